Context: an optimization exercise on an open-source flow, tuned for small area. The choices shown serve that exercise and are no tape-out recipe.
RTL that was checked went through simulation tests only; none was proved equivalent to the original.
The runs stand in the order in which they began. Some may have run side by side, so a run need not build on the results above it, and the first need not be the original design.
Some runs may be left out. An edit can pass the tests and still lose a function that they never use.
Function not checked in runs 3, 18 to 20, 27 and 28: the RTL went through the layout flow alone.
The clock port is modelled as an ideal driver; clocking choices that lean on that would not hold on a real chip.

**flow/run.sh**
```bash
#!/bin/bash
# synth_recipe.tcl (not shown) runs the flow's synth.tcl, then flattens the netlist and writes it again
# the make line also repeats each setting of config.mk as NAME=value (left out here)
make -C /OpenROAD-flow-scripts/flow DESIGN_CONFIG=/design/flow/config.mk WORK_HOME=/design/flow/orfs CLKGATE_MAP_FILE= SYNTH_SCRIPT=/design/flow/synth_recipe.tcl finish
```
**flow/config.mk**
```make
export PLATFORM = sky130hd
export DESIGN_NAME = SDRAM_arbit
export DESIGN_NICKNAME = SDRAM_arbit
export VERILOG_FILES = /design/flow/design.v
export SDC_FILE = /design/flow/constraint.sdc
export NUM_CORES = 4
export LEC_CHECK = 0
export CAP_MARGIN = 20
export CORE_MARGIN = 2
export CORE_UTILIZATION = 40
export SLEW_MARGIN = 20
```
**flow/constraint.sdc**
```tcl
create_clock -name core_clock -period 10.0 [get_ports {sysclk_100M}]
set_input_delay 2.0000 -clock core_clock [delete_from_list [all_inputs] [get_ports {sysclk_100M}]]
set_output_delay 2.0000 -clock core_clock [all_outputs]
set_load 0.01 [all_outputs]
```
**flow/design.v**
```verilog
module SDRAM_init(
    input                   sysclk_100M     ,        
    input                   rst_n           ,
    output  reg     [ 3:0]  cmd_reg         ,
    output          [1:0]   sdram_ba        ,
    output  reg     [12:0]  sdram_addr      ,
    output                  init_end_flag
);
localparam              POWERUP_200us    =   20000  ;
localparam              CMD_CNT          =   11     ;
localparam              NOP         =   4'b0111 ;
localparam              PRECHARGE   =   4'b0010 ;
localparam              REFRESH     =   4'b0001 ;
localparam              MODEREG_SET =   4'b0000 ;
reg     [14:0]      powerup_cnt     ;
reg     [ 3:0]       cmd_cnt         ;
wire                powerup_done    ;
always @(posedge sysclk_100M or negedge rst_n) begin
    if (rst_n == 1'b0)
        powerup_cnt     <=  11'd0   ;
    else if (powerup_cnt == POWERUP_200us)
        powerup_cnt     <=  POWERUP_200us   ;
    else
        powerup_cnt     <= powerup_cnt + 15'd1;
end
assign  powerup_done = (powerup_cnt == POWERUP_200us) ? 1'b1 : 1'b0;
always @(posedge sysclk_100M or negedge rst_n) begin
    if (rst_n == 1'b0)
        cmd_cnt     <= 4'd0     ;
    else if (cmd_cnt == CMD_CNT)
        cmd_cnt     <= CMD_CNT  ;
    else if (powerup_done == 1'b1)
        cmd_cnt     <=  cmd_cnt + 4'd1;
    else
        cmd_cnt     <=  4'd0    ;
end
always @(posedge sysclk_100M or negedge rst_n) begin
    if (rst_n == 1'b0)
        cmd_reg    <=   NOP ;
    else
        case (cmd_cnt)
            0:  begin
                cmd_reg     <=  NOP                     ;
                sdram_addr  <=  13'b0_0100_0000_0000    ;
                end
            1:  begin
                cmd_reg     <=  PRECHARGE               ;
                sdram_addr  <=  13'b0_0100_0000_0000    ;
                end
            3:  begin
                cmd_reg     <=  REFRESH                 ;
                sdram_addr  <=  13'b0_0100_0000_0000    ;
                end
           10:  begin
                cmd_reg     <=  MODEREG_SET             ;
                sdram_addr  <=  13'b0_0000_0011_0010    ;
                end
            default:    begin
                        cmd_reg     <=  NOP                     ;
                        sdram_addr  <=  13'b0_0100_0000_0000    ;
                        end
        endcase
end
assign sdram_ba = 2'b00;
assign init_end_flag = (cmd_cnt == CMD_CNT) ? 1'b1 : 1'b0;
endmodule
module SDRAM_refresh (
    input                       sysclk_100M         ,         
    input                       rst_n               ,
    output          [ 3:0]      cmd_reg             ,
    input                       arbit_refresh_ack   ,
    output                      arbit_refresh_req   ,
    output                      refresh_end      
);
localparam          CNT_7800ns  =   780         ;
localparam          CNT_70ns    =   7           ;
localparam              NOP         =   4'b0111 ;
localparam              REFRESH     =   4'b0001 ;
reg     [12:0]      cnt_refresh                 ;
reg     [ 3:0]      cnt_cmd                     ;
wire                time2refresh                ;
always @(posedge sysclk_100M or negedge rst_n) begin
    if (rst_n == 1'b0)
        cnt_refresh <= 13'd0;
    else if (arbit_refresh_ack == 1'b1)
        cnt_refresh <= 13'd0;
    else if (cnt_refresh == CNT_7800ns)
        cnt_refresh <= cnt_refresh;
    else
        cnt_refresh <= cnt_refresh + 13'd1;
end
assign time2refresh         = (cnt_refresh == CNT_7800ns) ? 1'b1 : 1'b0;
assign arbit_refresh_req    = time2refresh & (~arbit_refresh_ack);
always @(posedge sysclk_100M or negedge rst_n) begin
    if (rst_n == 1'b0)
        cnt_cmd <= 4'd0;
    else if (arbit_refresh_req == 1'b1)
        cnt_cmd <= 4'd0;
    else if (cnt_cmd == CNT_70ns)
        cnt_cmd <= cnt_cmd;
    else
        cnt_cmd <= cnt_cmd + 4'd1;
end
assign cmd_reg = (cnt_cmd == 4'd1) ? REFRESH : NOP;
assign refresh_end = (cnt_cmd == 4'd7) ? 1'b1 : 1'b0;
endmodule
module SDRAM_write(
    input                       sysclk_100M     ,
    input                       rst_n           ,
    output  reg                 arbit_write_req ,
    input                       arbit_write_ack ,
    output  reg                 arbit_prech_end ,
    output  reg                 write_end       ,
    input                       refresh_req     ,
    output  reg     [ 3:0]      cmd_reg         ,
    output  reg     [12:0]      sdram_addr      ,
    output  reg     [ 1:0]      sdram_bank_addr ,
    input                       write_trig      ,
    output  reg                 data_vld        
);
localparam          S_IDLE      =   5'b0_0001   ;
localparam          S_REQ       =   5'b0_0010   ;
localparam          S_ACT       =   5'b0_0100   ;
localparam          S_WRITE     =   5'b0_1000   ;
localparam          S_PRECHG    =   5'b1_0000   ;
localparam          ACTIVE_CMD  =   4'b0011     ;
localparam          WRITE_CMD   =   4'b0100     ;
localparam          NOP         =   4'b0111     ;
localparam          PRECHARGE   =   4'b0010     ;
localparam          ACT_END     =   1           ;
localparam          BURST_END   =   3           ;
localparam          PRECH_END   =   1           ;
localparam          WRITE_TIMEs =   64          ;
reg     [ 4:0]      state       ;
reg                 act_cnt     ;
reg     [ 1:0]      burst_cnt   ;
reg     [19:0]      write_cnt   ;
reg                 prech_cnt   ;
wire                row_end     ;
reg     [12:0]      row_addr    ;
reg     [ 6:0]      col_addr_p  ;
always @(posedge sysclk_100M or negedge rst_n) begin
    if (rst_n == 1'b0)
        state   <=  S_IDLE  ;
    else case (state)
        S_IDLE:
                if (write_trig == 1'b1)
                    state   <=  S_REQ   ;
                else
                    state   <=  S_IDLE  ;
        S_REQ:
                if (arbit_write_ack == 1'b1)
                    state   <=  S_ACT   ;
                else
                    state   <=  S_REQ   ;
        S_ACT:
                if (act_cnt == ACT_END)
                    state   <=  S_WRITE ;
                else
                    state   <=  S_ACT   ;
        S_WRITE:
                if (burst_cnt == 2'd3 && (refresh_req == 1'b1 || write_end == 1'b1 || row_end == 1'b1)     )
                    state   <=  S_PRECHG;
                else
                    state   <=  S_WRITE ;
        S_PRECHG:
                if (prech_cnt == PRECH_END && write_end == 1'b1)
                    state   <=  S_IDLE  ;
                else if (prech_cnt == PRECH_END && refresh_req == 1'b1)
                    state   <=  S_REQ   ;
                else if (prech_cnt == PRECH_END)
                    state   <=  S_ACT   ;
        default:    state   <=  S_IDLE  ;
    endcase
end
assign row_end = ({col_addr_p, burst_cnt} == 9'b1_1111_1111) ? 1'b1 : 1'b0;
always @(posedge sysclk_100M or negedge rst_n) begin
    if (rst_n == 1'b0)
        arbit_write_req <= 1'b0 ;
    else if (state == S_REQ)
        arbit_write_req <= 1'b1 ;
    else
        arbit_write_req <= 1'b0 ;
end
always @(posedge sysclk_100M or negedge rst_n) begin
    if (rst_n == 1'b0)
        write_cnt   <=  8'd0    ;
    else if (burst_cnt == 2'd3 && write_cnt == WRITE_TIMEs-1)
        write_cnt   <=  8'd0    ;
    else if (burst_cnt == 2'd3)
        write_cnt   <= write_cnt + 8'd1 ;
end
always @(posedge sysclk_100M or negedge rst_n) begin
    if (rst_n == 1'b0)
        write_end   <=  1'b0    ;
    else if (burst_cnt == 2'd2 && write_cnt == WRITE_TIMEs-1)
        write_end   <=  1'b1    ;
    else if (state == S_ACT)
        write_end   <=  1'b0    ;
end
always @(posedge sysclk_100M or negedge rst_n) begin
    if (rst_n == 1'b0)
        act_cnt <=  1'd0;
    else if (state == S_ACT)
        act_cnt <=  1'b1;
    else
        act_cnt <=  1'b0;
end
always @(posedge sysclk_100M or negedge rst_n) begin
    if (rst_n == 1'b0)
        prech_cnt <=    1'b0;
    else if (state == S_PRECHG)
        prech_cnt <=    1'b1;
    else
        prech_cnt <=    1'b0;
end
always @(posedge sysclk_100M or negedge rst_n) begin
    if (rst_n == 1'b0)
        arbit_prech_end <=  1'b0 ;
    else if (prech_cnt == PRECH_END)
        arbit_prech_end <=  1'b1 ;
    else
        arbit_prech_end <=  1'b0 ;
end
always @(posedge sysclk_100M or negedge rst_n) begin
    if (rst_n == 1'b0)
        data_vld    <=  1'b0    ;
    else if (state == S_WRITE)
        data_vld    <=  1'b1    ;
    else
        data_vld    <=  1'b0    ;
end
always @(posedge sysclk_100M or negedge rst_n) begin
    if (rst_n == 1'b0)
        burst_cnt   <=  2'd0    ;
    else if (state == S_WRITE && burst_cnt == BURST_END)
        burst_cnt   <=  2'd0    ;
    else if (state == S_WRITE)
        burst_cnt   <=  burst_cnt + 2'd1    ;
    else
        burst_cnt   <=  2'd0    ;
end
always @(posedge sysclk_100M) begin
    case (state)
        S_ACT: 
                if (act_cnt == 1'd0) begin
                    cmd_reg         <=      ACTIVE_CMD        ;
                    sdram_addr      <=      row_addr          ;
                    end
                else begin
                    cmd_reg         <=      NOP               ;
                    sdram_addr      <=      row_addr          ;
                    end
        S_WRITE:
                if (burst_cnt == 2'd0) begin
                    cmd_reg         <=      WRITE_CMD         ;
                    sdram_addr      <=      {4'b0000,col_addr_p, burst_cnt}    ;
                    end
                else begin
                    cmd_reg         <=      NOP               ;
                    sdram_addr      <=      {4'b0000,col_addr_p, burst_cnt}    ;
                    end
        S_PRECHG:
                if (prech_cnt == 1'd0) begin
                    cmd_reg         <=      PRECHARGE         ;
                    sdram_addr      <=      {4'b0000,col_addr_p, burst_cnt}    ;
                    end
                else begin
                    cmd_reg         <=      NOP               ;
                    sdram_addr      <=      {4'b0000,col_addr_p, burst_cnt}    ;
                    end
        default: 
                    begin
                    cmd_reg         <=      NOP               ;
                    sdram_addr      <=      {4'b0000,col_addr_p, burst_cnt}    ;
                    end
    endcase
end
always @(posedge sysclk_100M or negedge rst_n) begin
    if (rst_n == 1'b0)
        col_addr_p <= 7'd0;
    else if (row_addr == (938-1) && col_addr_p == ((256>>2)-1) && burst_cnt == BURST_END)
        col_addr_p <= 7'd0;
    else if (state == S_WRITE && burst_cnt == BURST_END) 
        col_addr_p <= col_addr_p + 7'd1;
    else
        col_addr_p  <=  col_addr_p  ;
end
always @(posedge sysclk_100M or negedge rst_n) begin
    if (rst_n == 1'b0)
        row_addr    <=  13'd0;
    else if (row_addr == (938-1) && col_addr_p == ((256>>2)-1) && burst_cnt == BURST_END)
        row_addr    <=  13'd0   ;
    else if (state == S_WRITE && {col_addr_p, burst_cnt} == 9'b1_1111_1111)
        row_addr    <=  row_addr + 13'd1;
    else
        row_addr    <=  row_addr    ;
end
always @(posedge sysclk_100M or negedge rst_n) begin
    if (rst_n == 1'b0)
        sdram_bank_addr   <=  2'd0    ;
    else if (row_addr == (938-1) && col_addr_p == ((256>>2)-1) && burst_cnt == BURST_END)
            sdram_bank_addr   <=  sdram_bank_addr + 2'b10   ;
    else
        sdram_bank_addr   <=  sdram_bank_addr   ;
end
endmodule
module SDRAM_read(
    input                       sysclk_100M     ,
    input                       rst_n           ,
    output  reg     [ 3:0]      cmd_reg         ,
    output  reg     [12:0]      sdram_addr      ,
    output  reg     [ 1:0]      sdram_bank_addr ,
    input                       refresh_req     ,
    output  reg                 arbit_read_req  ,
    input                       arbit_read_ack  ,
    output  reg                 arbit_read_end  ,
    output  reg                 arbit_prech_end ,
        input       [ 1:0]      write_bank_addr ,
    input                       read_trig       ,
    output  reg                 data_vld        
);
localparam                      BURST_TIMES =   64  ;   
localparam                      ACT_END     =   1   ;
localparam                      READ_END    =   7   ;
localparam                      PRECH_END   =   1   ;
localparam                      READ_CMD    =   4'b0101 ;
localparam                      ACTIVE_CMD  =   4'b0011     ;
localparam                      NOP         =   4'b0111     ;
localparam                      PRECH_CMD   =   4'b0010     ;
localparam                      S_IDLE      =   5'b0_0001   ;
localparam                      S_REQ       =   5'b0_0010   ;
localparam                      S_ACT       =   5'b0_0100   ;
localparam                      S_READ      =   5'b0_1000   ;
localparam                      S_PRECH     =   5'b1_0000   ;
reg                             act_cnt     ;
reg                             prech_cnt   ;
reg                 [ 2:0]      read_cnt    ;
reg                 [19:0]      burst_cnt   ;
reg                 [ 4:0]      state       ;
reg                             row_end     ;
reg                 [12:0]      row_addr    ;
reg                 [ 8:0]      col_addr    ;
always @(posedge sysclk_100M or negedge rst_n) begin
    if (rst_n == 1'b0)
        state   <= S_IDLE   ;
    else 
    case (state)
        S_IDLE: begin
                if (read_trig == 1'b1)
                    state   <=  S_REQ   ;
                else 
                    state   <=  S_IDLE  ;
                end
        S_REQ:  begin
                if (arbit_read_ack == 1'b1)
                    state   <=  S_ACT   ;
                else
                    state   <=  S_REQ   ;
                end
        S_ACT:  begin
                if (act_cnt == ACT_END)
                    state   <=  S_READ  ;
                else 
                    state   <=  S_ACT   ;
                end
        S_READ: begin
                if (read_cnt == READ_END && (arbit_read_end == 1'b1 || refresh_req == 1'b1 || row_end == 1'b1) )
                    state   <=  S_PRECH ;
                else
                    state   <=  S_READ  ;
                end
        S_PRECH:begin
                if (prech_cnt == PRECH_END && arbit_read_end == 1'b1)
                    state   <=  S_IDLE  ;
                else if (prech_cnt == PRECH_END && refresh_req == 1'b1)
                    state   <=  S_REQ   ;
                else if (prech_cnt == PRECH_END)
                    state   <=  S_ACT   ;
                else 
                    state   <=  S_PRECH ;
                end
        default:    state   <=  S_IDLE  ;
    endcase
end
always @(posedge sysclk_100M) begin
    case (state)
        S_ACT:  begin
                if (act_cnt == 1'b0)
                    cmd_reg <=  ACTIVE_CMD  ;
                else
                    cmd_reg <=  NOP         ;
                end
        S_READ: begin
                if (read_cnt == 3'd0)
                    cmd_reg <=  READ_CMD    ;
                else
                    cmd_reg <=  NOP         ;
                end
        S_PRECH:begin
                if (prech_cnt == 1'b0)
                    cmd_reg <=  PRECH_CMD   ;
                else
                    cmd_reg <=  NOP         ;
                end
        default: cmd_reg    <=  NOP         ;
    endcase
end
always @(posedge sysclk_100M) begin
    case (state)
        S_REQ:      arbit_read_req  <=  1'b1    ;
        default:    arbit_read_req  <=  1'b0    ;
    endcase
end
always @(posedge sysclk_100M) begin
    case (state)
        S_ACT:      sdram_addr   <=  row_addr   ;
        S_READ:     sdram_addr   <=  {4'b0000, col_addr}    ;
        default:    sdram_addr   <=  13'b0_0100_0000_0000   ;
    endcase
end
always @(posedge sysclk_100M or negedge rst_n) begin
    if (rst_n == 1'b0)
        col_addr    <=  9'd0    ;
    else if (row_addr == (938-1) && col_addr == (256-1-2'b11) && read_cnt == READ_END)
        col_addr    <=  9'd0    ;
    else if (read_cnt == 3'd7)
        col_addr    <=  col_addr + 9'd4 ;
end
always @(posedge sysclk_100M or negedge rst_n) begin
    if (rst_n == 1'b0)
        sdram_bank_addr <=  2'd0    ;
    else if (row_addr == (938-1) && col_addr == (256-1-2'b11) && read_cnt == READ_END) begin
            sdram_bank_addr <=  write_bank_addr + 2'b10     ;
    end
end
always @(posedge sysclk_100M or negedge rst_n) begin
    if (rst_n == 1'b0)
        row_addr <=  13'd0   ;
    else if (row_addr == (938-1) && col_addr == (256-1-2'b11) && read_cnt == READ_END)
        row_addr <=  13'd0   ;
    else if (state == S_READ && col_addr == 9'b1_1111_1100 && read_cnt == READ_END)
        row_addr <= row_addr + 13'd1;
end
always @(posedge sysclk_100M or negedge rst_n) begin
    if (rst_n == 1'b0)
        row_end     <=  1'b0   ;
    else if (col_addr == 9'b1_1111_1100)
        row_end     <=  1'b1   ;
    else if (state == S_ACT)
        row_end     <=  1'b0   ;
end
always @(posedge sysclk_100M or negedge rst_n) begin
    if (rst_n == 1'b0)
        act_cnt     <=  1'b0;
    else if (state == S_ACT && act_cnt == ACT_END)
        act_cnt     <=  act_cnt ;
    else if (state == S_ACT)
        act_cnt     <=  act_cnt + 1'b1;
    else
        act_cnt     <=  1'b0;
end
always @(posedge sysclk_100M or negedge rst_n) begin
    if (rst_n == 1'b0)
        read_cnt    <=  3'd0    ;
    else if (state == S_READ && read_cnt == READ_END)
        read_cnt    <=  3'd0;
    else if (state == S_READ)
        read_cnt    <=  read_cnt + 3'd1 ;
    else
        read_cnt    <=  3'd0    ;
end
always @(posedge sysclk_100M or negedge rst_n) begin
    if (rst_n == 1'b0)
        prech_cnt     <=  1'b0;
    else if (state == S_PRECH && prech_cnt == PRECH_END)
        prech_cnt     <=  prech_cnt ;
    else if (state == S_PRECH)
        prech_cnt     <=  prech_cnt + 1'b1;
    else
        prech_cnt     <=  1'b0;
end
always @(posedge sysclk_100M or negedge rst_n) begin
    if (rst_n == 1'b0)
        arbit_prech_end <=  1'b0 ;
    else if (prech_cnt == PRECH_END)
        arbit_prech_end <=  1'b1 ;
    else
        arbit_prech_end <=  1'b0 ;
end
always @(posedge sysclk_100M) begin
    if (read_cnt >= 3'd4 && read_cnt <= 3'd7)
        data_vld    <=  1'b1    ;
    else
        data_vld    <=  1'b0    ;
end
always @(posedge sysclk_100M or negedge rst_n) begin
    if (rst_n == 1'b0)
        burst_cnt   <=  4'd0    ;
    else if (burst_cnt == BURST_TIMES)
        burst_cnt   <=  4'd0    ;
    else if (state == S_READ && read_cnt == 3'd5)
        burst_cnt   <=  burst_cnt + 4'd1    ;
end
always @(posedge sysclk_100M or negedge rst_n) begin
    if (rst_n == 1'b0)
        arbit_read_end    <=  1'b1    ;
    else if (read_cnt == 3'd6 && burst_cnt == BURST_TIMES)
        arbit_read_end    <=  1'b1    ;
    else if (state == S_ACT)
        arbit_read_end    <=  1'b0    ;
end
endmodule
module SDRAM_arbit(
    input                   sysclk_100M         ,
    input                   rst_n               ,
    output                  CKE                 ,
    output  reg             cs_n                ,
    output  reg             ras_n               ,
    output  reg             cas_n               ,
    output  reg             we_n                ,
    output  reg     [12:0]  addr                ,
    output  reg     [ 1:0]  ba                  ,
    output          [ 1:0]  dqm                 ,
    output                  dq_oe               ,   
    input                   write_trig          ,   
    output                  write_data_vld      ,   
    input                   read_trig           ,
    output                  read_data_vld       ,   
    output                  write_end           
);
localparam              NOP     =   4'b0111     ;
localparam              S_INIT  =   5'b0_0001   ;
localparam              S_ARBIT =   5'b0_0010   ;
localparam              S_REF   =   5'b0_0100   ;
localparam              S_WRITE =   5'b0_1000   ;
localparam              S_READ  =   5'b1_0000   ;
reg         [ 4:0]      state                   ;
wire                    init_end_flag           ;
wire        [ 3:0]      cmd_init                ;
wire        [12:0]      sdram_addr_init         ;
wire        [ 1:0]      bank_addr_init          ;
wire                    arbit_refresh_req       ;
wire                    arbit_refresh_end       ;
reg                     arbit_refresh_ack       ;
wire        [ 3:0]      cmd_refresh             ;
wire        [12:0]      sdram_addr_refresh      ;
wire        [ 1:0]      bank_addr_refresh       ;
wire                    arbit_write_req         ;
wire                    write_prech_end         ;
reg                     arbit_write_ack         ;
wire        [ 3:0]      cmd_write               ;
wire        [12:0]      sdram_addr_write        ;
wire        [ 1:0]      bank_addr_write         ;
wire                    arbit_read_req          ;
wire                    read_prech_end          ;
reg                     arbit_read_ack          ;
wire                    read_end                ;
wire        [ 3:0]      cmd_read                ;
wire        [12:0]      sdram_addr_read         ;
wire        [ 1:0]      bank_addr_read          ;
reg                     write_read_flag         ;
assign dqm  = 2'b00         ;
assign CKE  = 1'b1          ;
assign dq_oe = (state == S_WRITE) ? 1'b1 : 1'b0   ;
always @(posedge sysclk_100M or negedge rst_n) begin
    if (rst_n == 1'b0)
        state <=    S_INIT  ;
    else
    case (state)
        S_INIT: 
                begin
                    if (init_end_flag == 1'b1)
                        state   <=  S_ARBIT ;
                    else
                        state   <=  S_INIT  ;
                end
        S_ARBIT:
                begin
                    if (arbit_refresh_req == 1'b1)
                        state   <=  S_REF    ;
                    else if (arbit_write_req == 1'b1 && arbit_read_req == 1'b1 && 
                            write_end == 1'b1 && read_end == 1'b1 && write_read_flag == 1'b0)
                        state   <=  S_WRITE ;
                    else if (arbit_write_req == 1'b1 && arbit_read_req == 1'b1 && 
                            write_end == 1'b1 && read_end == 1'b1 && write_read_flag == 1'b1)
                        state   <=  S_READ  ;
                    else if (arbit_write_req == 1'b1 && read_end == 1'b1)
                        state   <= S_WRITE  ;
                    else if (arbit_read_req == 1'b1 && write_end == 1'b1)
                        state   <=  S_READ  ;
                    else 
                        state   <=  S_ARBIT  ;
                end
        S_REF:
                begin
                    if (arbit_refresh_end == 1'b1)
                        state   <=  S_ARBIT ;
                    else
                        state   <=  S_REF   ;
                end
        S_WRITE:
                begin
                    if (write_prech_end == 1'b1 && (arbit_refresh_req == 1'b1 || write_end == 1'b1)) 
                        state   <=  S_ARBIT ;
                    else
                        state   <=  S_WRITE ;
                end
        S_READ:
                begin
                    if (read_prech_end == 1'b1 && (arbit_refresh_req == 1'b1 || read_end == 1'b1))
                        state   <=  S_ARBIT ;
                    else
                        state   <=  S_READ  ;
                end
        default:        state   <=  S_INIT  ;
    endcase
end
always @(posedge sysclk_100M) begin
    case (state)
        S_INIT: 
                begin
                    {cs_n, ras_n, cas_n, we_n}  <=  cmd_init            ;
                    addr                        <=  sdram_addr_init     ;
                    ba                          <=  bank_addr_init      ;
                    write_read_flag             <=  1'b0                ;
                    arbit_refresh_ack           <=  1'b0                ;
                    arbit_write_ack             <=  1'b0                ;
                    arbit_read_ack              <=  1'b0                ;
                end
        S_ARBIT: 
                begin
                    {cs_n, ras_n, cas_n, we_n}  <=  NOP                 ;
                    addr                        <=  addr                ;
                    ba                          <=  ba                  ;
                    write_read_flag             <=  write_read_flag     ;
                    if (arbit_refresh_req == 1'b1) begin
                        arbit_refresh_ack           <=  1'b1                ;
                        arbit_write_ack             <=  1'b0                ;
                        arbit_read_ack              <=  1'b0                ;
                    end
                    else if (arbit_write_req == 1'b1 && arbit_read_req == 1'b1 && 
                            write_end == 1'b1 && read_end == 1'b1 && write_read_flag == 1'b0) begin 
                        arbit_refresh_ack           <=  1'b0                ;
                        arbit_write_ack             <=  1'b1                ;
                        arbit_read_ack              <=  1'b0                ;
                    end
                    else if (arbit_write_req == 1'b1 && arbit_read_req == 1'b1 && 
                            write_end == 1'b1 && read_end == 1'b1 && write_read_flag == 1'b1) begin 
                        arbit_refresh_ack           <=  1'b0                ;
                        arbit_write_ack             <=  1'b0                ;
                        arbit_read_ack              <=  1'b1                ;
                    end
                    else if (arbit_write_req == 1'b1 && read_end == 1'b1) begin 
                        arbit_refresh_ack           <=  1'b0                ;
                        arbit_write_ack             <=  1'b1                ;
                        arbit_read_ack              <=  1'b0                ;
                    end
                    else if (arbit_read_req == 1'b1 && write_end == 1'b1) begin 
                        arbit_refresh_ack           <=  1'b0                ;
                        arbit_write_ack             <=  1'b0                ;
                        arbit_read_ack              <=  1'b1                ;
                    end
                    else begin
                        arbit_refresh_ack           <=  1'b0                ;
                        arbit_write_ack             <=  1'b0                ;
                        arbit_read_ack              <=  1'b0                ;
                    end
                end
        S_REF: 
                begin
                    {cs_n, ras_n, cas_n, we_n}  <=  cmd_refresh         ;
                    addr                        <=  sdram_addr_refresh  ;
                    ba                          <=  bank_addr_refresh   ;
                    write_read_flag             <=  write_read_flag     ;
                    arbit_refresh_ack           <=  1'b0                ;
                    arbit_write_ack             <=  1'b0                ;
                    arbit_read_ack              <=  1'b0                ;
                end
        S_WRITE: 
                begin
                    {cs_n, ras_n, cas_n, we_n}  <=  cmd_write           ;
                    addr                        <=  sdram_addr_write    ;
                    ba                          <=  bank_addr_write     ;
                    write_read_flag             <=  1'b1                ;
                    arbit_refresh_ack           <=  1'b0                ;
                    arbit_write_ack             <=  1'b0                ;
                    arbit_read_ack              <=  1'b0                ;
                end
        S_READ: 
                begin
                    {cs_n, ras_n, cas_n, we_n}  <=  cmd_read            ;
                    addr                        <=  sdram_addr_read     ;
                    ba                          <=  bank_addr_read      ;
                    write_read_flag             <=  1'b0                ;
                    arbit_refresh_ack           <=  1'b0                ;
                    arbit_write_ack             <=  1'b0                ;
                    arbit_read_ack              <=  1'b0                ;
                end
        default: 
                begin
                    {cs_n, ras_n, cas_n, we_n}  <=  NOP                 ;
                    addr                        <=  addr                ;
                    ba                          <=  ba                  ;
                    write_read_flag             <=  write_read_flag     ;
                    arbit_refresh_ack           <=  1'b0                ;
                    arbit_write_ack             <=  1'b0                ;
                    arbit_read_ack              <=  1'b0                ;
                end
    endcase
end
SDRAM_init SDRAM_init_inst(
    .sysclk_100M                (   sysclk_100M                 )   ,        
    .rst_n                      (   rst_n                       )   ,
    .cmd_reg                    (   cmd_init                    )   ,
    .sdram_ba                   (   bank_addr_init              )   ,
    .sdram_addr                 (   sdram_addr_init             )   ,
    .init_end_flag              (   init_end_flag               )
);
SDRAM_refresh SDRAM_refresh_inst(
    .sysclk_100M                (   sysclk_100M                 )   ,         
    .rst_n                      (   rst_n                       )   ,
    .cmd_reg                    (   cmd_refresh                 )   ,
    .arbit_refresh_ack          (   arbit_refresh_ack           )   ,
    .arbit_refresh_req          (   arbit_refresh_req           )   ,
    .refresh_end                (   arbit_refresh_end           )
);
assign  sdram_addr_refresh = 13'd0  ;
assign  bank_addr_refresh  = 2'd0   ;
SDRAM_write SDRAM_write_inst(
    .sysclk_100M                (   sysclk_100M                 )   ,
    .rst_n                      (   rst_n                       )   ,
    .arbit_write_req            (   arbit_write_req             )   ,
    .arbit_write_ack            (   arbit_write_ack             )   ,
    .arbit_prech_end            (   write_prech_end             )   ,
    .write_end                  (   write_end                   )   ,
    .refresh_req                (   arbit_refresh_req           )   ,
    .cmd_reg                    (   cmd_write                   )   ,
    .sdram_addr                 (   sdram_addr_write            )   ,
    .sdram_bank_addr            (   bank_addr_write             )   ,
    .write_trig                 (   write_trig                  )   ,
    .data_vld                   (   write_data_vld              )   
);
SDRAM_read SDRAM_read_inst(
    .sysclk_100M                (   sysclk_100M                 )   ,
    .rst_n                      (   rst_n                       )   ,
    .cmd_reg                    (   cmd_read                    )   ,
    .sdram_addr                 (   sdram_addr_read             )   ,
    .sdram_bank_addr            (   bank_addr_read              )   ,
    .refresh_req                (   arbit_refresh_req           )   ,
    .arbit_read_req             (   arbit_read_req              )   ,
    .arbit_read_ack             (   arbit_read_ack              )   ,
    .arbit_read_end             (   read_end                    )   ,
    .arbit_prech_end            (   read_prech_end              )   ,
        .write_bank_addr        (   bank_addr_write             )   ,
    .read_trig                  (   read_trig                   )   ,
    .data_vld                   (   read_data_vld               )   
);
endmodule
```
==> flow_metrics.env, run 1 <==
export IMPL_status="complete, no violations"
export IMPL_io_buffers=24
export IMPL_path_clk_slew_ns=0.06
export IMPL_met3_usage=0.0260
export IMPL_fillerInstances=2122
export IMPL_cts_tree="done"
export IMPL_routed_wl_mm=18.3
export IMPL_synth_area_top_cells="dfrtp_1, dfxtp_1, edfxtp_1"
export IMPL_startpoint="state[4]"
export IMPL_grt_pass1_wl_mm=31.8
export IMPL_max_freq_mhz=235
export IMPL_synth_top_flop_cell="dfrtp_1"
export IMPL_avgSynthCellArea_um2=10.5
export IMPL_via_per_inst=5.14
export IMPL_vias=6299
export IMPL_syn_to_final_growth_pct=14.4
export IMPL_yosys_area_top_type_share=0.390
export IMPL_syn_inst=888
export IMPL_grt_usage=0.158
export IMPL_gp_congestion=0.782
export IMPL_grt_most_used_layer="met1"
export IMPL_fin_crit_ns=4.25
export IMPL_antenna_left=0
export IMPL_die_area_um2=24500
export IMPL_drt_iter0_drc=375
export IMPL_worst_slew_pin_slew_ns=0.875
export IMPL_layout_commonest_cell="dfrtp_1"
export IMPL_tns_ns=0
export IMPL_cts_root_buf="clkbuf_16"
export IMPL_setup_viol=0
export IMPL_multi_input_area_um2=3990
export IMPL_min_path_type="register to register"
export IMPL_antenna_found_initial=0
export IMPL_grt_max_degree=111
export IMPL_ys_seq_area_frac=0.551
export IMPL_cts_made_buffers=23
export IMPL_r2r_setup_slack_ns=7.30
export IMPL_met2_usage=0.237
export IMPL_rsz0062_at_grt="no"
export IMPL_post_cts_resize_count=0
export IMPL_pre_cts_ws_ns=6.09
export IMPL_num_io_pins=30
export IMPL_post_cts_buffers=0
export IMPL_hold_violations=0
export IMPL_ys_warn_count=5
export IMPL_die_width_um=156
export IMPL_nNetsFinal=957
export IMPL_synth_top_area_cell="dfrtp_1"
export IMPL_ys_ff_latch=209
export IMPL_clock_latency_ns=0.51
export IMPL_core_um2=22700
export IMPL_synth_edf_count=17
export IMPL_crit_path_max_fanout=22
export IMPL_grt_pass1_vias=6195
export IMPL_num_rows=55
export IMPL_die_h_um=156
export IMPL_grtUsageMet1=0.241
export IMPL_yosysUniqueCellTypes=63
export IMPL_cp_start_kind="register"
export IMPL_cp_end_kind="output port"
export IMPL_holdWs_ns=0.396
export IMPL_wl_per_cell_um=14.9
export IMPL_hold_depth=0
export IMPL_async_flop_share=0.727
export IMPL_grt_overflow_total=0
export IMPL_final_seq_area_um2=5120
export IMPL_slew_violations=0
export IMPL_dpl_hpwl_mm=12.3
export IMPL_syn_area_um2=9300
export IMPL_finalCritPeriodShare=0.425
export IMPL_maxSlewHeadroom=0.417
export IMPL_first_pass_iters=5
export IMPL_ctsHoldBuffers=0
export IMPL_htree_levels=1
export IMPL_skew_ns=0.0150
export IMPL_maxCapViolCount=0
export IMPL_clock_sinks=209
export IMPL_drc=0
export IMPL_start_util=0.409
export IMPL_reg2reg_from="SDRAM_write_inst.burst_cnt[0]"
export IMPL_setup_ws_ns=5.75
export IMPL_top_regs="SDRAM_read_inst.burst_cnt (20), SDRAM_write_inst.write_cnt (20), SDRAM_init_inst.powerup_cnt (15)"
export IMPL_min_from="SDRAM_read_inst.prech_cnt"
export IMPL_required_ns=8.00
export IMPL_drive_above_1_share=0.0776
export IMPL_clockBufferDepth=3
export IMPL_arrival_ns=2.25
export IMPL_reg2regPathDepth=6
export IMPL_final_cell_mix="dfrtp_1, nand2_1, nor2_1"
export IMPL_diodes=0
export IMPL_critPathKind="register to output port"
final timing paths:
| path | end |
|---|---|
| worst max-delay path | dq_oe |
| worst min-delay path | SDRAM_read_inst.arbit_prech_end |
| worst max register to register | SDRAM_write_inst.row_addr[6] |
| worst min register to register | SDRAM_read_inst.arbit_prech_end |
| max in group asynchronous | state[3] |
| min in group asynchronous | SDRAM_write_inst.write_cnt[19] |
worst max-delay path, stage by stage (launching register included):
cell             delay [ns]
dfrtp_1                0.41
nor2_1                 0.20
nand3b_1               0.17
nor2_1                 0.12
buf_4                  0.26
clkdlybuf4s50_1        0.59
area by class of cell:
type,count,area share
sequential,209,0.482
clock buffer,33,0.0643
tap,285,0.0335
inverter,31,0.0109
multi-input combinational,629,0.375
timing repair buffer,30,0.0275
clock inverter,9,0.00706
per-stage QoR:
| stage | instances | instance area (µm²) | utilization |
|---|---|---|---|
| finish | 1226 | 10600 | 0.468 |
| global route | 1226 | 10600 | 0.468 |
| CTS | 1226 | 10600 | 0.468 |
| detailed placement | 1184 | 9870 | 0.435 |
| global placement | 1183 | 9860 | 0.434 |
| floorplan | 891 | 9310 | - |
metal layers:
layer | part of all wire | wire length [µm]
met5 | 0 | 0
met4 | 0.017 | 310
met1 | 0.51 | 9280
met3 | 0.037 | 679
met2 | 0.44 | 8050
cells by family (layout without fill, tap and decap cells):
kind of cell / count (synthesis) / after routing / share of synthesized area
simple gates: 394 / 394 / 0.219
flops: 209 / 209 / 0.551
compound gates: 108 / 108 / 0.0772
xor+xnor: 83 / 83 / 0.0782
buf+inv: 53 / 103 / 0.0234
fa+ha+maj: 29 / 29 / 0.0390
mux: 10 / 10 / 0.0114
other cells: 2 / 5 / 0.000808
synth_stat cells, types with 14 or more instances:
master    instances
a21oi_1          23
o21ai_0          28
dfxtp_1          40
nand4_1          33
nand2_1         100
a22o_1           17
xor2_1           34
xnor2_1          49
and2_1           14
inv_1            30
nor3_1           22
edfxtp_1         17
clkbuf_1         16
ha_1             29
dfrtp_1         145
nor2_1           85
nand3_1          43
Power of run 1 is not shown: the default activity estimate is doubtful for this run.
==> run 2, diff against run 1 <==
==> flow/design.v (replaced) <==
module SDRAM_arbit(
    input                   sysclk_100M         ,
    input                   rst_n               ,
    output                  CKE                 ,
    output                  cs_n                ,
    output  reg             ras_n               ,
    output  reg             cas_n               ,
    output  reg             we_n                ,
    output          [12:0]  addr                ,
    output          [ 1:0]  ba                  ,
    output          [ 1:0]  dqm                 ,
    output                  dq_oe               ,   
    input                   write_trig          ,   
    output  reg             write_data_vld      ,   
    input                   read_trig           ,
    output  reg             read_data_vld       ,   
    output  reg             write_end
);
localparam  RW      = 10                        ;    
localparam  [RW-1:0] ROW_LAST = 938 - 1;    
localparam  [6:0]    COL_LAST = (256 >> 2) - 1;  
localparam  [2:0]   A_INIT  = 3'b000 ,
                    A_ARB   = 3'b001 ,
                    A_REF   = 3'b010 ,
                    A_W0    = 3'b100 ,    
                    A_W1    = 3'b101 ,
                    A_R0    = 3'b110 ,    
                    A_R1    = 3'b111 ;
reg     [ 2:0]  ast         ;
reg             wr_flag     ;    
wire    a_init  = (ast == A_INIT)               ;
wire    a_arb   = (ast == A_ARB)                ;
wire    a_ref   = (ast == A_REF)                ;
wire    a_wr    = ast[2] & ~ast[1]              ;
wire    a_rd    = ast[2] &  ast[1]              ;
wire    ack_w   = (ast == A_W0)                 ;
wire    ack_r   = (ast == A_R0)                 ;
reg     [14:0]  cnt         ;
wire    c_hi        = cnt[14] & cnt[11] & cnt[10] & cnt[9] & cnt[5];     
wire    init_last   = c_hi & cnt[3] & cnt[1] & cnt[0];                   
wire    ref_req     = cnt[14] | (cnt[9] & cnt[8] & cnt[3] & cnt[2] & cnt[0]);  
always @(posedge sysclk_100M or negedge rst_n) begin
    if (rst_n == 1'b0)
        cnt <= 15'd0;
    else if (a_arb & ref_req)
        cnt <= 15'd0;
    else if (a_init | ~ref_req)
        cnt <= cnt + 15'd1;
end
localparam  [2:0]   W_IDLE  = 3'd0 ,
                    W_REQ0  = 3'd1 ,
                    W_REQ1  = 3'd2 ,
                    W_ACT0  = 3'd3 ,
                    W_ACT1  = 3'd4 ,
                    W_WR    = 3'd5 ,
                    W_PRE   = 3'd6 ;
reg     [ 2:0]  wst         ;
reg             w_pc        ;    
reg             w_pe        ;    
reg     [ 8:0]  w_al        ;    
reg             w_wrap      ;    
reg     [RW-1:0] w_row      ;
reg             w_bank      ;    
wire    w_row_last = &(w_row | ~ROW_LAST);
wire    w_req   = (wst == W_REQ1) | ((wst == W_ACT0) & ~w_pc);
wire    w_b3    = write_data_vld & (w_al[1:0] == 2'd2);      
wire    w_rowend = w_b3 & (w_al[8:2] == 7'h7f);
wire    w_wrapc = w_b3 & (w_al[8:2] == COL_LAST) & w_row_last;
always @(posedge sysclk_100M or negedge rst_n) begin
    if (rst_n == 1'b0)
        wst <= W_IDLE;
    else case (wst)
        W_IDLE: if (write_trig) wst <= W_REQ0;
        W_REQ0: wst <= W_REQ1;
        W_REQ1: if (ack_w) wst <= W_ACT0;
        W_ACT0: wst <= W_ACT1;
        W_ACT1: wst <= W_WR;
        W_WR:   if (w_b3 & (ref_req | write_end | w_rowend)) wst <= W_PRE;
        W_PRE:  if (w_pc) begin
                    if (write_end)      wst <= W_IDLE;
                    else if (ref_req)   wst <= W_REQ0;
                    else                wst <= W_ACT0;
                end
        default: wst <= W_IDLE;
    endcase
end
always @(posedge sysclk_100M or negedge rst_n) begin
    if (rst_n == 1'b0) begin
        w_pc            <= 1'b0;
        w_pe            <= 1'b0;
        write_data_vld  <= 1'b0;
        write_end       <= 1'b0;
        w_al            <= 9'd0;
        w_wrap          <= 1'b0;
        w_row           <= {RW{1'b0}};
        w_bank          <= 1'b0;
    end else begin
        w_pc            <= (wst == W_PRE);
        w_pe            <= w_pc;
        write_data_vld  <= (wst == W_WR);
        if (write_data_vld & (w_al[1:0] == 2'd1) & (w_al[7:2] == 6'h3f))
            write_end   <= 1'b1;
        else if (wst == W_ACT0 || wst == W_ACT1)
            write_end   <= 1'b0;
        w_wrap          <= w_wrapc;
        if (w_wrap)
            w_al        <= 9'd0;
        else
            w_al        <= w_al + {8'd0, write_data_vld};
        if (w_wrapc) begin
            w_row       <= {RW{1'b0}};
            w_bank      <= ~w_bank;
        end else if (w_rowend)
            w_row       <= w_row + 1'b1;
    end
end
localparam  [3:0]   R_IDLE  = 4'd0 ,
                    R_REQ0  = 4'd1 ,
                    R_REQ1  = 4'd2 ,
                    R_ACT0  = 4'd3 ,
                    R_ACT1  = 4'd4 ,
                    R_PRE   = 4'd5 ;
reg     [ 3:0]  rst         ;
reg             r_pc        ;
reg             r_pe        ;
reg             read_end    ;
reg     [ 6:0]  r_col       ;    
reg             r_wrap      ;    
reg     [RW-1:0] r_row      ;
reg             r_bank      ;
wire    r_rd    = rst[3];
wire    r_row_last = &(r_row | ~ROW_LAST);
wire    r_req   = (rst == R_REQ1) | ((rst == R_ACT0) & ~r_pc);
wire    r_c7    = (rst == 4'b1111);
wire    r_rowend = (r_col == 7'h7f);
wire    r_wrapc = r_c7 & (r_col == COL_LAST) & r_row_last;
always @(posedge sysclk_100M or negedge rst_n) begin
    if (rst_n == 1'b0)
        rst <= R_IDLE;
    else if (r_rd) begin
        if (rst[2:0] != 3'd7 || !(read_end | ref_req | r_rowend))
            rst <= {1'b1, rst[2:0] + 3'd1};
        else
            rst <= R_PRE;
    end else case (rst)
        R_IDLE: if (read_trig) rst <= R_REQ0;
        R_REQ0: rst <= R_REQ1;
        R_REQ1: if (ack_r) rst <= R_ACT0;
        R_ACT0: rst <= R_ACT1;
        R_ACT1: rst <= 4'b1000;
        R_PRE:  if (r_pc) begin
                    if (read_end)       rst <= R_IDLE;
                    else if (ref_req)   rst <= R_REQ0;
                    else                rst <= R_ACT0;
                end
        default: rst <= R_IDLE;
    endcase
end
always @(posedge sysclk_100M or negedge rst_n) begin
    if (rst_n == 1'b0) begin
        r_pc            <= 1'b0;
        r_pe            <= 1'b0;
        read_end        <= 1'b1;
        r_col           <= 7'h7f;
        r_wrap          <= 1'b0;
        r_row           <= {RW{1'b0}};
        r_bank          <= 1'b0;
    end else begin
        r_pc            <= (rst == R_PRE);
        r_pe            <= r_pc;
        if (rst == 4'b1110 && r_col[5:0] == 6'h3f)
            read_end    <= 1'b1;
        else if (rst == R_ACT0 || rst == R_ACT1)
            read_end    <= 1'b0;
        if (rst == 4'b1000) begin
            r_col       <= r_wrap ? 7'd0 : r_col + 7'd1;
            r_wrap      <= 1'b0;
        end else if (r_wrapc)
            r_wrap      <= 1'b1;
        if (r_wrapc) begin
            r_row       <= {RW{1'b0}};
            r_bank      <= ~w_bank;
        end else if (r_c7 & r_rowend)
            r_row       <= r_row + 1'b1;
    end
end
always @(posedge sysclk_100M)
    read_data_vld <= r_rd & rst[2];
wire    both    = w_req & r_req & write_end & read_end;
wire    go_w    = both ? ~wr_flag : (w_req & read_end);
wire    go_r    = both ?  wr_flag : (r_req & write_end);
always @(posedge sysclk_100M or negedge rst_n) begin
    if (rst_n == 1'b0)
        ast <= A_INIT;
    else case (ast)
        A_INIT: if (init_last) ast <= A_ARB;
        A_ARB:  if (ref_req)    ast <= A_REF;
                else if (go_w)  ast <= A_W0;
                else if (go_r)  ast <= A_R0;
        A_REF:  if (cnt[2:0] == 3'd7) ast <= A_ARB;
        A_W0:   ast <= A_W1;
        A_W1:   if (w_pe & (ref_req | write_end)) ast <= A_ARB;
        A_R0:   ast <= A_R1;
        A_R1:   if (r_pe & (ref_req | read_end)) ast <= A_ARB;
        default: ast <= A_INIT;
    endcase
end
always @(posedge sysclk_100M) begin
    if (a_init | a_rd)
        wr_flag <= 1'b0;
    else if (a_wr)
        wr_flag <= 1'b1;
end
wire        w_is_row = (wst == W_ACT1) | ((wst == W_WR) & ~write_data_vld);
wire        r_is_row = (rst == R_ACT1) | ((rst == 4'b1000) & ~read_data_vld);
wire        r_is_col = (r_rd & (rst[2:0] != 3'd0)) | ((rst == 4'b1000) & read_data_vld) |
                       ((rst == R_PRE) & ~r_pc);
reg     [ 2:0]  nx_cmd  ;
reg     [10:0]  nx_addr ;
reg             nx_ba   ;
reg     [10:0]  addr_q  ;
reg             ba_q    ;
always @(*) begin
    nx_cmd  = 3'b111;
    nx_addr = addr_q;
    nx_ba   = ba_q;
    if (a_init) begin
        if (c_hi && cnt[3:0] == 4'd2)   nx_cmd = 3'b010;     
        if (c_hi && cnt[3:0] == 4'd4)   nx_cmd = 3'b001;     
        if (init_last)                  nx_cmd = 3'b000;     
        nx_addr = init_last ? 11'h032 : 11'h400;
        nx_ba   = 1'b0;
    end else if (a_ref) begin
        if (cnt[2:0] == 3'd1)           nx_cmd = 3'b001;
        nx_addr = 11'h000;
        nx_ba   = 1'b0;
    end else if (a_wr) begin
        if (wst == W_ACT1)                                      nx_cmd = 3'b011;
        if (write_data_vld && w_al[1:0] == 2'd0)                nx_cmd = 3'b100;
        if (wst == W_PRE && w_pc)                               nx_cmd = 3'b010;
        nx_addr = w_is_row ? {{(11-RW){1'b0}}, w_row} : {2'b00, w_al};
        nx_ba   = w_bank;
    end else if (a_rd) begin
        if (rst == R_ACT1)                                      nx_cmd = 3'b011;
        if (rst == 4'b1001)                                     nx_cmd = 3'b101;
        if (rst == R_PRE && r_pc)                               nx_cmd = 3'b010;
        nx_addr = r_is_row ? {{(11-RW){1'b0}}, r_row} :
                  r_is_col ? {2'b00, r_col, 2'b00} : 11'h400;
        nx_ba   = r_bank;
    end
end
always @(posedge sysclk_100M) begin
    {ras_n, cas_n, we_n}    <= nx_cmd;
    addr_q                  <= nx_addr;
    ba_q                    <= nx_ba;
end
assign  addr    = {2'b00, addr_q};
assign  ba      = {ba_q, 1'b0};
assign  cs_n    = 1'b0;
assign  CKE     = 1'b1;
assign  dqm     = 2'b00;
assign  dq_oe   = a_wr;
endmodule
==> run 2 against run 1 <==
  * Sequential share of layout area decreased by 7.4 points
  * Global-route usage rose by 2.5 points
  * Fmax shrank 1.5%
  * Synthesized cell count down 42%
  * Critical endpoint unchanged
  * Area after synthesis shrank 47%
  * Die area fell by 46%
  * Critical path type unchanged
  * Cell count down 45%
  * Critical path depth down 2
  * Hold slack improved by 0.037 ns
  * Highest routed layer unchanged
  * Still clean
  * Count of clock-buffer cells in the layout shrank 22
  * First-iteration DRC count decreased by 44%
  * Clock skew decreased by 0.0082 ns
==> flow_metrics.env, run 2 <==
export IMPL_grt_max_degree=73
export IMPL_skew_ns=0.00671
export IMPL_synth_top_family_by_area="simple AND/OR/NAND/NOR gates"
export IMPL_min_from="w_pc"
export IMPL_required_ns=8.00
export IMPL_fillerInstances=1122
export IMPL_cp_start_kind="register"
export IMPL_rsz0062_at_grt="no"
export IMPL_reg2reg_from="r_col[0]"
export IMPL_largest_reg_flops=15
export IMPL_htree_levels=3
export IMPL_ys_ff_latch=89
export IMPL_fin_crit_ns=4.32
export IMPL_ctsHoldBuffers=0
export IMPL_arrival_ns=2.32
export IMPL_first_pass_iters=4
export IMPL_crit_buf_inv=2
export IMPL_clock_sinks=89
export IMPL_post_cts_buffers=0
export IMPL_wl_per_cell_um=16.5
export IMPL_placed_cells=663
export IMPL_final_cell_mix="dfrtp_1, nor2_1, nand2_1"
export IMPL_tns_ns=0
export IMPL_grt_pass1_wl_mm=19.0
export IMPL_maxSlewHeadroom=0.305
export IMPL_via_per_inst=5.63
export IMPL_maxCapViolCount=0
export IMPL_synth_simple_area_share=0.223
export IMPL_slew_violations=0
export IMPL_drc=0
export IMPL_pre_cts_ws_ns=6.05
export IMPL_die_width_um=115
export IMPL_diodes=0
export IMPL_top_register="cnt"
export IMPL_cts_root_buf="clkbuf_16"
export IMPL_top_regs="cnt (15), addr_q (11)"
export IMPL_cts_made_buffers=9
export IMPL_slowest_delay_ns=0.64
export IMPL_grt_usage=0.183
export IMPL_clock_latency_ns=0.35
export IMPL_critPathSlowestCell="dfrtp_1"
export IMPL_io_buffers=22
export IMPL_antenna_found_initial=0
export IMPL_dpl_hpwl_mm=7.85
export IMPL_finalCritPeriodShare=0.432
export IMPL_die_h_um=115
export IMPL_synth_compound_area_frac=0.141
export IMPL_max_freq_mhz=232
export IMPL_synth_common_cells="dfrtp_1, nor2_1, nand2_1"
export IMPL_multi_input_area_um2=2450
export IMPL_nNetsFinal=548
export IMPL_crit_chain="nand2b_1, clkinv_1, clkdlybuf4s50_1"
export IMPL_cts_tree="done"
export IMPL_syn_to_final_growth_pct=12.6
export IMPL_core_um2=12000
export IMPL_synth_area_top_cells="dfrtp_1, edfxtp_1, ha_1"
export IMPL_synth_most_common_cell="dfrtp_1"
export IMPL_post_cts_resize_count=0
export IMPL_worst_slew_pin_slew_ns=1.03
export IMPL_num_io_pins=30
export IMPL_synth_xor_xnor_area_share=0.0534
export IMPL_startpoint="ast[1]"
export IMPL_clockBufferDepth=2
export IMPL_crit_path_max_fanout=19
export IMPL_synth_mux_area_frac=0.0323
export IMPL_ys_warn_count=1
export IMPL_path_clk_slew_ns=0.06
export IMPL_setup_viol=0
export IMPL_yosys_area_top_type_share=0.325
export IMPL_critPathKind="register to output port"
export IMPL_async_flop_share=0.809
export IMPL_layout_commonest_cell="dfrtp_1"
export IMPL_gp_congestion=0.832
export IMPL_vias=3823
export IMPL_min_path_type="register to register"
export IMPL_drt_iter0_drc=211
export IMPL_crit_family="buffers and inverters"
export IMPL_start_util=0.410
export IMPL_syn_area_um2=4920
export IMPL_setup_ws_ns=5.68
export IMPL_antenna_left=0
export IMPL_grt_pass1_vias=3771
export IMPL_drive_above_1_share=0.0714
export IMPL_final_seq_area_um2=2260
export IMPL_hold_violations=0
export IMPL_synth_top_area_cell="dfrtp_1"
export IMPL_ys_seq_area_frac=0.460
export IMPL_avgSynthCellArea_um2=9.50
export IMPL_grt_overflow_total=0
export IMPL_cp_end_kind="output port"
export IMPL_die_area_um2=13200
export IMPL_synth_top_flop_cell="dfrtp_1"
export IMPL_num_rows=40
export IMPL_yosysUniqueCellTypes=63
export IMPL_synth_edf_count=11
export IMPL_finalNonFillerCells=679
export IMPL_status="complete, no violations"
export IMPL_routed_wl_mm=11.2
export IMPL_syn_inst=518
export IMPL_synth_fa_ha_area_frac=0.0432
run 2: cell count changes after synthesis, moves of 9 or more:
cell,delta
dfrtp_1,-81
nand2_1,-64
xnor2_1,-37
nor2_1,-36
dfxtp_1,-34
nand4_1,-18
xor2_1,-16
nand3_1,-13
a22o_1,-12
ha_1,-12
inv_1,-12
nor2b_1,+12
and2_1,-9
run 2: through the flow:
step                      instance area (µm²)  hold slack, ns  utilization
final                                    5540           0.433        0.461
after global routing                     5540           0.450        0.461
after CTS                                5540           0.443        0.461
after detailed placement                 5190           0.427        0.433
after global placement                   5190           0.418        0.433
after floorplan                          4940           0.390            -
run 2: area by class of cell:
type                    instances  area share
multi-input cells             385       0.443
repair buffers                 23      0.0402
flip-flops and latches         89       0.408
clock inverters                 5      0.0185
well taps                     147      0.0332
inverters                      19      0.0129
clock buffers                  11      0.0438
run 2: worst paths after layout:
check / slack, ns / depth (start not counted) / to
worst max-delay path: 5.68 / 3 / dq_oe
worst min-delay path: 0.43 / 0 / w_pe
worst max register to register: 7.14 / 6 / r_row[0]
worst min register to register: 0.43 / 0 / w_pe
max in group asynchronous: 7.51 / 2 / rst[1]
min in group asynchronous: 1.87 / 2 / w_row[4]
run 2: routing by layer:
| metal | track usage | share of wire | vias up |
|---|---|---|---|
| met5 | 0 | 0 | - |
| met4 | 0.0578 | 0.018 | 0 |
| met2 | 0.291 | 0.47 | 98 |
| met3 | 0.0411 | 0.047 | 15 |
| li1 | - | - | 1868 |
| met1 | 0.250 | 0.47 | 1842 |
run 2: kinds of logic after synthesis:
| group | count (synthesis) |
|---|---|
| flops | 89 |
| simple gates | 211 |
| compound gates | 105 |
| xor+xnor | 30 |
| mux | 15 |
| fa+ha+maj | 17 |
| other cells | 2 |
| buf+inv | 49 |
Power of run 2 is not shown: the default activity estimate is doubtful for this run.
==> run 3, diff against run 2 <==
--- a/flow/design.v
+++ b/flow/design.v
@@ -36,15 +36,15 @@
 wire    ack_w   = (ast == A_W0)                 ;
 wire    ack_r   = (ast == A_R0)                 ;
-reg     [14:0]  cnt         ;
-wire    c_hi        = cnt[14] & cnt[11] & cnt[10] & cnt[9] & cnt[5];     
-wire    init_last   = c_hi & cnt[3] & cnt[1] & cnt[0];                   
-wire    ref_req     = cnt[14] | (cnt[9] & cnt[8] & cnt[3] & cnt[2] & cnt[0]);  
-always @(posedge sysclk_100M or negedge rst_n) begin
-    if (rst_n == 1'b0)
-        cnt <= 15'd0;
+localparam  [14:0]  PWR_END = 15'd20000 ;    
+localparam  [ 9:0]  REF_SAT = 10'd781   ;    
+reg     [ 9:0]  cnt         ;
+wire    ref_req     = &(cnt | ~REF_SAT);
+always @(posedge sysclk_100M) begin
+    if (rst_n == 1'b0)
+        cnt <= 10'd0;
     else if (a_arb & ref_req)
-        cnt <= 15'd0;
-    else if (a_init | ~ref_req)
-        cnt <= cnt + 15'd1;
+        cnt <= 10'd0;
+    else if (~ref_req)
+        cnt <= cnt + 10'd1;
 end
 localparam  [2:0]   W_IDLE  = 3'd0 ,
@@ -59,13 +59,17 @@
 reg             w_pe        ;    
 reg     [ 8:0]  w_al        ;    
-reg             w_wrap      ;    
-reg     [RW-1:0] w_row      ;
+reg     [RW-1:0] w_rowl     ;    
 reg             w_bank      ;    
-wire    w_row_last = &(w_row | ~ROW_LAST);
+wire    w_row_last = &(w_rowl | ~ROW_LAST);
+wire    w_col_last = (w_al[8:2] == COL_LAST);
 wire    w_req   = (wst == W_REQ1) | ((wst == W_ACT0) & ~w_pc);
 wire    w_b3    = write_data_vld & (w_al[1:0] == 2'd2);      
 wire    w_rowend = w_b3 & (w_al[8:2] == 7'h7f);
-wire    w_wrapc = w_b3 & (w_al[8:2] == COL_LAST) & w_row_last;
-always @(posedge sysclk_100M or negedge rst_n) begin
+wire    w_wrapc = w_b3 & w_col_last & w_row_last;            
+wire    w_wrapd = (w_al[1:0] == 2'd3) & w_col_last & w_row_last;    
+wire    [14:0]  icnt    = {w_rowl[5:0], w_al};
+wire    c_hi        = &(icnt | ~PWR_END);                        
+wire    init_last   = a_init & c_hi & w_al[3] & w_al[1] & w_al[0];  
+always @(posedge sysclk_100M) begin
     if (rst_n == 1'b0)
         wst <= W_IDLE;
@@ -85,5 +89,5 @@
     endcase
 end
-always @(posedge sysclk_100M or negedge rst_n) begin
+always @(posedge sysclk_100M) begin
     if (rst_n == 1'b0) begin
         w_pc            <= 1'b0;
@@ -92,6 +96,5 @@
         write_end       <= 1'b0;
         w_al            <= 9'd0;
-        w_wrap          <= 1'b0;
-        w_row           <= {RW{1'b0}};
+        w_rowl          <= {RW{1'b0}};
         w_bank          <= 1'b0;
     end else begin
@@ -103,14 +106,10 @@
         else if (wst == W_ACT0 || wst == W_ACT1)
             write_end   <= 1'b0;
-        w_wrap          <= w_wrapc;
-        if (w_wrap)
-            w_al        <= 9'd0;
+        if (w_wrapd | init_last)
+            {w_rowl, w_al}  <= {(RW+9){1'b0}};
         else
-            w_al        <= w_al + {8'd0, write_data_vld};
-        if (w_wrapc) begin
-            w_row       <= {RW{1'b0}};
+            {w_rowl, w_al}  <= {w_rowl, w_al} + {{(RW+8){1'b0}}, write_data_vld | a_init};
+        if (w_wrapc)
             w_bank      <= ~w_bank;
-        end else if (w_rowend)
-            w_row       <= w_row + 1'b1;
     end
 end
@@ -125,15 +124,15 @@
 reg             r_pe        ;
 reg             read_end    ;
-reg     [ 6:0]  r_col       ;    
-reg             r_wrap      ;    
+reg             r_p7        ;    
+reg     [ 6:0]  r_col       ;
 reg     [RW-1:0] r_row      ;
-reg             r_bank      ;
+reg             r_bank      ;    
 wire    r_rd    = rst[3];
 wire    r_row_last = &(r_row | ~ROW_LAST);
+wire    r_col_last = (r_col == COL_LAST);
 wire    r_req   = (rst == R_REQ1) | ((rst == R_ACT0) & ~r_pc);
 wire    r_c7    = (rst == 4'b1111);
 wire    r_rowend = (r_col == 7'h7f);
-wire    r_wrapc = r_c7 & (r_col == COL_LAST) & r_row_last;
-always @(posedge sysclk_100M or negedge rst_n) begin
+always @(posedge sysclk_100M) begin
     if (rst_n == 1'b0)
         rst <= R_IDLE;
@@ -157,11 +156,11 @@
     endcase
 end
-always @(posedge sysclk_100M or negedge rst_n) begin
+always @(posedge sysclk_100M) begin
     if (rst_n == 1'b0) begin
         r_pc            <= 1'b0;
         r_pe            <= 1'b0;
         read_end        <= 1'b1;
-        r_col           <= 7'h7f;
-        r_wrap          <= 1'b0;
+        r_p7            <= 1'b0;
+        r_col           <= 7'd0;
         r_row           <= {RW{1'b0}};
         r_bank          <= 1'b0;
@@ -169,18 +168,17 @@
         r_pc            <= (rst == R_PRE);
         r_pe            <= r_pc;
+        r_p7            <= r_c7;
         if (rst == 4'b1110 && r_col[5:0] == 6'h3f)
             read_end    <= 1'b1;
         else if (rst == R_ACT0 || rst == R_ACT1)
             read_end    <= 1'b0;
-        if (rst == 4'b1000) begin
-            r_col       <= r_wrap ? 7'd0 : r_col + 7'd1;
-            r_wrap      <= 1'b0;
-        end else if (r_wrapc)
-            r_wrap      <= 1'b1;
-        if (r_wrapc) begin
-            r_row       <= {RW{1'b0}};
+        if (r_p7) begin
+            if (r_col_last & r_row_last)
+                {r_row, r_col}  <= {(RW+7){1'b0}};
+            else
+                {r_row, r_col}  <= {r_row, r_col} + 1'b1;
+        end
+        if (r_c7 & r_col_last & r_row_last)
             r_bank      <= ~w_bank;
-        end else if (r_c7 & r_rowend)
-            r_row       <= r_row + 1'b1;
     end
 end
@@ -190,5 +188,5 @@
 wire    go_w    = both ? ~wr_flag : (w_req & read_end);
 wire    go_r    = both ?  wr_flag : (r_req & write_end);
-always @(posedge sysclk_100M or negedge rst_n) begin
+always @(posedge sysclk_100M) begin
     if (rst_n == 1'b0)
         ast <= A_INIT;
@@ -213,7 +211,6 @@
 end
 wire        w_is_row = (wst == W_ACT1) | ((wst == W_WR) & ~write_data_vld);
-wire        r_is_row = (rst == R_ACT1) | ((rst == 4'b1000) & ~read_data_vld);
-wire        r_is_col = (r_rd & (rst[2:0] != 3'd0)) | ((rst == 4'b1000) & read_data_vld) |
-                       ((rst == R_PRE) & ~r_pc);
+wire        r_is_row = (rst == R_ACT1) | ((rst == 4'b1000) & ~r_p7);
+wire        r_is_col = (r_rd & (rst[2:0] != 3'd0)) | r_p7;
 reg     [ 2:0]  nx_cmd  ;
 reg     [10:0]  nx_addr ;
@@ -226,6 +223,6 @@
     nx_ba   = ba_q;
     if (a_init) begin
-        if (c_hi && cnt[3:0] == 4'd2)   nx_cmd = 3'b010;     
-        if (c_hi && cnt[3:0] == 4'd4)   nx_cmd = 3'b001;     
+        if (c_hi && w_al[3:0] == 4'd2)  nx_cmd = 3'b010;     
+        if (c_hi && w_al[3:0] == 4'd4)  nx_cmd = 3'b001;     
         if (init_last)                  nx_cmd = 3'b000;     
         nx_addr = init_last ? 11'h032 : 11'h400;
@@ -239,5 +236,5 @@
         if (write_data_vld && w_al[1:0] == 2'd0)                nx_cmd = 3'b100;
         if (wst == W_PRE && w_pc)                               nx_cmd = 3'b010;
-        nx_addr = w_is_row ? {{(11-RW){1'b0}}, w_row} : {2'b00, w_al};
+        nx_addr = w_is_row ? {{(11-RW){1'b0}}, w_rowl} : {2'b00, w_al};
         nx_ba   = w_bank;
     end else if (a_rd) begin
==> run 3 against run 2 <==
  * Worst setup slack better by 0.18 ns
  * Hold slack better by 0.043 ns
  * Global-route usage down 0.57 points
  * Sequential share of layout area down 4.3 points
  * Via count down 6.8%
  * Count of clock-buffer cells in the layout unchanged
  * Critical path depth up 1
  * Cell count down 3.1%
  * Critical endpoint unchanged
  * Clock skew up 0.0044 ns
  * Non-clock buffer count unchanged
  * Area after synthesis down 8.9%
  * First-iteration DRC count down 21%
==> flow_metrics.env, run 3 <==
export IMPL_synth_edf_count=11
export IMPL_status="complete, no violations"
export IMPL_synth_top_flop_cell="dfxtp_1"
export IMPL_hold_violations=0
export IMPL_critPathKind="register to output port"
export IMPL_clock_sinks=83
export IMPL_io_buffers=22
export IMPL_min_from="r_bank"
export IMPL_num_rows=38
export IMPL_path_clk_slew_ns=0.08
export IMPL_yosysUniqueCellTypes=71
export IMPL_syn_to_final_growth_pct=8.24
export IMPL_final_cell_mix="dfxtp_1, nor2_1, nand2_1"
export IMPL_synth_most_common_cell="dfxtp_1"
export IMPL_gp_congestion=0.873
export IMPL_finalNonFillerCells=658
export IMPL_htree_levels=3
export IMPL_async_flop_share=0
export IMPL_synth_area_top_cells="dfxtp_1, edfxtp_1, nor2_1"
export IMPL_ys_seq_area_frac=0.395
export IMPL_dpl_hpwl_mm=7.33
export IMPL_grt_pass1_vias=3313
export IMPL_grt_pass1_wl_mm=16.6
export IMPL_setup_viol=0
export IMPL_nNetsFinal=530
export IMPL_largest_reg_flops=11
export IMPL_r2r_end="w_rowl[5]"
export IMPL_cts_root_buf="clkbuf_8"
export IMPL_worst_slew_pin_slew_ns=0.876
export IMPL_drt_iter0_drc=167
export IMPL_slew_violations=0
export IMPL_synth_top_area_cell="dfxtp_1"
export IMPL_maxCapViolCount=0
export IMPL_grt_max_degree=27
export IMPL_antenna_left=0
export IMPL_diodes=0
export IMPL_drc=0
export IMPL_syn_area_um2=4480
export IMPL_die_width_um=110
export IMPL_clock_latency_ns=0.37
export IMPL_crit_chain="inv_2, nand2_1, inv_1, clkdlybuf4s50_1"
export IMPL_max_freq_mhz=242
export IMPL_num_io_pins=30
export IMPL_finalCritPeriodShare=0.413
export IMPL_cp_start_kind="register"
export IMPL_syn_inst=506
export IMPL_grt_overflow_total=0
export IMPL_min_path_type="register to register"
export IMPL_layout_commonest_cell="dfxtp_1"
export IMPL_reg2reg_from="ast[2]"
export IMPL_clockBufferDepth=2
export IMPL_crit_buf_inv=3
export IMPL_yosys_area_top_type_share=0.322
export IMPL_ys_ff_latch=83
export IMPL_core_um2=10900
export IMPL_r2r_setup_slack_ns=7.42
export IMPL_arrival_ns=2.13
export IMPL_placed_cells=642
export IMPL_via_per_inst=5.41
export IMPL_drive_above_1_share=0.0849
export IMPL_tns_ns=0
export IMPL_rsz0062_at_grt="no"
export IMPL_top_register="addr_q"
export IMPL_cts_tree="done"
export IMPL_ys_warn_count=1
export IMPL_skew_ns=0.0111
export IMPL_ctsHoldBuffers=0
export IMPL_vias=3563
export IMPL_post_cts_buffers=0
export IMPL_fin_crit_ns=4.13
export IMPL_start_util=0.412
export IMPL_hold_depth=2
export IMPL_grt_usage=0.177
export IMPL_die_area_um2=12100
export IMPL_crit_path_max_fanout=15
export IMPL_routed_wl_mm=10.0
export IMPL_required_ns=8.00
export IMPL_min_to="r_bank"
export IMPL_maxSlewHeadroom=0.414
export IMPL_antenna_found_initial=0
export IMPL_slowest_delay_ns=0.64
export IMPL_first_pass_iters=4
export IMPL_reg2regPathDepth=10
export IMPL_crit_family="buffers and inverters"
export IMPL_wl_per_cell_um=15.2
export IMPL_fillerInstances=1082
export IMPL_avgSynthCellArea_um2=8.86
export IMPL_die_h_um=110
export IMPL_synth_common_cells="dfxtp_1, nor2_1, nand2_1"
export IMPL_cp_end_kind="output port"
export IMPL_critPathSlowestCell="clkdlybuf4s50_1"
export IMPL_post_cts_resize_count=0
export IMPL_cts_made_buffers=9
run 3: cell count changes after synthesis, moves of 6 or more:
cell	change
nor2b_1	-9
nand3_1	-10
o21ai_0	-15
clkbuf_1	-8
xnor2_1	+7
a221oi_1	-7
dfxtp_1	+66
o31ai_1	-6
dfrtp_1	-64
nor2_1	+19
dfstp_2	-8
run 3: worst max-delay path by stage:
stage               startpoint     to  slack, ns  cells after the start
finish                  ast[1]  dq_oe       5.87                      4
global route            ast[1]  dq_oe       5.74                      4
CTS                     ast[1]  dq_oe       5.86                      4
detailed placement      ast[1]  dq_oe       6.26                      4
global placement        ast[1]  dq_oe       6.33                      4
floorplan               ast[1]  dq_oe       7.03                      5
run 3: kinds of logic after synthesis:
| group | after synthesis | synth area share |
|---|---|---|
| other cells | 2 | 0.00168 |
| compound gates | 80 | 0.128 |
| buf+inv | 54 | 0.0662 |
| mux | 15 | 0.0357 |
| flops | 83 | 0.395 |
| xor+xnor | 41 | 0.0801 |
| fa+ha+maj | 13 | 0.0363 |
| simple gates | 218 | 0.256 |
run 3: worst reg2reg max path: cells and delay by family (launching register included):
kind          cells  cell delay, ns
xor+xnor          1            0.11
fa+ha+maj         2            0.49
flops             1            0.40
buf+inv           2            0.30
simple gates      5            1.17
run 3: layout make-up:
type                       count  area (µm²)  area share
clock buffer                  11         131      0.0271
tap                          140         175      0.0361
sequential                    83        1770       0.365
inverter                      22        82.6      0.0170
multi-input combinational    374        2430       0.501
clock inverter                 5        30.0     0.00619
timing repair buffer          23         228      0.0469
run 3: routing by layer:
layer	wire, µm	GRT usage	part of all wire
met1	4710	0.233	0.47
met2	4770	0.284	0.48
met3	401	0.0409	0.040
met4	148	0.0651	0.015
met5	0	0	0
run 3: per-stage QoR:
| stage | instance area [µm²] | utilization | hold WS [ns] | setup WS [ns] |
|---|---|---|---|---|
| after floorplan | 4500 | - | 0.432 | 7.03 |
| after global placement | 4690 | 0.431 | 0.448 | 6.33 |
| after detailed placement | 4690 | 0.431 | 0.467 | 6.26 |
| after CTS | 4850 | 0.446 | 0.478 | 5.86 |
| after global routing | 4850 | 0.446 | 0.498 | 5.74 |
| final | 4850 | 0.446 | 0.477 | 5.87 |
Power of run 3 is not shown: the default activity estimate is doubtful for this run.
==> run 4, diff against run 3 <==
--- a/flow/design.v
+++ b/flow/design.v
@@ -40,4 +40,5 @@
 reg     [ 9:0]  cnt         ;
 wire    ref_req     = &(cnt | ~REF_SAT);
+wire    [ 9:0]  c_cy        = {c_cy[8:0] & cnt[8:0], ~ref_req};    
 always @(posedge sysclk_100M) begin
     if (rst_n == 1'b0)
@@ -45,6 +46,6 @@
     else if (a_arb & ref_req)
         cnt <= 10'd0;
-    else if (~ref_req)
-        cnt <= cnt + 10'd1;
+    else
+        cnt <= cnt ^ c_cy;
 end
 localparam  [2:0]   W_IDLE  = 3'd0 ,
@@ -68,4 +69,6 @@
 wire    w_wrapc = w_b3 & w_col_last & w_row_last;            
 wire    w_wrapd = (w_al[1:0] == 2'd3) & w_col_last & w_row_last;    
+wire    [RW+8:0]    w_cnt   = {w_rowl, w_al};
+wire    [RW+8:0]    w_cy    = {w_cy[RW+7:0] & w_cnt[RW+7:0], write_data_vld | a_init};
 wire    [14:0]  icnt    = {w_rowl[5:0], w_al};
 wire    c_hi        = &(icnt | ~PWR_END);                        
@@ -109,5 +112,5 @@
             {w_rowl, w_al}  <= {(RW+9){1'b0}};
         else
-            {w_rowl, w_al}  <= {w_rowl, w_al} + {{(RW+8){1'b0}}, write_data_vld | a_init};
+            {w_rowl, w_al}  <= {w_rowl, w_al} ^ w_cy;
         if (w_wrapc)
             w_bank      <= ~w_bank;
@@ -134,4 +137,6 @@
 wire    r_c7    = (rst == 4'b1111);
 wire    r_rowend = (r_col == 7'h7f);
+wire    [RW+6:0]    r_cnt   = {r_row, r_col};
+wire    [RW+6:0]    r_cy    = {r_cy[RW+5:0] & r_cnt[RW+5:0], r_p7};      
 always @(posedge sysclk_100M) begin
     if (rst_n == 1'b0)
@@ -173,10 +178,8 @@
         else if (rst == R_ACT0 || rst == R_ACT1)
             read_end    <= 1'b0;
-        if (r_p7) begin
-            if (r_col_last & r_row_last)
-                {r_row, r_col}  <= {(RW+7){1'b0}};
-            else
-                {r_row, r_col}  <= {r_row, r_col} + 1'b1;
-        end
+        if (r_p7 & r_col_last & r_row_last)
+            {r_row, r_col}  <= {(RW+7){1'b0}};
+        else
+            {r_row, r_col}  <= {r_row, r_col} ^ r_cy;
         if (r_c7 & r_col_last & r_row_last)
             r_bank      <= ~w_bank;
@@ -213,42 +216,32 @@
 wire        r_is_row = (rst == R_ACT1) | ((rst == 4'b1000) & ~r_p7);
 wire        r_is_col = (r_rd & (rst[2:0] != 3'd0)) | r_p7;
-reg     [ 2:0]  nx_cmd  ;
-reg     [10:0]  nx_addr ;
-reg             nx_ba   ;
+wire    i_pre   = a_init & c_hi & (w_al[3:0] == 4'd2);     
+wire    i_ref   = a_init & c_hi & (w_al[3:0] == 4'd4);     
+wire    i_mrs   = init_last;                                
+wire    f_ref   = a_ref & (cnt[2:0] == 3'd1);
+wire    c_act   = (a_wr & (wst == W_ACT1)) | (a_rd & (rst == R_ACT1));
+wire    c_pre   = (a_wr & (wst == W_PRE) & w_pc) | (a_rd & (rst == R_PRE) & r_pc) | i_pre;
+wire    c_wr    = a_wr & write_data_vld & (w_al[1:0] == 2'd0);
+wire    c_rd    = a_rd & (rst == 4'b1001);
+wire    c_ref   = i_ref | f_ref;
+wire    s_wrow  = a_wr & w_is_row;
+wire    s_wcol  = a_wr & ~w_is_row;
+wire    s_rrow  = a_rd & r_is_row;
+wire    s_rcol  = a_rd & ~r_is_row & r_is_col;
+wire    s_a10   = (a_rd & ~r_is_row & ~r_is_col) | (a_init & ~init_last);
 reg     [10:0]  addr_q  ;
 reg             ba_q    ;
-always @(*) begin
-    nx_cmd  = 3'b111;
-    nx_addr = addr_q;
-    nx_ba   = ba_q;
-    if (a_init) begin
-        if (c_hi && w_al[3:0] == 4'd2)  nx_cmd = 3'b010;     
-        if (c_hi && w_al[3:0] == 4'd4)  nx_cmd = 3'b001;     
-        if (init_last)                  nx_cmd = 3'b000;     
-        nx_addr = init_last ? 11'h032 : 11'h400;
-        nx_ba   = 1'b0;
-    end else if (a_ref) begin
-        if (cnt[2:0] == 3'd1)           nx_cmd = 3'b001;
-        nx_addr = 11'h000;
-        nx_ba   = 1'b0;
-    end else if (a_wr) begin
-        if (wst == W_ACT1)                                      nx_cmd = 3'b011;
-        if (write_data_vld && w_al[1:0] == 2'd0)                nx_cmd = 3'b100;
-        if (wst == W_PRE && w_pc)                               nx_cmd = 3'b010;
-        nx_addr = w_is_row ? {{(11-RW){1'b0}}, w_rowl} : {2'b00, w_al};
-        nx_ba   = w_bank;
-    end else if (a_rd) begin
-        if (rst == R_ACT1)                                      nx_cmd = 3'b011;
-        if (rst == 4'b1001)                                     nx_cmd = 3'b101;
-        if (rst == R_PRE && r_pc)                               nx_cmd = 3'b010;
-        nx_addr = r_is_row ? {{(11-RW){1'b0}}, r_row} :
-                  r_is_col ? {2'b00, r_col, 2'b00} : 11'h400;
-        nx_ba   = r_bank;
+always @(posedge sysclk_100M) begin
+    ras_n   <= ~(c_act | c_pre | c_ref | i_mrs);
+    cas_n   <= ~(c_wr | c_rd | c_ref | i_mrs);
+    we_n    <= ~(c_wr | c_pre | i_mrs);
+    if (~a_arb) begin
+        addr_q  <= ({11{s_wrow}} & {{(11-RW){1'b0}}, w_rowl}) |
+                   ({11{s_wcol}} & {2'b00, w_al}) |
+                   ({11{s_rrow}} & {{(11-RW){1'b0}}, r_row}) |
+                   ({11{s_rcol}} & {2'b00, r_col, 2'b00}) |
+                   {s_a10, 4'b0000, i_mrs, i_mrs, 2'b00, i_mrs, 1'b0};
+        ba_q    <= (a_wr & w_bank) | (a_rd & r_bank);
     end
-end
-always @(posedge sysclk_100M) begin
-    {ras_n, cas_n, we_n}    <= nx_cmd;
-    addr_q                  <= nx_addr;
-    ba_q                    <= nx_ba;
 end
 assign  addr    = {2'b00, addr_q};
==> run 4 against run 3 <==
  * Die area fell by 5.9%
  * Critical path depth rose by 18
  * Synthesized cell count fell by 18%
  * Wire length fell by 16%
  * Still clean
  * First-iteration DRC count fell by 24%
  * Flip-flop and latch count did not move
  * Count of clock-buffer cells in the layout fell by 1
  * Hold slack improved by 0.026 ns
  * Sequential share of layout area rose by 2.0 points
  * Critical path type is now register to register
==> flow_metrics.env, run 4 <==
export IMPL_status="complete, no violations"
export IMPL_path_clk_slew_ns=0.09
export IMPL_ctsHoldBuffers=0
export IMPL_grt_usage=0.157
export IMPL_slew_violations=0
export IMPL_max_freq_mhz=207
export IMPL_cp_end_kind="register"
export IMPL_setup_ws_ns=5.17
export IMPL_yosysUniqueCellTypes=68
export IMPL_tns_ns=0
export IMPL_synth_edf_count=12
export IMPL_htree_levels=3
export IMPL_grt_overflow_total=0
export IMPL_cts_made_buffers=9
export IMPL_setup_viol=0
export IMPL_vias=2964
export IMPL_gp_congestion=0.863
export IMPL_clock_sinks=83
export IMPL_die_h_um=107
export IMPL_die_width_um=107
export IMPL_drive_above_1_share=0.0862
export IMPL_yosys_area_top_type_share=0.338
export IMPL_antenna_left=0
export IMPL_syn_to_final_growth_pct=9.93
export IMPL_io_buffers=22
export IMPL_final_cell_mix="dfxtp_1, ha_1, and2_1"
export IMPL_top_register="addr_q"
export IMPL_clockBufferDepth=2
export IMPL_drt_iter0_drc=127
export IMPL_num_io_pins=30
export IMPL_ys_seq_area_frac=0.424
export IMPL_grt_pass1_vias=2774
export IMPL_wl_per_cell_um=14.9
export IMPL_diodes=0
export IMPL_maxCapViolCount=0
export IMPL_grt_max_degree=22
export IMPL_reg2reg_from="ast[1]"
export IMPL_nNetsFinal=477
export IMPL_synth_top_flop_cell="dfxtp_1"
export IMPL_min_path_type="register to register"
export IMPL_rsz0062_at_grt="no"
export IMPL_post_cts_buffers=0
export IMPL_via_per_inst=5.25
export IMPL_ys_warn_count=1
export IMPL_startpoint="ast[1]"
export IMPL_dpl_hpwl_mm=6.06
export IMPL_finalCritPeriodShare=0.483
export IMPL_synth_common_cells="dfxtp_1, ha_1, and2_1"
export IMPL_synth_most_common_cell="dfxtp_1"
export IMPL_arrival_ns=5.08
export IMPL_maxSlewHeadroom=0.357
export IMPL_placed_cells=549
export IMPL_critPathKind="register to register"
export IMPL_layout_commonest_cell="dfxtp_1"
export IMPL_syn_inst=413
export IMPL_min_from="wr_flag"
export IMPL_synth_top_area_cell="dfxtp_1"
export IMPL_final_core_util=0.450
export IMPL_syn_area_um2=4210
export IMPL_cts_tree="done"
export IMPL_post_cts_resize_count=0
export IMPL_worst_slew_pin_slew_ns=0.965
export IMPL_fin_crit_ns=4.83
export IMPL_ys_ff_latch=83
export IMPL_pre_cts_ws_ns=5.17
export IMPL_clock_latency_ns=0.36
export IMPL_drc=0
export IMPL_core_um2=10300
export IMPL_skew_ns=0.0106
export IMPL_cp_start_kind="register"
export IMPL_crit_path_max_fanout=21
export IMPL_avgSynthCellArea_um2=10.2
export IMPL_die_area_um2=11400
export IMPL_cts_root_buf="clkbuf_8"
export IMPL_first_pass_iters=4
export IMPL_required_ns=10.26
export IMPL_start_util=0.409
export IMPL_finalNonFillerCells=565
export IMPL_num_rows=37
export IMPL_hold_violations=0
export IMPL_async_flop_share=0
export IMPL_largest_reg_flops=11
export IMPL_synth_area_top_cells="dfxtp_1, ha_1, edfxtp_1"
export IMPL_antenna_found_initial=0
export IMPL_routed_wl_mm=8.42
export IMPL_grt_pass1_wl_mm=13.7
-- run 4: worst max-delay path, cell delays in order (launching register included) --
cell and delay (ns):
dfxtp_1 0.79, nor3_2 0.13, or2_2 0.31, ha_1 0.18, ha_1 0.19, ha_1 0.18
ha_1 0.18, ha_1 0.18, ha_1 0.18, ha_1 0.18, ha_1 0.18, ha_1 0.18
ha_1 0.18, ha_1 0.17, ha_1 0.17, ha_1 0.18, ha_1 0.18, ha_1 0.18
ha_1 0.18, ha_1 0.18, ha_1 0.18, xor2_1 0.13, and2_1 0.15
-- run 4: cells by family after synthesis --
| group | Yosys count | synth area share |
|---|---|---|
| AOI/OAI and AO/OA | 65 | 0.118 |
| buffers and inverters | 40 | 0.0515 |
| and+or+nand+nor | 155 | 0.215 |
| muxes | 15 | 0.0360 |
| DFF | 83 | 0.424 |
| xor gates and xnor gates | 4 | 0.00833 |
| other | 2 | 0.00179 |
| adders and majority gates | 49 | 0.146 |
-- run 4: worst paths after layout --
check               to  slack, ns  depth (start not counted)
max          w_rowl[9]       5.17                         22
min            wr_flag       0.50                          2
max reg2reg  w_rowl[9]       5.17                         22
min reg2reg    wr_flag       0.50                          2
-- run 4: stage by stage --
step,cell area (µm²),hold WS [ns]
after global placement,4450,0.475
final,4620,0.503
after global routing,4620,0.537
after floorplan,4230,0.458
after CTS,4620,0.509
after detailed placement,4450,0.496
-- run 4: layout make-up --
| class | instances | area [µm²] |
|---|---|---|
| Clock buffer | 10 | 128 |
| Clock inverter | 6 | 48.8 |
| Fill cell | 1019 | 5650 |
| Inverter | 13 | 48.8 |
| Multi-Input combinational cell | 295 | 2230 |
| Sequential cell | 83 | 1780 |
| Tap cell | 136 | 170 |
| Timing Repair Buffer | 22 | 220 |
-- run 4: metal layers --
layer | GRT usage | up-vias | routed length (µm)
li1 | - | 1488 | -
met1 | 0.211 | 1408 | 4080
met2 | 0.242 | 54 | 3940
met3 | 0.0288 | 14 | 252
met4 | 0.0742 | 0 | 144
met5 | 0 | - | 0
Power of run 4 is not shown: the default activity estimate is doubtful for this run.
==> run 5, diff against run 4 <==
--- a/flow/design.v
+++ b/flow/design.v
@@ -37,16 +37,23 @@
 wire    ack_r   = (ast == A_R0)                 ;
 localparam  [14:0]  PWR_END = 15'd20000 ;    
-localparam  [ 9:0]  REF_SAT = 10'd781   ;    
+localparam  [ 9:0]  S780    = 10'b0011010100;
+localparam  [ 9:0]  M780    = 10'b1101101110;
 reg     [ 9:0]  cnt         ;
-wire    ref_req     = &(cnt | ~REF_SAT);
-wire    [ 9:0]  c_cy        = {c_cy[8:0] & cnt[8:0], ~ref_req};    
-always @(posedge sysclk_100M) begin
-    if (rst_n == 1'b0)
-        cnt <= 10'd0;
-    else if (a_arb & ref_req)
-        cnt <= 10'd0;
-    else
-        cnt <= cnt ^ c_cy;
-end
+reg             ref_req     ;
+always @(posedge sysclk_100M) begin
+    if (rst_n == 1'b0) begin
+        cnt     <= 10'd0;
+        ref_req <= 1'b0;
+    end else if (a_arb & ref_req) begin
+        cnt     <= 10'd0;
+        ref_req <= 1'b0;
+    end else begin
+        cnt     <= {cnt[8:0], ~(cnt[9] ^ cnt[6])};
+        if ((cnt & M780) == (S780 & M780))
+            ref_req <= 1'b1;
+    end
+end
+wire    ref_cmd     = cnt[0] & ~cnt[1];      
+wire    ref_last    = cnt[6];                
 localparam  [2:0]   W_IDLE  = 3'd0 ,
                     W_REQ0  = 3'd1 ,
@@ -127,5 +134,4 @@
 reg             r_pe        ;
 reg             read_end    ;
-reg             r_p7        ;    
 reg     [ 6:0]  r_col       ;
 reg     [RW-1:0] r_row      ;
@@ -136,4 +142,5 @@
 wire    r_req   = (rst == R_REQ1) | ((rst == R_ACT0) & ~r_pc);
 wire    r_c7    = (rst == 4'b1111);
+wire    r_p7    = ((rst == 4'b1000) & read_data_vld) | ((rst == R_PRE) & ~r_pc);
 wire    r_rowend = (r_col == 7'h7f);
 wire    [RW+6:0]    r_cnt   = {r_row, r_col};
@@ -166,5 +173,4 @@
         r_pe            <= 1'b0;
         read_end        <= 1'b1;
-        r_p7            <= 1'b0;
         r_col           <= 7'd0;
         r_row           <= {RW{1'b0}};
@@ -173,5 +179,4 @@
         r_pc            <= (rst == R_PRE);
         r_pe            <= r_pc;
-        r_p7            <= r_c7;
         if (rst == 4'b1110 && r_col[5:0] == 6'h3f)
             read_end    <= 1'b1;
@@ -199,5 +204,5 @@
                 else if (go_w)  ast <= A_W0;
                 else if (go_r)  ast <= A_R0;
-        A_REF:  if (cnt[2:0] == 3'd7) ast <= A_ARB;
+        A_REF:  if (ref_last) ast <= A_ARB;
         A_W0:   ast <= A_W1;
         A_W1:   if (w_pe & (ref_req | write_end)) ast <= A_ARB;
@@ -219,5 +224,5 @@
 wire    i_ref   = a_init & c_hi & (w_al[3:0] == 4'd4);     
 wire    i_mrs   = init_last;                                
-wire    f_ref   = a_ref & (cnt[2:0] == 3'd1);
+wire    f_ref   = a_ref & ref_cmd;
 wire    c_act   = (a_wr & (wst == W_ACT1)) | (a_rd & (rst == R_ACT1));
 wire    c_pre   = (a_wr & (wst == W_PRE) & w_pc) | (a_rd & (rst == R_PRE) & r_pc) | i_pre;
==> run 5 against run 4 <==
  * Wire length fell by 2.1%
  * Sequential share of layout area rose by 1.4 points
  * Cell count fell by 3.2%
  * Global-route usage rose by 1.4 points
  * Die area fell by 6.0%
  * Clock skew barely moved
  * Largest cell class unchanged
==> flow_metrics.env, run 5 <==
export IMPL_tns_ns=0
export IMPL_io_buffers=22
export IMPL_nNetsFinal=453
export IMPL_largest_reg_flops=11
export IMPL_grt_pass1_wl_mm=13.9
export IMPL_wl_per_cell_um=15.1
export IMPL_yosys_area_top_type_share=0.361
export IMPL_avgSynthCellArea_um2=9.96
export IMPL_syn_inst=396
export IMPL_htree_levels=3
export IMPL_top_register="addr_q"
export IMPL_async_flop_share=0
export IMPL_clockBufferDepth=2
export IMPL_grt_pass1_vias=2819
export IMPL_drc=0
export IMPL_syn_area_um2=3940
export IMPL_num_io_pins=30
export IMPL_diodes=0
export IMPL_cts_root_buf="clkbuf_8"
export IMPL_start_util=0.407
export IMPL_rsz0062_at_grt="no"
export IMPL_maxSlewHeadroom=0.505
export IMPL_maxCapViolCount=0
export IMPL_hold_violations=0
export IMPL_cp_end_kind="register"
export IMPL_die_width_um=103
export IMPL_synth_most_common_cell="dfxtp_1"
export IMPL_synth_common_cells="dfxtp_1, and2_1, ha_1"
export IMPL_yosysUniqueCellTypes=57
export IMPL_min_path_type="register to register"
export IMPL_crit_path_max_fanout=13
export IMPL_num_rows=36
export IMPL_drt_iter0_drc=140
export IMPL_synth_top_area_cell="dfxtp_1"
export IMPL_path_clk_slew_ns=0.08
export IMPL_ctsHoldBuffers=0
export IMPL_hold_depth=1
export IMPL_syn_to_final_growth_pct=13.1
export IMPL_status="complete, no violations"
export IMPL_routed_wl_mm=8.24
export IMPL_worst_slew_pin_slew_ns=0.738
export IMPL_post_cts_buffers=0
export IMPL_synth_edf_count=12
export IMPL_slew_violations=0
export IMPL_critPathKind="register to register"
export IMPL_setup_viol=0
export IMPL_antenna_found_initial=0
export IMPL_via_per_inst=5.35
export IMPL_grt_most_used_layer="met2"
export IMPL_grtUsageMet1=0.225
export IMPL_die_h_um=103
export IMPL_grt_max_degree=20
export IMPL_drive_above_1_share=0.0628
export IMPL_reg2regPathDepth=22
export IMPL_finalCritPeriodShare=0.460
export IMPL_grt_usage=0.170
export IMPL_final_cell_mix="dfxtp_1, and2_1, ha_1"
export IMPL_met2_usage=0.261
export IMPL_fin_crit_ns=4.60
export IMPL_ys_warn_count=1
export IMPL_met3_usage=0.0491
export IMPL_crit_chain="nor3_2, or2_2, ha_1, ha_1, ha_1, ha_1, ha_1, ha_1, ha_1, ha_1, ha_1, ha_1, ha_1, ha_1, ha_1, ha_1, ha_1, ha_1, ha_1, ha_1, xor2_1, and2_1"
export IMPL_required_ns=10.26
export IMPL_synth_top_flop_cell="dfxtp_1"
export IMPL_synth_area_top_cells="dfxtp_1, ha_1, edfxtp_1"
export IMPL_arrival_ns=4.85
export IMPL_gp_congestion=0.860
export IMPL_ys_ff_latch=83
export IMPL_fillerInstances=922
export IMPL_cp_start_kind="register"
export IMPL_core_um2=9680
export IMPL_layout_commonest_cell="dfxtp_1"
export IMPL_first_pass_iters=4
export IMPL_skew_ns=0.0108
export IMPL_vias=2928
export IMPL_slowest_delay_ns=0.60
export IMPL_cts_made_buffers=9
export IMPL_critical_path_most_common_cell="ha_1"
export IMPL_clock_sinks=83
export IMPL_ys_seq_area_frac=0.452
export IMPL_grt_overflow_total=0
export IMPL_clock_latency_ns=0.36
export IMPL_post_cts_resize_count=0
export IMPL_die_area_um2=10700
export IMPL_cts_tree="done"
export IMPL_dpl_hpwl_mm=5.94
export IMPL_critPathSlowestCell="dfxtp_1"
export IMPL_antenna_left=0
export IMPL_max_freq_mhz=218
==> run 5: cell types whose count changed after synthesis, moves of 4 or more <==
cell / previous run / this run
ha_1: 49 / 40
and2_1: 41 / 49
clkbuf_1: 4 / 8
mux2i_1: 14 / 4
buf_2: 11 / 7
o21ai_0: 8 / 15
and2_4: 9 / 0
a22o_1: 2 / 6
==> run 5: through the flow <==
step | instances | utilization | hold WS, ns | worst slack [ns] | area, µm²
finish | 547 | 0.461 | 0.432 | 5.40 | 4460
global route | 547 | 0.461 | 0.445 | 5.12 | 4460
CTS | 547 | 0.461 | 0.437 | 5.38 | 4460
detailed placement | 531 | 0.435 | 0.416 | 5.40 | 4210
global placement | 531 | 0.435 | 0.410 | 5.48 | 4210
floorplan | 401 | - | 0.406 | 5.82 | 3960
==> run 5: final cells by class <==
class / count / area [µm²] / area share
inverters: 13 / 48.8 / 0.0109
flip-flops and latches: 83 / 1780 / 0.399
multi-input cells: 280 / 2000 / 0.447
repair buffers: 22 / 220 / 0.0494
clock buffers: 9 / 124 / 0.0278
well taps: 133 / 166 / 0.0373
clock inverters: 7 / 124 / 0.0278
==> run 5: metal layers <==
metal	wire length [µm]	up-vias
met5	0	-
met2	3670	75
li1	-	1435
met1	4010	1404
met3	402	14
met4	152	0
==> run 5: kinds of logic after synthesis <==
family                   after synthesis  share of synthesized area
AND/OR/NAND/NOR                      149                      0.213
flip-flops                            83                      0.452
AO/OA/AOI/OAI                         76                      0.141
adder cells (fa/ha/maj)               40                      0.127
buffers and inverters                 38                     0.0467
XOR/XNOR                               4                    0.00889
multiplexers                           4                     0.0102
other                                  2                    0.00190
==> run 5: path summary, 6_finish.rpt <==
kind | from | to | slack, ns
setup / recovery | ast[1] | w_rowl[9] | 5.40
hold / removal | cnt[4] | cnt[5] | 0.43
setup reg to reg | ast[1] | w_rowl[9] | 5.40
hold reg to reg | cnt[4] | cnt[5] | 0.43
==> run 5: worst max-delay path: cells and delay by family, from the launching register on <==
family,cells,cell delay (ns)
fa+ha+maj,18,3.17
flops,1,0.60
xor+xnor,1,0.14
simple gates,3,0.58
Power of run 5 is not shown: the default activity estimate is doubtful for this run.
==> run 6, diff against run 5 <==
==> flow/flow/run.sh (new file) <==
#!/bin/bash
cp standard.sh standard_sh_copy.log
export BUFFER_PORTS_ARGS="-buffer_cell sky130_fd_sc_hd__buf_1"
export CTS_ARGS="-sink_clustering_enable -repair_clock_nets -dont_use_dummy_load -buf_list sky130_fd_sc_hd__clkbuf_4 -root_buf sky130_fd_sc_hd__clkbuf_8 -sink_clustering_size 10"
bash standard.sh > standard.log 2>&1
==> flow/standard.sh (new file) <==
#!/bin/bash
# synth_recipe.tcl (not shown) runs the flow's synth.tcl, then flattens the netlist and writes it again
# the make line also repeats each setting of config.mk as NAME=value (left out here)
make -C /OpenROAD-flow-scripts/flow DESIGN_CONFIG=/design/flow/config.mk WORK_HOME=/design/flow/orfs CLKGATE_MAP_FILE= SYNTH_SCRIPT=/design/flow/synth_recipe.tcl "${@:-finish}"
removed: flow/run.sh
==> run 6 against run 5 <==
  * Worst setup slack got worse by 0.016 ns
  * Fmax decreased by 0.35%
  * Hold slack improved by 0.0024 ns
  * Global-route usage decreased by 0.61 points
  * Wire length decreased by 2.3%
  * Cell count decreased by 1.3%
  * Synthesized cell count unchanged
==> flow_metrics.env, run 6 <==
export IMPL_syn_area_um2=3940
export IMPL_wl_per_cell_um=14.9
export IMPL_num_io_pins=30
export IMPL_yosysUniqueCellTypes=57
export IMPL_post_cts_resize_count=0
export IMPL_nNetsFinal=453
export IMPL_syn_inst=396
export IMPL_finalNonFillerCells=540
export IMPL_skew_ns=0.0336
export IMPL_antenna_left=0
export IMPL_setup_viol=0
export IMPL_critPathKind="register to register"
export IMPL_first_pass_iters=5
export IMPL_post_cts_buffers=0
export IMPL_avgSynthCellArea_um2=9.96
export IMPL_startpoint="ast[0]"
export IMPL_crit_path_max_fanout=14
export IMPL_vias=2879
export IMPL_synth_xor_xnor_area_share=0.00889
export IMPL_maxSlewHeadroom=0.502
export IMPL_synth_area_top_cells="dfxtp_1, ha_1, edfxtp_1"
export IMPL_ys_ff_latch=83
export IMPL_tns_ns=0
export IMPL_slew_violations=0
export IMPL_drt_iter0_drc=197
export IMPL_gp_congestion=0.874
export IMPL_synth_compound_area_frac=0.141
export IMPL_via_per_inst=5.33
export IMPL_ys_warn_count=1
export IMPL_dpl_hpwl_mm=5.74
export IMPL_synth_mux_area_frac=0.0102
export IMPL_drive_above_1_share=0.0467
export IMPL_synth_most_common_cell="dfxtp_1"
export IMPL_clockBufferDepth=2
export IMPL_antenna_found_initial=0
export IMPL_synth_fa_ha_area_frac=0.127
export IMPL_arrival_ns=4.88
export IMPL_hold_violations=0
export IMPL_grt_usage=0.164
export IMPL_cts_made_buffers=9
export IMPL_synth_common_cells="dfxtp_1, and2_1, ha_1"
export IMPL_reg2reg_from="ast[0]"
export IMPL_finalCritPeriodShare=0.461
export IMPL_grt_pass1_vias=2699
export IMPL_yosys_area_top_type_share=0.361
export IMPL_cts_tree="done"
export IMPL_layout_commonest_cell="dfxtp_1"
export IMPL_fin_crit_ns=4.61
export IMPL_largest_reg_flops=11
export IMPL_clock_sinks=83
export IMPL_min_from="cnt[4]"
export IMPL_start_util=0.407
export IMPL_maxCapViolCount=0
export IMPL_die_width_um=103
export IMPL_synth_top_flop_cell="dfxtp_1"
export IMPL_async_flop_share=0
export IMPL_max_freq_mhz=217
export IMPL_synth_simple_area_share=0.213
export IMPL_cp_start_kind="register"
export IMPL_routed_wl_mm=8.05
export IMPL_io_buffers=22
export IMPL_ys_seq_area_frac=0.452
export IMPL_grt_pass1_wl_mm=13.5
export IMPL_die_h_um=103
export IMPL_cts_root_buf="clkbuf_8"
export IMPL_final_seq_area_um2=1780
export IMPL_worst_slew_pin_slew_ns=0.747
export IMPL_crit_chain="nor3_2, or2_2, ha_1, ha_1, ha_1, ha_1, ha_1, ha_1, ha_1, ha_1, ha_1, ha_1, ha_1, ha_1, ha_1, ha_1, ha_1, ha_1, ha_1, ha_1, xor2_1, and2_1"
export IMPL_min_path_type="register to register"
export IMPL_syn_to_final_growth_pct=6.51
export IMPL_final_cell_mix="dfxtp_1, and2_1, ha_1"
export IMPL_fillerInstances=961
export IMPL_rsz0062_at_grt="no"
export IMPL_top_register="addr_q"
export IMPL_diodes=0
export IMPL_multi_input_area_um2=2000
export IMPL_die_area_um2=10700
export IMPL_placed_cells=531
export IMPL_required_ns=10.26
export IMPL_clock_latency_ns=0.36
export IMPL_grt_overflow_total=0
export IMPL_drc=0
export IMPL_htree_levels=3
export IMPL_path_clk_slew_ns=0.10
export IMPL_cp_end_kind="register"
export IMPL_ctsHoldBuffers=0
export IMPL_status="complete, no violations"
export IMPL_core_um2=9680
export IMPL_slowest_delay_ns=0.59
export IMPL_synth_top_family_by_area="simple AND/OR/NAND/NOR gates"
export IMPL_critPathSlowestCell="dfxtp_1"
export IMPL_holdWs_ns=0.434
export IMPL_synth_edf_count=12
export IMPL_synth_top_area_cell="dfxtp_1"
export IMPL_grt_max_degree=20
export IMPL_critical_path_most_common_cell="ha_1"
export IMPL_num_rows=36
==> run 6: per-layer routing <==
layer	track usage	part of all wire	up-vias
li1	-	-	1422
met3	0.0437	0.030	16
met4	0.0547	0.020	0
met1	0.238	0.51	1371
met5	0	0	-
met2	0.237	0.44	70
==> run 6: cell families (layout without fill, tap and decap cells) <==
kind of cell             count (synthesis)  count (layout)
flip-flops                              83              83
XOR/XNOR                                 4               4
AO/OA/AOI/OAI                           76              76
multiplexers                             4               4
other                                    2               7
adder cells (fa/ha/maj)                 40              40
AND/OR/NAND/NOR                        149             149
buffers and inverters                   38              44
==> run 6: area by class of cell <==
cell class,instances,area share
Multi-Input combinational cell,280,0.475
Sequential cell,83,0.424
Tap cell,133,0.0396
Clock buffer,9,0.0295
Timing Repair Buffer,22,0.0197
Inverter,13,0.0116
==> run 6: worst paths after layout <==
kind / cells after the start / slack, ns / to
worst min-delay path: 1 / 0.43 / cnt[5]
worst max register to register: 22 / 5.39 / w_rowl[9]
worst max-delay path: 22 / 5.39 / w_rowl[9]
worst min register to register: 1 / 0.43 / cnt[5]
==> run 6: critical path, delay by kind of cell, from the launching register on <==
family / cells / cell delay (ns)
xor+xnor: 1 / 0.13
fa+ha+maj: 18 / 3.21
flops: 1 / 0.59
simple gates: 3 / 0.59
==> run 6: metrics by stage <==
step / setup WS (ns) / util / instance area, µm²
2_1_floorplan: 5.82 / - / 3960
3_3_place_gp: 5.48 / 0.421 / 4080
3_5_place_dp: 5.37 / 0.421 / 4080
4_1_cts: 5.38 / 0.434 / 4200
5_1_grt: 5.10 / 0.434 / 4200
6_report: 5.39 / 0.434 / 4200
Power of run 6 is not shown: the default activity estimate is doubtful for this run.
==> run 7, diff against run 6 <==
==> flow/flow/run.sh (replaced) <==
#!/bin/bash
cp standard.sh standard_sh_copy.log
export BUFFER_PORTS_ARGS="-buffer_cell sky130_fd_sc_hd__buf_1"
export CTS_ARGS="-sink_clustering_enable -repair_clock_nets -dont_use_dummy_load -buf_list sky130_fd_sc_hd__clkbuf_8 -root_buf sky130_fd_sc_hd__clkbuf_8"
bash standard.sh > standard.log 2>&1
==> run 7 against run 6 <==
  * Fmax unchanged
  * Register-to-register slack about the same
  * Largest cell class unchanged
  * First-iteration DRC count unchanged
  * Hold slack unchanged
  * Worst setup slack unchanged
  * Wire length unchanged
  * Die area unchanged
  * Synthesized cell count unchanged
  * Area after synthesis unchanged
==> flow_metrics.env, run 7 <==
export IMPL_required_ns=10.26
export IMPL_via_per_inst=5.33
export IMPL_gp_congestion=0.874
export IMPL_avgSynthCellArea_um2=9.96
export IMPL_ys_ff_latch=83
export IMPL_top_register="addr_q"
export IMPL_async_flop_share=0
export IMPL_placed_cells=531
export IMPL_yosysUniqueCellTypes=57
export IMPL_antenna_left=0
export IMPL_ctsHoldBuffers=0
export IMPL_core_um2=9680
export IMPL_routed_wl_mm=8.05
export IMPL_layout_commonest_cell="dfxtp_1"
export IMPL_syn_inst=396
export IMPL_diodes=0
export IMPL_worst_slew_pin_slew_ns=0.747
export IMPL_grt_max_degree=20
export IMPL_drc=0
export IMPL_drt_iter0_drc=197
export IMPL_htree_levels=3
export IMPL_largest_reg_flops=11
export IMPL_r2r_setup_slack_ns=5.39
export IMPL_min_to="cnt[5]"
export IMPL_crit_buf_inv=0
export IMPL_cp_start_kind="register"
export IMPL_min_path_type="register to register"
export IMPL_maxCapViolCount=0
export IMPL_nNetsFinal=453
export IMPL_slew_violations=0
export IMPL_maxSlewHeadroom=0.502
export IMPL_critical_path_most_common_cell="ha_1"
export IMPL_synth_area_top_cells="dfxtp_1, ha_1, edfxtp_1"
export IMPL_synth_top_area_cell="dfxtp_1"
export IMPL_synth_edf_count=12
export IMPL_die_area_um2=10700
export IMPL_post_cts_buffers=0
export IMPL_die_width_um=103
export IMPL_crit_chain="nor3_2, or2_2, ha_1, ha_1, ha_1, ha_1, ha_1, ha_1, ha_1, ha_1, ha_1, ha_1, ha_1, ha_1, ha_1, ha_1, ha_1, ha_1, ha_1, ha_1, xor2_1, and2_1"
export IMPL_skew_ns=0.0336
export IMPL_vias=2879
export IMPL_max_freq_mhz=217
export IMPL_crit_path_max_fanout=14
export IMPL_cts_made_buffers=9
export IMPL_arrival_ns=4.88
export IMPL_drive_above_1_share=0.0467
export IMPL_start_util=0.407
export IMPL_first_pass_iters=5
export IMPL_syn_area_um2=3940
export IMPL_status="complete, no violations"
export IMPL_crit_family="adder cells"
export IMPL_final_cell_mix="dfxtp_1, and2_1, ha_1"
export IMPL_finalNonFillerCells=540
export IMPL_wl_per_cell_um=14.9
export IMPL_tns_ns=0
export IMPL_critPathKind="register to register"
export IMPL_cp_end_kind="register"
export IMPL_die_h_um=103
export IMPL_hold_depth=1
export IMPL_critPathSlowestCell="dfxtp_1"
export IMPL_num_rows=36
export IMPL_grt_pass1_wl_mm=13.5
export IMPL_finalCritPeriodShare=0.461
export IMPL_num_io_pins=30
export IMPL_dpl_hpwl_mm=5.74
export IMPL_synth_common_cells="dfxtp_1, and2_1, ha_1"
export IMPL_clock_sinks=83
export IMPL_syn_to_final_growth_pct=6.51
export IMPL_synth_most_common_cell="dfxtp_1"
export IMPL_path_clk_slew_ns=0.10
export IMPL_clock_latency_ns=0.36
export IMPL_post_cts_resize_count=0
export IMPL_r2r_end="w_rowl[9]"
export IMPL_reg2regPathDepth=22
export IMPL_hold_violations=0
export IMPL_synth_top_flop_cell="dfxtp_1"
export IMPL_setup_viol=0
export IMPL_fillerInstances=961
export IMPL_rsz0062_at_grt="no"
export IMPL_clockBufferDepth=2
export IMPL_cts_root_buf="clkbuf_8"
export IMPL_slowest_delay_ns=0.59
export IMPL_grt_pass1_vias=2699
export IMPL_ys_warn_count=1
export IMPL_grt_usage=0.164
export IMPL_io_buffers=22
export IMPL_min_from="cnt[4]"
export IMPL_fin_crit_ns=4.61
export IMPL_cts_tree="done"
export IMPL_ys_seq_area_frac=0.452
export IMPL_yosys_area_top_type_share=0.361
export IMPL_reg2reg_from="ast[0]"
export IMPL_grt_overflow_total=0
export IMPL_antenna_found_initial=0
## run 7: cell counts after synthesis
Identical to the previous run, type by type.
## run 7: worst register-to-register path, delay by kind of cell, from the launching register on
kind | cells | cell delay, ns
adders and majority gates | 18 | 3.21
DFF | 1 | 0.59
and+or+nand+nor | 3 | 0.59
xor gates and xnor gates | 1 | 0.13
## run 7: kinds of logic (layout without fill, tap and decap cells)
group | Yosys count | in the layout | synth area share
other cells | 2 | 7 | 0.00190
xor+xnor | 4 | 4 | 0.00889
mux | 4 | 4 | 0.0102
compound gates | 76 | 76 | 0.141
buf+inv | 38 | 44 | 0.0467
fa+ha+maj | 40 | 40 | 0.127
flops | 83 | 83 | 0.452
simple gates | 149 | 149 | 0.213
## run 7: worst max-delay path by stage
stage | startpoint | endpoint | cells after the start
global route | ast[0] | w_rowl[9] | 22
CTS | ast[0] | w_rowl[9] | 22
floorplan | ast[0] | w_rowl[9] | 22
detailed placement | ast[0] | w_rowl[9] | 22
global placement | ast[0] | w_rowl[9] | 22
finish | ast[0] | w_rowl[9] | 22
## run 7: metrics by stage
step	area, µm²	utilization	hold slack, ns	setup slack (ns)
after global placement	4080	0.421	0.408	5.48
after detailed placement	4080	0.421	0.416	5.37
after CTS	4200	0.434	0.439	5.38
after floorplan	3960	-	0.406	5.82
after global routing	4200	0.434	0.454	5.10
final	4200	0.434	0.434	5.39
## run 7: area by class of cell
class | instances | area [µm²] | share of cell area
Clock buffer | 9 | 124 | 0.0295
Inverter | 13 | 48.8 | 0.0116
Timing Repair Buffer | 22 | 82.6 | 0.0197
Multi-Input combinational cell | 280 | 2000 | 0.475
Sequential cell | 83 | 1780 | 0.424
Tap cell | 133 | 166 | 0.0396
## run 7: per-layer routing
metal  wire length, µm  share of wire  GRT usage  up-vias
li1                  -              -          -     1422
met1              4110           0.51      0.238     1371
met2              3530           0.44      0.237       70
met3               243          0.030     0.0437       16
met4               161          0.020     0.0547        0
met5                 0              0          0        -
Power of run 7 is not shown: the default activity estimate is doubtful for this run.
==> run 8, diff against run 7 <==
==> flow/flow/run.sh (replaced) <==
#!/bin/bash
cp standard.sh standard_sh_copy.log
export BUFFER_PORTS_ARGS="-buffer_cell sky130_fd_sc_hd__buf_1"
export CTS_ARGS="-sink_clustering_enable -repair_clock_nets -dont_use_dummy_load -buf_list sky130_fd_sc_hd__clkbuf_4 -root_buf sky130_fd_sc_hd__clkbuf_8 -tree_buf sky130_fd_sc_hd__clkbuf_4 -sink_clustering_buffer sky130_fd_sc_hd__clkbuf_4 -sink_clustering_size 10"
bash standard.sh > standard.log 2>&1
==> run 8 against run 7 <==
  * Still clean
  * Flip-flop and latch count stayed put
  * First-iteration DRC count did not move
  * Cell area stayed put
  * Worst setup slack unchanged
  * Fmax did not move
  * Non-clock buffer count unchanged
  * Sequential share of layout area unchanged
  * Cell count unchanged
  * Area after synthesis did not move
  * Global-route usage stayed put
  * Clock skew unchanged
  * Critical endpoint unchanged
==> flow_metrics.env, run 8 <==
export IMPL_cp_end_kind="register"
export IMPL_crit_path_max_fanout=14
export IMPL_cp_start_kind="register"
export IMPL_cts_tree="done"
export IMPL_gp_congestion=0.874
export IMPL_crit_buf_inv=0
export IMPL_critical_path_most_common_cell="ha_1"
export IMPL_num_io_pins=30
export IMPL_ys_ff_latch=83
export IMPL_grt_max_degree=20
export IMPL_largest_reg_flops=11
export IMPL_clock_latency_ns=0.36
export IMPL_post_cts_resize_count=0
export IMPL_syn_area_um2=3940
export IMPL_antenna_found_initial=0
export IMPL_crit_family="adder cells"
export IMPL_final_cell_mix="dfxtp_1, and2_1, ha_1"
export IMPL_nNetsFinal=453
export IMPL_num_rows=36
export IMPL_cts_root_buf="clkbuf_8"
export IMPL_drt_iter0_drc=197
export IMPL_antenna_left=0
export IMPL_io_buffers=22
export IMPL_finalCritPeriodShare=0.461
export IMPL_arrival_ns=4.88
export IMPL_skew_ns=0.0336
export IMPL_clockBufferDepth=2
export IMPL_grt_overflow_total=0
export IMPL_cts_made_buffers=9
export IMPL_placed_cells=531
export IMPL_finalNonFillerCells=540
export IMPL_fin_crit_ns=4.61
export IMPL_syn_to_final_growth_pct=6.51
export IMPL_core_um2=9680
export IMPL_grt_pass1_vias=2699
export IMPL_crit_chain="nor3_2, or2_2, ha_1, ha_1, ha_1, ha_1, ha_1, ha_1, ha_1, ha_1, ha_1, ha_1, ha_1, ha_1, ha_1, ha_1, ha_1, ha_1, ha_1, ha_1, xor2_1, and2_1"
export IMPL_slowest_delay_ns=0.59
export IMPL_post_cts_buffers=0
export IMPL_critPathSlowestCell="dfxtp_1"
export IMPL_ys_seq_area_frac=0.452
export IMPL_layout_commonest_cell="dfxtp_1"
export IMPL_setup_viol=0
export IMPL_routed_wl_mm=8.05
export IMPL_hold_violations=0
export IMPL_synth_area_top_cells="dfxtp_1, ha_1, edfxtp_1"
export IMPL_via_per_inst=5.33
export IMPL_critPathKind="register to register"
export IMPL_min_path_type="register to register"
export IMPL_grt_usage=0.164
export IMPL_die_h_um=103
export IMPL_synth_common_cells="dfxtp_1, and2_1, ha_1"
export IMPL_synth_edf_count=12
export IMPL_rsz0062_at_grt="no"
export IMPL_slew_violations=0
export IMPL_maxSlewHeadroom=0.502
export IMPL_maxCapViolCount=0
export IMPL_yosys_area_top_type_share=0.361
export IMPL_htree_levels=3
export IMPL_async_flop_share=0
export IMPL_avgSynthCellArea_um2=9.96
export IMPL_die_width_um=103
export IMPL_max_freq_mhz=217
export IMPL_worst_slew_pin_slew_ns=0.747
export IMPL_synth_top_flop_cell="dfxtp_1"
export IMPL_required_ns=10.26
export IMPL_synth_top_area_cell="dfxtp_1"
export IMPL_die_area_um2=10700
export IMPL_drc=0
export IMPL_first_pass_iters=5
export IMPL_ctsHoldBuffers=0
export IMPL_synth_most_common_cell="dfxtp_1"
export IMPL_yosysUniqueCellTypes=57
export IMPL_clock_sinks=83
export IMPL_tns_ns=0
export IMPL_ys_warn_count=1
export IMPL_start_util=0.407
export IMPL_top_register="addr_q"
export IMPL_grt_pass1_wl_mm=13.5
export IMPL_drive_above_1_share=0.0467
export IMPL_dpl_hpwl_mm=5.74
export IMPL_diodes=0
export IMPL_vias=2879
export IMPL_path_clk_slew_ns=0.10
export IMPL_syn_inst=396
export IMPL_status="complete, no violations"
export IMPL_wl_per_cell_um=14.9
-- run 8: cell counts after synthesis --
Identical to the previous run, type by type.
-- run 8: layer usage --
| layer | vias to the layer above | GRT usage | wire length, µm | part of all wire |
|---|---|---|---|---|
| met5 | - | 0 | 0 | 0 |
| li1 | 1422 | - | - | - |
| met3 | 16 | 0.0437 | 243 | 0.030 |
| met2 | 70 | 0.237 | 3530 | 0.44 |
| met1 | 1371 | 0.238 | 4110 | 0.51 |
| met4 | 0 | 0.0547 | 161 | 0.020 |
-- run 8: per-stage QoR --
stage	utilization	worst slack (ns)	hold slack, ns	instance area (µm²)
6_report	0.434	5.39	0.434	4200
5_1_grt	0.434	5.10	0.454	4200
4_1_cts	0.434	5.38	0.439	4200
3_5_place_dp	0.421	5.37	0.416	4080
3_3_place_gp	0.421	5.48	0.408	4080
2_1_floorplan	-	5.82	0.406	3960
-- run 8: layout make-up --
type	count	area, µm²
Fill cell	961	5490
Clock buffer	9	124
Timing Repair Buffer	22	82.6
Multi-Input combinational cell	280	2000
Tap cell	133	166
Sequential cell	83	1780
Inverter	13	48.8
-- run 8: kinds of logic after synthesis --
kind of cell / after synthesis / share of synthesized area
adders and majority gates: 40 / 0.127
DFF: 83 / 0.452
other: 2 / 0.00190
buffers and inverters: 38 / 0.0467
and+or+nand+nor: 149 / 0.213
AOI/OAI and AO/OA: 76 / 0.141
muxes: 4 / 0.0102
xor gates and xnor gates: 4 / 0.00889
-- run 8: final timing paths --
kind          start   endpoint  slack, ns  depth (start not counted)
max          ast[0]  w_rowl[9]       5.39                         22
min          cnt[4]     cnt[5]       0.43                          1
max reg2reg  ast[0]  w_rowl[9]       5.39                         22
min reg2reg  cnt[4]     cnt[5]       0.43                          1
Power of run 8 is not shown: the default activity estimate is doubtful for this run.
==> run 9, diff against run 8 <==
==> flow/flow/run.sh (replaced) <==
#!/bin/bash
cp standard.sh standard_sh_copy.log
export BUFFER_PORTS_ARGS="-buffer_cell sky130_fd_sc_hd__buf_1"
export CTS_ARGS="-sink_clustering_enable -repair_clock_nets -dont_use_dummy_load -buf_list sky130_fd_sc_hd__clkbuf_4 -root_buf sky130_fd_sc_hd__clkbuf_8 -tree_buf sky130_fd_sc_hd__clkbuf_4 -sink_clustering_buffer sky130_fd_sc_hd__clkbuf_4 -sink_clustering_size 6"
bash standard.sh > standard.log 2>&1
==> run 9 against run 8 <==
  * Still clean on timing, DRC and antenna
  * Area after synthesis unchanged
  * Register-to-register slack about the same
  * First-iteration DRC count unchanged
  * Flip-flop and latch count unchanged
  * Worst setup slack unchanged
  * Synthesized cell count unchanged
  * Largest cell class unchanged
==> flow_metrics.env, run 9 <==
export IMPL_grt_usage=0.164
export IMPL_async_flop_share=0
export IMPL_clock_sinks=83
export IMPL_grt_overflow_total=0
export IMPL_htree_levels=3
export IMPL_status="complete, no violations"
export IMPL_cts_root_buf="clkbuf_8"
export IMPL_syn_inst=396
export IMPL_max_freq_mhz=217
export IMPL_routed_wl_mm=8.05
export IMPL_met2_usage=0.237
export IMPL_num_io_pins=30
export IMPL_nNetsFinal=453
export IMPL_crit_path_max_fanout=14
export IMPL_drc=0
export IMPL_required_ns=10.26
export IMPL_cp_start_kind="register"
export IMPL_final_cell_mix="dfxtp_1, and2_1, ha_1"
export IMPL_r2r_setup_slack_ns=5.39
export IMPL_min_path_type="register to register"
export IMPL_grtUsageMet1=0.238
export IMPL_antenna_left=0
export IMPL_antenna_found_initial=0
export IMPL_gp_congestion=0.874
export IMPL_yosys_area_top_type_share=0.361
export IMPL_syn_area_um2=3940
export IMPL_drive_above_1_share=0.0467
export IMPL_fin_crit_ns=4.61
export IMPL_die_h_um=103
export IMPL_path_clk_slew_ns=0.10
export IMPL_grt_pass1_vias=2699
export IMPL_fillerInstances=961
export IMPL_synth_top_area_cell="dfxtp_1"
export IMPL_clockBufferDepth=2
export IMPL_grt_pass1_wl_mm=13.5
export IMPL_diodes=0
export IMPL_multi_input_area_um2=2000
export IMPL_worst_slew_pin_slew_ns=0.747
export IMPL_synth_most_common_cell="dfxtp_1"
export IMPL_ctsHoldBuffers=0
export IMPL_num_rows=36
export IMPL_synth_common_cells="dfxtp_1, and2_1, ha_1"
export IMPL_cts_tree="done"
export IMPL_cts_made_buffers=9
export IMPL_core_um2=9680
export IMPL_hold_violations=0
export IMPL_synth_edf_count=12
export IMPL_maxSlewHeadroom=0.502
export IMPL_largest_reg_flops=11
export IMPL_ys_ff_latch=83
export IMPL_ys_seq_area_frac=0.452
export IMPL_first_pass_iters=5
export IMPL_rsz0062_at_grt="no"
export IMPL_avgSynthCellArea_um2=9.96
export IMPL_yosysUniqueCellTypes=57
export IMPL_io_buffers=22
export IMPL_vias=2879
export IMPL_arrival_ns=4.88
export IMPL_die_area_um2=10700
export IMPL_synth_area_top_cells="dfxtp_1, ha_1, edfxtp_1"
export IMPL_die_width_um=103
export IMPL_dpl_hpwl_mm=5.74
export IMPL_grt_max_degree=20
export IMPL_cp_end_kind="register"
export IMPL_top_register="addr_q"
export IMPL_via_per_inst=5.33
export IMPL_slew_violations=0
export IMPL_grt_most_used_layer="met1"
export IMPL_critPathKind="register to register"
export IMPL_tns_ns=0
export IMPL_finalCritPeriodShare=0.461
export IMPL_clock_latency_ns=0.36
export IMPL_drt_iter0_drc=197
export IMPL_met3_usage=0.0437
export IMPL_synth_top_flop_cell="dfxtp_1"
export IMPL_post_cts_buffers=0
export IMPL_final_seq_area_um2=1780
export IMPL_wl_per_cell_um=14.9
export IMPL_syn_to_final_growth_pct=6.51
export IMPL_layout_commonest_cell="dfxtp_1"
export IMPL_maxCapViolCount=0
export IMPL_start_util=0.407
export IMPL_post_cts_resize_count=0
export IMPL_ys_warn_count=1
export IMPL_skew_ns=0.0336
export IMPL_setup_viol=0
## run 9: cell counts in the layout (fill, tap and decap cells not counted)
No cell type changed its count.
## run 9: routing by layer
layer  wire [µm]  vias to the layer above  part of all wire
li1            -                     1422                 -
met4         161                        0             0.020
met3         243                       16             0.030
met2        3530                       70              0.44
met1        4110                     1371              0.51
met5           0                        -                 0
## run 9: path summary, 6_finish.rpt
path | from | cells after the start | endpoint
worst max-delay path | ast[0] | 22 | w_rowl[9]
worst min register to register | cnt[4] | 1 | cnt[5]
worst max register to register | ast[0] | 22 | w_rowl[9]
worst min-delay path | cnt[4] | 1 | cnt[5]
## run 9: metrics by stage
stage / area, µm² / setup WS (ns) / util / hold WS, ns / std cells
2_1_floorplan: 3960 / 5.82 / - / 0.406 / 401
3_3_place_gp: 4080 / 5.48 / 0.421 / 0.408 / 531
3_5_place_dp: 4080 / 5.37 / 0.421 / 0.416 / 531
4_1_cts: 4200 / 5.38 / 0.434 / 0.439 / 540
5_1_grt: 4200 / 5.10 / 0.434 / 0.454 / 540
6_report: 4200 / 5.39 / 0.434 / 0.434 / 540
## run 9: final cells by class
cell class              instances  share of cell area
repair buffers                 22              0.0197
multi-input cells             280               0.475
well taps                     133              0.0396
clock buffers                   9              0.0295
flip-flops and latches         83               0.424
inverters                      13              0.0116
## run 9: cell families after synthesis
family                   after synthesis  share of synthesized area
flip-flops                            83                      0.452
AND/OR/NAND/NOR                      149                      0.213
multiplexers                           4                     0.0102
adder cells (fa/ha/maj)               40                      0.127
AO/OA/AOI/OAI                         76                      0.141
buffers and inverters                 38                     0.0467
other                                  2                    0.00190
XOR/XNOR                               4                    0.00889
## run 9: critical path, stage by stage (launching register included)
cell and delay [ns]:
dfxtp_1 0.59, nor3_2 0.14, or2_2 0.30, ha_1 0.18, ha_1 0.18, ha_1 0.18
ha_1 0.18, ha_1 0.18, ha_1 0.18, ha_1 0.18, ha_1 0.18, ha_1 0.18
ha_1 0.18, ha_1 0.18, ha_1 0.17, ha_1 0.18, ha_1 0.18, ha_1 0.18
ha_1 0.17, ha_1 0.17, ha_1 0.18, xor2_1 0.13, and2_1 0.15
Power of run 9 is not shown: the default activity estimate is doubtful for this run.
==> run 10, diff against run 9 <==
==> flow/flow/run.sh (replaced) <==
#!/bin/bash
cp standard.sh standard_sh_copy.log
export BUFFER_PORTS_ARGS="-buffer_cell sky130_fd_sc_hd__buf_1"
export CTS_ARGS="-sink_clustering_enable -repair_clock_nets -dont_use_dummy_load -buf_list sky130_fd_sc_hd__clkbuf_8 -root_buf sky130_fd_sc_hd__clkbuf_8"
export SKIP_REPAIR_TIE_FANOUT=1
bash standard.sh > standard.log 2>&1
==> run 10 against run 9 <==
  * Still clean on timing, DRC and antenna
  * Critical path depth stayed put
  * First-iteration DRC count is 28% higher
  * Via count is 1.5% lower
  * Register-to-register slack worse by 0.03 ns
  * Flip-flop and latch count stayed put
  * Synthesized cell count stayed put
  * Clock skew is 0.0045 ns higher
==> flow_metrics.env, run 10 <==
export IMPL_status="complete, no violations"
export IMPL_yosys_area_top_type_share=0.361
export IMPL_cts_root_buf="clkbuf_8"
export IMPL_rsz0062_at_grt="no"
export IMPL_diodes=0
export IMPL_hold_depth=1
export IMPL_grt_pass1_vias=2663
export IMPL_ys_seq_area_frac=0.452
export IMPL_gp_congestion=0.897
export IMPL_final_cell_mix="dfxtp_1, and2_1, ha_1"
export IMPL_die_width_um=103
export IMPL_antenna_left=0
export IMPL_reg2regPathDepth=22
export IMPL_first_pass_iters=4
export IMPL_tns_ns=0
export IMPL_clock_latency_ns=0.37
export IMPL_post_cts_resize_count=0
export IMPL_crit_family="adder cells"
export IMPL_drt_iter0_drc=252
export IMPL_clock_sinks=83
export IMPL_dpl_hpwl_mm=5.79
export IMPL_yosysUniqueCellTypes=57
export IMPL_drive_above_1_share=0.0473
export IMPL_skew_ns=0.0382
export IMPL_cp_start_kind="register"
export IMPL_antenna_found_initial=0
export IMPL_min_path_type="register to register"
export IMPL_layout_commonest_cell="dfxtp_1"
export IMPL_grt_overflow_total=0
export IMPL_worst_slew_pin_slew_ns=0.726
export IMPL_finalCritPeriodShare=0.464
export IMPL_maxCapViolCount=0
export IMPL_critPathKind="register to register"
export IMPL_cts_tree="done"
export IMPL_num_io_pins=30
export IMPL_htree_levels=3
export IMPL_synth_common_cells="dfxtp_1, and2_1, ha_1"
export IMPL_ctsHoldBuffers=0
export IMPL_fin_crit_ns=4.64
export IMPL_setup_viol=0
export IMPL_crit_buf_inv=0
export IMPL_post_cts_buffers=0
export IMPL_die_h_um=103
export IMPL_start_util=0.407
export IMPL_synth_edf_count=12
export IMPL_path_clk_slew_ns=0.08
export IMPL_syn_to_final_growth_pct=6.03
export IMPL_io_buffers=22
export IMPL_async_flop_share=0
export IMPL_clockBufferDepth=2
export IMPL_maxSlewHeadroom=0.516
export IMPL_cts_made_buffers=9
export IMPL_via_per_inst=5.30
export IMPL_grt_usage=0.169
export IMPL_max_freq_mhz=215
export IMPL_r2r_setup_slack_ns=5.36
export IMPL_place_area_um2=4060
export IMPL_arrival_ns=4.90
export IMPL_top_register="addr_q"
export IMPL_nNetsFinal=448
export IMPL_ys_ff_latch=83
export IMPL_final_cell_area_um2=4180
export IMPL_crit_chain="nor3_2, or2_2, ha_1, ha_1, ha_1, ha_1, ha_1, ha_1, ha_1, ha_1, ha_1, ha_1, ha_1, ha_1, ha_1, ha_1, ha_1, ha_1, ha_1, ha_1, xor2_1, and2_1"
export IMPL_slowest_delay_ns=0.59
export IMPL_num_rows=36
export IMPL_grt_pass1_wl_mm=13.5
export IMPL_wl_per_cell_um=15.1
export IMPL_synth_most_common_cell="dfxtp_1"
export IMPL_synth_area_top_cells="dfxtp_1, ha_1, edfxtp_1"
export IMPL_hold_violations=0
export IMPL_critical_path_most_common_cell="ha_1"
export IMPL_required_ns=10.26
export IMPL_die_area_um2=10700
export IMPL_crit_cells=22
export IMPL_critPathSlowestCell="dfxtp_1"
export IMPL_grt_max_degree=20
export IMPL_vias=2835
export IMPL_fillerInstances=949
export IMPL_largest_reg_flops=11
export IMPL_core_um2=9680
export IMPL_synth_top_flop_cell="dfxtp_1"
export IMPL_slew_violations=0
export IMPL_syn_area_um2=3940
export IMPL_routed_wl_mm=8.05
export IMPL_synth_top_area_cell="dfxtp_1"
export IMPL_avgSynthCellArea_um2=9.96
export IMPL_cp_end_kind="register"
export IMPL_ys_warn_count=1
export IMPL_syn_inst=396
export IMPL_crit_path_max_fanout=13
export IMPL_drc=0
[run 10: cell counts after synthesis]
Identical to the previous run, type by type.
[run 10: cells by family (layout without fill, tap and decap cells)]
| kind of cell | after synthesis | after routing | share of synthesized area |
|---|---|---|---|
| fa+ha+maj | 40 | 40 | 0.127 |
| mux | 4 | 4 | 0.0102 |
| simple gates | 149 | 149 | 0.213 |
| xor+xnor | 4 | 4 | 0.00889 |
| compound gates | 76 | 76 | 0.141 |
| other cells | 2 | 2 | 0.00190 |
| buf+inv | 38 | 44 | 0.0467 |
| flops | 83 | 83 | 0.452 |
[run 10: final timing paths]
path	start	endpoint
worst max-delay path	ast[1]	w_rowl[9]
worst min-delay path	cnt[4]	cnt[5]
worst max register to register	ast[1]	w_rowl[9]
worst min register to register	cnt[4]	cnt[5]
[run 10: area by class of cell]
cell class | instances | area, µm² | share of cell area
clock buffers | 9 | 124 | 0.0296
multi-input cells | 275 | 1980 | 0.473
inverters | 13 | 48.8 | 0.0117
repair buffers | 22 | 82.6 | 0.0198
flip-flops and latches | 83 | 1780 | 0.426
well taps | 133 | 166 | 0.0398
[run 10: through the flow]
stage | setup WS (ns) | cells | util | hold WS [ns]
floorplan | 5.82 | 396 | - | 0.406
global placement | 5.47 | 526 | 0.419 | 0.410
detailed placement | 5.37 | 526 | 0.419 | 0.417
CTS | 5.35 | 535 | 0.432 | 0.439
global route | 5.08 | 535 | 0.432 | 0.466
finish | 5.36 | 535 | 0.432 | 0.433
[run 10: layer usage]
| metal | up-vias | wire [µm] | track usage |
|---|---|---|---|
| met5 | - | 0 | 0 |
| met4 | 0 | 199 | 0.0779 |
| met3 | 13 | 443 | 0.0343 |
| met2 | 73 | 3450 | 0.244 |
| met1 | 1318 | 3960 | 0.242 |
| li1 | 1431 | - | - |
Power of run 10 is not shown: the default activity estimate is doubtful for this run.
==> run 11, diff against run 10 <==
==> flow/flow/run.sh (replaced) <==
#!/bin/bash
cp standard.sh standard_sh_copy.log
export BUFFER_PORTS_ARGS="-buffer_cell sky130_fd_sc_hd__buf_1"
export CTS_ARGS="-sink_clustering_enable -repair_clock_nets -dont_use_dummy_load -buf_list sky130_fd_sc_hd__clkbuf_16 -root_buf sky130_fd_sc_hd__clkbuf_8"
export SKIP_REPAIR_TIE_FANOUT=1
bash standard.sh > standard.log 2>&1
==> run 11 against run 10 <==
  * Highest routed layer unchanged
  * Cell area is the same
  * Critical path type unchanged
  * Worst setup slack did not move
  * Still clean
  * Global-route usage stayed put
  * Sequential share of layout area is the same
  * Fmax unchanged
  * Flip-flop and latch count is the same
  * Die area unchanged
  * Largest cell class unchanged
  * Area after synthesis unchanged
  * Via count is the same
==> flow_metrics.env, run 11 <==
export IMPL_critPathSlowestCell="dfxtp_1"
export IMPL_largest_reg_flops=11
export IMPL_core_um2=9680
export IMPL_crit_chain="nor3_2, or2_2, ha_1, ha_1, ha_1, ha_1, ha_1, ha_1, ha_1, ha_1, ha_1, ha_1, ha_1, ha_1, ha_1, ha_1, ha_1, ha_1, ha_1, ha_1, xor2_1, and2_1"
export IMPL_dpl_hpwl_mm=5.79
export IMPL_synth_simple_area_share=0.213
export IMPL_final_cell_area_um2=4180
export IMPL_hold_depth=1
export IMPL_r2r_setup_slack_ns=5.36
export IMPL_async_flop_share=0
export IMPL_min_from="cnt[4]"
export IMPL_post_cts_resize_count=0
export IMPL_top_register="addr_q"
export IMPL_maxSlewHeadroom=0.516
export IMPL_drt_iter0_drc=252
export IMPL_crit_path_max_fanout=13
export IMPL_cts_tree="done"
export IMPL_synth_compound_area_frac=0.141
export IMPL_crit_buf_inv=0
export IMPL_num_rows=36
export IMPL_ys_seq_area_frac=0.452
export IMPL_synth_top_area_cell="dfxtp_1"
export IMPL_critical_path_most_common_cell="ha_1"
export IMPL_die_area_um2=10700
export IMPL_final_cell_mix="dfxtp_1, and2_1, ha_1"
export IMPL_htree_levels=3
export IMPL_clock_latency_ns=0.37
export IMPL_diodes=0
export IMPL_skew_ns=0.0382
export IMPL_slowest_delay_ns=0.59
export IMPL_cp_start_kind="register"
export IMPL_cts_root_buf="clkbuf_8"
export IMPL_min_to="cnt[5]"
export IMPL_maxCapViolCount=0
export IMPL_avgSynthCellArea_um2=9.96
export IMPL_r2r_end="w_rowl[9]"
export IMPL_min_path_type="register to register"
export IMPL_reg2reg_from="ast[1]"
export IMPL_die_h_um=103
export IMPL_rsz0062_at_grt="no"
export IMPL_synth_fa_ha_area_frac=0.127
export IMPL_die_width_um=103
export IMPL_io_buffers=22
export IMPL_synth_common_cells="dfxtp_1, and2_1, ha_1"
export IMPL_synth_top_family_by_area="simple AND/OR/NAND/NOR gates"
export IMPL_nNetsFinal=448
export IMPL_slew_violations=0
export IMPL_synth_xor_xnor_area_share=0.00889
export IMPL_yosysUniqueCellTypes=57
export IMPL_cts_made_buffers=9
export IMPL_finalCritPeriodShare=0.464
export IMPL_crit_family="adder cells"
export IMPL_antenna_left=0
export IMPL_synth_mux_area_frac=0.0102
export IMPL_setup_viol=0
export IMPL_fin_crit_ns=4.64
export IMPL_ys_warn_count=1
export IMPL_routed_wl_mm=8.05
export IMPL_synth_top_flop_cell="dfxtp_1"
export IMPL_worst_slew_pin_slew_ns=0.726
export IMPL_synth_edf_count=12
export IMPL_gp_congestion=0.897
export IMPL_drc=0
export IMPL_layout_commonest_cell="dfxtp_1"
export IMPL_synth_area_top_cells="dfxtp_1, ha_1, edfxtp_1"
export IMPL_hold_violations=0
export IMPL_start_util=0.407
export IMPL_drive_above_1_share=0.0473
export IMPL_max_freq_mhz=215
export IMPL_syn_to_final_growth_pct=6.03
export IMPL_syn_area_um2=3940
export IMPL_first_pass_iters=4
export IMPL_ctsHoldBuffers=0
export IMPL_grt_pass1_wl_mm=13.5
export IMPL_yosys_area_top_type_share=0.361
export IMPL_clock_sinks=83
export IMPL_clockBufferDepth=2
export IMPL_grt_max_degree=20
export IMPL_status="complete, no violations"
export IMPL_via_per_inst=5.30
export IMPL_ys_ff_latch=83
export IMPL_grt_pass1_vias=2663
export IMPL_reg2regPathDepth=22
export IMPL_grt_overflow_total=0
export IMPL_vias=2835
export IMPL_antenna_found_initial=0
export IMPL_synth_most_common_cell="dfxtp_1"
export IMPL_critPathKind="register to register"
export IMPL_required_ns=10.26
export IMPL_cp_end_kind="register"
export IMPL_place_area_um2=4060
export IMPL_post_cts_buffers=0
export IMPL_num_io_pins=30
export IMPL_arrival_ns=4.90
export IMPL_tns_ns=0
export IMPL_wl_per_cell_um=15.1
export IMPL_path_clk_slew_ns=0.08
export IMPL_grt_usage=0.169
export IMPL_syn_inst=396
run 11: cell counts after synthesis:
No cell type changed its count.
run 11: worst max-delay path by stage:
| stage | start | slack (ns) | to | cells after the start |
|---|---|---|---|---|
| floorplan | ast[0] | 5.82 | w_rowl[9] | 22 |
| CTS | ast[1] | 5.35 | w_rowl[9] | 22 |
| global route | ast[1] | 5.08 | w_rowl[9] | 22 |
| global placement | ast[0] | 5.47 | w_rowl[9] | 22 |
| finish | ast[1] | 5.36 | w_rowl[9] | 22 |
| detailed placement | ast[1] | 5.37 | w_rowl[9] | 22 |
run 11: final cells by class:
class	instances	area (µm²)
clock buffer	9	124
fill	949	5500
inverter	13	48.8
multi-input combinational	275	1980
sequential	83	1780
tap	133	166
timing repair buffer	22	82.6
run 11: logic make-up after synthesis:
family                   after synthesis
AO/OA/AOI/OAI                         76
XOR/XNOR                               4
adder cells (fa/ha/maj)               40
buffers and inverters                 38
flip-flops                            83
multiplexers                           4
other                                  2
AND/OR/NAND/NOR                      149
run 11: worst reg2reg max path: cells and delay by family, from the launching register on:
| kind | cells | cell delay, ns |
|---|---|---|
| xor gates and xnor gates | 1 | 0.13 |
| and+or+nand+nor | 3 | 0.58 |
| DFF | 1 | 0.59 |
| adders and majority gates | 18 | 3.28 |
run 11: stage by stage:
stage                     utilization  worst slack (ns)  std cells  hold WS (ns)
after global routing            0.432              5.08        535         0.466
after CTS                       0.432              5.35        535         0.439
final                           0.432              5.36        535         0.433
after global placement          0.419              5.47        526         0.410
after detailed placement        0.419              5.37        526         0.417
after floorplan                     -              5.82        396         0.406
run 11: metal layers:
metal  GRT usage  part of all wire  up-vias
li1            -                 -     1431
met1       0.242              0.49     1318
met2       0.244              0.43       73
met3      0.0343             0.055       13
met4      0.0779             0.025        0
met5           0                 0        -
Power of run 11 is not shown: the default activity estimate is doubtful for this run.
==> run 12, diff against run 11 <==
==> flow/flow/run.sh (replaced) <==
#!/bin/bash
cp standard.sh standard_sh_copy.log
export BUFFER_PORTS_ARGS="-buffer_cell sky130_fd_sc_hd__buf_1"
export CTS_ARGS="-sink_clustering_enable -repair_clock_nets -dont_use_dummy_load -buf_list sky130_fd_sc_hd__clkbuf_8 -root_buf sky130_fd_sc_hd__clkbuf_8"
export SKIP_REPAIR_TIE_FANOUT=1
# after clock tree synthesis, size cells down where timing allows
export POST_CTS_TCL="$(pwd)/flow/recover.tcl"
bash standard.sh > standard.log 2>&1
==> flow/flow/recover.tcl (new file) <==
# After clock tree synthesis: the design has several ns of setup slack, so
# size cells down where timing allows (power recovery), then re-legalize.
log_cmd estimate_parasitics -placement
log_cmd repair_timing -recover_power 100 -verbose
log_cmd detailed_placement
log_cmd check_placement -verbose
==> run 12 against run 11 <==
  * Still clean on timing, DRC and antenna
  * Die area stayed put
  * Hold slack better by 0.0046 ns
  * Cell count is 0.19% higher
  * Critical endpoint unchanged
  * Critical path type unchanged
  * Fmax is 0.67% lower
  * Count of clock-buffer cells in the layout stayed put
==> flow_metrics.env, run 12 <==
export IMPL_skew_ns=0.0359
export IMPL_start_util=0.407
export IMPL_syn_area_um2=3940
export IMPL_fin_crit_ns=4.67
export IMPL_layout_commonest_cell="dfxtp_1"
export IMPL_dpl_hpwl_mm=5.79
export IMPL_syn_inst=396
export IMPL_grt_pass1_vias=2662
export IMPL_synth_top_flop_cell="dfxtp_1"
export IMPL_async_flop_share=0
export IMPL_fillerInstances=953
export IMPL_synth_top_area_cell="dfxtp_1"
export IMPL_cts_tree="done"
export IMPL_slew_violations=0
export IMPL_routed_wl_mm=8.08
export IMPL_grt_max_degree=20
export IMPL_diodes=0
export IMPL_nNetsFinal=449
export IMPL_ys_ff_latch=83
export IMPL_die_h_um=103
export IMPL_tns_ns=0
export IMPL_drc=0
export IMPL_setup_viol=0
export IMPL_yosysUniqueCellTypes=57
export IMPL_largest_reg_flops=11
export IMPL_finalCritPeriodShare=0.467
export IMPL_synth_most_common_cell="dfxtp_1"
export IMPL_via_per_inst=5.29
export IMPL_num_rows=36
export IMPL_worst_slew_pin_slew_ns=0.741
export IMPL_arrival_ns=4.93
export IMPL_die_area_um2=10700
export IMPL_vias=2837
export IMPL_hold_violations=0
export IMPL_ys_seq_area_frac=0.452
export IMPL_cp_end_kind="register"
export IMPL_cp_start_kind="register"
export IMPL_grt_pass1_wl_mm=13.4
export IMPL_io_buffers=22
export IMPL_yosys_area_top_type_share=0.361
export IMPL_crit_path_max_fanout=13
export IMPL_synth_edf_count=12
export IMPL_maxSlewHeadroom=0.506
export IMPL_clock_latency_ns=0.37
export IMPL_grt_usage=0.168
export IMPL_synth_common_cells="dfxtp_1, and2_1, ha_1"
export IMPL_synth_area_top_cells="dfxtp_1, ha_1, edfxtp_1"
export IMPL_core_um2=9680
export IMPL_drt_iter0_drc=274
export IMPL_wl_per_cell_um=15.1
export IMPL_drive_above_1_share=0.0397
export IMPL_antenna_found_initial=0
export IMPL_max_freq_mhz=214
export IMPL_rsz0062_at_grt="no"
export IMPL_maxCapViolCount=0
export IMPL_path_clk_slew_ns=0.08
export IMPL_final_cell_mix="dfxtp_1, ha_1, and2_1"
export IMPL_gp_congestion=0.897
export IMPL_grt_overflow_total=0
export IMPL_antenna_left=0
export IMPL_critPathKind="register to register"
export IMPL_avgSynthCellArea_um2=9.96
export IMPL_ys_warn_count=1
export IMPL_status="complete, no violations"
export IMPL_clock_sinks=83
export IMPL_top_register="addr_q"
export IMPL_required_ns=10.26
export IMPL_first_pass_iters=4
export IMPL_die_width_um=103
export IMPL_num_io_pins=30
export IMPL_min_path_type="register to register"
export IMPL_syn_to_final_growth_pct=5.84
[run 12: worst max-delay path, cell delays in order, from the launching register on]
cell	delay (ns)
dfxtp_1	0.57
nor3_1	0.17
or2_2	0.31
ha_1	0.19
ha_1	0.19
ha_1	0.18
ha_1	0.18
ha_1	0.18
ha_1	0.18
ha_1	0.17
ha_1	0.18
ha_1	0.18
ha_1	0.18
ha_1	0.18
ha_1	0.18
ha_1	0.18
ha_1	0.19
ha_1	0.19
ha_1	0.19
ha_1	0.18
ha_1	0.18
xor2_1	0.13
and2_0	0.15
[run 12: per-layer routing]
layer | up-vias | global-route usage | wire length, µm
met2 | 84 | 0.245 | 3500
met3 | 12 | 0.0343 | 462
met5 | - | 0 | 0
met1 | 1312 | 0.240 | 3970
li1 | 1429 | - | -
met4 | 0 | 0.0739 | 136
[run 12: logic make-up (layout without fill, tap and decap cells)]
logic type,Yosys count,in the layout,share of synthesized area
buffers and inverters,38,45,0.0467
adder cells (fa/ha/maj),40,40,0.127
flip-flops,83,83,0.452
AND/OR/NAND/NOR,149,149,0.213
multiplexers,4,4,0.0102
AO/OA/AOI/OAI,76,76,0.141
XOR/XNOR,4,4,0.00889
other,2,2,0.00190
[run 12: worst paths after layout]
path / start / to / slack, ns / cells after the start
min reg2reg: cnt[4] / cnt[5] / 0.44 / 1
min: cnt[4] / cnt[5] / 0.44 / 1
max reg2reg: ast[1] / w_rowl[9] / 5.33 / 22
max: ast[1] / w_rowl[9] / 5.33 / 22
[run 12: area by class of cell]
type,instances,area (µm²),area share
clock buffer,9,124,0.0297
inverter,13,48.8,0.0117
multi-input combinational,275,1960,0.470
sequential,83,1780,0.427
tap,133,166,0.0399
timing repair buffer,23,90.1,0.0216
[run 12: through the flow]
| step | hold WS, ns | worst slack (ns) | cell area (µm²) | cells | utilization |
|---|---|---|---|---|---|
| after detailed placement | 0.417 | 5.37 | 4060 | 526 | 0.419 |
| after global placement | 0.410 | 5.47 | 4060 | 526 | 0.419 |
| after floorplan | 0.406 | 5.82 | 3940 | 396 | - |
| final | 0.438 | 5.33 | 4170 | 536 | 0.431 |
| after global routing | 0.473 | 5.04 | 4170 | 536 | 0.431 |
Power of run 12 is not shown: the default activity estimate is doubtful for this run.
==> run 13, diff against run 12 <==
==> flow/flow/run.sh (replaced) <==
#!/bin/bash
cp standard.sh standard_sh_copy.log
export BUFFER_PORTS_ARGS="-buffer_cell sky130_fd_sc_hd__buf_1"
export CTS_ARGS="-sink_clustering_enable -repair_clock_nets -dont_use_dummy_load -root_buf sky130_fd_sc_hd__clkbuf_16 -buf_list sky130_fd_sc_hd__clkbuf_4"
export SKIP_REPAIR_TIE_FANOUT=1
# after clock tree synthesis, size cells down where timing allows
export POST_CTS_TCL="$(pwd)/flow/recover.tcl"
bash standard.sh > standard.log 2>&1
==> run 13 against run 12 <==
  * Still clean on timing, DRC and antenna
  * Count of clock-buffer cells in the layout is the same
  * Area after synthesis is the same
  * Critical path type unchanged
  * Clock skew shrank 0.014 ns
  * Flip-flop and latch count is the same
  * Critical path depth is the same
  * Via count shrank 0.49%
  * Hold slack lost 0.0034 ns
  * Die area is the same
  * Global-route usage grew 0.16 points
  * Cell count is the same
  * Non-clock buffer count is the same
  * Cell area grew 2.4%
  * Critical endpoint unchanged
  * Largest cell class unchanged
==> flow_metrics.env, run 13 <==
export IMPL_route_met2_wl_mm=3.47
export IMPL_rsz0062_at_grt="no"
export IMPL_grt_overflow_total=0
export IMPL_largest_reg_flops=11
export IMPL_cp_end_kind="register"
export IMPL_top_layer_used="met4"
export IMPL_grt_max_degree=20
export IMPL_nNetsFinal=449
export IMPL_num_rows=36
export IMPL_antenna_found_initial=0
export IMPL_via_per_inst=5.27
export IMPL_diodes=0
export IMPL_gp_congestion=0.897
export IMPL_skew_ns=0.0220
export IMPL_start_util=0.407
export IMPL_grt_usage=0.169
export IMPL_syn_inst=396
export IMPL_wl_met3_um=336
export IMPL_synth_most_common_cell="dfxtp_1"
export IMPL_fin_crit_ns=4.68
export IMPL_hold_violations=0
export IMPL_grt_pass1_wl_mm=13.6
export IMPL_synth_edf_count=12
export IMPL_tns_ns=0
export IMPL_status="complete, no violations"
export IMPL_num_io_pins=30
export IMPL_die_width_um=103
export IMPL_synth_common_cells="dfxtp_1, and2_1, ha_1"
export IMPL_avgSynthCellArea_um2=9.96
export IMPL_dpl_hpwl_mm=5.79
export IMPL_met1_length_mm=4.10
export IMPL_clock_latency_ns=0.34
export IMPL_synth_area_top_cells="dfxtp_1, ha_1, edfxtp_1"
export IMPL_finalCritPeriodShare=0.468
export IMPL_die_h_um=103
export IMPL_cts_tree="done"
export IMPL_drt_iter0_drc=232
export IMPL_ys_ff_latch=83
export IMPL_antenna_left=0
export IMPL_path_clk_slew_ns=0.06
export IMPL_maxCapViolCount=0
export IMPL_required_ns=10.23
export IMPL_setup_viol=0
export IMPL_synth_top_flop_cell="dfxtp_1"
export IMPL_io_buffers=22
export IMPL_r2r_setup_slack_ns=5.32
export IMPL_grt_pass1_vias=2675
export IMPL_routed_wl_mm=8.11
export IMPL_die_area_um2=10700
export IMPL_wl_per_cell_um=15.1
export IMPL_max_freq_mhz=214
export IMPL_crit_path_max_fanout=13
export IMPL_clock_sinks=83
export IMPL_maxSlewHeadroom=0.519
export IMPL_core_um2=9680
export IMPL_async_flop_share=0
export IMPL_synth_top_area_cell="dfxtp_1"
export IMPL_syn_area_um2=3940
export IMPL_ys_warn_count=1
export IMPL_worst_slew_pin_slew_ns=0.721
export IMPL_arrival_ns=4.91
export IMPL_drive_above_1_share=0.0397
export IMPL_ys_seq_area_frac=0.452
export IMPL_syn_to_final_growth_pct=8.41
export IMPL_min_path_type="register to register"
export IMPL_vias=2823
export IMPL_yosysUniqueCellTypes=57
export IMPL_layout_commonest_cell="dfxtp_1"
export IMPL_top_register="addr_q"
export IMPL_drc=0
export IMPL_yosys_area_top_type_share=0.361
export IMPL_critPathKind="register to register"
export IMPL_final_cell_mix="dfxtp_1, ha_1, and2_1"
export IMPL_cp_start_kind="register"
export IMPL_first_pass_iters=4
export IMPL_slew_violations=0
## run 13: layout make-up
class	instances	area, µm²
tap	133	166
sequential	83	1780
timing repair buffer	23	90.1
multi-input combinational	275	1960
clock buffer	9	225
fill	944	5410
inverter	13	48.8
## run 13: critical path: stages (launching register included)
cell and delay, ns:
dfxtp_1 0.56, nor3_1 0.17, or2_2 0.31, ha_1 0.19
ha_1 0.18, ha_1 0.18, ha_1 0.18, ha_1 0.18
ha_1 0.18, ha_1 0.17, ha_1 0.18, ha_1 0.18
ha_1 0.18, ha_1 0.18, ha_1 0.18, ha_1 0.17
ha_1 0.18, ha_1 0.20, ha_1 0.19, ha_1 0.18
ha_1 0.18, xor2_1 0.13, and2_0 0.15
## run 13: worst paths after layout
path / from / to / depth (start not counted)
hold reg to reg: cnt[4] / cnt[5] / 1
setup reg to reg: ast[1] / w_rowl[9] / 22
hold / removal: cnt[4] / cnt[5] / 1
setup / recovery: ast[1] / w_rowl[9] / 22
## run 13: metal layers
metal	track usage	vias to the layer above
met5	0	-
met4	0.0830	0
met3	0.0262	14
met2	0.248	48
met1	0.243	1332
li1	-	1429
## run 13: cells by family after synthesis
kind of cell | count (synthesis) | share of synthesized area
adder cells (fa/ha/maj) | 40 | 0.127
flip-flops | 83 | 0.452
buffers and inverters | 38 | 0.0467
AO/OA/AOI/OAI | 76 | 0.141
multiplexers | 4 | 0.0102
AND/OR/NAND/NOR | 149 | 0.213
XOR/XNOR | 4 | 0.00889
other | 2 | 0.00190
## run 13: metrics by stage
stage / util / setup WS, ns / instances / hold slack, ns / area, µm²
after floorplan: - / 5.82 / 396 / 0.406 / 3940
after global placement: 0.419 / 5.47 / 526 / 0.410 / 4060
after detailed placement: 0.419 / 5.37 / 526 / 0.417 / 4060
after global routing: 0.441 / 5.00 / 536 / 0.469 / 4270
final: 0.441 / 5.32 / 536 / 0.435 / 4270
Power of run 13 is not shown: the default activity estimate is doubtful for this run.
==> run 14, diff against run 13 <==
==> flow/flow/run.sh (replaced) <==
#!/bin/bash
cp standard.sh standard_sh_copy.log
export BUFFER_PORTS_ARGS="-buffer_cell sky130_fd_sc_hd__buf_1"
export CTS_ARGS="-sink_clustering_enable -repair_clock_nets -dont_use_dummy_load -root_buf sky130_fd_sc_hd__clkbuf_8 -buf_list sky130_fd_sc_hd__clkbuf_4 -sink_clustering_buffer sky130_fd_sc_hd__clkbuf_4 -sink_clustering_size 8 -sink_clustering_max_diameter 30 -sink_clustering_levels 2"
export SKIP_REPAIR_TIE_FANOUT=1
# after clock tree synthesis, size cells down where timing allows
export POST_CTS_TCL="$(pwd)/flow/recover.tcl"
bash standard.sh > standard.log 2>&1
==> run 14 against run 13 <==
  * Area after synthesis did not move
  * Worst setup slack gained 0.0041 ns
  * Clock skew grew 0.014 ns
  * Core utilization shrank 1.0 points
  * Count of clock-buffer cells in the layout did not move
  * Register-to-register slack hardly changed
  * Critical endpoint unchanged
==> flow_metrics.env, run 14 <==
export IMPL_synth_edf_count=12
export IMPL_synth_area_top_cells="dfxtp_1, ha_1, edfxtp_1"
export IMPL_critPathSlowestCell="dfxtp_1"
export IMPL_ys_ff_latch=83
export IMPL_antenna_left=0
export IMPL_maxCapViolCount=0
export IMPL_required_ns=10.26
export IMPL_crit_chain="nor3_1, or2_2, ha_1, ha_1, ha_1, ha_1, ha_1, ha_1, ha_1, ha_1, ha_1, ha_1, ha_1, ha_1, ha_1, ha_1, ha_1, ha_1, ha_1, ha_1, xor2_1, and2_0"
export IMPL_drive_above_1_share=0.0397
export IMPL_crit_buf_inv=0
export IMPL_first_pass_iters=4
export IMPL_maxSlewHeadroom=0.506
export IMPL_min_path_type="register to register"
export IMPL_largest_reg_flops=11
export IMPL_drc=0
export IMPL_final_core_util=0.431
export IMPL_num_rows=36
export IMPL_cp_end_kind="register"
export IMPL_ys_seq_area_frac=0.452
export IMPL_rsz0062_at_grt="no"
export IMPL_synth_most_common_cell="dfxtp_1"
export IMPL_io_buffers=22
export IMPL_antenna_found_initial=0
export IMPL_num_io_pins=30
export IMPL_grt_pass1_vias=2662
export IMPL_slowest_delay_ns=0.57
export IMPL_final_cell_mix="dfxtp_1, ha_1, and2_1"
export IMPL_cts_tree="done"
export IMPL_worst_slew_pin_slew_ns=0.741
export IMPL_crit_path_max_fanout=13
export IMPL_via_per_inst=5.29
export IMPL_grt_overflow_total=0
export IMPL_skew_ns=0.0359
export IMPL_yosysUniqueCellTypes=57
export IMPL_avgSynthCellArea_um2=9.96
export IMPL_synth_top_area_cell="dfxtp_1"
export IMPL_status="complete, no violations"
export IMPL_slew_violations=0
export IMPL_arrival_ns=4.93
export IMPL_syn_inst=396
export IMPL_finalCritPeriodShare=0.467
export IMPL_layout_commonest_cell="dfxtp_1"
export IMPL_synth_common_cells="dfxtp_1, and2_1, ha_1"
export IMPL_die_area_um2=10700
export IMPL_syn_area_um2=3940
export IMPL_grt_max_degree=20
export IMPL_top_register="addr_q"
export IMPL_ys_warn_count=1
export IMPL_grt_pass1_wl_mm=13.4
export IMPL_die_width_um=103
export IMPL_gp_congestion=0.897
export IMPL_max_freq_mhz=214
export IMPL_start_util=0.407
export IMPL_grt_usage=0.168
export IMPL_yosys_area_top_type_share=0.361
export IMPL_diodes=0
export IMPL_wl_per_cell_um=15.1
export IMPL_synth_top_flop_cell="dfxtp_1"
export IMPL_setup_viol=0
export IMPL_async_flop_share=0
export IMPL_path_clk_slew_ns=0.08
export IMPL_hold_violations=0
export IMPL_vias=2837
export IMPL_clock_sinks=83
export IMPL_tns_ns=0
export IMPL_core_um2=9680
export IMPL_fin_crit_ns=4.67
export IMPL_die_h_um=103
export IMPL_dpl_hpwl_mm=5.79
export IMPL_routed_wl_mm=8.08
export IMPL_syn_to_final_growth_pct=5.84
export IMPL_clock_latency_ns=0.37
export IMPL_critical_path_most_common_cell="ha_1"
export IMPL_critPathKind="register to register"
export IMPL_crit_family="adder cells"
export IMPL_drt_iter0_drc=274
export IMPL_cp_start_kind="register"
export IMPL_nNetsFinal=449
run 14: changes by cell type in the layout (fill, tap and decap cells not counted):
cell / delta
clkbuf_16: -9
clkbuf_8: +9
run 14: area by class of cell:
| cell class | instances | area (µm²) |
|---|---|---|
| inverter | 13 | 48.8 |
| fill | 953 | 5510 |
| clock buffer | 9 | 124 |
| tap | 133 | 166 |
| multi-input combinational | 275 | 1960 |
| sequential | 83 | 1780 |
| timing repair buffer | 23 | 90.1 |
run 14: worst paths after layout:
| kind | startpoint | endpoint | slack (ns) | depth (start not counted) |
|---|---|---|---|---|
| max | ast[1] | w_rowl[9] | 5.33 | 22 |
| min | cnt[4] | cnt[5] | 0.44 | 1 |
| max reg2reg | ast[1] | w_rowl[9] | 5.33 | 22 |
| min reg2reg | cnt[4] | cnt[5] | 0.44 | 1 |
run 14: cells by family after synthesis:
kind of cell,after synthesis,synth area share
flip-flops,83,0.452
AO/OA/AOI/OAI,76,0.141
AND/OR/NAND/NOR,149,0.213
adder cells (fa/ha/maj),40,0.127
XOR/XNOR,4,0.00889
multiplexers,4,0.0102
buffers and inverters,38,0.0467
other,2,0.00190
run 14: worst register-to-register path, cell delays in order (launching register included):
cell and delay, ns:
dfxtp_1 0.57, nor3_1 0.17, or2_2 0.31, ha_1 0.19
ha_1 0.19, ha_1 0.18, ha_1 0.18, ha_1 0.18
ha_1 0.18, ha_1 0.17, ha_1 0.18, ha_1 0.18
ha_1 0.18, ha_1 0.18, ha_1 0.18, ha_1 0.18
ha_1 0.19, ha_1 0.19, ha_1 0.19, ha_1 0.18
ha_1 0.18, xor2_1 0.13, and2_0 0.15
run 14: metrics by stage:
stage	worst slack (ns)	hold slack, ns	instance area, µm²	instances
finish	5.33	0.438	4170	536
floorplan	5.82	0.406	3940	396
global placement	5.47	0.410	4060	526
global route	5.04	0.473	4170	536
detailed placement	5.37	0.417	4060	526
run 14: layer usage:
| metal | track usage | up-vias | routed length [µm] |
|---|---|---|---|
| li1 | - | 1429 | - |
| met1 | 0.240 | 1312 | 3970 |
| met2 | 0.245 | 84 | 3500 |
| met3 | 0.0343 | 12 | 462 |
| met4 | 0.0739 | 0 | 136 |
| met5 | 0 | - | 0 |
Power of run 14 is not shown: the default activity estimate is doubtful for this run.
==> run 15, diff against run 14 <==
==> flow/flow/run.sh (replaced) <==
#!/bin/bash
# The standard layout (standard.sh: standard synthesis, floorplan, place,
# CTS, route, finish) with changes made only through ORFS's own variables:
#  - the port buffers use the smallest buffer cell (buf_1);
#  - clock tree synthesis builds the tree from clkbuf_8 without dummy loads;
#  - the two tie cells of synthesis (tie-high, tie-low) are kept instead of
#    one tie cell per constant pin;
#  - after clock tree synthesis, cells are sized down where timing allows
#    (flow/recover.tcl).
# All tool output goes to standard.log here and to ORFS's logs under orfs/.
cp standard.sh standard_sh_copy.log
export BUFFER_PORTS_ARGS="-buffer_cell sky130_fd_sc_hd__buf_1"
export CTS_ARGS="-sink_clustering_enable -repair_clock_nets -dont_use_dummy_load -buf_list sky130_fd_sc_hd__clkbuf_8 -root_buf sky130_fd_sc_hd__clkbuf_8"
export SKIP_REPAIR_TIE_FANOUT=1
export POST_CTS_TCL="$(pwd)/flow/recover.tcl"
bash standard.sh > standard.log 2>&1
==> run 15 against run 14 <==
  * Still clean
  * Via count unchanged
  * Worst setup slack unchanged
  * Sequential share of layout area unchanged
  * Critical endpoint unchanged
==> flow_metrics.env, run 15 <==
export IMPL_gp_congestion=0.897
export IMPL_final_cell_mix="dfxtp_1, ha_1, and2_1"
export IMPL_hold_violations=0
export IMPL_ys_ff_latch=83
export IMPL_grt_most_used_layer="met2"
export IMPL_diodes=0
export IMPL_die_h_um=103
export IMPL_ys_warn_count=1
export IMPL_routed_wl_mm=8.08
export IMPL_critPathKind="register to register"
export IMPL_grt_usage=0.168
export IMPL_core_um2=9680
export IMPL_synth_top_area_cell="dfxtp_1"
export IMPL_dpl_hpwl_mm=5.79
export IMPL_avgSynthCellArea_um2=9.96
export IMPL_crit_path_max_fanout=13
export IMPL_drt_iter0_drc=274
export IMPL_slew_violations=0
export IMPL_io_buffers=22
export IMPL_cts_tree="done"
export IMPL_skew_ns=0.0359
export IMPL_rsz0062_at_grt="no"
export IMPL_grtUsageMet1=0.240
export IMPL_synth_area_top_cells="dfxtp_1, ha_1, edfxtp_1"
export IMPL_grt_overflow_total=0
export IMPL_met3_usage=0.0343
export IMPL_antenna_found_initial=0
export IMPL_clock_sinks=83
export IMPL_max_freq_mhz=214
export IMPL_grt_max_degree=20
export IMPL_syn_inst=396
export IMPL_cp_start_kind="register"
export IMPL_yosysUniqueCellTypes=57
export IMPL_async_flop_share=0
export IMPL_num_io_pins=30
export IMPL_syn_area_um2=3940
export IMPL_nNetsFinal=449
export IMPL_vias=2837
export IMPL_fin_crit_ns=4.67
export IMPL_top_register="addr_q"
export IMPL_maxSlewHeadroom=0.506
export IMPL_min_path_type="register to register"
export IMPL_arrival_ns=4.93
export IMPL_start_util=0.407
export IMPL_syn_to_final_growth_pct=5.84
export IMPL_layout_commonest_cell="dfxtp_1"
export IMPL_wl_per_cell_um=15.1
export IMPL_setup_viol=0
export IMPL_die_area_um2=10700
export IMPL_synth_top_flop_cell="dfxtp_1"
export IMPL_clock_latency_ns=0.37
export IMPL_via_per_inst=5.29
export IMPL_yosys_area_top_type_share=0.361
export IMPL_required_ns=10.26
export IMPL_status="complete, no violations"
export IMPL_die_width_um=103
export IMPL_tns_ns=0
export IMPL_largest_reg_flops=11
export IMPL_met2_usage=0.245
export IMPL_num_rows=36
export IMPL_synth_edf_count=12
export IMPL_path_clk_slew_ns=0.08
export IMPL_drc=0
export IMPL_finalCritPeriodShare=0.467
export IMPL_maxCapViolCount=0
export IMPL_synth_most_common_cell="dfxtp_1"
export IMPL_grt_pass1_wl_mm=13.4
export IMPL_cp_end_kind="register"
export IMPL_antenna_left=0
export IMPL_r2r_setup_slack_ns=5.33
export IMPL_worst_slew_pin_slew_ns=0.741
export IMPL_ys_seq_area_frac=0.452
export IMPL_drive_above_1_share=0.0397
export IMPL_grt_pass1_vias=2662
export IMPL_synth_common_cells="dfxtp_1, and2_1, ha_1"
export IMPL_first_pass_iters=4
==> run 15: cell counts after synthesis <==
Identical to the previous run, type by type.
==> run 15: path summary, 6_finish.rpt <==
path          start         to  cells after the start
max          ast[1]  w_rowl[9]                     22
min          cnt[4]     cnt[5]                      1
max reg2reg  ast[1]  w_rowl[9]                     22
min reg2reg  cnt[4]     cnt[5]                      1
==> run 15: cell type report <==
type | count | area [µm²]
clock buffer | 9 | 124
multi-input combinational | 275 | 1960
sequential | 83 | 1780
tap | 133 | 166
timing repair buffer | 23 | 90.1
fill | 953 | 5510
inverter | 13 | 48.8
==> run 15: layer usage <==
layer / wire length (µm) / part of all wire
met5: 0 / 0
met4: 136 / 0.017
met3: 462 / 0.057
met2: 3500 / 0.43
met1: 3970 / 0.49
==> run 15: through the flow <==
step	hold slack [ns]	utilization	cell area [µm²]	setup WS, ns	cells
after global routing	0.473	0.431	4170	5.04	536
after global placement	0.410	0.419	4060	5.47	526
after detailed placement	0.417	0.419	4060	5.37	526
after floorplan	0.406	-	3940	5.82	396
final	0.438	0.431	4170	5.33	536
==> run 15: critical path, cell delays in order (launching register included) <==
cell	delay (ns)
dfxtp_1	0.57
nor3_1	0.17
or2_2	0.31
ha_1	0.19
ha_1	0.19
ha_1	0.18
ha_1	0.18
ha_1	0.18
ha_1	0.18
ha_1	0.17
ha_1	0.18
ha_1	0.18
ha_1	0.18
ha_1	0.18
ha_1	0.18
ha_1	0.18
ha_1	0.19
ha_1	0.19
ha_1	0.19
ha_1	0.18
ha_1	0.18
xor2_1	0.13
and2_0	0.15
==> run 15: kinds of logic after synthesis <==
family | Yosys count | synth area share
flops | 83 | 0.452
buf+inv | 38 | 0.0467
mux | 4 | 0.0102
other cells | 2 | 0.00190
fa+ha+maj | 40 | 0.127
xor+xnor | 4 | 0.00889
simple gates | 149 | 0.213
compound gates | 76 | 0.141
Power of run 15 is not shown: the default activity estimate is doubtful for this run.
==> run 16, diff against run 15 <==
--- a/flow/flow/run.sh
+++ b/flow/flow/run.sh
@@ -14,3 +14,4 @@
 export SKIP_REPAIR_TIE_FANOUT=1
 export POST_CTS_TCL="$(pwd)/flow/recover.tcl"
+export POST_FLOORPLAN_TCL="$(pwd)/flow/remap.tcl"
 bash standard.sh > standard.log 2>&1
==> flow/flow/remap.tcl (new file) <==
# After floorplan: re-map the combinational logic for area with OpenROAD's
# restructure (ABC), keeping every register.
log_cmd estimate_parasitics -placement
set lib [lindex $::env(LIB_FILES) 0]
log_cmd restructure -target area -liberty_file $lib \
  -tiehi_port sky130_fd_sc_hd__conb_1/HI -tielo_port sky130_fd_sc_hd__conb_1/LO \
  -work_dir $::env(OBJECTS_DIR) -abc_logfile $::env(LOG_DIR)/2_restructure_abc.log
==> run 16 against run 15 <==
  * Die area unchanged
  * Critical path depth grew 3
  * Wire length up 8.4%
  * Critical endpoint unchanged
  * Worst setup slack worse by 0.016 ns
  * Critical path type unchanged
  * Via count rose by 10%
==> flow_metrics.env, run 16 <==
export IMPL_max_freq_mhz=213
export IMPL_cts_tree="done"
export IMPL_ys_seq_area_frac=0.452
export IMPL_startpoint="ast[2]"
export IMPL_top_register="addr_q"
export IMPL_drc=0
export IMPL_via_per_inst=5.41
export IMPL_place_area_um2=3810
export IMPL_drive_above_1_share=0.0202
export IMPL_start_util=0.407
export IMPL_avgSynthCellArea_um2=9.96
export IMPL_grt_pass1_wl_mm=13.9
export IMPL_grt_pass1_vias=2755
export IMPL_vias=3125
export IMPL_critPathKind="register to register"
export IMPL_core_um2=9680
export IMPL_first_pass_iters=5
export IMPL_layout_commonest_cell="dfxtp_1"
export IMPL_clock_latency_ns=0.36
export IMPL_syn_to_final_growth_pct=-0.476
export IMPL_hold_violations=0
export IMPL_finalNonFillerCells=578
export IMPL_crit_path_max_fanout=10
export IMPL_syn_inst=396
export IMPL_reg2reg_from="ast[2]"
export IMPL_synth_common_cells="dfxtp_1, and2_1, ha_1"
export IMPL_antenna_found_initial=0
export IMPL_yosys_area_top_type_share=0.361
export IMPL_skew_ns=0.0229
export IMPL_setup_viol=0
export IMPL_synth_most_common_cell="dfxtp_1"
export IMPL_syn_area_um2=3940
export IMPL_die_h_um=103
export IMPL_path_clk_slew_ns=0.09
export IMPL_arrival_ns=4.99
export IMPL_maxCapViolCount=0
export IMPL_fin_crit_ns=4.69
export IMPL_tns_ns=0
export IMPL_yosysUniqueCellTypes=57
export IMPL_finalCritPeriodShare=0.469
export IMPL_final_cell_mix="dfxtp_1, clkinv_1, nor2_1"
export IMPL_fillerInstances=988
export IMPL_cp_end_kind="register"
export IMPL_cp_start_kind="register"
export IMPL_diodes=0
export IMPL_synth_top_area_cell="dfxtp_1"
export IMPL_routed_wl_mm=8.76
export IMPL_grt_max_degree=17
export IMPL_dpl_hpwl_mm=6.42
export IMPL_synth_area_top_cells="dfxtp_1, ha_1, edfxtp_1"
export IMPL_drt_iter0_drc=226
export IMPL_num_io_pins=30
export IMPL_gp_congestion=0.893
export IMPL_grt_usage=0.171
export IMPL_die_area_um2=10700
export IMPL_clock_sinks=83
export IMPL_grt_overflow_total=0
export IMPL_antenna_left=0
export IMPL_multi_input_area_um2=1520
export IMPL_nNetsFinal=451
export IMPL_final_seq_area_um2=1780
export IMPL_slew_violations=0
export IMPL_ys_warn_count=1
export IMPL_placed_cells=569
export IMPL_min_from="cnt[2]"
export IMPL_num_rows=36
export IMPL_die_width_um=103
export IMPL_final_cell_area_um2=3920
export IMPL_largest_reg_flops=11
export IMPL_ys_ff_latch=83
export IMPL_maxSlewHeadroom=0.356
export IMPL_synth_top_flop_cell="dfxtp_1"
export IMPL_rsz0062_at_grt="no"
export IMPL_status="complete, no violations"
export IMPL_synth_edf_count=12
export IMPL_async_flop_share=0
export IMPL_wl_per_cell_um=15.2
export IMPL_worst_slew_pin_slew_ns=0.957
export IMPL_min_path_type="register to register"
export IMPL_required_ns=10.30
export IMPL_io_buffers=22
==> run 16: final timing paths <==
kind	endpoint	depth (start not counted)	slack, ns
max	w_rowl[9]	25	5.31
min	cnt[3]	2	0.42
max reg2reg	w_rowl[9]	25	5.31
min reg2reg	cnt[3]	2	0.42
==> run 16: logic make-up after synthesis <==
family                   count (synthesis)  share of synthesized area
flip-flops                              83                      0.452
AND/OR/NAND/NOR                        149                      0.213
XOR/XNOR                                 4                    0.00889
adder cells (fa/ha/maj)                 40                      0.127
AO/OA/AOI/OAI                           76                      0.141
other                                    2                    0.00190
multiplexers                             4                     0.0102
buffers and inverters                   38                     0.0467
==> run 16: metal layers <==
layer	vias to the layer above	global-route usage	share of wire	wire length, µm
met5	-	0	0	0
met4	0	0.0516	0.013	116
met3	12	0.0336	0.056	494
met2	85	0.256	0.44	3890
met1	1477	0.250	0.49	4260
li1	1551	-	-	-
==> run 16: through the flow <==
stage          setup slack, ns  hold slack (ns)   util
2_1_floorplan             5.82            0.406      -
3_3_place_gp              5.69            0.412  0.393
3_5_place_dp              5.45            0.417  0.393
5_1_grt                   4.75            0.451  0.405
6_report                  5.31            0.424  0.405
==> run 16: cell type report <==
cell class	instances	share of cell area
Clock buffer	9	0.0316
Inverter	65	0.0622
Multi-Input combinational cell	264	0.387
Timing Repair Buffer	24	0.0230
Tap cell	133	0.0424
Sequential cell	83	0.454
==> run 16: worst max-delay path, stage by stage (launching register included) <==
cell and delay [ns]:
dfxtp_1 0.35, clkinv_1 0.17, nand2_1 0.13, nor2_1 0.51, o21ai_0 0.26, nor2_1 0.26
clkinv_1 0.13, nor3_1 0.26, and2_0 0.26, and3_1 0.22, nand2_1 0.10, nor2_1 0.15
clkinv_1 0.10, nor2_1 0.14, clkinv_1 0.10, nor2_1 0.15, clkinv_1 0.11, nor2_1 0.14
clkinv_1 0.10, nor2_1 0.18, nand2_1 0.12, nor2_1 0.18, nand2_1 0.13, nor2_1 0.19
o21ai_0 0.09, a21oi_1 0.12
Power of run 16 is not shown: the default activity estimate is doubtful for this run.
==> run 17, diff against run 16 <==
--- a/flow/flow/run.sh
+++ b/flow/flow/run.sh
@@ -2,4 +2,6 @@
 # The standard layout (standard.sh: standard synthesis, floorplan, place,
 # CTS, route, finish) with changes made only through ORFS's own variables:
+#  - after floorplan, OpenROAD's restructure re-maps the combinational logic
+#    for area (flow/remap.tcl); registers are not touched;
 #  - the port buffers use the smallest buffer cell (buf_1);
 #  - clock tree synthesis builds the tree from clkbuf_8 without dummy loads;
@@ -13,5 +15,5 @@
 export CTS_ARGS="-sink_clustering_enable -repair_clock_nets -dont_use_dummy_load -buf_list sky130_fd_sc_hd__clkbuf_8 -root_buf sky130_fd_sc_hd__clkbuf_8"
 export SKIP_REPAIR_TIE_FANOUT=1
+export POST_FLOORPLAN_TCL="$(pwd)/flow/remap.tcl"
 export POST_CTS_TCL="$(pwd)/flow/recover.tcl"
-export POST_FLOORPLAN_TCL="$(pwd)/flow/remap.tcl"
 bash standard.sh > standard.log 2>&1
==> run 17 against run 16 <==
  * First-iteration DRC count unchanged
  * Die area is the same
  * Core utilization unchanged
  * Via count is the same
  * Cell count unchanged
  * Critical path type unchanged
  * Highest routed layer unchanged
==> flow_metrics.env, run 17 <==
export IMPL_die_h_um=103
export IMPL_route_met2_wl_mm=3.89
export IMPL_worst_slew_pin_slew_ns=0.957
export IMPL_num_rows=36
export IMPL_yosysUniqueCellTypes=57
export IMPL_syn_area_um2=3940
export IMPL_syn_inst=396
export IMPL_via_per_inst=5.41
export IMPL_wl_per_cell_um=15.2
export IMPL_core_um2=9680
export IMPL_synth_most_common_cell="dfxtp_1"
export IMPL_clock_sinks=83
export IMPL_vias=3125
export IMPL_top_register="addr_q"
export IMPL_drt_iter0_drc=226
export IMPL_syn_to_final_growth_pct=-0.476
export IMPL_required_ns=10.30
export IMPL_crit_path_max_fanout=10
export IMPL_wl_met3_um=494
export IMPL_cp_end_kind="register"
export IMPL_grt_pass1_vias=2755
export IMPL_grt_overflow_total=0
export IMPL_die_width_um=103
export IMPL_critPathKind="register to register"
export IMPL_yosys_area_top_type_share=0.361
export IMPL_met1_length_mm=4.26
export IMPL_placed_cells=569
export IMPL_first_pass_iters=5
export IMPL_holdWs_ns=0.424
export IMPL_finalNonFillerCells=578
export IMPL_antenna_left=0
export IMPL_crit_family="simple AND/OR/NAND/NOR gates"
export IMPL_die_area_um2=10700
export IMPL_synth_top_area_cell="dfxtp_1"
export IMPL_max_freq_mhz=213
export IMPL_antenna_found_initial=0
export IMPL_crit_buf_inv=6
export IMPL_grt_usage=0.171
export IMPL_num_io_pins=30
export IMPL_final_cell_area_um2=3920
export IMPL_tns_ns=0
export IMPL_synth_top_flop_cell="dfxtp_1"
export IMPL_drive_above_1_share=0.0202
export IMPL_setup_viol=0
export IMPL_async_flop_share=0
export IMPL_layout_commonest_cell="dfxtp_1"
export IMPL_cp_start_kind="register"
export IMPL_path_clk_slew_ns=0.09
export IMPL_finalCritPeriodShare=0.469
export IMPL_cts_tree="done"
export IMPL_io_buffers=22
export IMPL_start_util=0.407
export IMPL_dpl_hpwl_mm=6.42
export IMPL_hold_violations=0
export IMPL_final_cell_mix="dfxtp_1, clkinv_1, nor2_1"
export IMPL_skew_ns=0.0229
export IMPL_clock_latency_ns=0.36
export IMPL_status="complete, no violations"
export IMPL_drc=0
export IMPL_ys_ff_latch=83
export IMPL_grt_pass1_wl_mm=13.9
export IMPL_place_area_um2=3810
export IMPL_synth_area_top_cells="dfxtp_1, ha_1, edfxtp_1"
export IMPL_maxCapViolCount=0
export IMPL_slowest_delay_ns=0.51
export IMPL_routed_wl_mm=8.76
export IMPL_largest_reg_flops=11
export IMPL_critical_path_most_common_cell="nor2_1"
export IMPL_fin_crit_ns=4.69
export IMPL_arrival_ns=4.99
export IMPL_slew_violations=0
export IMPL_top_layer_used="met4"
export IMPL_maxSlewHeadroom=0.356
export IMPL_diodes=0
export IMPL_critPathSlowestCell="nor2_1"
export IMPL_ys_seq_area_frac=0.452
export IMPL_synth_common_cells="dfxtp_1, and2_1, ha_1"
export IMPL_nNetsFinal=451
export IMPL_rsz0062_at_grt="no"
export IMPL_ys_warn_count=1
export IMPL_avgSynthCellArea_um2=9.96
export IMPL_synth_edf_count=12
export IMPL_min_path_type="register to register"
export IMPL_gp_congestion=0.893
export IMPL_grt_max_degree=17
==> run 17: cell counts in the layout (fill, tap and decap cells not counted) <==
No cell type changed its count.
==> run 17: worst reg2reg max path, cell delays in order, from the launching register on <==
cell      delay [ns]
dfxtp_1         0.35
clkinv_1        0.17
nand2_1         0.13
nor2_1          0.51
o21ai_0         0.26
nor2_1          0.26
clkinv_1        0.13
nor3_1          0.26
and2_0          0.26
and3_1          0.23
nand2_1         0.10
nor2_1          0.15
clkinv_1        0.10
nor2_1          0.14
clkinv_1        0.10
nor2_1          0.15
clkinv_1        0.11
nor2_1          0.14
clkinv_1        0.10
nor2_1          0.18
nand2_1         0.12
nor2_1          0.18
nand2_1         0.13
nor2_1          0.19
o21ai_0         0.09
a21oi_1         0.12
==> run 17: worst paths after layout <==
| kind | from | endpoint | slack (ns) | cells after the start |
|---|---|---|---|---|
| hold reg to reg | cnt[2] | cnt[3] | 0.42 | 2 |
| setup reg to reg | ast[2] | w_rowl[9] | 5.31 | 25 |
| setup / recovery | ast[2] | w_rowl[9] | 5.31 | 25 |
| hold / removal | cnt[2] | cnt[3] | 0.42 | 2 |
==> run 17: cell families (layout without fill, tap and decap cells) <==
logic type	count (synthesis)	in the layout	synth area share
muxes	4	0	0.0102
buffers and inverters	38	98	0.0467
other	2	9	0.00190
and+or+nand+nor	149	148	0.213
DFF	83	83	0.452
adders and majority gates	40	0	0.127
xor gates and xnor gates	4	0	0.00889
AOI/OAI and AO/OA	76	107	0.141
==> run 17: stage by stage <==
step	util	setup WS, ns
global route	0.405	4.75
finish	0.405	5.31
global placement	0.393	5.69
floorplan	-	5.82
detailed placement	0.393	5.45
==> run 17: layout make-up <==
| type | instances | area (µm²) |
|---|---|---|
| fill | 988 | 5760 |
| sequential | 83 | 1780 |
| multi-input combinational | 264 | 1520 |
| inverter | 65 | 244 |
| tap | 133 | 166 |
| clock buffer | 9 | 124 |
| timing repair buffer | 24 | 90.1 |
==> run 17: metal layers <==
layer / GRT usage / vias up
li1: - / 1551
met1: 0.250 / 1477
met2: 0.256 / 85
met3: 0.0336 / 12
met4: 0.0516 / 0
met5: 0 / -
Power of run 17 is not shown: the default activity estimate is doubtful for this run.
==> run 18, diff against run 17 <==
--- a/flow/design.v
+++ b/flow/design.v
@@ -12,7 +12,7 @@
     output                  dq_oe               ,   
     input                   write_trig          ,   
-    output  reg             write_data_vld      ,   
+    output                  write_data_vld      ,   
     input                   read_trig           ,
-    output  reg             read_data_vld       ,   
+    output                  read_data_vld       ,   
     output  reg             write_end
 );
@@ -62,5 +62,6 @@
                     W_ACT1  = 3'd4 ,
                     W_WR    = 3'd5 ,
-                    W_PRE   = 3'd6 ;
+                    W_PRE   = 3'd6 ,
+                    W_WRF   = 3'd7 ;     
 reg     [ 2:0]  wst         ;
 reg             w_pc        ;    
@@ -72,4 +73,5 @@
 wire    w_col_last = (w_al[8:2] == COL_LAST);
 wire    w_req   = (wst == W_REQ1) | ((wst == W_ACT0) & ~w_pc);
+assign  write_data_vld = (wst == W_WR) | ((wst == W_PRE) & ~w_pc);
 wire    w_b3    = write_data_vld & (w_al[1:0] == 2'd2);      
 wire    w_rowend = w_b3 & (w_al[8:2] == 7'h7f);
@@ -89,5 +91,6 @@
         W_REQ1: if (ack_w) wst <= W_ACT0;
         W_ACT0: wst <= W_ACT1;
-        W_ACT1: wst <= W_WR;
+        W_ACT1: wst <= W_WRF;
+        W_WRF:  wst <= W_WR;
         W_WR:   if (w_b3 & (ref_req | write_end | w_rowend)) wst <= W_PRE;
         W_PRE:  if (w_pc) begin
@@ -103,5 +106,4 @@
         w_pc            <= 1'b0;
         w_pe            <= 1'b0;
-        write_data_vld  <= 1'b0;
         write_end       <= 1'b0;
         w_al            <= 9'd0;
@@ -111,5 +113,4 @@
         w_pc            <= (wst == W_PRE);
         w_pe            <= w_pc;
-        write_data_vld  <= (wst == W_WR);
         if (write_data_vld & (w_al[1:0] == 2'd1) & (w_al[7:2] == 6'h3f))
             write_end   <= 1'b1;
@@ -129,5 +130,6 @@
                     R_ACT0  = 4'd3 ,
                     R_ACT1  = 4'd4 ,
-                    R_PRE   = 4'd5 ;
+                    R_PRE   = 4'd5 ,
+                    R_RDF   = 4'd6 ;     
 reg     [ 3:0]  rst         ;
 reg             r_pc        ;
@@ -142,5 +144,6 @@
 wire    r_req   = (rst == R_REQ1) | ((rst == R_ACT0) & ~r_pc);
 wire    r_c7    = (rst == 4'b1111);
-wire    r_p7    = ((rst == 4'b1000) & read_data_vld) | ((rst == R_PRE) & ~r_pc);
+wire    r_p7    = (rst == 4'b1000) | ((rst == R_PRE) & ~r_pc);
+assign  read_data_vld = (r_rd & rst[2] & (rst[1:0] != 2'd0)) | r_p7;
 wire    r_rowend = (r_col == 7'h7f);
 wire    [RW+6:0]    r_cnt   = {r_row, r_col};
@@ -159,5 +162,6 @@
         R_REQ1: if (ack_r) rst <= R_ACT0;
         R_ACT0: rst <= R_ACT1;
-        R_ACT1: rst <= 4'b1000;
+        R_ACT1: rst <= R_RDF;
+        R_RDF:  rst <= 4'b1001;
         R_PRE:  if (r_pc) begin
                     if (read_end)       rst <= R_IDLE;
@@ -191,6 +195,4 @@
     end
 end
-always @(posedge sysclk_100M)
-    read_data_vld <= r_rd & rst[2];
 wire    both    = w_req & r_req & write_end & read_end;
 wire    go_w    = both ? ~wr_flag : (w_req & read_end);
@@ -218,6 +220,6 @@
         wr_flag <= 1'b1;
 end
-wire        w_is_row = (wst == W_ACT1) | ((wst == W_WR) & ~write_data_vld);
-wire        r_is_row = (rst == R_ACT1) | ((rst == 4'b1000) & ~r_p7);
+wire        w_is_row = (wst == W_ACT1) | (wst == W_WRF);
+wire        r_is_row = (rst == R_ACT1) | (rst == R_RDF);
 wire        r_is_col = (r_rd & (rst[2:0] != 3'd0)) | r_p7;
 wire    i_pre   = a_init & c_hi & (w_al[3:0] == 4'd2);     
==> run 18 against run 17 <==
  * Critical path type unchanged
  * Hold slack better by 0.017 ns
  * Global-route usage shrank 1.7 points
  * Fmax increased by 14%
  * Cell count increased by 1.4%
  * Die area up 4.1%
  * Sequential share of layout area shrank 0.82 points
==> flow_metrics.env, run 18 <==
export IMPL_setup_viol=0
export IMPL_syn_to_final_growth_pct=-5.02
export IMPL_maxCapViolCount=0
export IMPL_largest_reg_flops=11
export IMPL_skew_ns=0.0255
export IMPL_synth_common_cells="dfxtp_1, ha_1, and2_1"
export IMPL_maxSlewHeadroom=0.502
export IMPL_die_area_um2=11100
export IMPL_drt_iter0_drc=209
export IMPL_final_cell_mix="dfxtp_1, clkinv_1, nor2_1"
export IMPL_met1_length_mm=3.93
export IMPL_top_layer_used="met4"
export IMPL_grt_overflow_total=0
export IMPL_place_area_um2=3770
export IMPL_wl_per_cell_um=14.0
export IMPL_num_rows=37
export IMPL_clock_sinks=81
export IMPL_slowest_delay_ns=0.47
export IMPL_tns_ns=0
export IMPL_antenna_found_initial=0
export IMPL_worst_slew_pin_slew_ns=0.742
export IMPL_grt_pass1_vias=2765
export IMPL_vias=3116
export IMPL_wl_met3_um=447
export IMPL_critical_path_most_common_cell="nand2_1"
export IMPL_gp_congestion=0.880
export IMPL_ys_ff_latch=81
export IMPL_crit_chain="nand2_1, nor2_1, nand2_1, nand2_1, o21ai_0, nor3_1, nand2_1, nor2_1, clkinv_1, nor2_1, clkinv_1, nor2_1, clkinv_1, nor2_1, nand2_1, clkinv_1, and3_1, and3_1, and2_0, and3_1, nand2_1, o21ai_0, a21oi_1"
export IMPL_routed_wl_mm=8.20
export IMPL_diodes=0
export IMPL_die_h_um=105
export IMPL_rsz0062_at_grt="no"
export IMPL_nNetsFinal=456
export IMPL_grt_usage=0.154
export IMPL_crit_buf_inv=4
export IMPL_antenna_left=0
export IMPL_synth_most_common_cell="dfxtp_1"
export IMPL_cp_end_kind="register"
export IMPL_core_um2=10100
export IMPL_dpl_hpwl_mm=6.16
export IMPL_path_clk_slew_ns=0.08
export IMPL_grt_pass1_wl_mm=13.5
export IMPL_syn_inst=409
export IMPL_ys_seq_area_frac=0.423
export IMPL_crit_family="simple AND/OR/NAND/NOR gates"
export IMPL_fin_crit_ns=4.12
export IMPL_required_ns=10.23
export IMPL_die_width_um=105
export IMPL_route_met2_wl_mm=3.73
export IMPL_async_flop_share=0
export IMPL_crit_path_max_fanout=7
export IMPL_top_register="addr_q"
export IMPL_max_freq_mhz=243
export IMPL_grt_max_degree=17
export IMPL_status="complete, no violations"
export IMPL_holdWs_ns=0.442
export IMPL_synth_area_top_cells="dfxtp_1, ha_1, edfxtp_1"
export IMPL_clock_latency_ns=0.35
export IMPL_io_buffers=22
export IMPL_drc=0
export IMPL_num_io_pins=30
export IMPL_slew_violations=0
export IMPL_start_util=0.406
export IMPL_yosys_area_top_type_share=0.336
export IMPL_layout_commonest_cell="dfxtp_1"
export IMPL_syn_area_um2=4110
export IMPL_hold_violations=0
export IMPL_cts_tree="done"
export IMPL_avgSynthCellArea_um2=10.1
export IMPL_synth_top_area_cell="dfxtp_1"
export IMPL_min_path_type="register to register"
export IMPL_drive_above_1_share=0.0267
export IMPL_critPathSlowestCell="dfxtp_1"
export IMPL_synth_top_flop_cell="dfxtp_1"
export IMPL_first_pass_iters=6
export IMPL_final_cell_area_um2=3910
export IMPL_ys_warn_count=1
export IMPL_synth_edf_count=12
export IMPL_finalCritPeriodShare=0.412
export IMPL_via_per_inst=5.32
export IMPL_arrival_ns=4.35
export IMPL_cp_start_kind="register"
export IMPL_critPathKind="register to register"
export IMPL_yosysUniqueCellTypes=70
==> run 18: cell types whose count changed after synthesis, sizes merged, moves of 4 or more <==
cell    before  now
a222oi       2    6
a221o        7    0
nand2       19   37
a22o         6    2
clkbuf      10    1
a21o         0    4
a22oi        2    6
buf         15   27
==> run 18: worst reg2reg max path: cells and delay by family, from the launching register on <==
family	cells	cell delay [ns]
compound gates	3	0.43
buf+inv	4	0.38
flops	1	0.47
simple gates	16	2.73
==> run 18: cell families (layout without fill, tap and decap cells) <==
logic type | count (synthesis) | in the layout | synth area share
AND/OR/NAND/NOR | 166 | 147 | 0.235
flip-flops | 81 | 81 | 0.423
AO/OA/AOI/OAI | 73 | 116 | 0.133
adder cells (fa/ha/maj) | 40 | 0 | 0.122
buffers and inverters | 38 | 96 | 0.0639
multiplexers | 5 | 0 | 0.0122
XOR/XNOR | 4 | 1 | 0.00852
other | 2 | 9 | 0.00183
==> run 18: final timing paths <==
kind | to | slack, ns | cells after the start | startpoint
max | r_row[9] | 5.88 | 23 | rst[0]
min | cnt[8] | 0.44 | 1 | cnt[7]
max reg2reg | r_row[9] | 5.88 | 23 | rst[0]
min reg2reg | cnt[8] | 0.44 | 1 | cnt[7]
==> run 18: area by class of cell <==
class / count / area (µm²)
multi-input cells: 273 / 1540
flip-flops and latches: 81 / 1740
inverters: 63 / 236
clock buffers: 9 / 124
well taps: 136 / 170
fillers: 1040 / 6230
repair buffers: 24 / 97.6
==> run 18: routing by layer <==
layer  vias to the layer above  global-route usage
met4                         0              0.0581
met2                        87               0.236
li1                       1571                   -
met5                         -                   0
met3                         7              0.0284
met1                      1451               0.214
==> run 18: metrics by stage <==
| step | utilization | instances | setup slack [ns] |
|---|---|---|---|
| after floorplan | - | 409 | 5.53 |
| after global placement | 0.372 | 576 | 5.97 |
| after detailed placement | 0.372 | 576 | 5.86 |
| after global routing | 0.385 | 586 | 5.28 |
| final | 0.385 | 586 | 5.88 |
Power of run 18 is not shown: the default activity estimate is doubtful for this run.
==> run 19, diff against run 18 <==
--- a/flow/design.v
+++ b/flow/design.v
@@ -12,7 +12,7 @@
     output                  dq_oe               ,   
     input                   write_trig          ,   
-    output                  write_data_vld      ,   
+    output  reg             write_data_vld      ,   
     input                   read_trig           ,
-    output                  read_data_vld       ,   
+    output  reg             read_data_vld       ,   
     output  reg             write_end
 );
@@ -21,19 +21,17 @@
 localparam  [6:0]    COL_LAST = (256 >> 2) - 1;  
 localparam  [2:0]   A_INIT  = 3'b000 ,
-                    A_ARB   = 3'b001 ,
-                    A_REF   = 3'b010 ,
-                    A_W0    = 3'b100 ,    
-                    A_W1    = 3'b101 ,
-                    A_R0    = 3'b110 ,    
-                    A_R1    = 3'b111 ;
+                    A_ARB_R = 3'b001 ,
+                    A_ARB_W = 3'b011 ,
+                    A_REF_R = 3'b101 ,
+                    A_REF_W = 3'b111 ,
+                    A_WR    = 3'b010 ,
+                    A_RD    = 3'b100 ;
 reg     [ 2:0]  ast         ;
-reg             wr_flag     ;    
-wire    a_init  = (ast == A_INIT)               ;
-wire    a_arb   = (ast == A_ARB)                ;
-wire    a_ref   = (ast == A_REF)                ;
-wire    a_wr    = ast[2] & ~ast[1]              ;
-wire    a_rd    = ast[2] &  ast[1]              ;
-wire    ack_w   = (ast == A_W0)                 ;
-wire    ack_r   = (ast == A_R0)                 ;
+wire    a_init  = (ast == A_INIT)                       ;
+wire    a_arb   = (ast == A_ARB_R) | (ast == A_ARB_W)   ;
+wire    a_ref   = (ast == A_REF_R) | (ast == A_REF_W)   ;
+wire    a_wr    = (ast == A_WR)                         ;
+wire    a_rd    = (ast == A_RD)                         ;
+wire    wr_flag = ast[1] & ast[0]                       ;    
 localparam  [14:0]  PWR_END = 15'd20000 ;    
 localparam  [ 9:0]  S780    = 10'b0011010100;
@@ -62,6 +60,5 @@
                     W_ACT1  = 3'd4 ,
                     W_WR    = 3'd5 ,
-                    W_PRE   = 3'd6 ,
-                    W_WRF   = 3'd7 ;     
+                    W_PRE   = 3'd6 ;
 reg     [ 2:0]  wst         ;
 reg             w_pc        ;    
@@ -73,5 +70,5 @@
 wire    w_col_last = (w_al[8:2] == COL_LAST);
 wire    w_req   = (wst == W_REQ1) | ((wst == W_ACT0) & ~w_pc);
-assign  write_data_vld = (wst == W_WR) | ((wst == W_PRE) & ~w_pc);
+wire    ack_w   = a_wr & (wst == W_REQ1);
 wire    w_b3    = write_data_vld & (w_al[1:0] == 2'd2);      
 wire    w_rowend = w_b3 & (w_al[8:2] == 7'h7f);
@@ -91,6 +88,5 @@
         W_REQ1: if (ack_w) wst <= W_ACT0;
         W_ACT0: wst <= W_ACT1;
-        W_ACT1: wst <= W_WRF;
-        W_WRF:  wst <= W_WR;
+        W_ACT1: wst <= W_WR;
         W_WR:   if (w_b3 & (ref_req | write_end | w_rowend)) wst <= W_PRE;
         W_PRE:  if (w_pc) begin
@@ -106,4 +102,5 @@
         w_pc            <= 1'b0;
         w_pe            <= 1'b0;
+        write_data_vld  <= 1'b0;
         write_end       <= 1'b0;
         w_al            <= 9'd0;
@@ -113,4 +110,5 @@
         w_pc            <= (wst == W_PRE);
         w_pe            <= w_pc;
+        write_data_vld  <= (wst == W_WR);
         if (write_data_vld & (w_al[1:0] == 2'd1) & (w_al[7:2] == 6'h3f))
             write_end   <= 1'b1;
@@ -130,6 +128,5 @@
                     R_ACT0  = 4'd3 ,
                     R_ACT1  = 4'd4 ,
-                    R_PRE   = 4'd5 ,
-                    R_RDF   = 4'd6 ;     
+                    R_PRE   = 4'd5 ;
 reg     [ 3:0]  rst         ;
 reg             r_pc        ;
@@ -143,7 +140,7 @@
 wire    r_col_last = (r_col == COL_LAST);
 wire    r_req   = (rst == R_REQ1) | ((rst == R_ACT0) & ~r_pc);
+wire    ack_r   = a_rd & (rst == R_REQ1);
 wire    r_c7    = (rst == 4'b1111);
-wire    r_p7    = (rst == 4'b1000) | ((rst == R_PRE) & ~r_pc);
-assign  read_data_vld = (r_rd & rst[2] & (rst[1:0] != 2'd0)) | r_p7;
+wire    r_p7    = ((rst == 4'b1000) & read_data_vld) | ((rst == R_PRE) & ~r_pc);
 wire    r_rowend = (r_col == 7'h7f);
 wire    [RW+6:0]    r_cnt   = {r_row, r_col};
@@ -162,6 +159,5 @@
         R_REQ1: if (ack_r) rst <= R_ACT0;
         R_ACT0: rst <= R_ACT1;
-        R_ACT1: rst <= R_RDF;
-        R_RDF:  rst <= 4'b1001;
+        R_ACT1: rst <= 4'b1000;
         R_PRE:  if (r_pc) begin
                     if (read_end)       rst <= R_IDLE;
@@ -195,4 +191,6 @@
     end
 end
+always @(posedge sysclk_100M)
+    read_data_vld <= r_rd & rst[2];
 wire    both    = w_req & r_req & write_end & read_end;
 wire    go_w    = both ? ~wr_flag : (w_req & read_end);
@@ -202,24 +200,18 @@
         ast <= A_INIT;
     else case (ast)
-        A_INIT: if (init_last) ast <= A_ARB;
-        A_ARB:  if (ref_req)    ast <= A_REF;
-                else if (go_w)  ast <= A_W0;
-                else if (go_r)  ast <= A_R0;
-        A_REF:  if (ref_last) ast <= A_ARB;
-        A_W0:   ast <= A_W1;
-        A_W1:   if (w_pe & (ref_req | write_end)) ast <= A_ARB;
-        A_R0:   ast <= A_R1;
-        A_R1:   if (r_pe & (ref_req | read_end)) ast <= A_ARB;
+        A_INIT:  if (init_last) ast <= A_ARB_R;
+        A_ARB_R,
+        A_ARB_W: if (ref_req)   ast <= wr_flag ? A_REF_W : A_REF_R;
+                 else if (go_w) ast <= A_WR;
+                 else if (go_r) ast <= A_RD;
+        A_REF_R: if (ref_last)  ast <= A_ARB_R;
+        A_REF_W: if (ref_last)  ast <= A_ARB_W;
+        A_WR:    if (w_pe & (ref_req | write_end)) ast <= A_ARB_W;
+        A_RD:    if (r_pe & (ref_req | read_end))  ast <= A_ARB_R;
         default: ast <= A_INIT;
     endcase
 end
-always @(posedge sysclk_100M) begin
-    if (a_init | a_rd)
-        wr_flag <= 1'b0;
-    else if (a_wr)
-        wr_flag <= 1'b1;
-end
-wire        w_is_row = (wst == W_ACT1) | (wst == W_WRF);
-wire        r_is_row = (rst == R_ACT1) | (rst == R_RDF);
+wire        w_is_row = (wst == W_ACT1) | ((wst == W_WR) & ~write_data_vld);
+wire        r_is_row = (rst == R_ACT1) | ((rst == 4'b1000) & ~r_p7);
 wire        r_is_col = (r_rd & (rst[2:0] != 3'd0)) | r_p7;
 wire    i_pre   = a_init & c_hi & (w_al[3:0] == 4'd2);     
==> run 19 against run 18 <==
  * Wire length is 6.0% higher
  * Synthesized cell count is 4.9% higher
  * Highest routed layer unchanged
  * Still clean
  * Clock skew is 0.0036 ns lower
==> flow_metrics.env, run 19 <==
export IMPL_grt_usage=0.162
export IMPL_synth_most_common_cell="dfxtp_1"
export IMPL_drc=0
export IMPL_largest_reg_flops=11
export IMPL_maxSlewHeadroom=0.459
export IMPL_antenna_left=0
export IMPL_drive_above_1_share=0.0224
export IMPL_die_area_um2=11200
export IMPL_grt_pass1_wl_mm=14.2
export IMPL_synth_top_area_cell="dfxtp_1"
export IMPL_vias=3091
export IMPL_maxCapViolCount=0
export IMPL_rsz0062_at_grt="no"
export IMPL_routed_wl_mm=8.69
export IMPL_worst_slew_pin_slew_ns=0.803
export IMPL_grt_overflow_total=0
export IMPL_die_h_um=106
export IMPL_crit_path_max_fanout=8
export IMPL_critical_path_most_common_cell="or3_1"
export IMPL_yosysUniqueCellTypes=68
export IMPL_cp_end_kind="register"
export IMPL_dpl_hpwl_mm=6.53
export IMPL_via_per_inst=5.30
export IMPL_crit_buf_inv=2
export IMPL_grt_max_degree=19
export IMPL_synth_edf_count=12
export IMPL_required_ns=10.24
export IMPL_critPathKind="register to register"
export IMPL_gp_congestion=0.871
export IMPL_final_cell_mix="dfxtp_1, clkinv_1, nor2_1"
export IMPL_tns_ns=0
export IMPL_skew_ns=0.0219
export IMPL_first_pass_iters=4
export IMPL_cp_start_kind="register"
export IMPL_min_path_type="register to register"
export IMPL_diodes=0
export IMPL_layout_commonest_cell="dfxtp_1"
export IMPL_synth_top_flop_cell="dfxtp_1"
export IMPL_start_util=0.407
export IMPL_finalCritPeriodShare=0.467
export IMPL_avgSynthCellArea_um2=9.71
export IMPL_ys_warn_count=1
export IMPL_antenna_found_initial=0
export IMPL_top_register="addr_q"
export IMPL_syn_inst=429
export IMPL_cts_tree="done"
export IMPL_die_width_um=106
export IMPL_slew_violations=0
export IMPL_clock_sinks=82
export IMPL_path_clk_slew_ns=0.08
export IMPL_ys_ff_latch=82
export IMPL_grt_pass1_vias=2842
export IMPL_arrival_ns=4.91
export IMPL_max_freq_mhz=214
export IMPL_setup_viol=0
export IMPL_clock_latency_ns=0.36
export IMPL_status="complete, no violations"
export IMPL_r2r_setup_slack_ns=5.33
export IMPL_wl_per_cell_um=14.9
export IMPL_crit_family="simple AND/OR/NAND/NOR gates"
export IMPL_async_flop_share=0
export IMPL_nNetsFinal=453
export IMPL_io_buffers=22
export IMPL_slowest_delay_ns=0.44
export IMPL_critPathSlowestCell="dfxtp_1"
export IMPL_hold_violations=0
export IMPL_num_io_pins=30
export IMPL_ys_seq_area_frac=0.423
export IMPL_fin_crit_ns=4.67
export IMPL_core_um2=10200
export IMPL_syn_to_final_growth_pct=-5.77
export IMPL_num_rows=37
export IMPL_crit_chain="clkinv_1, nor4_1, clkinv_1, o32a_1, nor3_1, and2_0, nand4_1, or3_1, or3_1, or3_1, nand2b_1, or3_1, a2111oi_0"
export IMPL_synth_common_cells="dfxtp_1, ha_1, inv_1"
export IMPL_synth_area_top_cells="dfxtp_1, ha_1, edfxtp_1"
export IMPL_syn_area_um2=4170
export IMPL_drt_iter0_drc=185
export IMPL_yosys_area_top_type_share=0.336
## run 19: changes by cell type after synthesis, moves of 4 or more
cell / change
buf_6: -7
o221ai_1: +7
o21ai_0: +4
a222oi_1: -6
inv_1: +30
and2_1: -9
nand2_1: -12
clkbuf_1: +10
a22oi_1: -5
and2_4: -9
nand3_1: -4
nor2_1: -6
nor3_1: +13
## run 19: area by class of cell
type,count,area (µm²)
multi-input combinational,263,1520
inverter,68,255
sequential,82,1760
fill,1061,6300
clock buffer,9,124
timing repair buffer,25,97.6
tap,136,170
## run 19: cells by family after synthesis
family / Yosys count / synth area share
AOI/OAI and AO/OA: 85 / 0.158
xor gates and xnor gates: 3 / 0.00631
adders and majority gates: 39 / 0.117
buffers and inverters: 64 / 0.0703
DFF: 82 / 0.423
muxes: 6 / 0.0144
other: 2 / 0.00180
and+or+nand+nor: 148 / 0.209
## run 19: worst paths after layout
check,startpoint,end,cells past startpoint
setup / recovery,rst[0],r_row[8],13
hold / removal,cnt[7],cnt[8],1
setup reg to reg,rst[0],r_row[8],13
hold reg to reg,cnt[7],cnt[8],1
## run 19: routing by layer
metal,up-vias,global-route usage,wire length (µm)
met5,-,0,0
met4,0,0.0883,263
met3,18,0.0331,354
met2,77,0.246,3870
met1,1437,0.217,4210
li1,1559,-,-
## run 19: per-stage QoR
step | hold slack (ns) | std cells | util | cell area (µm²) | worst slack, ns
after floorplan | 0.406 | 429 | - | 4170 | 5.77
after global placement | 0.419 | 573 | 0.372 | 3800 | 5.47
after detailed placement | 0.433 | 574 | 0.372 | 3810 | 5.38
after global routing | 0.460 | 583 | 0.384 | 3930 | 4.84
final | 0.446 | 583 | 0.384 | 3930 | 5.33
Power of run 19 is not shown: the default activity estimate is doubtful for this run.
==> run 20, diff against run 19 <==
==> flow/design.v: back to that of run 18 <==
--- a/flow/flow/run.sh
+++ b/flow/flow/run.sh
@@ -3,5 +3,6 @@
 # CTS, route, finish) with changes made only through ORFS's own variables:
 #  - after floorplan, OpenROAD's restructure re-maps the combinational logic
-#    for area (flow/remap.tcl); registers are not touched;
+#    for area (flow/remap.tcl), with the platform's liberty less its
+#    don't-use cells (flow/filter_lib.py); registers are not touched;
 #  - the port buffers use the smallest buffer cell (buf_1);
 #  - clock tree synthesis builds the tree from clkbuf_8 without dummy loads;
==> flow/flow/filter_lib.py (new file) <==
#!/usr/bin/env python3
# Copy a liberty file without the cells named (glob patterns allowed) in
# the DONT_USE_CELLS environment variable.
# usage: filter_lib.py IN.lib OUT.lib
import fnmatch, os, re, sys
pats = os.environ.get('DONT_USE_CELLS', '').split()
src, dst = sys.argv[1], sys.argv[2]
out = []
depth = 0
skip_depth = None
cell_re = re.compile(r'^\s*cell\s*\(\s*"?([^")\s]+)"?\s*\)')
removed = []
with open(src) as f:
    for line in f:
        if skip_depth is None and depth == 1:
            m = cell_re.match(line)
            if m and any(fnmatch.fnmatchcase(m.group(1), p) for p in pats):
                skip_depth = depth
                removed.append(m.group(1))
        opens, closes = line.count('{'), line.count('}')
        if skip_depth is None:
            out.append(line)
        depth += opens - closes
        if skip_depth is not None and depth <= skip_depth and (opens or closes):
            skip_depth = None
with open(dst, 'w') as f:
    f.writelines(out)
print('removed %d cells: %s' % (len(removed), ' '.join(removed)))
==> flow/flow/remap.tcl (replaced) <==
# After floorplan: re-map the combinational logic for area with OpenROAD's
# restructure (ABC), keeping every register. ABC gets the platform's liberty
# without the cells the platform marks don't-use (filter_lib.py).
set flow_dir [file dirname [file normalize [info script]]]
set lib_in [lindex $::env(LIB_FILES) 0]
set lib_out $::env(OBJECTS_DIR)/restructure_lib.lib
puts [exec python3 $flow_dir/filter_lib.py $lib_in $lib_out]
log_cmd estimate_parasitics -placement
log_cmd restructure -target area -liberty_file $lib_out \
  -tiehi_port sky130_fd_sc_hd__conb_1/HI -tielo_port sky130_fd_sc_hd__conb_1/LO \
  -work_dir $::env(OBJECTS_DIR) -abc_logfile $::env(LOG_DIR)/2_restructure_abc.log
==> run 20 against run 19 <==
  * Critical path depth increased by 10
  * Core utilization increased by 0.15 points
  * Fmax increased by 13%
  * Area after synthesis decreased by 1.3%
  * Sequential share of layout area decreased by 0.28 points
  * Hold slack got worse by 0.0040 ns
  * Count of clock-buffer cells in the layout unchanged
  * Still clean
  * Via count increased by 0.81%
  * Highest routed layer unchanged
  * Synthesized cell count decreased by 4.7%
  * Clock skew increased by 0.0036 ns
==> flow_metrics.env, run 20 <==
export IMPL_worst_slew_pin_slew_ns=0.742
export IMPL_ys_seq_area_frac=0.423
export IMPL_gp_congestion=0.880
export IMPL_path_clk_slew_ns=0.08
export IMPL_fin_crit_ns=4.12
export IMPL_setup_viol=0
export IMPL_ys_ff_latch=81
export IMPL_grt_usage=0.154
export IMPL_syn_to_final_growth_pct=-5.02
export IMPL_finalCritPeriodShare=0.412
export IMPL_arrival_ns=4.35
export IMPL_slowest_delay_ns=0.47
export IMPL_fillerInstances=1040
export IMPL_multi_input_area_um2=1540
export IMPL_rsz0062_at_grt="no"
export IMPL_core_um2=10100
export IMPL_clock_sinks=81
export IMPL_final_seq_area_um2=1740
export IMPL_synth_edf_count=12
export IMPL_crit_chain="nand2_1, nor2_1, nand2_1, nand2_1, o21ai_0, nor3_1, nand2_1, nor2_1, clkinv_1, nor2_1, clkinv_1, nor2_1, clkinv_1, nor2_1, nand2_1, clkinv_1, and3_1, and3_1, and2_0, and3_1, nand2_1, o21ai_0, a21oi_1"
export IMPL_required_ns=10.23
export IMPL_die_width_um=105
export IMPL_cp_end_kind="register"
export IMPL_yosys_area_top_type_share=0.336
export IMPL_critPathKind="register to register"
export IMPL_min_path_type="register to register"
export IMPL_routed_wl_mm=8.20
export IMPL_cts_tree="done"
export IMPL_yosysUniqueCellTypes=70
export IMPL_die_h_um=105
export IMPL_layout_commonest_cell="dfxtp_1"
export IMPL_drt_iter0_drc=209
export IMPL_synth_top_area_cell="dfxtp_1"
export IMPL_skew_ns=0.0255
export IMPL_vias=3116
export IMPL_maxSlewHeadroom=0.502
export IMPL_status="complete, no violations"
export IMPL_io_buffers=22
export IMPL_num_io_pins=30
export IMPL_final_cell_mix="dfxtp_1, clkinv_1, nor2_1"
export IMPL_crit_buf_inv=4
export IMPL_cp_start_kind="register"
export IMPL_largest_reg_flops=11
export IMPL_hold_violations=0
export IMPL_first_pass_iters=6
export IMPL_top_register="addr_q"
export IMPL_clock_latency_ns=0.35
export IMPL_syn_inst=409
export IMPL_synth_common_cells="dfxtp_1, ha_1, and2_1"
export IMPL_diodes=0
export IMPL_grt_pass1_wl_mm=13.5
export IMPL_critical_path_most_common_cell="nand2_1"
export IMPL_dpl_hpwl_mm=6.16
export IMPL_crit_path_max_fanout=7
export IMPL_maxCapViolCount=0
export IMPL_start_util=0.406
export IMPL_die_area_um2=11100
export IMPL_slew_violations=0
export IMPL_num_rows=37
export IMPL_antenna_found_initial=0
export IMPL_synth_top_flop_cell="dfxtp_1"
export IMPL_antenna_left=0
export IMPL_ys_warn_count=1
export IMPL_synth_area_top_cells="dfxtp_1, ha_1, edfxtp_1"
export IMPL_grt_overflow_total=0
export IMPL_grt_max_degree=17
export IMPL_crit_family="simple AND/OR/NAND/NOR gates"
export IMPL_max_freq_mhz=243
export IMPL_async_flop_share=0
export IMPL_nNetsFinal=456
export IMPL_tns_ns=0
export IMPL_drive_above_1_share=0.0267
export IMPL_grt_pass1_vias=2765
export IMPL_critPathSlowestCell="dfxtp_1"
export IMPL_synth_most_common_cell="dfxtp_1"
export IMPL_syn_area_um2=4110
export IMPL_via_per_inst=5.32
export IMPL_drc=0
export IMPL_avgSynthCellArea_um2=10.1
export IMPL_wl_per_cell_um=14.0
-- run 20: logic make-up (layout without fill, tap and decap cells) --
group / count (synthesis) / count (layout) / share of synthesized area
AO/OA/AOI/OAI: 73 / 116 / 0.133
XOR/XNOR: 4 / 1 / 0.00852
adder cells (fa/ha/maj): 40 / 0 / 0.122
buffers and inverters: 38 / 96 / 0.0639
flip-flops: 81 / 81 / 0.423
multiplexers: 5 / 0 / 0.0122
other: 2 / 9 / 0.00183
AND/OR/NAND/NOR: 166 / 147 / 0.235
-- run 20: worst paths after layout --
| kind | startpoint | endpoint | slack [ns] | cells after the start |
|---|---|---|---|---|
| worst min-delay path | cnt[7] | cnt[8] | 0.44 | 1 |
| worst max-delay path | rst[0] | r_row[9] | 5.88 | 23 |
| worst min register to register | cnt[7] | cnt[8] | 0.44 | 1 |
| worst max register to register | rst[0] | r_row[9] | 5.88 | 23 |
-- run 20: through the flow --
stage / hold slack (ns) / instances / util / setup slack [ns] / area (µm²)
finish: 0.442 / 586 / 0.385 / 5.88 / 3910
global route: 0.468 / 586 / 0.385 / 5.28 / 3910
detailed placement: 0.425 / 576 / 0.372 / 5.86 / 3770
global placement: 0.420 / 576 / 0.372 / 5.97 / 3770
floorplan: 0.406 / 409 / - / 5.53 / 4110
-- run 20: metal layers --
| layer | routed length, µm | up-vias | part of all wire | GRT usage |
|---|---|---|---|---|
| li1 | - | 1571 | - | - |
| met1 | 3930 | 1451 | 0.48 | 0.214 |
| met4 | 88 | 0 | 0.011 | 0.0581 |
| met3 | 447 | 7 | 0.055 | 0.0284 |
| met2 | 3730 | 87 | 0.46 | 0.236 |
| met5 | 0 | - | 0 | 0 |
-- run 20: area by class of cell --
type                       count  area share
inverter                      63      0.0605
timing repair buffer          24      0.0250
sequential                    81       0.446
clock buffer                   9      0.0317
multi-input combinational    273       0.393
tap                          136      0.0436
-- run 20: worst reg2reg max path, stage by stage (launching register included) --
cell,delay (ns)
dfxtp_1,0.47
nand2_1,0.20
nor2_1,0.18
nand2_1,0.09
nand2_1,0.13
o21ai_0,0.19
nor3_1,0.37
nand2_1,0.13
nor2_1,0.15
clkinv_1,0.09
nor2_1,0.13
clkinv_1,0.10
nor2_1,0.13
clkinv_1,0.11
nor2_1,0.17
nand2_1,0.10
clkinv_1,0.08
and3_1,0.21
and3_1,0.23
and2_0,0.20
and3_1,0.21
nand2_1,0.10
o21ai_0,0.18
a21oi_1,0.06
Power of run 20 is not shown: the default activity estimate is doubtful for this run.
==> run 21, diff against run 20 <==
--- a/flow/design.v
+++ b/flow/design.v
@@ -21,19 +21,17 @@
 localparam  [6:0]    COL_LAST = (256 >> 2) - 1;  
 localparam  [2:0]   A_INIT  = 3'b000 ,
-                    A_ARB   = 3'b001 ,
-                    A_REF   = 3'b010 ,
-                    A_W0    = 3'b100 ,    
-                    A_W1    = 3'b101 ,
-                    A_R0    = 3'b110 ,    
-                    A_R1    = 3'b111 ;
+                    A_ARB_R = 3'b001 ,
+                    A_ARB_W = 3'b011 ,
+                    A_REF_R = 3'b101 ,
+                    A_REF_W = 3'b111 ,
+                    A_WR    = 3'b010 ,
+                    A_RD    = 3'b100 ;
 reg     [ 2:0]  ast         ;
-reg             wr_flag     ;    
-wire    a_init  = (ast == A_INIT)               ;
-wire    a_arb   = (ast == A_ARB)                ;
-wire    a_ref   = (ast == A_REF)                ;
-wire    a_wr    = ast[2] & ~ast[1]              ;
-wire    a_rd    = ast[2] &  ast[1]              ;
-wire    ack_w   = (ast == A_W0)                 ;
-wire    ack_r   = (ast == A_R0)                 ;
+wire    a_init  = (ast == A_INIT)                       ;
+wire    a_arb   = (ast == A_ARB_R) | (ast == A_ARB_W)   ;
+wire    a_ref   = (ast == A_REF_R) | (ast == A_REF_W)   ;
+wire    a_wr    = (ast == A_WR)                         ;
+wire    a_rd    = (ast == A_RD)                         ;
+wire    wr_flag = ast[1] & ast[0]                       ;    
 localparam  [14:0]  PWR_END = 15'd20000 ;    
 localparam  [ 9:0]  S780    = 10'b0011010100;
@@ -73,4 +71,5 @@
 wire    w_col_last = (w_al[8:2] == COL_LAST);
 wire    w_req   = (wst == W_REQ1) | ((wst == W_ACT0) & ~w_pc);
+wire    ack_w   = a_wr & (wst == W_REQ1);
 assign  write_data_vld = (wst == W_WR) | ((wst == W_PRE) & ~w_pc);
 wire    w_b3    = write_data_vld & (w_al[1:0] == 2'd2);      
@@ -143,4 +142,5 @@
 wire    r_col_last = (r_col == COL_LAST);
 wire    r_req   = (rst == R_REQ1) | ((rst == R_ACT0) & ~r_pc);
+wire    ack_r   = a_rd & (rst == R_REQ1);
 wire    r_c7    = (rst == 4'b1111);
 wire    r_p7    = (rst == 4'b1000) | ((rst == R_PRE) & ~r_pc);
@@ -202,21 +202,15 @@
         ast <= A_INIT;
     else case (ast)
-        A_INIT: if (init_last) ast <= A_ARB;
-        A_ARB:  if (ref_req)    ast <= A_REF;
-                else if (go_w)  ast <= A_W0;
-                else if (go_r)  ast <= A_R0;
-        A_REF:  if (ref_last) ast <= A_ARB;
-        A_W0:   ast <= A_W1;
-        A_W1:   if (w_pe & (ref_req | write_end)) ast <= A_ARB;
-        A_R0:   ast <= A_R1;
-        A_R1:   if (r_pe & (ref_req | read_end)) ast <= A_ARB;
+        A_INIT:  if (init_last) ast <= A_ARB_R;
+        A_ARB_R,
+        A_ARB_W: if (ref_req)   ast <= wr_flag ? A_REF_W : A_REF_R;
+                 else if (go_w) ast <= A_WR;
+                 else if (go_r) ast <= A_RD;
+        A_REF_R: if (ref_last)  ast <= A_ARB_R;
+        A_REF_W: if (ref_last)  ast <= A_ARB_W;
+        A_WR:    if (w_pe & (ref_req | write_end)) ast <= A_ARB_W;
+        A_RD:    if (r_pe & (ref_req | read_end))  ast <= A_ARB_R;
         default: ast <= A_INIT;
     endcase
-end
-always @(posedge sysclk_100M) begin
-    if (a_init | a_rd)
-        wr_flag <= 1'b0;
-    else if (a_wr)
-        wr_flag <= 1'b1;
 end
 wire        w_is_row = (wst == W_ACT1) | (wst == W_WRF);
==> run 21 against run 20 <==
  * Die area down 4.8%
  * Critical path type is now register to output port
  * Clock skew up 0.0022 ns
  * Critical endpoint is now read_data_vld
  * Worst setup slack better by 0.047 ns
  * Sequential share of layout area up 0.088 points
  * Via count down 1.4%
  * Still clean on timing, DRC and antenna
==> flow_metrics.env, run 21 <==
export IMPL_status="complete, no violations"
export IMPL_min_to="cnt[1]"
export IMPL_synth_edf_count=12
export IMPL_hold_depth=2
export IMPL_drc=0
export IMPL_critPathKind="register to output port"
export IMPL_required_ns=8.00
export IMPL_die_area_um2=10600
export IMPL_slew_violations=0
export IMPL_clock_latency_ns=0.36
export IMPL_die_width_um=103
export IMPL_synth_common_cells="dfxtp_1, and2_1, ha_1"
export IMPL_avgSynthCellArea_um2=9.77
export IMPL_worst_slew_pin_slew_ns=0.879
export IMPL_met1_length_mm=4.08
export IMPL_hold_violations=0
export IMPL_nNetsFinal=453
export IMPL_top_register="addr_q"
export IMPL_setup_ws_ns=5.93
export IMPL_drive_above_1_share=0.0246
export IMPL_via_per_inst=5.29
export IMPL_synth_most_common_cell="dfxtp_1"
export IMPL_reg2regPathDepth=21
export IMPL_wl_met3_um=491
export IMPL_cp_end_kind="output port"
export IMPL_path_clk_slew_ns=0.07
export IMPL_synth_xor_xnor_area_share=0.0112
export IMPL_die_h_um=103
export IMPL_route_met2_wl_mm=3.63
export IMPL_gp_congestion=0.830
export IMPL_grt_pass1_wl_mm=13.6
export IMPL_start_util=0.405
export IMPL_synth_mux_area_frac=0.00768
export IMPL_reg2reg_from="rst[2]"
export IMPL_min_from="cnt[0]"
export IMPL_synth_area_top_cells="dfxtp_1, ha_1, edfxtp_1"
export IMPL_pre_cts_ws_ns=6.32
export IMPL_grt_overflow_total=0
export IMPL_dpl_hpwl_mm=6.30
export IMPL_cp_start_kind="register"
export IMPL_tns_ns=0
export IMPL_fin_crit_ns=4.07
export IMPL_num_rows=36
export IMPL_r2r_end="r_row[9]"
export IMPL_ys_seq_area_frac=0.441
export IMPL_vias=3071
export IMPL_maxSlewHeadroom=0.409
export IMPL_largest_reg_flops=11
export IMPL_grt_usage=0.168
export IMPL_synth_top_family_by_area="simple AND/OR/NAND/NOR gates"
export IMPL_cts_tree="done"
export IMPL_diodes=0
export IMPL_min_path_type="register to register"
export IMPL_crit_path_max_fanout=6
export IMPL_grt_pass1_vias=2753
export IMPL_syn_area_um2=3910
export IMPL_final_core_util=0.400
export IMPL_drt_iter0_drc=213
export IMPL_maxCapViolCount=0
export IMPL_max_freq_mhz=245
export IMPL_setup_viol=0
export IMPL_wl_per_cell_um=14.5
export IMPL_ys_warn_count=1
export IMPL_syn_inst=400
export IMPL_num_io_pins=30
export IMPL_core_um2=9640
export IMPL_synth_fa_ha_area_frac=0.125
export IMPL_top_layer_used="met4"
export IMPL_grt_max_degree=17
export IMPL_antenna_left=0
export IMPL_startpoint="rst[1]"
export IMPL_synth_compound_area_frac=0.125
export IMPL_finalCritPeriodShare=0.407
export IMPL_r2r_setup_slack_ns=6.28
export IMPL_skew_ns=0.0277
export IMPL_antenna_found_initial=0
export IMPL_yosys_area_top_type_share=0.348
export IMPL_ys_ff_latch=80
export IMPL_synth_simple_area_share=0.240
export IMPL_arrival_ns=2.07
export IMPL_first_pass_iters=5
export IMPL_synth_top_area_cell="dfxtp_1"
export IMPL_async_flop_share=0
export IMPL_io_buffers=22
export IMPL_yosysUniqueCellTypes=62
export IMPL_rsz0062_at_grt="no"
export IMPL_clock_sinks=80
export IMPL_routed_wl_mm=8.39
export IMPL_final_cell_mix="dfxtp_1, nor2_1, clkinv_1"
export IMPL_syn_to_final_growth_pct=-1.38
export IMPL_synth_top_flop_cell="dfxtp_1"
==> run 21: metrics by stage <==
stage                     std cells  hold WS, ns  cell area, µm²
after floorplan                 400        0.406            3910
after global placement          570        0.418            3730
after detailed placement        570        0.420            3730
after global routing            580        0.452            3850
final                           580        0.437            3850
==> run 21: final cells by class <==
type	instances	area [µm²]
flip-flops and latches	80	1720
fillers	982	5790
inverters	66	248
well taps	133	166
repair buffers	24	93.8
multi-input cells	268	1500
clock buffers	9	124
==> run 21: how the worst max path moves through the flow <==
stage and endpoint:
2_1_floorplan w_rowl[9], 3_3_place_gp read_data_vld, 6_report read_data_vld, 5_1_grt read_data_vld, 3_5_place_dp read_data_vld
==> run 21: cells by family after synthesis <==
group                      after synthesis
buffers and inverters                   38
muxes                                    3
other                                    2
AOI/OAI and AO/OA                       67
adders and majority gates               39
and+or+nand+nor                        166
DFF                                     80
xor gates and xnor gates                 5
==> run 21: critical path: stages (launching register included) <==
cell	delay [ns]
dfxtp_1	0.42
clkinv_1	0.17
nand2_1	0.21
nor3_1	0.10
nor2_1	0.18
clkinv_1	0.13
o21ai_0	0.20
o21ai_0	0.16
buf_1	0.16
==> run 21: routing by layer <==
metal / global-route usage / vias up
li1: - / 1538
met1: 0.236 / 1410
met2: 0.250 / 108
met3: 0.0386 / 15
met4: 0.0638 / 0
met5: 0 / -
Power of run 21 is not shown: the default activity estimate is doubtful for this run.
==> run 22, diff against run 21 <==
--- a/flow/flow/run.sh
+++ b/flow/flow/run.sh
@@ -6,5 +6,6 @@
 #    don't-use cells (flow/filter_lib.py); registers are not touched;
 #  - the port buffers use the smallest buffer cell (buf_1);
-#  - clock tree synthesis builds the tree from clkbuf_8 without dummy loads;
+#  - clock tree synthesis builds the tree from clkbuf_4 without dummy loads,
+#    then buffers driving more than 9 pins become clkbuf_8 (flow/clk.tcl);
 #  - the two tie cells of synthesis (tie-high, tie-low) are kept instead of
 #    one tie cell per constant pin;
@@ -14,7 +15,7 @@
 cp standard.sh standard_sh_copy.log
 export BUFFER_PORTS_ARGS="-buffer_cell sky130_fd_sc_hd__buf_1"
-export CTS_ARGS="-sink_clustering_enable -repair_clock_nets -dont_use_dummy_load -buf_list sky130_fd_sc_hd__clkbuf_8 -root_buf sky130_fd_sc_hd__clkbuf_8"
+export CTS_ARGS="-sink_clustering_enable -repair_clock_nets -dont_use_dummy_load -buf_list sky130_fd_sc_hd__clkbuf_4 -root_buf sky130_fd_sc_hd__clkbuf_4"
 export SKIP_REPAIR_TIE_FANOUT=1
 export POST_FLOORPLAN_TCL="$(pwd)/flow/remap.tcl"
-export POST_CTS_TCL="$(pwd)/flow/recover.tcl"
+export POST_CTS_TCL="$(pwd)/flow/clk.tcl"
 bash standard.sh > standard.log 2>&1
==> flow/flow/clk.tcl (new file) <==
# After clock tree synthesis with clkbuf_4: clock buffers that drive many
# pins (and the root) become clkbuf_8, so every flip-flop clock pin keeps a
# fast slew; then the rest of the post-CTS steps (recover.tcl).
set n 0
foreach inst [get_cells *] {
  if { [get_property $inst ref_name] != "sky130_fd_sc_hd__clkbuf_4" } { continue }
  set out [get_pins -of_objects $inst -filter "direction == output"]
  set net [get_nets -of_objects $out]
  set loads [llength [get_pins -of_objects $net -filter "direction == input"]]
  if { $loads > 9 } {
    replace_cell $inst sky130_fd_sc_hd__clkbuf_8
    incr n
  }
}
puts "clk.tcl: $n clock buffers up-sized to clkbuf_8"
source [file dirname [file normalize [info script]]]/recover.tcl
==> run 22 against run 21 <==
  * Core utilization decreased by 0.26 points
  * Fmax decreased by 2.5%
  * Via count increased by 0.33%
  * Worst setup slack got worse by 0.10 ns
  * Non-clock buffer count unchanged
==> flow_metrics.env, run 22 <==
export IMPL_status="complete, no violations"
export IMPL_multi_input_area_um2=1500
export IMPL_die_width_um=103
export IMPL_start_util=0.405
export IMPL_syn_inst=400
export IMPL_slew_violations=0
export IMPL_yosys_area_top_type_share=0.348
export IMPL_final_seq_area_um2=1720
export IMPL_placed_cells=570
export IMPL_largest_reg_flops=11
export IMPL_syn_area_um2=3910
export IMPL_critPathKind="register to output port"
export IMPL_setup_viol=0
export IMPL_antenna_found_initial=0
export IMPL_drc=0
export IMPL_final_cell_mix="dfxtp_1, nor2_1, clkinv_1"
export IMPL_num_rows=36
export IMPL_antenna_left=0
export IMPL_clock_sinks=80
export IMPL_routed_wl_mm=8.58
export IMPL_min_path_type="register to register"
export IMPL_maxSlewHeadroom=0.442
export IMPL_grtUsageMet1=0.236
export IMPL_diodes=0
export IMPL_core_um2=9640
export IMPL_finalNonFillerCells=580
export IMPL_maxCapViolCount=0
export IMPL_avgSynthCellArea_um2=9.77
export IMPL_synth_most_common_cell="dfxtp_1"
export IMPL_syn_to_final_growth_pct=-2.02
export IMPL_synth_top_area_cell="dfxtp_1"
export IMPL_cp_start_kind="register"
export IMPL_ys_warn_count=1
export IMPL_fin_crit_ns=4.18
export IMPL_wl_per_cell_um=14.8
export IMPL_clock_latency_ns=0.42
export IMPL_vias=3081
export IMPL_gp_congestion=0.830
export IMPL_synth_top_flop_cell="dfxtp_1"
export IMPL_tns_ns=0
export IMPL_num_io_pins=30
export IMPL_synth_common_cells="dfxtp_1, and2_1, ha_1"
export IMPL_dpl_hpwl_mm=6.30
export IMPL_rsz0062_at_grt="no"
export IMPL_met3_usage=0.0325
export IMPL_async_flop_share=0
export IMPL_met2_usage=0.259
export IMPL_grt_pass1_vias=2773
export IMPL_grt_usage=0.170
export IMPL_hold_violations=0
export IMPL_grt_overflow_total=0
export IMPL_io_buffers=22
export IMPL_grt_max_degree=17
export IMPL_nNetsFinal=453
export IMPL_worst_slew_pin_slew_ns=0.830
export IMPL_drt_iter0_drc=276
export IMPL_fillerInstances=993
export IMPL_path_clk_slew_ns=0.10
export IMPL_via_per_inst=5.31
export IMPL_synth_edf_count=12
export IMPL_required_ns=8.00
export IMPL_cts_tree="done"
export IMPL_arrival_ns=2.18
export IMPL_grt_most_used_layer="met2"
export IMPL_die_area_um2=10600
export IMPL_skew_ns=0.0318
export IMPL_first_pass_iters=6
export IMPL_grt_pass1_wl_mm=13.8
export IMPL_crit_path_max_fanout=6
export IMPL_drive_above_1_share=0.0246
export IMPL_ys_seq_area_frac=0.441
export IMPL_yosysUniqueCellTypes=62
export IMPL_finalCritPeriodShare=0.418
export IMPL_ys_ff_latch=80
export IMPL_cp_end_kind="output port"
export IMPL_max_freq_mhz=239
export IMPL_top_register="addr_q"
export IMPL_synth_area_top_cells="dfxtp_1, ha_1, edfxtp_1"
export IMPL_die_h_um=103
-- run 22: cell type report --
| cell class | instances | area share |
|---|---|---|
| Sequential cell | 80 | 0.450 |
| Tap cell | 133 | 0.0435 |
| Inverter | 66 | 0.0647 |
| Multi-Input combinational cell | 268 | 0.392 |
| Clock buffer | 9 | 0.0258 |
| Timing Repair Buffer | 24 | 0.0245 |
-- run 22: final timing paths --
check | startpoint | end | slack [ns] | cells after the start
worst max-delay path | rst[1] | read_data_vld | 5.82 | 8
worst min-delay path | cnt[7] | cnt[8] | 0.44 | 1
worst max register to register | rst[2] | r_row[9] | 6.23 | 21
worst min register to register | cnt[7] | cnt[8] | 0.44 | 1
-- run 22: cell families (layout without fill, tap and decap cells) --
family | after synthesis | after routing | share of synthesized area
mux | 3 | 0 | 0.00769
fa+ha+maj | 39 | 0 | 0.125
flops | 80 | 80 | 0.441
simple gates | 166 | 149 | 0.240
other cells | 2 | 9 | 0.00192
xor+xnor | 5 | 1 | 0.0112
buf+inv | 38 | 99 | 0.0484
compound gates | 67 | 109 | 0.125
-- run 22: metrics by stage --
step | instance area, µm² | utilization | setup slack, ns | hold slack, ns
6_report | 3830 | 0.397 | 5.82 | 0.438
5_1_grt | 3830 | 0.397 | 5.60 | 0.453
3_5_place_dp | 3730 | 0.387 | 6.32 | 0.420
3_3_place_gp | 3730 | 0.387 | 6.42 | 0.418
2_1_floorplan | 3910 | - | 5.51 | 0.406
-- run 22: worst max-delay path, stage by stage, from the launching register on --
cell and delay (ns):
dfxtp_1 0.43, clkinv_1 0.17, nand2_1 0.21, nor3_1 0.10, nor2_1 0.18, clkinv_1 0.14, o21ai_0 0.20, o21ai_0 0.16
buf_1 0.16
-- run 22: routing by layer --
| layer | vias up | share of wire |
|---|---|---|
| li1 | 1541 | - |
| met1 | 1402 | 0.48 |
| met2 | 128 | 0.44 |
| met3 | 10 | 0.065 |
| met4 | 0 | 0.017 |
| met5 | - | 0 |
Power of run 22 is not shown: the default activity estimate is doubtful for this run.
==> run 23, diff against run 22 <==
--- a/flow/flow/run.sh
+++ b/flow/flow/run.sh
@@ -7,7 +7,8 @@
 #  - the port buffers use the smallest buffer cell (buf_1);
 #  - clock tree synthesis builds the tree from clkbuf_4 without dummy loads,
-#    then buffers driving more than 9 pins become clkbuf_8 (flow/clk.tcl);
-#  - the two tie cells of synthesis (tie-high, tie-low) are kept instead of
-#    one tie cell per constant pin;
+#    then buffers driving more than 12 pins become clkbuf_8 (flow/clk.tcl);
+#  - one tie-high and one tie-low cell drive all constant pins and ports
+#    (ORFS's tie fanout repair is skipped; flow/ties.tcl merges the tie cells
+#    that restructure inserts);
 #  - after clock tree synthesis, cells are sized down where timing allows
 #    (flow/recover.tcl).
--- a/flow/flow/clk.tcl
+++ b/flow/flow/clk.tcl
@@ -8,5 +8,5 @@
   set net [get_nets -of_objects $out]
   set loads [llength [get_pins -of_objects $net -filter "direction == input"]]
-  if { $loads > 9 } {
+  if { $loads > 12 } {
     replace_cell $inst sky130_fd_sc_hd__clkbuf_8
     incr n
--- a/flow/flow/remap.tcl
+++ b/flow/flow/remap.tcl
@@ -10,2 +10,4 @@
   -tiehi_port sky130_fd_sc_hd__conb_1/HI -tielo_port sky130_fd_sc_hd__conb_1/LO \
   -work_dir $::env(OBJECTS_DIR) -abc_logfile $::env(LOG_DIR)/2_restructure_abc.log
+# one tie-low and one tie-high cell for all constant pins and ports
+source $flow_dir/ties.tcl
==> flow/flow/ties.tcl (new file) <==
# Restructure inserts one tie cell per constant pin or port; keep one tie-low
# and one tie-high net and move every constant load (and port) onto them.
set block [ord::get_db_block]
array set master {LO "" HI ""}
set removed 0
foreach inst [$block getInsts] {
  if { [[$inst getMaster] getName] != "sky130_fd_sc_hd__conb_1" } { continue }
  foreach port {LO HI} {
    set it [$inst findITerm $port]
    set net [$it getNet]
    if { $net == "NULL" } { continue }
    if { $master($port) == "" } { set master($port) $net; continue }
    foreach oit [$net getITerms] {
      if { [$oit getInst] != $inst } { $oit disconnect; $oit connect $master($port) }
    }
    foreach bt [$net getBTerms] { $bt connect $master($port) }
    $it disconnect
    odb::dbNet_destroy $net
  }
  if { [[$inst findITerm LO] getNet] == "NULL" && [[$inst findITerm HI] getNet] == "NULL" } {
    odb::dbInst_destroy $inst
    incr removed
  }
}
puts "ties.tcl: removed $removed tie cells"
==> run 23 against run 22 <==
  * Global-route usage is 0.083 points lower
  * Still clean
  * Core utilization decreased by 0.47 points
  * Register-to-register slack got worse by 0.07 ns
  * Wire length fell by 1.3%
  * Cell area decreased by 1.2%
  * Critical path depth unchanged
  * Hold slack better by 0.0058 ns
  * Synthesized cell count is the same
  * Count of clock-buffer cells in the layout did not move
  * First-iteration DRC count is 19% lower
  * Worst setup slack got worse by 0.019 ns
  * Critical path type unchanged
==> flow_metrics.env, run 23 <==
export IMPL_drive_above_1_share=0.0250
export IMPL_grt_pass1_wl_mm=13.8
export IMPL_synth_area_top_cells="dfxtp_1, ha_1, edfxtp_1"
export IMPL_finalCritPeriodShare=0.420
export IMPL_ys_seq_area_frac=0.441
export IMPL_num_io_pins=30
export IMPL_cp_end_kind="output port"
export IMPL_via_per_inst=5.40
export IMPL_num_rows=36
export IMPL_diodes=0
export IMPL_wl_per_cell_um=14.8
export IMPL_slew_violations=0
export IMPL_min_path_type="register to register"
export IMPL_antenna_found_initial=0
export IMPL_drc=0
export IMPL_synth_top_flop_cell="dfxtp_1"
export IMPL_dpl_hpwl_mm=6.28
export IMPL_gp_congestion=0.825
export IMPL_syn_inst=400
export IMPL_avgSynthCellArea_um2=9.77
export IMPL_top_register="addr_q"
export IMPL_vias=3094
export IMPL_routed_wl_mm=8.48
export IMPL_fin_crit_ns=4.20
export IMPL_ys_ff_latch=80
export IMPL_critPathKind="register to output port"
export IMPL_grt_max_degree=17
export IMPL_final_cell_mix="dfxtp_1, nor2_1, clkinv_1"
export IMPL_yosys_area_top_type_share=0.348
export IMPL_io_buffers=22
export IMPL_hold_violations=0
export IMPL_required_ns=8.00
export IMPL_core_um2=9640
export IMPL_grt_usage=0.169
export IMPL_path_clk_slew_ns=0.09
export IMPL_synth_top_area_cell="dfxtp_1"
export IMPL_tns_ns=0
export IMPL_first_pass_iters=8
export IMPL_maxCapViolCount=0
export IMPL_start_util=0.405
export IMPL_synth_common_cells="dfxtp_1, and2_1, ha_1"
export IMPL_grt_pass1_vias=2894
export IMPL_yosysUniqueCellTypes=62
export IMPL_crit_path_max_fanout=6
export IMPL_clock_latency_ns=0.43
export IMPL_nNetsFinal=446
export IMPL_die_area_um2=10600
export IMPL_async_flop_share=0
export IMPL_largest_reg_flops=11
export IMPL_arrival_ns=2.20
export IMPL_setup_viol=0
export IMPL_die_width_um=103
export IMPL_syn_area_um2=3910
export IMPL_ys_warn_count=1
export IMPL_worst_slew_pin_slew_ns=0.782
export IMPL_clock_sinks=80
export IMPL_antenna_left=0
export IMPL_cts_tree="done"
export IMPL_grt_overflow_total=0
export IMPL_status="complete, no violations"
export IMPL_rsz0062_at_grt="no"
export IMPL_max_freq_mhz=238
export IMPL_maxSlewHeadroom=0.474
export IMPL_drt_iter0_drc=223
export IMPL_synth_edf_count=12
export IMPL_syn_to_final_growth_pct=-3.17
export IMPL_cp_start_kind="register"
export IMPL_skew_ns=0.0374
export IMPL_r2r_setup_slack_ns=6.16
export IMPL_die_h_um=103
export IMPL_synth_most_common_cell="dfxtp_1"
==> run 23: cell counts after synthesis <==
No cell type changed its count.
==> run 23: path summary, 6_finish.rpt <==
kind,cells after the start,from,end
max,8,rst[1],read_data_vld
min,1,cnt[7],cnt[8]
max reg2reg,21,rst[2],r_row[9]
min reg2reg,1,cnt[7],cnt[8]
==> run 23: worst max-delay path: stages (launching register included) <==
cell      delay, ns
dfxtp_1        0.44
clkinv_1       0.18
nand2_1        0.23
nor3_1         0.11
nor2_1         0.18
clkinv_1       0.13
o21ai_0        0.20
o21ai_0        0.15
buf_1          0.16
==> run 23: per-layer routing <==
| layer | wire length, µm | vias to the layer above | track usage |
|---|---|---|---|
| li1 | - | 1524 | - |
| met1 | 4140 | 1453 | 0.235 |
| met5 | 0 | - | 0 |
| met2 | 3690 | 102 | 0.259 |
| met4 | 181 | 0 | 0.0729 |
| met3 | 457 | 15 | 0.0285 |
==> run 23: area by class of cell <==
cell class,count,area [µm²]
multi-input cells,261,1470
inverters,66,248
repair buffers,24,93.8
well taps,133,166
fillers,1000,5860
flip-flops and latches,80,1720
clock buffers,9,80.1
==> run 23: cell families (layout without fill, tap and decap cells) <==
kind of cell / after synthesis / count (layout) / synth area share
multiplexers: 3 / 0 / 0.00769
AND/OR/NAND/NOR: 166 / 149 / 0.240
adder cells (fa/ha/maj): 39 / 0 / 0.125
flip-flops: 80 / 80 / 0.441
AO/OA/AOI/OAI: 67 / 109 / 0.125
XOR/XNOR: 5 / 1 / 0.0112
buffers and inverters: 38 / 99 / 0.0484
other: 2 / 2 / 0.00192
==> run 23: through the flow <==
stage	util	cell area, µm²	worst slack [ns]	hold slack [ns]	cells
final	0.393	3780	5.80	0.444	573
after floorplan	-	3910	5.51	0.406	400
after global routing	0.393	3780	5.64	0.468	573
after detailed placement	0.384	3700	6.30	0.426	563
after global placement	0.384	3700	6.42	0.420	563
Power of run 23 is not shown: the default activity estimate is doubtful for this run.
==> run 24, diff against run 23 <==
--- a/flow/flow/run.sh
+++ b/flow/flow/run.sh
@@ -8,7 +8,6 @@
 #  - clock tree synthesis builds the tree from clkbuf_4 without dummy loads,
 #    then buffers driving more than 12 pins become clkbuf_8 (flow/clk.tcl);
-#  - one tie-high and one tie-low cell drive all constant pins and ports
-#    (ORFS's tie fanout repair is skipped; flow/ties.tcl merges the tie cells
-#    that restructure inserts);
+#  - the two tie cells of synthesis (tie-high, tie-low) are kept instead of
+#    one tie cell per constant pin;
 #  - after clock tree synthesis, cells are sized down where timing allows
 #    (flow/recover.tcl).
--- a/flow/flow/remap.tcl
+++ b/flow/flow/remap.tcl
@@ -10,4 +10,2 @@
   -tiehi_port sky130_fd_sc_hd__conb_1/HI -tielo_port sky130_fd_sc_hd__conb_1/LO \
   -work_dir $::env(OBJECTS_DIR) -abc_logfile $::env(LOG_DIR)/2_restructure_abc.log
-# one tie-low and one tie-high cell for all constant pins and ports
-source $flow_dir/ties.tcl
removed: flow/flow/ties.tcl
==> run 24 against run 23 <==
  * Still clean
  * Synthesized cell count is the same
  * Area after synthesis is the same
  * Register-to-register slack better by 0.05 ns
  * Global-route usage is 0.17 points lower
  * Largest cell class unchanged
==> flow_metrics.env, run 24 <==
export IMPL_syn_area_um2=3910
export IMPL_cp_start_kind="register"
export IMPL_maxCapViolCount=0
export IMPL_skew_ns=0.0242
export IMPL_setup_viol=0
export IMPL_synth_mux_area_frac=0.00768
export IMPL_synth_fa_ha_area_frac=0.125
export IMPL_synth_simple_area_share=0.240
export IMPL_grt_max_degree=17
export IMPL_num_rows=36
export IMPL_wl_per_cell_um=14.6
export IMPL_clock_latency_ns=0.41
export IMPL_die_area_um2=10600
export IMPL_synth_compound_area_frac=0.125
export IMPL_grt_pass1_wl_mm=13.6
export IMPL_required_ns=8.00
export IMPL_final_cell_mix="dfxtp_1, nor2_1, clkinv_1"
export IMPL_grt_overflow_total=0
export IMPL_path_clk_slew_ns=0.11
export IMPL_vias=3072
export IMPL_die_h_um=103
export IMPL_cp_end_kind="output port"
export IMPL_routed_wl_mm=8.45
export IMPL_fin_crit_ns=4.16
export IMPL_grt_usage=0.167
export IMPL_critPathSlowestCell="dfxtp_1"
export IMPL_diodes=0
export IMPL_max_freq_mhz=240
export IMPL_ys_seq_area_frac=0.441
export IMPL_hold_depth=2
export IMPL_maxSlewHeadroom=0.443
export IMPL_drt_iter0_drc=238
export IMPL_synth_top_area_cell="dfxtp_1"
export IMPL_synth_area_top_cells="dfxtp_1, ha_1, edfxtp_1"
export IMPL_worst_slew_pin_slew_ns=0.828
export IMPL_syn_inst=400
export IMPL_ys_warn_count=1
export IMPL_num_io_pins=30
export IMPL_hold_violations=0
export IMPL_antenna_left=0
export IMPL_slowest_delay_ns=0.44
export IMPL_finalCritPeriodShare=0.416
export IMPL_first_pass_iters=6
export IMPL_avgSynthCellArea_um2=9.77
export IMPL_min_path_type="register to register"
export IMPL_status="complete, no violations"
export IMPL_tns_ns=0
export IMPL_clock_sinks=80
export IMPL_start_util=0.405
export IMPL_via_per_inst=5.30
export IMPL_cp_endpoint="read_data_vld"
export IMPL_crit_chain="clkinv_1, nand2_1, nor3_1, nor2_1, clkinv_1, o21ai_0, o21ai_0, buf_1"
export IMPL_reg2regPathDepth=21
export IMPL_ys_ff_latch=80
export IMPL_largest_reg_flops=11
export IMPL_slew_violations=0
export IMPL_critPathKind="register to output port"
export IMPL_yosysUniqueCellTypes=62
export IMPL_top_register="addr_q"
export IMPL_reg2reg_from="rst[2]"
export IMPL_r2r_end="r_row[9]"
export IMPL_dpl_hpwl_mm=6.30
export IMPL_synth_top_family_by_area="simple AND/OR/NAND/NOR gates"
export IMPL_crit_path_max_fanout=6
export IMPL_arrival_ns=2.16
export IMPL_rsz0062_at_grt="no"
export IMPL_synth_common_cells="dfxtp_1, and2_1, ha_1"
export IMPL_startpoint="rst[1]"
export IMPL_antenna_found_initial=0
export IMPL_r2r_setup_slack_ns=6.21
export IMPL_synth_edf_count=12
export IMPL_synth_top_flop_cell="dfxtp_1"
export IMPL_async_flop_share=0
export IMPL_syn_to_final_growth_pct=-2.66
export IMPL_gp_congestion=0.830
export IMPL_grt_pass1_vias=2758
export IMPL_fillerInstances=989
export IMPL_core_um2=9640
export IMPL_cts_tree="done"
export IMPL_synth_most_common_cell="dfxtp_1"
export IMPL_drc=0
export IMPL_nNetsFinal=453
export IMPL_die_width_um=103
export IMPL_drive_above_1_share=0.0246
export IMPL_yosys_area_top_type_share=0.348
export IMPL_io_buffers=22
export IMPL_synth_xor_xnor_area_share=0.0112
-- run 24: cell count changes in the layout (fill, tap and decap cells not counted), sizes merged --
cell | before | now
conb | 2 | 9
-- run 24: critical path, delay by kind of cell (launching register included) --
family / cells / cell delay (ns)
flip-flops: 1 / 0.44
buffers and inverters: 3 / 0.47
AND/OR/NAND/NOR: 3 / 0.49
AO/OA/AOI/OAI: 2 / 0.36
-- run 24: final cells by class --
cell class / instances / area [µm²] / share of cell area
flip-flops and latches: 80 / 1720 / 0.453
multi-input cells: 268 / 1500 / 0.394
inverters: 66 / 248 / 0.0651
well taps: 133 / 166 / 0.0438
repair buffers: 24 / 93.8 / 0.0247
clock buffers: 9 / 73.8 / 0.0194
-- run 24: metrics by stage --
step	hold slack [ns]	cells	cell area (µm²)	util	setup slack, ns
final	0.443	580	3800	0.395	5.84
after global routing	0.458	580	3800	0.395	5.62
after detailed placement	0.420	570	3730	0.387	6.32
after global placement	0.418	570	3730	0.387	6.42
after floorplan	0.406	400	3910	-	5.51
-- run 24: worst min path at each step --
stage	from	to	slack, ns
floorplan	cnt[4]	cnt[5]	0.41
detailed placement	cnt[0]	cnt[1]	0.42
global placement	cnt[7]	cnt[8]	0.42
global route	cnt[0]	cnt[1]	0.46
finish	cnt[0]	cnt[1]	0.44
-- run 24: cell families (layout without fill, tap and decap cells) --
family / count (synthesis) / count (layout)
simple gates: 166 / 149
fa+ha+maj: 39 / 0
buf+inv: 38 / 99
mux: 3 / 0
flops: 80 / 80
other cells: 2 / 9
compound gates: 67 / 109
xor+xnor: 5 / 1
-- run 24: routing by layer --
metal | up-vias | routed length [µm] | GRT usage
li1 | 1542 | - | -
met1 | 1406 | 4120 | 0.234
met2 | 114 | 3690 | 0.252
met3 | 10 | 493 | 0.0325
met4 | 0 | 141 | 0.0709
met5 | - | 0 | 0
Power of run 24 is not shown: the default activity estimate is doubtful for this run.
==> run 25, diff against run 24 <==
--- a/flow/flow/run.sh
+++ b/flow/flow/run.sh
@@ -7,7 +7,8 @@
 #  - the port buffers use the smallest buffer cell (buf_1);
 #  - clock tree synthesis builds the tree from clkbuf_4 without dummy loads,
-#    then buffers driving more than 12 pins become clkbuf_8 (flow/clk.tcl);
-#  - the two tie cells of synthesis (tie-high, tie-low) are kept instead of
-#    one tie cell per constant pin;
+#    then buffers driving more than 9 pins become clkbuf_8 (flow/clk.tcl);
+#  - one tie-high and one tie-low cell drive all constant pins and ports
+#    (ORFS's tie fanout repair is skipped; flow/ties.tcl merges the tie cells
+#    that restructure inserts);
 #  - after clock tree synthesis, cells are sized down where timing allows
 #    (flow/recover.tcl).
--- a/flow/flow/clk.tcl
+++ b/flow/flow/clk.tcl
@@ -8,5 +8,5 @@
   set net [get_nets -of_objects $out]
   set loads [llength [get_pins -of_objects $net -filter "direction == input"]]
-  if { $loads > 12 } {
+  if { $loads > 9 } {
     replace_cell $inst sky130_fd_sc_hd__clkbuf_8
     incr n
--- a/flow/flow/remap.tcl
+++ b/flow/flow/remap.tcl
@@ -10,2 +10,4 @@
   -tiehi_port sky130_fd_sc_hd__conb_1/HI -tielo_port sky130_fd_sc_hd__conb_1/LO \
   -work_dir $::env(OBJECTS_DIR) -abc_logfile $::env(LOG_DIR)/2_restructure_abc.log
+# one tie-low and one tie-high cell for all constant pins and ports
+source $flow_dir/ties.tcl
==> flow/flow/ties.tcl (new file) <==
# Restructure inserts one tie cell per constant pin or port; keep one tie-low
# and one tie-high net and move every constant load (and port) onto them.
set block [ord::get_db_block]
array set master {LO "" HI ""}
set removed 0
foreach inst [$block getInsts] {
  if { [[$inst getMaster] getName] != "sky130_fd_sc_hd__conb_1" } { continue }
  foreach port {LO HI} {
    set it [$inst findITerm $port]
    set net [$it getNet]
    if { $net == "NULL" } { continue }
    if { $master($port) == "" } { set master($port) $net; continue }
    foreach oit [$net getITerms] {
      if { [$oit getInst] != $inst } { $oit disconnect; $oit connect $master($port) }
    }
    foreach bt [$net getBTerms] { $bt connect $master($port) }
    $it disconnect
    odb::dbNet_destroy $net
  }
  if { [[$inst findITerm LO] getNet] == "NULL" && [[$inst findITerm HI] getNet] == "NULL" } {
    odb::dbInst_destroy $inst
    incr removed
  }
}
puts "ties.tcl: removed $removed tie cells"
==> run 25 against run 24 <==
  * Area after synthesis unchanged
  * Highest routed layer unchanged
  * Wire length increased by 1.1%
  * Count of clock-buffer cells in the layout unchanged
==> flow_metrics.env, run 25 <==
export IMPL_status="complete, no violations"
export IMPL_worst_slew_pin_slew_ns=0.846
export IMPL_synth_area_top_cells="dfxtp_1, ha_1, edfxtp_1"
export IMPL_dpl_hpwl_mm=6.28
export IMPL_num_io_pins=30
export IMPL_diodes=0
export IMPL_die_h_um=103
export IMPL_cp_start_kind="register"
export IMPL_grt_pass1_vias=2922
export IMPL_yosysUniqueCellTypes=62
export IMPL_drc=0
export IMPL_crit_path_max_fanout=6
export IMPL_skew_ns=0.0328
export IMPL_final_cell_mix="dfxtp_1, nor2_1, clkinv_1"
export IMPL_synth_most_common_cell="dfxtp_1"
export IMPL_finalCritPeriodShare=0.421
export IMPL_clock_latency_ns=0.43
export IMPL_first_pass_iters=6
export IMPL_cp_end_kind="output port"
export IMPL_max_freq_mhz=238
export IMPL_fin_crit_ns=4.21
export IMPL_top_register="addr_q"
export IMPL_core_um2=9640
export IMPL_setup_viol=0
export IMPL_grt_overflow_total=0
export IMPL_gp_congestion=0.825
export IMPL_vias=3134
export IMPL_maxCapViolCount=0
export IMPL_holdWs_ns=0.444
export IMPL_die_area_um2=10600
export IMPL_slew_violations=0
export IMPL_drive_above_1_share=0.0250
export IMPL_grt_pass1_wl_mm=13.8
export IMPL_routed_wl_mm=8.54
export IMPL_syn_area_um2=3910
export IMPL_synth_top_flop_cell="dfxtp_1"
export IMPL_hold_violations=0
export IMPL_clock_sinks=80
export IMPL_syn_to_final_growth_pct=-2.85
export IMPL_grt_max_degree=17
export IMPL_largest_reg_flops=11
export IMPL_ys_ff_latch=80
export IMPL_wl_per_cell_um=14.9
export IMPL_reg2regPathDepth=21
export IMPL_nNetsFinal=446
export IMPL_ys_warn_count=1
export IMPL_min_path_type="register to register"
export IMPL_antenna_found_initial=0
export IMPL_path_clk_slew_ns=0.09
export IMPL_antenna_left=0
export IMPL_grt_usage=0.169
export IMPL_synth_common_cells="dfxtp_1, and2_1, ha_1"
export IMPL_io_buffers=22
export IMPL_yosys_area_top_type_share=0.348
export IMPL_start_util=0.405
export IMPL_drt_iter0_drc=236
export IMPL_ys_seq_area_frac=0.441
export IMPL_num_rows=36
export IMPL_via_per_inst=5.47
export IMPL_cts_tree="done"
export IMPL_synth_top_area_cell="dfxtp_1"
export IMPL_tns_ns=0
export IMPL_required_ns=8.00
export IMPL_syn_inst=400
export IMPL_async_flop_share=0
export IMPL_maxSlewHeadroom=0.431
export IMPL_crit_chain="clkinv_1, nand2_1, nor3_1, nor2_1, clkinv_1, o21ai_0, o21ai_0, buf_1"
export IMPL_rsz0062_at_grt="no"
export IMPL_avgSynthCellArea_um2=9.77
export IMPL_hold_depth=1
export IMPL_die_width_um=103
export IMPL_critPathSlowestCell="dfxtp_1"
export IMPL_synth_edf_count=12
export IMPL_slowest_delay_ns=0.44
export IMPL_arrival_ns=2.21
export IMPL_critPathKind="register to output port"
-- run 25: changes by cell type in the layout (fill, tap and decap cells not counted) --
cell,before,now
clkbuf_8,1,4
clkbuf_4,8,5
conb_1,9,2
-- run 25: worst max-delay path: cells and delay by family (launching register included) --
kind	cells	cell delay (ns)
AND/OR/NAND/NOR	3	0.52
buffers and inverters	3	0.48
flip-flops	1	0.44
AO/OA/AOI/OAI	2	0.35
-- run 25: final timing paths --
| kind | from | end | slack [ns] |
|---|---|---|---|
| min reg2reg | cnt[7] | cnt[8] | 0.44 |
| min | cnt[7] | cnt[8] | 0.44 |
| max | rst[1] | read_data_vld | 5.79 |
| max reg2reg | rst[2] | r_row[9] | 6.16 |
-- run 25: per-layer routing --
| metal | up-vias | GRT usage | routed length, µm | share of wire |
|---|---|---|---|---|
| li1 | 1529 | - | - | - |
| met1 | 1465 | 0.235 | 4120 | 0.48 |
| met2 | 116 | 0.258 | 3660 | 0.43 |
| met3 | 24 | 0.0264 | 528 | 0.062 |
| met4 | 0 | 0.0789 | 238 | 0.028 |
| met5 | - | 0 | 0 | 0 |
-- run 25: layout make-up --
| class | instances | area (µm²) |
|---|---|---|
| Timing Repair Buffer | 24 | 93.8 |
| Inverter | 66 | 248 |
| Clock buffer | 9 | 92.6 |
| Multi-Input combinational cell | 261 | 1470 |
| Fill cell | 997 | 5840 |
| Sequential cell | 80 | 1720 |
| Tap cell | 133 | 166 |
-- run 25: cells by family (layout without fill, tap and decap cells) --
group | Yosys count | in the layout | synth area share
AOI/OAI and AO/OA | 67 | 109 | 0.125
xor gates and xnor gates | 5 | 1 | 0.0112
adders and majority gates | 39 | 0 | 0.125
buffers and inverters | 38 | 99 | 0.0484
DFF | 80 | 80 | 0.441
muxes | 3 | 0 | 0.00769
other | 2 | 2 | 0.00192
and+or+nand+nor | 166 | 149 | 0.240
-- run 25: metrics by stage --
stage	instances	utilization	setup WS, ns	instance area [µm²]
6_report	573	0.394	5.79	3800
5_1_grt	573	0.394	5.63	3800
3_5_place_dp	563	0.384	6.30	3700
3_3_place_gp	563	0.384	6.42	3700
2_1_floorplan	400	-	5.51	3910
Power of run 25 is not shown: the default activity estimate is doubtful for this run.
==> run 26, diff against run 25 <==
--- a/flow/design.v
+++ b/flow/design.v
@@ -237,12 +237,11 @@
     cas_n   <= ~(c_wr | c_rd | c_ref | i_mrs);
     we_n    <= ~(c_wr | c_pre | i_mrs);
-    if (~a_arb) begin
-        addr_q  <= ({11{s_wrow}} & {{(11-RW){1'b0}}, w_rowl}) |
-                   ({11{s_wcol}} & {2'b00, w_al}) |
-                   ({11{s_rrow}} & {{(11-RW){1'b0}}, r_row}) |
-                   ({11{s_rcol}} & {2'b00, r_col, 2'b00}) |
-                   {s_a10, 4'b0000, i_mrs, i_mrs, 2'b00, i_mrs, 1'b0};
-        ba_q    <= (a_wr & w_bank) | (a_rd & r_bank);
-    end
+    addr_q  <= ({11{s_wrow}} & {{(11-RW){1'b0}}, w_rowl}) |
+               ({11{s_wcol}} & {2'b00, w_al}) |
+               ({11{s_rrow}} & {{(11-RW){1'b0}}, r_row}) |
+               ({11{s_rcol}} & {2'b00, r_col, 2'b00}) |
+               {s_a10, 4'b0000, i_mrs, i_mrs, 2'b00, i_mrs, 1'b0} |
+               ({11{a_arb}} & addr_q);
+    ba_q    <= (a_wr & w_bank) | (a_rd & r_bank) | (a_arb & ba_q);
 end
 assign  addr    = {2'b00, addr_q};
==> run 26 against run 25 <==
  * Still clean on timing, DRC and antenna
  * Die area down 0.74%
  * Worst setup slack worse by 0.0013 ns
  * Fmax about the same
  * Hold slack worse by 0.016 ns
  * Clock skew down 0.0023 ns
  * Via count down 0.13%
  * Critical path depth down 1
  * Flip-flop and latch count unchanged
  * Sequential share of layout area down 2.3 points
  * Non-clock buffer count unchanged
  * Global-route usage up 0.53 points
==> flow_metrics.env, run 26 <==
export IMPL_status="complete, no violations"
export IMPL_skew_ns=0.0305
export IMPL_drt_iter0_drc=199
export IMPL_avgSynthCellArea_um2=9.46
export IMPL_slew_violations=0
export IMPL_cp_start_kind="register"
export IMPL_first_pass_iters=5
export IMPL_required_ns=8.00
export IMPL_synth_common_cells="dfxtp_1, and2_1, ha_1"
export IMPL_top_register="addr_q"
export IMPL_critPathKind="register to output port"
export IMPL_core_um2=9330
export IMPL_ys_ff_latch=80
export IMPL_syn_area_um2=3880
export IMPL_arrival_ns=2.21
export IMPL_grt_usage=0.174
export IMPL_final_cell_mix="dfxtp_1, clkinv_1, nor2_1"
export IMPL_syn_inst=410
export IMPL_grt_max_degree=18
export IMPL_final_seq_area_um2=1600
export IMPL_synth_top_flop_cell="dfxtp_1"
export IMPL_die_h_um=102
export IMPL_layout_commonest_cell="dfxtp_1"
export IMPL_maxCapViolCount=0
export IMPL_drive_above_1_share=0.0204
export IMPL_yosysUniqueCellTypes=59
export IMPL_largest_reg_flops=11
export IMPL_path_clk_slew_ns=0.10
export IMPL_synth_edf_count=0
export IMPL_max_freq_mhz=238
export IMPL_clock_latency_ns=0.43
export IMPL_setup_viol=0
export IMPL_async_flop_share=0
export IMPL_gp_congestion=0.836
export IMPL_rsz0062_at_grt="no"
export IMPL_cp_end_kind="output port"
export IMPL_die_area_um2=10500
export IMPL_die_width_um=102
export IMPL_tns_ns=0
export IMPL_clock_sinks=80
export IMPL_min_path_type="register to register"
export IMPL_num_io_pins=30
export IMPL_start_util=0.416
export IMPL_synth_top_area_cell="dfxtp_1"
export IMPL_finalCritPeriodShare=0.421
export IMPL_ys_warn_count=1
export IMPL_crit_path_max_fanout=9
export IMPL_wl_per_cell_um=15.1
export IMPL_grt_overflow_total=0
export IMPL_nNetsFinal=448
export IMPL_worst_slew_pin_slew_ns=0.803
export IMPL_grt_pass1_vias=2815
export IMPL_yosys_area_top_type_share=0.413
export IMPL_fillerInstances=970
export IMPL_synth_area_top_cells="dfxtp_1, ha_1, and2_1"
export IMPL_cts_tree="done"
export IMPL_syn_to_final_growth_pct=-4.16
export IMPL_vias=3130
export IMPL_maxSlewHeadroom=0.465
export IMPL_routed_wl_mm=8.62
export IMPL_grt_pass1_wl_mm=14.0
export IMPL_via_per_inst=5.48
export IMPL_fin_crit_ns=4.21
export IMPL_multi_input_area_um2=1480
export IMPL_dpl_hpwl_mm=6.54
export IMPL_drc=0
export IMPL_num_rows=35
export IMPL_io_buffers=22
export IMPL_diodes=0
export IMPL_hold_violations=0
export IMPL_antenna_left=0
export IMPL_ys_seq_area_frac=0.413
export IMPL_synth_most_common_cell="dfxtp_1"
export IMPL_antenna_found_initial=0
## run 26: changes by cell type in the layout (fill, tap and decap cells not counted), moves of 3 or more
cell / change
a222oi_1: +4
edfxtp_1: -12
dfxtp_1: +12
a21oi_1: +3
a221oi_1: +3
a211oi_1: -3
o221ai_1: +5
nor2_1: -9
o21ai_0: -8
nand4_1: -3
clkinv_1: +10
## run 26: cell type report
type                            instances  share of cell area
Clock buffer                            9              0.0266
Inverter                               76              0.0768
Multi-Input combinational cell        253               0.398
Sequential cell                        80               0.431
Tap cell                              129              0.0434
Timing Repair Buffer                   24              0.0242
## run 26: logic make-up (layout without fill, tap and decap cells)
group,after synthesis,after routing,share of synthesized area
AND/OR/NAND/NOR,168,135,0.251
flip-flops,80,80,0.413
AO/OA/AOI/OAI,73,116,0.137
buffers and inverters,40,109,0.0520
adder cells (fa/ha/maj),39,0,0.126
XOR/XNOR,5,0,0.0113
multiplexers,3,0,0.00774
other,2,2,0.00194
## run 26: worst paths after layout
path / cells after the start / startpoint / slack (ns) / endpoint
setup / recovery: 7 / rst[0] / 5.79 / read_data_vld
setup reg to reg: 26 / wst[1] / 5.92 / w_rowl[9]
hold reg to reg: 2 / cnt[2] / 0.43 / cnt[3]
hold / removal: 2 / cnt[2] / 0.43 / cnt[3]
## run 26: routing by layer
metal | part of all wire | track usage
met1 | 0.45 | 0.228
met2 | 0.46 | 0.279
met3 | 0.067 | 0.0472
met4 | 0.020 | 0.0585
met5 | 0 | 0
## run 26: worst max-delay path, cell delays in order, from the launching register on
cell and delay, ns:
dfxtp_1 0.40, clkinv_1 0.12, nor2_1 0.08, a31oi_1 0.38
clkinv_1 0.21, o21ai_0 0.23, o21ai_0 0.18, buf_1 0.16
## run 26: per-stage QoR
step,area (µm²),hold WS (ns),setup slack [ns],cells,util
2_1_floorplan,3880,0.406,5.46,410,-
3_5_place_dp,3630,0.416,5.75,562,0.389
5_1_grt,3720,0.448,5.20,571,0.398
3_3_place_gp,3620,0.407,5.81,561,0.389
6_report,3720,0.427,5.79,571,0.398
Power of run 26 is not shown: the default activity estimate is doubtful for this run.
==> run 27, diff against run 26 <==
--- a/flow/design.v
+++ b/flow/design.v
@@ -130,8 +130,8 @@
                     R_ACT1  = 4'd4 ,
                     R_PRE   = 4'd5 ,
-                    R_RDF   = 4'd6 ;     
+                    R_RDF   = 4'd6 ,     
+                    R_ACT1P = 4'd7 ;     
 reg     [ 3:0]  rst         ;
 reg             r_pc        ;
-reg             r_pe        ;
 reg             read_end    ;
 reg     [ 6:0]  r_col       ;
@@ -139,4 +139,6 @@
 reg             r_bank      ;    
 wire    r_rd    = rst[3];
+wire    r_act1  = (rst == R_ACT1) | (rst == R_ACT1P);
+wire    r_pe    = (r_pc & (rst != R_PRE)) | (rst == R_ACT1P);
 wire    r_row_last = &(r_row | ~ROW_LAST);
 wire    r_col_last = (r_col == COL_LAST);
@@ -161,6 +163,7 @@
         R_REQ0: rst <= R_REQ1;
         R_REQ1: if (ack_r) rst <= R_ACT0;
-        R_ACT0: rst <= R_ACT1;
-        R_ACT1: rst <= R_RDF;
+        R_ACT0: rst <= r_pc ? R_ACT1P : R_ACT1;
+        R_ACT1,
+        R_ACT1P: rst <= R_RDF;
         R_RDF:  rst <= 4'b1001;
         R_PRE:  if (r_pc) begin
@@ -175,5 +178,4 @@
     if (rst_n == 1'b0) begin
         r_pc            <= 1'b0;
-        r_pe            <= 1'b0;
         read_end        <= 1'b1;
         r_col           <= 7'd0;
@@ -182,8 +184,7 @@
     end else begin
         r_pc            <= (rst == R_PRE);
-        r_pe            <= r_pc;
         if (rst == 4'b1110 && r_col[5:0] == 6'h3f)
             read_end    <= 1'b1;
-        else if (rst == R_ACT0 || rst == R_ACT1)
+        else if (rst == R_ACT0 || r_act1)
             read_end    <= 1'b0;
         if (r_p7 & r_col_last & r_row_last)
@@ -215,5 +216,5 @@
 end
 wire        w_is_row = (wst == W_ACT1) | (wst == W_WRF);
-wire        r_is_row = (rst == R_ACT1) | (rst == R_RDF);
+wire        r_is_row = r_act1 | (rst == R_RDF);
 wire        r_is_col = (r_rd & (rst[2:0] != 3'd0)) | r_p7;
 wire    i_pre   = a_init & c_hi & (w_al[3:0] == 4'd2);     
@@ -221,5 +222,5 @@
 wire    i_mrs   = init_last;                                
 wire    f_ref   = a_ref & ref_cmd;
-wire    c_act   = (a_wr & (wst == W_ACT1)) | (a_rd & (rst == R_ACT1));
+wire    c_act   = (a_wr & (wst == W_ACT1)) | (a_rd & r_act1);
 wire    c_pre   = (a_wr & (wst == W_PRE) & w_pc) | (a_rd & (rst == R_PRE) & r_pc) | i_pre;
 wire    c_wr    = a_wr & write_data_vld & (w_al[1:0] == 2'd0);
==> run 27 against run 26 <==
  * Core utilization up 1.2 points
  * First-iteration DRC count up 0.50%
  * Register-to-register slack worse by 0.33 ns
  * Wire length down 0.61%
  * Synthesized cell count down 0.24%
  * Cell area up 2.4%
  * Critical endpoint unchanged
  * Critical path depth up 2
==> flow_metrics.env, run 27 <==
export IMPL_ys_ff_latch=79
export IMPL_start_util=0.415
export IMPL_setup_viol=0
export IMPL_num_rows=35
export IMPL_worst_slew_pin_slew_ns=0.732
export IMPL_rsz0062_at_grt="no"
export IMPL_synth_area_top_cells="dfxtp_1, ha_1, and2_1"
export IMPL_drive_above_1_share=0.0241
export IMPL_grt_pass1_wl_mm=14.4
export IMPL_ys_seq_area_frac=0.410
export IMPL_path_clk_slew_ns=0.09
export IMPL_fillerInstances=973
export IMPL_critPathKind="register to output port"
export IMPL_layout_commonest_cell="dfxtp_1"
export IMPL_die_area_um2=10400
export IMPL_clock_latency_ns=0.42
export IMPL_top_register="addr_q"
export IMPL_max_freq_mhz=223
export IMPL_ys_warn_count=1
export IMPL_diodes=0
export IMPL_synth_most_common_cell="dfxtp_1"
export IMPL_largest_reg_flops=11
export IMPL_syn_area_um2=3860
export IMPL_cp_end_kind="output port"
export IMPL_core_um2=9280
export IMPL_grt_usage=0.178
export IMPL_yosys_area_top_type_share=0.410
export IMPL_syn_to_final_growth_pct=-1.33
export IMPL_die_width_um=102
export IMPL_io_buffers=22
export IMPL_syn_inst=409
export IMPL_finalCritPeriodShare=0.448
export IMPL_hold_violations=0
export IMPL_tns_ns=0
export IMPL_required_ns=8.00
export IMPL_drc=0
export IMPL_grt_overflow_total=0
export IMPL_cp_start_kind="register"
export IMPL_antenna_found_initial=0
export IMPL_first_pass_iters=4
export IMPL_synth_edf_count=0
export IMPL_vias=3160
export IMPL_status="complete, no violations"
export IMPL_synth_top_area_cell="dfxtp_1"
export IMPL_nNetsFinal=462
export IMPL_skew_ns=0.0306
export IMPL_synth_common_cells="dfxtp_1, and2_1, ha_1"
export IMPL_crit_path_max_fanout=5
export IMPL_grt_max_degree=20
export IMPL_dpl_hpwl_mm=6.55
export IMPL_avgSynthCellArea_um2=9.43
export IMPL_async_flop_share=0
export IMPL_grt_pass1_vias=2978
export IMPL_min_path_type="register to register"
export IMPL_gp_congestion=0.921
export IMPL_synth_top_flop_cell="dfxtp_1"
export IMPL_maxSlewHeadroom=0.509
export IMPL_final_cell_mix="dfxtp_1, clkinv_1, nor2_1"
export IMPL_drt_iter0_drc=200
export IMPL_antenna_left=0
export IMPL_num_io_pins=30
export IMPL_fin_crit_ns=4.48
export IMPL_slew_violations=0
export IMPL_cts_tree="done"
export IMPL_die_h_um=102
export IMPL_routed_wl_mm=8.57
export IMPL_clock_sinks=79
export IMPL_via_per_inst=5.40
export IMPL_yosysUniqueCellTypes=59
export IMPL_wl_per_cell_um=14.6
export IMPL_r2r_setup_slack_ns=5.59
export IMPL_maxCapViolCount=0
export IMPL_arrival_ns=2.48
run 27: path summary, 6_finish.rpt:
check               from             to  cells after the start
setup reg to reg  wst[1]      w_rowl[9]                     27
hold reg to reg   cnt[4]         cnt[5]                      1
hold / removal    cnt[4]         cnt[5]                      1
setup / recovery  rst[0]  read_data_vld                      9
run 27: through the flow:
step / area (µm²) / utilization / hold slack, ns / instances / worst slack [ns]
final: 3810 / 0.410 / 0.408 / 585 / 5.52
after global routing: 3810 / 0.410 / 0.430 / 585 / 4.69
after detailed placement: 3710 / 0.400 / 0.420 / 575 / 5.58
after global placement: 3710 / 0.400 / 0.417 / 575 / 5.85
after floorplan: 3860 / - / 0.406 / 409 / 5.35
run 27: critical path, stage by stage (launching register included):
cell and delay [ns]:
dfxtp_1 0.36, clkinv_1 0.12, nor2_1 0.21, clkinv_1 0.12
nor2_1 0.18, clkinv_1 0.19, o32ai_1 0.32, clkinv_1 0.24
o31ai_1 0.13, buf_1 0.18
run 27: per-layer routing:
metal  vias to the layer above  part of all wire  track usage  wire (µm)
li1                       1610                 -            -          -
met1                      1456              0.47        0.239       4070
met2                        77              0.45        0.280       3890
met3                        17             0.050       0.0363        432
met4                         0             0.021       0.0759        176
met5                         -                 0            0          0
run 27: logic make-up after synthesis:
group           count (synthesis)  share of synthesized area
mux                             9                     0.0234
buf+inv                        41                     0.0503
fa+ha+maj                      39                      0.127
other cells                     2                    0.00195
simple gates                  152                      0.218
xor+xnor                        6                     0.0136
flops                          79                      0.410
compound gates                 81                      0.156
run 27: final cells by class:
| cell class | count | area, µm² | area share |
|---|---|---|---|
| clock buffer | 9 | 92.6 | 0.0243 |
| tap | 129 | 161 | 0.0424 |
| inverter | 76 | 285 | 0.0750 |
| sequential | 79 | 1580 | 0.416 |
| timing repair buffer | 24 | 93.8 | 0.0247 |
| multi-input combinational | 268 | 1590 | 0.418 |
Power of run 27 is not shown: the default activity estimate is doubtful for this run.
==> run 28, diff against run 27 <==
--- a/flow/design.v
+++ b/flow/design.v
@@ -40,15 +40,14 @@
 reg             ref_req     ;
 always @(posedge sysclk_100M) begin
-    if (rst_n == 1'b0) begin
+    if (rst_n == 1'b0 || (a_arb & ref_req))
         cnt     <= 10'd0;
+    else
+        cnt     <= {cnt[8:0], ~(cnt[9] ^ cnt[6])};
+end
+always @(posedge sysclk_100M) begin
+    if (a_arb & ref_req)
         ref_req <= 1'b0;
-    end else if (a_arb & ref_req) begin
-        cnt     <= 10'd0;
-        ref_req <= 1'b0;
-    end else begin
-        cnt     <= {cnt[8:0], ~(cnt[9] ^ cnt[6])};
-        if ((cnt & M780) == (S780 & M780))
-            ref_req <= 1'b1;
-    end
+    else if ((cnt & M780) == (S780 & M780))
+        ref_req <= 1'b1;
 end
 wire    ref_cmd     = cnt[0] & ~cnt[1];      
@@ -103,6 +102,4 @@
 always @(posedge sysclk_100M) begin
     if (rst_n == 1'b0) begin
-        w_pc            <= 1'b0;
-        w_pe            <= 1'b0;
         write_end       <= 1'b0;
         w_al            <= 9'd0;
@@ -110,6 +107,4 @@
         w_bank          <= 1'b0;
     end else begin
-        w_pc            <= (wst == W_PRE);
-        w_pe            <= w_pc;
         if (write_data_vld & (w_al[1:0] == 2'd1) & (w_al[7:2] == 6'h3f))
             write_end   <= 1'b1;
@@ -124,4 +119,8 @@
     end
 end
+always @(posedge sysclk_100M) begin
+    w_pc            <= (wst == W_PRE);
+    w_pe            <= w_pc;
+end
 localparam  [3:0]   R_IDLE  = 4'd0 ,
                     R_REQ0  = 4'd1 ,
@@ -130,8 +129,8 @@
                     R_ACT1  = 4'd4 ,
                     R_PRE   = 4'd5 ,
-                    R_RDF   = 4'd6 ,     
-                    R_ACT1P = 4'd7 ;     
+                    R_RDF   = 4'd6 ;     
 reg     [ 3:0]  rst         ;
 reg             r_pc        ;
+reg             r_pe        ;
 reg             read_end    ;
 reg     [ 6:0]  r_col       ;
@@ -139,6 +138,4 @@
 reg             r_bank      ;    
 wire    r_rd    = rst[3];
-wire    r_act1  = (rst == R_ACT1) | (rst == R_ACT1P);
-wire    r_pe    = (r_pc & (rst != R_PRE)) | (rst == R_ACT1P);
 wire    r_row_last = &(r_row | ~ROW_LAST);
 wire    r_col_last = (r_col == COL_LAST);
@@ -163,7 +160,6 @@
         R_REQ0: rst <= R_REQ1;
         R_REQ1: if (ack_r) rst <= R_ACT0;
-        R_ACT0: rst <= r_pc ? R_ACT1P : R_ACT1;
-        R_ACT1,
-        R_ACT1P: rst <= R_RDF;
+        R_ACT0: rst <= R_ACT1;
+        R_ACT1: rst <= R_RDF;
         R_RDF:  rst <= 4'b1001;
         R_PRE:  if (r_pc) begin
@@ -177,5 +173,4 @@
 always @(posedge sysclk_100M) begin
     if (rst_n == 1'b0) begin
-        r_pc            <= 1'b0;
         read_end        <= 1'b1;
         r_col           <= 7'd0;
@@ -183,8 +178,7 @@
         r_bank          <= 1'b0;
     end else begin
-        r_pc            <= (rst == R_PRE);
         if (rst == 4'b1110 && r_col[5:0] == 6'h3f)
             read_end    <= 1'b1;
-        else if (rst == R_ACT0 || r_act1)
+        else if (rst == R_ACT0 || rst == R_ACT1)
             read_end    <= 1'b0;
         if (r_p7 & r_col_last & r_row_last)
@@ -195,4 +189,8 @@
             r_bank      <= ~w_bank;
     end
+end
+always @(posedge sysclk_100M) begin
+    r_pc            <= (rst == R_PRE);
+    r_pe            <= r_pc;
 end
 wire    both    = w_req & r_req & write_end & read_end;
@@ -216,5 +214,5 @@
 end
 wire        w_is_row = (wst == W_ACT1) | (wst == W_WRF);
-wire        r_is_row = r_act1 | (rst == R_RDF);
+wire        r_is_row = (rst == R_ACT1) | (rst == R_RDF);
 wire        r_is_col = (r_rd & (rst[2:0] != 3'd0)) | r_p7;
 wire    i_pre   = a_init & c_hi & (w_al[3:0] == 4'd2);     
@@ -222,5 +220,5 @@
 wire    i_mrs   = init_last;                                
 wire    f_ref   = a_ref & ref_cmd;
-wire    c_act   = (a_wr & (wst == W_ACT1)) | (a_rd & r_act1);
+wire    c_act   = (a_wr & (wst == W_ACT1)) | (a_rd & (rst == R_ACT1));
 wire    c_pre   = (a_wr & (wst == W_PRE) & w_pc) | (a_rd & (rst == R_PRE) & r_pc) | i_pre;
 wire    c_wr    = a_wr & write_data_vld & (w_al[1:0] == 2'd0);
==> run 28 against run 27 <==
  * Via count is 1.9% lower
  * Critical path depth fell by 2
  * First-iteration DRC count rose by 13%
  * Critical path type unchanged
  * Clock skew decreased by 0.0088 ns
  * Cell area shrank 1.8%
  * Hold slack lost 0.016 ns
==> flow_metrics.env, run 28 <==
export IMPL_syn_inst=402
export IMPL_min_path_type="register to register"
export IMPL_vias=3100
export IMPL_maxCapViolCount=0
export IMPL_rsz0062_at_grt="no"
export IMPL_die_width_um=103
export IMPL_required_ns=8.00
export IMPL_yosys_area_top_type_share=0.412
export IMPL_synth_compound_area_frac=0.138
export IMPL_avgSynthCellArea_um2=9.66
export IMPL_start_util=0.416
export IMPL_ys_seq_area_frac=0.412
export IMPL_diodes=0
export IMPL_final_cell_mix="dfxtp_1, clkinv_1, nor2_1"
export IMPL_io_buffers=22
export IMPL_place_area_um2=3660
export IMPL_die_area_um2=10500
export IMPL_synth_top_family_by_area="simple AND/OR/NAND/NOR gates"
export IMPL_setup_viol=0
export IMPL_first_pass_iters=5
export IMPL_clock_latency_ns=0.42
export IMPL_synth_mux_area_frac=0.00515
export IMPL_synth_top_flop_cell="dfxtp_1"
export IMPL_slew_violations=0
export IMPL_antenna_left=0
export IMPL_top_register="addr_q"
export IMPL_nNetsFinal=451
export IMPL_synth_top_area_cell="dfxtp_1"
export IMPL_clock_sinks=80
export IMPL_grt_overflow_total=0
export IMPL_crit_path_max_fanout=11
export IMPL_yosysUniqueCellTypes=64
export IMPL_max_freq_mhz=233
export IMPL_synth_fa_ha_area_frac=0.126
export IMPL_drt_iter0_drc=225
export IMPL_path_clk_slew_ns=0.10
export IMPL_grt_pass1_vias=2852
export IMPL_drive_above_1_share=0.0225
export IMPL_synth_most_common_cell="dfxtp_1"
export IMPL_maxSlewHeadroom=0.311
export IMPL_via_per_inst=5.40
export IMPL_layout_commonest_cell="dfxtp_1"
export IMPL_ys_ff_latch=80
export IMPL_routed_wl_mm=8.37
export IMPL_skew_ns=0.0218
export IMPL_die_h_um=103
export IMPL_drc=0
export IMPL_grt_pass1_wl_mm=13.8
export IMPL_critPathKind="register to output port"
export IMPL_largest_reg_flops=11
export IMPL_core_um2=9330
export IMPL_worst_slew_pin_slew_ns=1.02
export IMPL_arrival_ns=2.29
export IMPL_fin_crit_ns=4.29
export IMPL_async_flop_share=0
export IMPL_final_cell_area_um2=3740
export IMPL_tns_ns=0
export IMPL_num_io_pins=30
export IMPL_cp_end_kind="output port"
export IMPL_wl_per_cell_um=14.6
export IMPL_cts_tree="done"
export IMPL_status="complete, no violations"
export IMPL_num_rows=35
export IMPL_syn_to_final_growth_pct=-3.77
export IMPL_hold_violations=0
export IMPL_synth_simple_area_share=0.249
export IMPL_synth_xor_xnor_area_share=0.0113
export IMPL_cp_start_kind="register"
export IMPL_synth_area_top_cells="dfxtp_1, ha_1, and2_1"
export IMPL_gp_congestion=0.880
export IMPL_synth_edf_count=0
export IMPL_ys_warn_count=1
export IMPL_syn_area_um2=3880
export IMPL_grt_usage=0.171
export IMPL_finalCritPeriodShare=0.429
export IMPL_grt_max_degree=19
export IMPL_dpl_hpwl_mm=6.37
export IMPL_synth_common_cells="dfxtp_1, and2_1, ha_1"
export IMPL_antenna_found_initial=0
## run 28: cell count changes after synthesis, sizes merged, moves of 3 or more
cell / before / now
mux2i: 9 / 2
a21oi: 15 / 10
nor3b: 2 / 6
nand3: 9 / 15
a222oi: 1 / 7
a221oi: 3 / 0
o221ai: 8 / 0
buf: 12 / 16
nor2b: 6 / 9
clkbuf: 18 / 11
o311ai: 1 / 4
## run 28: per-layer routing
layer / vias up / track usage / wire (µm)
met3: 14 / 0.0380 / 377
met1: 1448 / 0.235 / 4100
met5: - / 0 / 0
met4: 0 / 0.0708 / 146
met2: 77 / 0.260 / 3750
li1: 1561 / - / -
## run 28: layout make-up
class / count / area [µm²]
clock buffers: 9 / 86.3
fillers: 971 / 5590
inverters: 73 / 274
multi-input cells: 260 / 1530
flip-flops and latches: 80 / 1600
well taps: 129 / 161
repair buffers: 23 / 86.3
## run 28: through the flow
stage | std cells | hold slack, ns | utilization | worst slack, ns
after floorplan | 402 | 0.358 | - | 5.50
after global placement | 565 | 0.376 | 0.392 | 6.27
after detailed placement | 565 | 0.379 | 0.392 | 6.09
after global routing | 574 | 0.409 | 0.401 | 5.40
final | 574 | 0.393 | 0.401 | 5.71
## run 28: cells by family (layout without fill, tap and decap cells)
logic type | after synthesis | count (layout)
AO/OA/AOI/OAI | 70 | 104
XOR/XNOR | 5 | 0
adder cells (fa/ha/maj) | 39 | 0
buffers and inverters | 38 | 105
flip-flops | 80 | 80
multiplexers | 2 | 0
other | 2 | 2
AND/OR/NAND/NOR | 166 | 154
## run 28: final timing paths
path	startpoint	to	slack (ns)	cells past startpoint
min	w_pc	w_pe	0.39	0
max reg2reg	wst[1]	w_rowl[9]	6.03	27
max	rst[2]	read_data_vld	5.71	7
min reg2reg	w_pc	w_pe	0.39	0
## run 28: worst max-delay path: stages (launching register included)
cell      delay (ns)
dfxtp_1         0.54
clkinv_1        0.26
nor3_1          0.30
nor2_1          0.10
clkinv_1        0.10
o21ai_0         0.25
o31ai_1         0.14
buf_1           0.18
Power of run 28 is not shown: the default activity estimate is doubtful for this run.

## what the ideal ports hide
Ports are ideal in the flow. The routed layouts listed here were re-timed in OpenROAD.
Step 1 sets driving cells, clkbuf_16 on the clock port and buf_2 on the other inputs (assumed; they add their load-dependent delay and slew).
Step 2 times the ports against the registers' clock, not the clock port: input delays grow and output delays shrink by t, the midpoint of the rising clock arrivals with the driver on.
a / b / c = ideal ports / drivers / drivers and shift; a / b = the first two.
run	shift t [ns]	setup slack, ns	worst register clock-pin slew, ns
run 1	0.542	5.747 / 5.704 / 6.235	0.06 / 0.06
run 2	0.380	5.684 / 5.645 / 6.025	0.06 / 0.06
run 3	0.397	5.865 / 5.831 / 6.228	0.09 / 0.09
run 4	0.387	5.173 / 5.173 / 5.173	0.09 / 0.09
run 5	0.391	5.404 / 5.404 / 5.404	0.09 / 0.09
run 6	0.378	5.388 / 5.388 / 5.388	0.10 / 0.10
run 7	0.378	5.388 / 5.388 / 5.388	0.10 / 0.10
run 8	0.378	5.388 / 5.388 / 5.388	0.10 / 0.10
run 9	0.378	5.388 / 5.388 / 5.388	0.10 / 0.10
run 10	0.379	5.358 / 5.358 / 5.358	0.09 / 0.09
run 11	0.379	5.358 / 5.358 / 5.358	0.09 / 0.09
run 12	0.379	5.327 / 5.327 / 5.327	0.09 / 0.09
run 13	0.364	5.323 / 5.323 / 5.323	0.06 / 0.06
run 14	0.379	5.327 / 5.327 / 5.327	0.09 / 0.09
run 15	0.379	5.327 / 5.327 / 5.327	0.09 / 0.09
run 16	0.378	5.311 / 5.311 / 5.311	0.09 / 0.09
run 17	0.378	5.311 / 5.311 / 5.311	0.09 / 0.09
run 18	0.372	5.879 / 5.879 / 5.816	0.09 / 0.09
run 19	0.386	5.329 / 5.329 / 5.329	0.08 / 0.08
run 20	0.372	5.879 / 5.879 / 5.816	0.09 / 0.09
run 21	0.377	5.926 / 5.895 / 6.272	0.09 / 0.09
run 22	0.434	5.823 / 5.796 / 6.229	0.10 / 0.10
run 23	0.444	5.804 / 5.774 / 6.158	0.12 / 0.12
run 24	0.420	5.836 / 5.810 / 6.213	0.11 / 0.11
run 25	0.443	5.792 / 5.762 / 6.160	0.10 / 0.10
run 26	0.445	5.790 / 5.761 / 5.772	0.10 / 0.10
run 27	0.438	5.520 / 5.491 / 5.595	0.10 / 0.10
run 28	0.441	5.707 / 5.677 / 6.027	0.10 / 0.10
After both steps every run listed still meets setup and hold.
